Context: an optimization exercise on an open-source flow, tuned for small area, a short achievable clock period and few clock cycles. The choices shown serve that exercise and are no tape-out recipe.
RTL that was checked went through simulation tests only; none was proved equivalent to the original.
The runs stand in the order in which they began. Some may have run side by side, so a run need not build on the results above it, and the first need not be the original design.
Not every run is shown, and edits may drop behaviour that the tests do not exercise.
Only the layout flow was run in runs 3 to 8, 16, 21 and 22; the RTL was not checked for function there.

**flow/config.mk**
```make
export PLATFORM = sky130hd
export DESIGN_NAME = geofence
export DESIGN_NICKNAME = geofence
export VERILOG_FILES = /design/flow/design.v
export SDC_FILE = /design/flow/constraint.sdc
export NUM_CORES = 4
export LEC_CHECK = 0
export CAP_MARGIN = 20
export CORE_MARGIN = 2
export CORE_UTILIZATION = 35
export GPL_ROUTABILITY_DRIVEN = 1
export PLACE_DENSITY = 0.5
export SLEW_MARGIN = 20
```
**flow/constraint.sdc**
```tcl
create_clock -name core_clock -period 24.0 [get_ports {clk}]
set_input_delay 4.8000 -clock core_clock [delete_from_list [all_inputs] [get_ports {clk}]]
set_output_delay 4.8000 -clock core_clock [all_outputs]
set_load 0.01 [all_outputs]
```
**flow/design.v**
```verilog
module geofence ( clk,reset,X,Y,R,valid,is_inside);
    input clk;
    input reset;
    input [9:0] X;
    input [9:0] Y;
    input [10:0] R;
    output valid;
    output is_inside;
    parameter S_GET = 0;
    parameter S_SORT = 1;
    parameter S_SORT2 = 10;
    parameter S_AREA = 2;
    parameter S_AREA2 = 11;
    parameter S_AREA3 = 12;
    parameter S_PREP = 3;
    parameter S_PREP2 = 4;
    parameter S_PREP3 = 5;
    parameter S_SQRT = 6;
    parameter S_SQRT2 = 7;
    parameter S_SQRT3 = 8;
    parameter S_OUT = 9;
    reg [3:0] state_r, state_w;
    reg [2:0] count_r, count_w;
    reg [9:0] X_data_r[0:5], X_data_w[0:5];
    reg [9:0] Y_data_r[0:5], Y_data_w[0:5];
    reg [10:0] R_data_r[0:5], R_data_w[0:5];
    reg [23:0] area_r, area_w;
    reg [10:0] sqrt0_r, sqrt0_w;
    reg [10:0] sqrt1_r, sqrt1_w;
    wire count_or_not;
    wire current_S_get;
    wire current_S_sort;
    wire current_S_sort2;
    wire current_S_area;
    wire current_S_area2;
    wire current_S_area3;
    wire current_S_prep;
    wire current_S_prep2;
    wire current_S_prep3;
    wire current_S_sqrt;
    wire current_S_sqrt2;
    wire current_S_sqrt3;
    wire current_S_out;
    reg exchange;
    reg [9:0] X0,X1,X2,Y0,Y1,Y2;
    reg [10:0] R1,R2;
    reg [11:0] inst_A_addsub_0, inst_B_addsub_0;
    reg [11:0] inst_A_addsub_1, inst_B_addsub_1;
    reg [11:0] inst_A_addsub_2, inst_B_addsub_2;
    reg [11:0] inst_A_addsub_3, inst_B_addsub_3;
    reg [23:0] inst_A_addsub_4, inst_B_addsub_4;
    wire [11:0] SUM_inst_addsub_0;
    wire [11:0] SUM_inst_addsub_1;
    wire [11:0] SUM_inst_addsub_2;
    wire [11:0] SUM_inst_addsub_3;
    wire [23:0] SUM_inst_addsub_4;
    reg [11:0] inst_A_mult_0, inst_B_mult_0;
    reg [11:0] inst_A_mult_1, inst_B_mult_1;
    wire [23:0] PRODUCT_inst_mult_0, PRODUCT_inst_mult_1;
    reg [19:0] radicand_0, radicand_1;
    wire [9:0] square_root_0, square_root_1;
    assign valid = current_S_out;
    assign is_inside = !area_r[23];
    assign current_S_get = state_r==S_GET;
    assign current_S_sort = state_r==S_SORT;
    assign current_S_sort2 = state_r==S_SORT2;
    assign current_S_area = state_r==S_AREA;
    assign current_S_area2 = state_r==S_AREA2;
    assign current_S_area3 = state_r==S_AREA3;
    assign current_S_prep = state_r==S_PREP;
    assign current_S_prep2 = state_r==S_PREP2;
    assign current_S_prep3 = state_r==S_PREP3;
    assign current_S_sqrt = state_r==S_SQRT;
    assign current_S_sqrt2 = state_r==S_SQRT2;
    assign current_S_sqrt3 = state_r==S_SQRT3;
    assign current_S_out = state_r==S_OUT;
    assign count_or_not = current_S_get || current_S_sort2 || current_S_area3 || current_S_sqrt3;
    wire [2:0] count_temp, count_temp2;
    assign count_temp = count_r + 3'd1;
    assign count_temp2 = count_r + 3'd2;
    reg  [23:0] SUM_inst4_pipeline_r;
    wire [23:0] SUM_inst4_pipeline_w;
    assign SUM_inst4_pipeline_w = SUM_inst_addsub_4;
    reg  [23:0] PRODUCT_mult_pipeline0_r;
    wire [23:0] PRODUCT_mult_pipeline0_w;
    assign PRODUCT_mult_pipeline0_w = PRODUCT_inst_mult_0;
    reg  [23:0] PRODUCT_mult_pipeline1_r;
    wire [23:0] PRODUCT_mult_pipeline1_w;
    assign PRODUCT_mult_pipeline1_w = PRODUCT_inst_mult_1;
    reg inst_ADD_SUB_0, inst_ADD_SUB_1, inst_ADD_SUB_2, inst_ADD_SUB_3, inst_ADD_SUB_4;
    wire CO_inst_0;
    wire inst_CI_1;
    assign inst_CI_1 = (current_S_area3) ? CO_inst_0 : 0;
    always@ (*) begin
        if((count_r==3'd4 && current_S_sort2 && (!exchange)) || (exchange && current_S_sort2)) begin
            count_w = 0;
        end
        else if ((current_S_area3 || current_S_sqrt3) && count_r==3'd5)begin
            count_w = 0;
        end
        else if(count_or_not) begin
            count_w = count_r + 1;
        end
        else begin
            count_w = count_r;
        end
    end
    always@ (*) begin
        case(state_r) 
            S_GET:  state_w = (count_r==3'd5) ? S_SORT : S_GET;
            S_SORT: state_w = S_SORT2;
            S_SORT2: state_w = (count_r==3'd4 && (!exchange)) ? S_AREA : S_SORT;
            S_AREA: state_w = S_AREA2;
            S_AREA2: state_w = S_AREA3;
            S_AREA3: state_w = (count_r==3'd5) ? S_PREP : S_AREA;
            S_PREP: state_w = S_PREP2;
            S_PREP2: state_w = S_PREP3;
            S_PREP3: state_w = S_SQRT;
            S_SQRT: state_w = S_SQRT2;
            S_SQRT2: state_w = S_SQRT3;
            S_SQRT3: state_w = (count_r==3'd5) ? S_OUT : S_PREP;
            S_OUT: state_w = S_GET;
            default: state_w = state_r;
        endcase
    end
    always@ (*) begin
        X0 = (count_r==3'd4) ? X_data_r[1] : X_data_r[0];
        Y0 = (count_r==3'd4) ? Y_data_r[1] : Y_data_r[0];
        X1 = (current_S_sort || current_S_sort2) ? X_data_r[count_temp] : X_data_r[count_r];
        Y1 = (current_S_sort || current_S_sort2) ? Y_data_r[count_temp] : Y_data_r[count_r];
        R1 =  R_data_r[count_r]; 
        X2 = ((current_S_sort || current_S_sort2)&&(count_r!=3'd4)) ? X_data_r[count_temp2] : (((current_S_sort || current_S_sort2)&&count_r==3'd4) || (count_r==3'd5)) ? X_data_r[0] : X_data_r[count_temp];
        Y2 = ((current_S_sort || current_S_sort2)&&(count_r!=3'd4)) ? Y_data_r[count_temp2] : (((current_S_sort || current_S_sort2)&&count_r==3'd4) || (count_r==3'd5)) ? Y_data_r[0] : Y_data_r[count_temp];
        R2 = (((current_S_sort || current_S_sort2)&&count_r==3'd4) || (count_r==3'd5)) ? R_data_r[0] : R_data_r[count_temp];
    end
    always@ (*) begin
        case(state_r)
            S_SORT: begin   
                inst_A_addsub_0 = {2'd0, X1};
                inst_B_addsub_0 = {2'd0, X0};
                inst_A_addsub_1 = {2'd0, Y1};
                inst_B_addsub_1 = {2'd0, Y0};
                inst_A_addsub_2 = {2'd0, X2};
                inst_B_addsub_2 = {2'd0, X0};
                inst_A_addsub_3 = {2'd0, Y2};
                inst_B_addsub_3 = {2'd0, Y0};
                inst_ADD_SUB_0 = 1;
                inst_ADD_SUB_1 = 1;
                inst_ADD_SUB_2 = 1;
                inst_ADD_SUB_3 = 1;
            end
            S_AREA3: begin   
                inst_A_addsub_0 = SUM_inst4_pipeline_r[0 +: 12];
                inst_B_addsub_0 = area_r[0 +: 12];
                inst_A_addsub_1 = SUM_inst4_pipeline_r[12 +: 12];
                inst_B_addsub_1 = area_r[12 +: 12];
                inst_A_addsub_2 = 0;
                inst_B_addsub_2 = 0;
                inst_A_addsub_3 = 0;
                inst_B_addsub_3 = 0;
                inst_ADD_SUB_0 = 0;
                inst_ADD_SUB_1 = 0;
                inst_ADD_SUB_2 = 0;
                inst_ADD_SUB_3 = 0;
            end
            S_PREP: begin
                inst_A_addsub_0 = {2'd0, X2};
                inst_B_addsub_0 = {2'd0, X1};
                inst_A_addsub_1 = {2'd0, Y2};
                inst_B_addsub_1 = {2'd0, Y1};
                inst_A_addsub_2 = 0;
                inst_B_addsub_2 = 0;
                inst_A_addsub_3 = 0;
                inst_B_addsub_3 = 0;
                inst_ADD_SUB_0 = 1;
                inst_ADD_SUB_1 = 1;
                inst_ADD_SUB_2 = 0;
                inst_ADD_SUB_3 = 0;
            end
            S_PREP3: begin
                inst_A_addsub_0 = 0;
                inst_B_addsub_0 = 0;
                inst_A_addsub_1 = 0;
                inst_B_addsub_1 = 0;
                inst_A_addsub_2 = {1'd0, sqrt1_r};
                inst_B_addsub_2 = {1'd0, R1};
                inst_A_addsub_3 = SUM_inst_addsub_2;
                inst_B_addsub_3 = {2'd0, R2};
                inst_ADD_SUB_0 = 1;
                inst_ADD_SUB_1 = 1;
                inst_ADD_SUB_2 = 0;
                inst_ADD_SUB_3 = 0;
            end
            S_SQRT: begin
                inst_A_addsub_0 = {1'd0, sqrt0_r};
                inst_B_addsub_0 = {1'd0, sqrt1_r};
                inst_A_addsub_1 = {1'd0, sqrt0_r};
                inst_B_addsub_1 = {1'd0, R1};
                inst_A_addsub_2 = {1'd0, sqrt0_r};
                inst_B_addsub_2 = {1'd0, R2};
                inst_A_addsub_3 = 0;
                inst_B_addsub_3 = 0;
                inst_ADD_SUB_0 = 1;
                inst_ADD_SUB_1 = 1;
                inst_ADD_SUB_2 = 1;
                inst_ADD_SUB_3 = 0;
            end
            default: begin
                inst_A_addsub_0 = 0;
                inst_B_addsub_0 = 0;
                inst_A_addsub_1 = 0;
                inst_B_addsub_1 = 0;
                inst_A_addsub_2 = 0;
                inst_B_addsub_2 = 0;
                inst_A_addsub_3 = 0;
                inst_B_addsub_3 = 0;
                inst_ADD_SUB_0 =  0;
                inst_ADD_SUB_1 =  0;
                inst_ADD_SUB_2 =  0;
                inst_ADD_SUB_3 =  0;
            end
        endcase
    end
    always@ (*) begin
        case(state_r)
            S_SORT: begin
                inst_A_mult_0 = SUM_inst_addsub_0;
                inst_B_mult_0 = SUM_inst_addsub_3;
                inst_A_mult_1 = SUM_inst_addsub_1;
                inst_B_mult_1 = SUM_inst_addsub_2;
            end
            S_AREA: begin
                inst_A_mult_0 = {2'd0, X1};
                inst_B_mult_0 = {2'd0, Y2};
                inst_A_mult_1 = {2'd0, X2};
                inst_B_mult_1 = {2'd0, Y1};
            end
            S_PREP: begin
                inst_A_mult_0 = SUM_inst_addsub_0;
                inst_B_mult_0 = SUM_inst_addsub_0;
                inst_A_mult_1 = SUM_inst_addsub_1;
                inst_B_mult_1 = SUM_inst_addsub_1;
            end
            S_SQRT: begin
                inst_A_mult_0 = {2'd0, sqrt0_r};
                inst_B_mult_0 = (SUM_inst_addsub_0[11]) ? (~SUM_inst_addsub_0+1) : SUM_inst_addsub_0;
                inst_A_mult_1 = (SUM_inst_addsub_1[11]) ? (~SUM_inst_addsub_1+1) : SUM_inst_addsub_1;
                inst_B_mult_1 = (SUM_inst_addsub_2[11]) ? (~SUM_inst_addsub_2+1) : SUM_inst_addsub_2;
            end
            S_SQRT3: begin
                inst_A_mult_0 = {1'd0, sqrt0_r};
                inst_B_mult_0 = {1'd0, sqrt1_r};
                inst_A_mult_1 = 0;
                inst_B_mult_1 = 0;
            end 
            default: begin
                inst_A_mult_0 = 0;
                inst_B_mult_0 = 0;
                inst_A_mult_1 = 0;
                inst_B_mult_1 = 0;
            end
        endcase
    end
    assign PRODUCT_inst_mult_0 = $signed(inst_A_mult_0) * $signed(inst_B_mult_0);
    assign PRODUCT_inst_mult_1 = $signed(inst_A_mult_1) * $signed(inst_B_mult_1);
    DW01_addsub_inst #(.width(12)) addsub0 (.inst_A(inst_A_addsub_0), .inst_B(inst_B_addsub_0), .inst_CI(1'd0), .inst_ADD_SUB(inst_ADD_SUB_0), .SUM_inst(SUM_inst_addsub_0), .CO_inst(CO_inst_0));
    DW01_addsub_inst #(.width(12)) addsub1 (.inst_A(inst_A_addsub_1), .inst_B(inst_B_addsub_1), .inst_CI(inst_CI_1), .inst_ADD_SUB(inst_ADD_SUB_1), .SUM_inst(SUM_inst_addsub_1), .CO_inst());
    DW01_addsub_inst #(.width(12)) addsub2 (.inst_A(inst_A_addsub_2), .inst_B(inst_B_addsub_2), .inst_CI(1'd0), .inst_ADD_SUB(inst_ADD_SUB_2), .SUM_inst(SUM_inst_addsub_2), .CO_inst());
    DW01_addsub_inst #(.width(12)) addsub3 (.inst_A(inst_A_addsub_3), .inst_B(inst_B_addsub_3), .inst_CI(1'd0), .inst_ADD_SUB(inst_ADD_SUB_3), .SUM_inst(SUM_inst_addsub_3), .CO_inst());
    DW01_addsub_inst #(.width(24)) addsub4 (.inst_A(inst_A_addsub_4), .inst_B(inst_B_addsub_4), .inst_CI(1'd0), .inst_ADD_SUB(inst_ADD_SUB_4), .SUM_inst(SUM_inst_addsub_4), .CO_inst());
    DW_sqrt_inst #(.radicand_width(20), .tc_mode(0)) sqrt0 (.radicand(radicand_0), .square_root(square_root_0));
    DW_sqrt_inst #(.radicand_width(20), .tc_mode(0)) sqrt1 (.radicand(radicand_1), .square_root(square_root_1));
    always@ (*) begin
        case(state_r)
            S_SORT2: begin
                inst_A_addsub_4 = PRODUCT_mult_pipeline0_r;
                inst_B_addsub_4 = PRODUCT_mult_pipeline1_r;
                inst_ADD_SUB_4 = 1;
            end
            S_AREA2: begin
                inst_A_addsub_4 = PRODUCT_mult_pipeline0_r;
                inst_B_addsub_4 = PRODUCT_mult_pipeline1_r;
                inst_ADD_SUB_4 = 1;
            end
            S_PREP: begin
                inst_A_addsub_4 = PRODUCT_inst_mult_0;
                inst_B_addsub_4 = PRODUCT_inst_mult_1;
                inst_ADD_SUB_4 = 0;
            end
            S_SQRT3: begin
                inst_A_addsub_4 = area_r;
                inst_B_addsub_4 = PRODUCT_inst_mult_0;
                inst_ADD_SUB_4 = 1;
            end
            default: begin
                inst_A_addsub_4 = 0;
                inst_B_addsub_4 = 0;
                inst_ADD_SUB_4 = 0;
            end 
        endcase
    end
    always@ (*) begin
        case(state_r) 
            S_PREP2: begin
                radicand_0 = SUM_inst4_pipeline_r[0 +: 20];
                radicand_1 = 0;
            end
            S_SQRT2: begin
                radicand_0 = PRODUCT_mult_pipeline0_r[0 +: 20];
                radicand_1 = PRODUCT_mult_pipeline1_r[0 +: 20];
            end
            default: begin
                radicand_0 = 0;
                radicand_1 = 0;
            end
        endcase
    end
    always@ (*) begin
        if(current_S_prep2) begin
            sqrt0_w = 0;
            sqrt1_w = {1'd0, square_root_0};
        end
        else if(current_S_prep3) begin
            sqrt0_w = SUM_inst_addsub_3[1 +: 11];
            sqrt1_w = sqrt1_r;
        end
        else if(current_S_sqrt2) begin
            sqrt0_w = {1'd0, square_root_0};
            sqrt1_w = {1'd0, square_root_1};
        end
        else begin
            sqrt0_w = sqrt0_r;
            sqrt1_w = sqrt1_r;
        end
    end
    always@ (*) begin
        if(current_S_get) begin
            area_w = 0;
        end
        else if(current_S_area3 && count_r!=3'd5) begin
            area_w = {SUM_inst_addsub_1, SUM_inst_addsub_0};
        end
        else if(current_S_area3 && count_r==3'd5) begin
            area_w = {SUM_inst_addsub_1, SUM_inst_addsub_0} >> 1;
        end
        else if(current_S_sqrt3) begin
            area_w = SUM_inst_addsub_4;
        end
        else begin
            area_w = area_r;
        end
    end
    always@ (*) begin
        exchange = SUM_inst_addsub_4[23] && current_S_sort2;
    end
    integer j;
    always@ (*) begin
        for(j=0; j<=5; j=j+1) begin
            X_data_w[j] = X_data_r[j];
            Y_data_w[j] = Y_data_r[j];
            R_data_w[j] = R_data_r[j];
        end
        if(current_S_get) begin
            X_data_w[0] = X_data_r[1];
            Y_data_w[0] = Y_data_r[1];
            R_data_w[0] = R_data_r[1];
            X_data_w[1] = X_data_r[2];
            Y_data_w[1] = Y_data_r[2];
            R_data_w[1] = R_data_r[2];
            X_data_w[2] = X_data_r[3];
            Y_data_w[2] = Y_data_r[3];
            R_data_w[2] = R_data_r[3];
            X_data_w[3] = X_data_r[4];
            Y_data_w[3] = Y_data_r[4];
            R_data_w[3] = R_data_r[4];
            X_data_w[4] = X_data_r[5];
            Y_data_w[4] = Y_data_r[5];
            R_data_w[4] = R_data_r[5];
            X_data_w[5] = X;
            Y_data_w[5] = Y;
            R_data_w[5] = R;
        end
        else if(exchange) begin
            if(count_r==3'd4) begin
                X_data_w[0] = X_data_r[5];
                X_data_w[5] = X_data_r[0];
                Y_data_w[0] = Y_data_r[5];
                Y_data_w[5] = Y_data_r[0];
                R_data_w[0] = R_data_r[5];
                R_data_w[5] = R_data_r[0];
            end
            else begin
                X_data_w[count_temp] = X2;
                X_data_w[count_temp2] = X1;
                Y_data_w[count_temp] = Y2;
                Y_data_w[count_temp2] = Y1;
                R_data_w[count_temp] = R_data_r[count_temp2];
                R_data_w[count_temp2] = R_data_r[count_temp];
            end
        end
    end
    integer i;
    always@ (posedge clk or posedge reset) begin
        if(reset) begin
            state_r <= 0;
            count_r <= 0;
            area_r <= 0;
            sqrt0_r <= 0;
            sqrt1_r <= 0;
            SUM_inst4_pipeline_r <= 0;
            PRODUCT_mult_pipeline0_r <= 0;
            PRODUCT_mult_pipeline1_r <= 0;
            for(i=0; i<=5; i=i+1) begin
                X_data_r[i] <= 0;
                Y_data_r[i] <= 0;
                R_data_r[i] <= 0;
            end
        end
        else begin
            state_r <= state_w;
            count_r <= count_w;
            area_r <= area_w;
            sqrt0_r <= sqrt0_w;
            sqrt1_r <= sqrt1_w;
            SUM_inst4_pipeline_r <= SUM_inst4_pipeline_w;
            PRODUCT_mult_pipeline0_r <= PRODUCT_mult_pipeline0_w;
            PRODUCT_mult_pipeline1_r <= PRODUCT_mult_pipeline1_w;
            for(i=0; i<=5; i=i+1) begin
                X_data_r[i] <= X_data_w[i];
                Y_data_r[i] <= Y_data_w[i];
                R_data_r[i] <= R_data_w[i];
            end
        end
    end
endmodule
module DW01_addsub_inst( inst_A, inst_B, inst_CI, inst_ADD_SUB, SUM_inst, CO_inst );
    parameter width = 8;
    input [width-1 : 0] inst_A;
    input [width-1 : 0] inst_B;
    input inst_CI;
    input inst_ADD_SUB;
    output [width-1 : 0] SUM_inst;
    output CO_inst;
    wire [width:0] add_r = {1'b0, inst_A} + {1'b0, inst_B} + {{width{1'b0}}, inst_CI};
    wire [width:0] sub_r = {1'b0, inst_A} - {1'b0, inst_B} - {{width{1'b0}}, inst_CI};
    assign {CO_inst, SUM_inst} = inst_ADD_SUB ? sub_r : add_r;
endmodule
module DW_sqrt_inst (radicand, square_root);
    parameter radicand_width = 8;
    parameter tc_mode = 0;
    input [radicand_width-1 : 0] radicand;
    output [(radicand_width+1)/2-1 : 0] square_root;
    localparam RW = (radicand_width+1)/2;
    localparam PW = 2*RW;
    wire [PW-1:0] rad_p = {{(PW-radicand_width){1'b0}}, radicand};
    reg [RW+1:0] rem;
    reg [RW+1:0] trial;
    reg [RW-1:0] root;
    integer k;
    always @(*) begin
        rem = 0;
        root = 0;
        for (k = RW-1; k >= 0; k = k - 1) begin
            rem = {rem[RW-1:0], rad_p[2*k+1], rad_p[2*k]};
            trial = {root, 2'b01};
            if (rem >= trial) begin
                rem = rem - trial;
                root = {root[RW-2:0], 1'b1};
            end
            else begin
                root = {root[RW-2:0], 1'b0};
            end
        end
    end
    assign square_root = root;
endmodule
```
**flow/run.sh**
```bash
#!/bin/bash
# synth_recipe.tcl (not shown) runs the flow's synth.tcl, then flattens the netlist and writes it again
# the make line also repeats each setting of config.mk as NAME=value (left out here)
make -C /OpenROAD-flow-scripts/flow DESIGN_CONFIG=/design/flow/config.mk WORK_HOME=/design/flow/orfs CLKGATE_MAP_FILE= SYNTH_SCRIPT=/design/flow/synth_recipe.tcl finish
```
==> notes.md, run 1 <==
* Per-cell via count in the routed design at 6.13
* Area taken by multi-input logic gates at 0.0349 mm²
* Post-synthesis to final-layout area growth at 8.75%
* Worst min-delay path startpoint: area_r[1]
* Top area cells in the synthesized netlist: dfrtp_1 17%, fa_1 13%, ha_1 8.8%
* Gr usage total at around 28%
* Via count of the routed design at 45838
* Worst hold-check path type: register to register
* Post-synth top flop: dfrtp_1
* Most used cell along the critical path: ha_1
* Top fanout value on the critical path at 25
* Final ANT Viol Nets at 0
* WL/cell at 26.0 µm
* Nature of the critical path startpoint: register
* Register area at 0.00776 mm²
* Proportion of register bits with asynchronous set or reset after synthesis at 100%
* Vert. Die Dim at 366 µm
* Detailed-route wire length at 194000 µm
* Setup slack of the worst register-to-register path at ~2.2 ns
* Number of filler cells placed in the layout at ~14000
* Maximum clock frequency at roughly 0.046 GHz
* Instance count of the mapped netlist at 5817
* Worst reg2reg startpoint: state_r[3]
* Sequential-to-total area share from yosys stat at 16.9%
* Minimum clock period at between 20 and 25 ns
* End of the worst register-to-register path: sqrt1_r[0]
* Sort of element at the end of the critical path: register
* Syn. warnings at 8
* Fraction of layout cells with a size suffix above 1 at 9.70%
* Clock tree from TritonCTS: yes
* Final GP Congestion at roughly 1
* Max-Slew Margin vs Limit at 11.1%
* Number of clock buffers inserted by TritonCTS at 42
* Buffer count from post-CTS setup fixing at 0
* First drt pass iteration count at 9
* Antenna violations before repair at 12
* CTS root buffer: clkbuf_16
* Data required time of the worst path at roughly 24 ns
* Hold Crit Depth at 2
* Aggregate global routing overflow at 0
* First-iteration detailed-routing DRC count at 5763
* Total Negative Setup Slacks at 0 ns
* Initial core utilization at between 30% and 40%
* Fraction of post-synthesis cell area in the top cell type by area at 16.9%
* Wire length of the first global-routing pass at 292000 µm
* I/O pin count at 35
* RSZ-0062 raised after global routing: no
* Layout Nets at approximately 6300
* Netlist area before placement at roughly 0.046 mm²
* Final cell count without fillers at 7479
* Clock buffer depth at 3
* Die extent in x at 366 µm
* Number of flip-flops and latches in the synthesized netlist at 310
* Period Utilization, post-route at 90.9%
* Number of levels in the clock H-tree at 2
* Final routed DRC violation total at 0
* Post-synth EDFFs at 0
* Die area at 0.134 mm²
* Count of cells along the worst register-to-register path at 89
* Clock-pin slew of the registers on the worst-case setup and hold paths at 0.06 ns
* Data arrival time of the critical path at 22.26 ns
* Final worst hold slack at slightly above 0.5 ns
* Cts-stage hold buffer count at 0
* Max cap viols at 0
* Pin count of the biggest net entering global routing at 175
* Terminating pin of the worst hold path: area_r[1]
* Fin Clk Skew at 0.0309 ns
* Vias in the first global route at 44093
* Final hold viol count at 0
* Commonest cells in the netlist: 737 x nand2_1, 509 x inv_1, 463 x nor2_1, 415 x o21ai_0, 365 x a21oi_1
* Mean instance size in the synthesized netlist at 7.87 µm²
* Worst-margin pin slew at 1.32 ns
* Insertion delay to the later sink of the worst-skew pair at 0.62 ns
* Area inside the core boundary at 0.130 mm²
* Post-Synthesis Net Count at ~6500
* Slowest stage delay, CP at 0.86 ns
* Max-slew violation count at 0
* Post-cts repair resize count at 0
* Port bufs at 34
* Area leader, netlist: dfrtp_1
* Final count of negative-setup-slack endpoints at 0
* Number of library cell types mapped by synthesis at between 100 and 150
* Run status: no timing/DRC/antenna violations
* FP Rows at 132
* Sinks on Clock Net at 310
* Most frequent cell after synthesis: nand2_1
* Placed Cells at between 7000 and 8000
* Hpwl dp at 142000 µm
* Cell type of the slowest stage on the worst timing path: dfrtp_1
* Type of the worst setup path: register to register
==> metal layers <==
metal,routed length (µm),GRT usage (%)
met5,49,0
met3,18600,4.77
met2,83100,42.5
met1,85000,40.6
met4,7620,9.87
==> cells by family after synthesis <==
group | after synthesis | share of synthesized area [%]
adder cells (fa/ha/maj) | 609 | 21.3
AND/OR/NAND/NOR | 1743 | 17.1
XOR/XNOR | 257 | 4.93
AO/OA/AOI/OAI | 1769 | 26.2
flip-flops | 310 | 16.9
buffers and inverters | 878 | 7.41
multiplexers | 251 | 6.01
==> layout by cell type (no fill, tap or decap), types with 66 or more instances in the layout <==
cell / netlist / final
ha_1: 323 / 318
xnor2_1: 176 / 176
mux2_2: 162 / 162
mux2i_1: 72 / 72
a21o_1: 80 / 80
nand2_1: 737 / 732
nand2b_1: 66 / 66
o211ai_1: 100 / 100
nand3_1: 138 / 137
a222oi_1: 81 / 81
a22oi_1: 100 / 100
o21ai_0: 415 / 412
nor3_1: 78 / 74
fa_1: 286 / 286
xor2_1: 80 / 80
a21oi_1: 365 / 364
o22ai_1: 78 / 75
nor2_1: 463 / 458
inv_1: 509 / 508
dfrtp_1: 310 / 308
buf_4: 7 / 168
==> sequential cells by signal, summed over array words and instances, names as in the netlist <==
name and cells:
SUM_inst4_pipeline_r 24, R_data_r 66, area_r 24, PRODUCT_mult_pipeline0_r 24, PRODUCT_mult_pipeline1_r 24, count_r 3
Y_data_r 60, state_r 4, X_data_r 60, sqrt1_r 10, sqrt0_r 11
==> critical path, delay by kind of cell, from the launching register on <==
family                   cells  cell delay, ns
flip-flops                   1            0.86
adder cells (fa/ha/maj)      9            2.91
AO/OA/AOI/OAI               39            8.22
multiplexers                 7            2.27
buffers and inverters        7            1.57
AND/OR/NAND/NOR             27            5.82
==> per-stage QoR <==
step           setup WS (ns)  area (µm²)  util, %
3_3_place_gp            2.88       48400     37.3
6_report                2.18       49800     38.4
2_1_floorplan           5.12       45800        -
5_1_grt                0.273       49800     38.4
4_1_cts                 2.33       49800     38.4
3_5_place_dp            2.38       48400     37.3
==> layout make-up <==
cell class,instances,area share [%]
Antenna cell,4,0.0201
Clock buffer,56,2.44
Tap cell,1742,4.38
Multi-Input combinational cell,4629,70.0
Inverter,518,3.92
Sequential cell,310,15.6
Timing Repair Buffer,204,3.27
Clock inverter,16,0.394
==> worst max-delay path by stage <==
stage | start | endpoint | slack [ns] | cells past startpoint
after floorplan | state_r[0] | sqrt1_r[0] | 5.12 | 93
after global placement | state_r[3] | sqrt1_r[0] | 2.88 | 88
after detailed placement | state_r[3] | sqrt1_r[0] | 2.38 | 88
after CTS | state_r[3] | sqrt1_r[0] | 2.33 | 88
after global routing | state_r[3] | sqrt1_r[0] | 0.27 | 89
final | state_r[3] | sqrt1_r[0] | 2.18 | 89
Testbench counts, summed over its fixed seeds: cycles 157,200.
Power of run 1 is left out: the tool's default activity adds up to more than one toggle a clock period on the data nets, which glitch-free logic cannot reach.
==> run 2, diff against run 1 <==
==> flow/design.v (replaced) <==
module geofence (clk, reset, X, Y, R, valid, is_inside);
    input clk;
    input reset;
    input [9:0] X;
    input [9:0] Y;
    input [10:0] R;
    output valid;
    output is_inside;
    localparam SORT = 5'd24;
    reg [4:0] cyc;
    reg valid_r;
    reg fb;                  
    reg nonconv;
    reg [1:0] sj;            
    reg [2:0] si;            
    reg sph;                 
    assign valid = valid_r;
    wire sort_done = (cyc == SORT) && sph && (sj == 2'd3) && (si == 3'd4);
    always @(posedge clk or posedge reset) begin
        if (reset) begin
            cyc <= 5'd0;
            valid_r <= 1'b0;
            fb <= 1'b0;
            sj <= 2'd0;
            si <= 3'd0;
            sph <= 1'b0;
        end else begin
            valid_r <= (cyc == 5'd22) && (fb || !nonconv);
            if (cyc == 5'd22)
                cyc <= (fb || !nonconv) ? 5'd23 : SORT;
            else if (cyc == 5'd23)
                cyc <= 5'd0;
            else if (cyc == SORT)
                cyc <= sort_done ? 5'd7 : SORT;
            else
                cyc <= cyc + 5'd1;
            if (cyc == 5'd22 && !fb && nonconv)
                fb <= 1'b1;
            else if (cyc == 5'd23)
                fb <= 1'b0;
            if (cyc == SORT) begin
                sph <= ~sph;
                if (sph) begin
                    sj <= sj + 2'd1;
                    if (sj == 2'd3) si <= si + 3'd1;
                end
            end else begin
                sph <= 1'b0; sj <= 2'd0; si <= 3'd0;
            end
        end
    end
    wire load = (cyc <= 5'd5);
    reg [9:0]  rx [0:5];
    reg [9:0]  ry [0:5];
    reg [10:0] rr [0:5];
    reg [2:0]  rk [0:5];
    wire [19:0] pkey = {X, Y};
    reg  [5:0] vld, lt, gt;
    reg  [2:0] newrank;
    integer k;
    always @(*) begin
        newrank = 3'd0;
        for (k = 0; k < 6; k = k + 1) begin
            vld[k] = (k >= 6 - cyc);
            lt[k] = vld[k] && ({rx[k], ry[k]} < pkey);
            gt[k] = vld[k] && ({rx[k], ry[k]} > pkey);
            newrank = newrank + {2'b0, lt[k]};
        end
    end
    always @(posedge clk) begin
        for (k = 0; k < 5; k = k + 1) begin
            rx[k] <= rx[k+1];
            ry[k] <= ry[k+1];
            rr[k] <= rr[k+1];
            rk[k] <= load ? rk[k+1] + {2'b0, gt[k+1]} : rk[k+1];
        end
        if (load) begin
            rx[5] <= X; ry[5] <= Y; rr[5] <= R; rk[5] <= newrank;
        end else begin
            rx[5] <= rx[0]; ry[5] <= ry[0]; rr[5] <= rr[0]; rk[5] <= rk[0];
        end
    end
    function [19:0] rdxy;
        input [2:0] want;
        input [59:0] xs, ys;
        input [17:0] ks;
        integer i;
        begin
            rdxy = 20'd0;
            for (i = 0; i < 6; i = i + 1)
                if (ks[3*i +: 3] == want) rdxy = rdxy | {xs[10*i +: 10], ys[10*i +: 10]};
        end
    endfunction
    function [10:0] rdr;
        input [2:0] want;
        input [65:0] rs;
        input [17:0] ks;
        integer i;
        begin
            rdr = 11'd0;
            for (i = 0; i < 6; i = i + 1)
                if (ks[3*i +: 3] == want) rdr = rdr | rs[11*i +: 11];
        end
    endfunction
    wire [59:0] xs = {rx[5], rx[4], rx[3], rx[2], rx[1], rx[0]};
    wire [59:0] ys = {ry[5], ry[4], ry[3], ry[2], ry[1], ry[0]};
    wire [65:0] rs = {rr[5], rr[4], rr[3], rr[2], rr[1], rr[0]};
    wire [17:0] ks = {rk[5], rk[4], rk[3], rk[2], rk[1], rk[0]};
    reg f1, f2, f3, f4;           
    reg [2:0] lastU, lastL;       
    reg [2:0] p2, p3, p4;         
    reg [2:0] p0rank;             
    reg [2:0] perm1, perm2, perm3, perm4, perm5;    
    wire [2:0] n1 = (f2 == f1) ? 3'd2 : (f3 == f1) ? 3'd3 : (f4 == f1) ? 3'd4 : 3'd5;
    wire [2:0] n2 = (f3 == f2) ? 3'd3 : (f4 == f2) ? 3'd4 : 3'd5;
    wire [2:0] n3 = (f4 == f3) ? 3'd4 : 3'd5;
    reg [2:0] sa_rank, sb_rank;   
    always @(*) begin
        case (sj)
            2'd0: begin sa_rank = perm1; sb_rank = perm2; end
            2'd1: begin sa_rank = perm2; sb_rank = perm3; end
            2'd2: begin sa_rank = perm3; sb_rank = perm4; end
            default: begin sa_rank = perm4; sb_rank = perm5; end
        endcase
    end
    reg [2:0] co, ca, cb;
    reg cx_ld;
    always @(*) begin
        cx_ld = 1'b1;
        co = 3'd0; ca = 3'd5; cb = cyc[2:0] - 3'd5;      
        if (cyc == SORT) begin
            co = p0rank; ca = sa_rank; cb = sb_rank; cx_ld = ~sph;
        end else if (cyc == 5'd11) begin
            co = 3'd0; ca = 3'd1; cb = n1;
        end else if (cyc == 5'd18) begin
            co = p2; ca = 3'd2; cb = n2;
        end else if (cyc == 5'd19) begin
            co = p3; ca = 3'd3; cb = n3;
        end else if (cyc == 5'd20) begin
            co = p4; ca = 3'd4; cb = 3'd5;
        end else if (!(cyc >= 5'd6 && cyc <= 5'd9)) begin
            cx_ld = 1'b0;
        end
    end
    wire [19:0] po = rdxy(co, xs, ys, ks);
    wire [19:0] pA = rdxy(ca, xs, ys, ks);
    wire [19:0] pB = rdxy(cb, xs, ys, ks);
    wire [10:0] ax = {1'b0, pA[19:10]} - {1'b0, po[19:10]};
    wire [10:0] ay = {1'b0, pA[9:0]}   - {1'b0, po[9:0]};
    wire [10:0] bx = {1'b0, pB[19:10]} - {1'b0, po[19:10]};
    wire [10:0] by = {1'b0, pB[9:0]}   - {1'b0, po[9:0]};
    wire [9:0] aax = ax[10] ? (10'd0 - ax[9:0]) : ax[9:0];
    wire [9:0] aay = ay[10] ? (10'd0 - ay[9:0]) : ay[9:0];
    wire [9:0] abx = bx[10] ? (10'd0 - bx[9:0]) : bx[9:0];
    wire [9:0] aby = by[10] ? (10'd0 - by[9:0]) : by[9:0];
    reg [2:0] wa, wb;
    reg wdir;                     
    reg [2:0] fo0, fo1;
    always @(*) begin
        case (cyc)
            5'd7:  begin fo0 = p0rank; fo1 = perm1; end
            5'd8:  begin fo0 = perm1;  fo1 = perm2; end
            5'd9:  begin fo0 = perm2;  fo1 = perm3; end
            5'd10: begin fo0 = perm3;  fo1 = perm4; end
            5'd11: begin fo0 = perm4;  fo1 = perm5; end
            default: begin fo0 = perm5; fo1 = p0rank; end
        endcase
        wdir = (fo0 < fo1);
        if (fb) begin
            wa = wdir ? fo0 : fo1;
            wb = wdir ? fo1 : fo0;
        end else begin
            case (cyc)
                5'd7:  begin wa = 3'd0; wb = 3'd1; end
                5'd8:  begin wa = 3'd4; wb = 3'd5; end
                5'd9:  begin wa = f2 ? lastU : lastL; wb = 3'd2; end
                5'd10: begin wa = f3 ? lastU : lastL; wb = 3'd3; end
                5'd11: begin wa = f4 ? lastU : lastL; wb = 3'd4; end
                default: begin wa = f4 ? lastL : lastU; wb = 3'd5; end
            endcase
        end
    end
    always @(posedge clk) begin
        if (cyc == 5'd8) begin
            lastU <= f1 ? 3'd1 : 3'd0;
            lastL <= f1 ? 3'd0 : 3'd1;
        end else if (cyc == 5'd9) begin
            if (f2) lastU <= 3'd2; else lastL <= 3'd2;
        end else if (cyc == 5'd10) begin
            if (f3) lastU <= 3'd3; else lastL <= 3'd3;
        end else if (cyc == 5'd11) begin
            if (f4) lastU <= 3'd4; else lastL <= 3'd4;
        end
        if (!fb) begin
            if (cyc == 5'd9)  p2 <= wa;
            if (cyc == 5'd10) p3 <= wa;
            if (cyc == 5'd11) p4 <= wa;
        end
    end
    wire [19:0] pa = rdxy(wa, xs, ys, ks);
    wire [19:0] pb = rdxy(wb, xs, ys, ks);
    wire [9:0]  s0_dx = pb[19:10] - pa[19:10];
    wire [10:0] s0_dys = {1'b0, pb[9:0]} - {1'b0, pa[9:0]};
    wire [9:0]  s0_dy = s0_dys[10] ? (10'd0 - s0_dys[9:0]) : s0_dys[9:0];
    wire [10:0] s0_h  = {1'b0, pa[9:0]} + {1'b0, pb[9:0]};
    reg [9:0] s1_dx, s1_dy; reg [10:0] s1_h; reg [2:0] s1_ra, s1_rb; reg s1_dir;
    always @(posedge clk) begin
        s1_dx <= s0_dx; s1_dy <= s0_dy; s1_h <= s0_h; s1_ra <= wa; s1_rb <= wb; s1_dir <= wdir;
    end
    reg [20:0] s1_d2;
    integer i, j;
    always @(*) begin
        s1_d2 = 21'd0;
        for (i = 0; i < 10; i = i + 1) begin
            s1_d2 = s1_d2 + ({20'd0, s1_dx[i]} << (2*i)) + ({20'd0, s1_dy[i]} << (2*i));
            for (j = i + 1; j < 10; j = j + 1)
                s1_d2 = s1_d2 + ({20'd0, s1_dx[i] & s1_dx[j]} << (i+j+1))
                              + ({20'd0, s1_dy[i] & s1_dy[j]} << (i+j+1));
        end
    end
    reg [19:0] s2_d2; reg [9:0] s2_dx; reg [10:0] s2_h; reg [2:0] s2_ra, s2_rb; reg s2_dir;
    always @(posedge clk) begin
        s2_d2 <= s1_d2[19:0]; s2_dx <= s1_dx; s2_h <= s1_h; s2_ra <= s1_ra; s2_rb <= s1_rb; s2_dir <= s1_dir;
    end
    wire [12:0] c2_r; wire [9:0] c2_q;
    nrsqrt #(0, 4) sqc0 (.r_in(13'd0), .q_in(10'd0), .rad(s2_d2), .r_out(c2_r), .q_out(c2_q));
    reg [12:0] s3_r; reg [9:0] s3_q; reg [19:0] s3_rad; reg [9:0] s3_dx; reg [10:0] s3_h; reg [2:0] s3_ra, s3_rb; reg s3_dir;
    always @(posedge clk) begin
        s3_r <= c2_r; s3_q <= c2_q; s3_rad <= s2_d2; s3_dx <= s2_dx; s3_h <= s2_h; s3_ra <= s2_ra; s3_rb <= s2_rb; s3_dir <= s2_dir;
    end
    wire [12:0] c3_r; wire [9:0] c3_q;
    nrsqrt #(4, 7) sqc1 (.r_in(s3_r), .q_in(s3_q), .rad(s3_rad), .r_out(c3_r), .q_out(c3_q));
    reg [12:0] s4_r; reg [9:0] s4_q; reg [19:0] s4_rad; reg [2:0] s4_ra, s4_rb;
    always @(posedge clk) begin
        s4_r <= c3_r; s4_q <= c3_q; s4_rad <= s3_rad; s4_ra <= s3_ra; s4_rb <= s3_rb;
    end
    wire [12:0] c4_r; wire [9:0] c4_q;
    nrsqrt #(7, 10) sqc2 (.r_in(s4_r), .q_in(s4_q), .rad(s4_rad), .r_out(c4_r), .q_out(c4_q));
    reg [9:0] s5_c; reg [2:0] s5_ra, s5_rb;
    always @(posedge clk) begin
        s5_c <= c4_q; s5_ra <= s4_ra; s5_rb <= s4_rb;
    end
    wire [10:0] ra5 = rdr(s5_ra, rs, ks);
    wire [10:0] rb5 = rdr(s5_rb, rs, ks);
    wire [11:0] e5 = {1'b0, ra5} + {1'b0, rb5};
    wire [11:0] d5 = {1'b0, ra5} - {1'b0, rb5};
    wire [12:0] sum5 = {1'b0, e5} + {3'b0, s5_c};
    wire [12:0] smc  = {1'b0, e5} - {3'b0, s5_c};
    wire [12:0] sma  = {3'b0, s5_c} - {d5[11], d5};
    wire [12:0] smb  = {3'b0, s5_c} + {d5[11], d5};
    wire [11:0] hsmc = smc[12:1];
    wire [11:0] hsma = sma[12:1];
    wire [11:0] hsmb = smb[12:1];
    wire [10:0] s5_s = sum5[11:1];
    wire [10:0] s5_p = hsmc[11] ? (11'd0 - hsmc[10:0]) : hsmc[10:0];
    wire [10:0] s5_q = hsma[11] ? (11'd0 - hsma[10:0]) : hsma[10:0];
    wire [10:0] s5_rr = hsmb[11] ? (11'd0 - hsmb[10:0]) : hsmb[10:0];
    reg [10:0] m_a0, m_b0, m_a1, m_b1;
    reg neg1, neg2;
    always @(posedge clk) begin
        if (cx_ld) begin
            m_a0 <= {1'b0, aax}; m_b0 <= {1'b0, aby};
            m_a1 <= {1'b0, aay}; m_b1 <= {1'b0, abx};
            neg1 <= ax[10] ^ by[10]; neg2 <= ay[10] ^ bx[10];
        end else begin
            m_a0 <= s5_s; m_b0 <= s5_p;
            m_a1 <= s5_q; m_b1 <= s5_rr;
        end
    end
    wire [19:0] u6 = m_a0 * m_b0;
    wire [19:0] v6 = m_a1 * m_b1;
    wire gt6 = (u6 > v6);
    wire eq6 = (u6 == v6);
    wire cz = eq6 && ((neg1 == neg2) || (u6 == 20'd0));
    wire cpos = (neg1 == neg2) ? (neg1 ^ gt6) : ~neg1;     
    always @(posedge clk) begin
        if (cyc == 5'd7)  f1 <= cpos;
        if (cyc == 5'd8)  f2 <= cpos;
        if (cyc == 5'd9)  f3 <= cpos;
        if (cyc == 5'd10) f4 <= cpos;
    end
    always @(posedge clk) begin
        if (cyc == 5'd6)
            nonconv <= 1'b0;
        else if (cyc >= 5'd7 && cyc <= 5'd10)
            nonconv <= nonconv | cz;
        else if (cyc == 5'd12)
            nonconv <= nonconv | cz | (cpos == f1);
        else if (cyc == 5'd19)
            nonconv <= nonconv | cz | (cpos == f2);
        else if (cyc == 5'd20)
            nonconv <= nonconv | cz | (cpos == f3);
        else if (cyc == 5'd21)
            nonconv <= nonconv | cz | (cpos == f4);
    end
    always @(posedge clk) begin
        if (cyc == 5'd6) begin
            p0rank <= rk[0];
            perm1 <= rk[1]; perm2 <= rk[2]; perm3 <= rk[3]; perm4 <= rk[4]; perm5 <= rk[5];
        end else if (cyc == SORT && sph && !cpos && !cz) begin
            case (sj)
                2'd0: begin perm1 <= perm2; perm2 <= perm1; end
                2'd1: begin perm2 <= perm3; perm3 <= perm2; end
                2'd2: begin perm3 <= perm4; perm4 <= perm3; end
                default: begin perm4 <= perm5; perm5 <= perm4; end
            endcase
        end
    end
    reg [19:0] s7_u, s7_v;
    always @(posedge clk) begin
        s7_u <= u6; s7_v <= v6;
    end
    wire [12:0] u7_r, v7_r; wire [9:0] u7_q, v7_q;
    nrsqrt #(0, 4) squ0 (.r_in(13'd0), .q_in(10'd0), .rad(s7_u), .r_out(u7_r), .q_out(u7_q));
    nrsqrt #(0, 4) sqv0 (.r_in(13'd0), .q_in(10'd0), .rad(s7_v), .r_out(v7_r), .q_out(v7_q));
    reg [12:0] s8_ur, s8_vr; reg [9:0] s8_uq, s8_vq; reg [19:0] s8_u, s8_v;
    always @(posedge clk) begin
        s8_ur <= u7_r; s8_vr <= v7_r; s8_uq <= u7_q; s8_vq <= v7_q; s8_u <= s7_u; s8_v <= s7_v;
    end
    wire [12:0] u8_r, v8_r; wire [9:0] u8_q, v8_q;
    nrsqrt #(4, 7) squ1 (.r_in(s8_ur), .q_in(s8_uq), .rad(s8_u), .r_out(u8_r), .q_out(u8_q));
    nrsqrt #(4, 7) sqv1 (.r_in(s8_vr), .q_in(s8_vq), .rad(s8_v), .r_out(v8_r), .q_out(v8_q));
    reg [12:0] s9_ur, s9_vr; reg [9:0] s9_uq, s9_vq; reg [19:0] s9_u, s9_v;
    always @(posedge clk) begin
        s9_ur <= u8_r; s9_vr <= v8_r; s9_uq <= u8_q; s9_vq <= v8_q; s9_u <= s8_u; s9_v <= s8_v;
    end
    wire [12:0] u9_r, v9_r; wire [9:0] u9_q, v9_q;
    nrsqrt #(7, 10) squ2 (.r_in(s9_ur), .q_in(s9_uq), .rad(s9_u), .r_out(u9_r), .q_out(u9_q));
    nrsqrt #(7, 10) sqv2 (.r_in(s9_vr), .q_in(s9_vq), .rad(s9_v), .r_out(v9_r), .q_out(v9_q));
    reg plusP;
    always @(*) begin
        if (fb)
            plusP = s3_dir;
        else case (cyc)
            5'd10: plusP = ~f1;
            5'd11: plusP = ~f4;
            5'd12: plusP = ~f2;
            5'd13: plusP = ~f3;
            5'd14: plusP = ~f4;
            default: plusP = f4;
        endcase
    end
    reg [9:0] ma_r;
    reg [11:0] mb_r;
    always @(posedge clk) begin
        if (cyc >= 5'd10 && cyc <= 5'd15) begin
            ma_r <= s3_dx;
            mb_r <= plusP ? {1'b0, s3_h} : (12'd0 - {1'b0, s3_h});
        end else begin
            ma_r <= u9_q;
            mb_r <= {1'b0, v9_q, 1'b0};
        end
    end
    wire signed [22:0] mprod = $signed({1'b0, ma_r}) * $signed(mb_r);
    reg signed [25:0] acc;
    always @(posedge clk) begin
        if (cyc >= 5'd11 && cyc <= 5'd22)
            acc <= ((cyc == 5'd11) ? -26'sd1 : acc) + mprod;
    end
    assign is_inside = acc[25];
endmodule
module nrsqrt #(parameter J0 = 0, parameter J1 = 10) (r_in, q_in, rad, r_out, q_out);
    input  [12:0] r_in;
    input  [9:0]  q_in;
    input  [19:0] rad;
    output [12:0] r_out;
    output [9:0]  q_out;
    wire [12:0] rw [J0:J1];
    wire [9:0]  qw [J0:J1];
    assign rw[J0] = r_in;
    assign qw[J0] = q_in;
    genvar j;
    generate
        for (j = J0; j < J1; j = j + 1) begin : row
            localparam W = j + 3;
            wire [W-1:0] base = {rw[j][W-3:0], rad[2*(9-j)+1], rad[2*(9-j)]};
            wire [W-1:0] t;
            wire neg = (j == 0) ? 1'b0 : rw[j][W-2];
            if (j == 0) begin : t0
                assign t = {{(W-2){1'b0}}, 2'b01};
            end else begin : tj
                assign t = {{(W-2-j){1'b0}}, qw[j][j-1:0], neg, 1'b1};
            end
            wire [W-1:0] res = neg ? base + t : base - t;
            assign rw[j+1] = {{(13-W){res[W-1]}}, res};
            assign qw[j+1] = {qw[j][8:0], ~res[W-1]};
        end
    endgenerate
    assign r_out = rw[J1];
    assign q_out = qw[J1];
endmodule
==> notes.md, run 2 <==
* Sort of element at the end of the critical path: register
* Sinks on Clock Net at 656
* Insertion delay to the later sink of the worst-skew pair at a little under 0.7 ns
* Pre-CTS setup slack at 14.25 ns
* Slowest stage delay, CP at 0.50 ns
* Hpwl dp at roughly 130000 µm
* RSZ-0062 raised after global routing: no
* Most frequent cell after synthesis: inv_1
* Area leader, netlist: dfxtp_1
* Layout Nets at 7132
* Instance count of the mapped netlist at ~6100
* Data required time of the worst path at ~25 ns
* Detailed-route wire length at 165000 µm
* Total Negative Setup Slacks at 0 ns
* Post-cts repair resize count at 0
* Maximum clock frequency at approximately 0.11 GHz
* Worst-margin pin slew at 1.08 ns
* Biggest regs: rr x66, rx x60, ry x60
* Critical Path, Cell by Cell: clkdlybuf4s50_1, inv_1, ha_1, a21o_1, a21o_1, a21o_1, a21o_1, a21oi_1, o21ai_0, a221oi_1, o21ai_0, a31oi_1, fa_1, fa_1, ha_1, fa_1, mux2_2
* Most common cell after layout, fill and taps aside: inv_1
* Final worst hold slack at 0.319 ns
* Post-synth top flop: dfxtp_1
* Nature of the critical path startpoint: primary input
* Count of cells along the worst register-to-register path at 29
* Number of levels in the clock H-tree at 3
* Biggest register: rr
* Number of flip-flops and latches in the synthesized netlist at around 660
* Commonest cells in the netlist: 712 x inv_1, 655 x ha_1, 578 x dfxtp_1, 447 x nand2_1, 396 x fa_1
* Number of library cell types mapped by synthesis at 112
* Initial core utilization at 35.2%
* Top area cells in the synthesized netlist: dfxtp_1 21%, ha_1 15%, fa_1 14%
* Via count of the routed design at 43430
* Final critical-path setup slack at 14.94 ns
* Cts-stage hold buffer count at 0
* Max cap viols at 0
* I/O pin count at 35
* Vert. Die Dim at 405 µm
* Flip-flop count of the largest register, all copies and words added at 66
* Fraction of post-synthesis cell area in the top cell type by area at between 20% and 30%
* Proportion of register bits with asynchronous set or reset after synthesis at roughly 2%
* WL/cell at between 15 and 20 µm
* FP Rows at 147
* Post-Synthesis Net Count at 7197
* Worst hold-check path type: register to register
* Post-synthesis to final-layout area growth at 9.69%
* Period Utilization, post-route at 37.7%
* Syn. warnings at 8
* Final hold viol count at 0
* Pin count of the biggest net entering global routing at 50
* Buffer count from post-CTS setup fixing at 0
* Max-Slew Margin vs Limit at 26.3%
* Hold Crit Depth at 0
* Final GP Congestion at 0.901
* Number of clock buffers inserted by TritonCTS at 79
* Clock buffer depth at 3
* Wire length of the first global-routing pass at 260000 µm
* Cell type of the slowest stage on the worst timing path: fa_1
* Mean instance size in the synthesized netlist at ~9 µm²
* Max-slew violation count at 0
* Clock-pin slew of the registers on the worst-case setup and hold paths at about 0.060 ns
* Type of the worst setup path: primary input to register
* Final routed DRC violation total at 0
* Die extent in x at 405 µm
* Port bufs at 34
* Commonest cells after routing, fill and taps aside: 712 x inv_1, 655 x ha_1, 578 x dfxtp_1
* Antenna violations before repair at 8
* Area inside the core boundary at 0.160 mm²
* Die area at 0.164 mm²
* Fin Clk Skew at 0.0360 ns
* Minimum clock period at 9.06 ns
* Vias in the first global route at approximately 44000
* Netlist area before placement at about 0.056 mm²
* First-iteration detailed-routing DRC count at 3441
* CTS root buffer: clkbuf_16
* Fraction of layout cells with a size suffix above 1 at 5.96%
* Sequential-to-total area share from yosys stat at 24.6%
* Final count of negative-setup-slack endpoints at 0
* Final ANT Viol Nets at 0
* Top fanout value on the critical path at 6
* Aggregate global routing overflow at 0
* Per-cell via count in the routed design at 5.25
* Gr usage total at 20.2%
* Run status: no timing/DRC/antenna violations
* Post-synth EDFFs at 65
* First drt pass iteration count at 7
* Number of filler cells placed in the layout at 16084
* Data arrival time of the critical path at 9.64 ns
* Clock tree from TritonCTS: yes
* Most used cell along the critical path: a21o_1
run 2: changes by cell type in the layout (fill, tap and decap cells not counted), moves of 181 or more:
cell,delta
nor2_1,-231
ha_1,+337
and2_1,+188
a22oi_1,+181
inv_1,+204
dfxtp_1,+578
o21ai_0,-222
nand2_1,-285
dfrtp_1,-295
xnor2_1,+214
run 2: final timing paths:
path | from | end | slack [ns]
setup / recovery | Y[1] | rk[5][1] | 14.94
hold / removal | s2_dir | s3_dir | 0.32
setup reg to reg | cyc[0] | s1_dy[7] | 15.12
hold reg to reg | s2_dir | s3_dir | 0.32
max in group asynchronous | reset | si[2] | 19.11
min in group asynchronous | reset | cyc[4] | 4.47
run 2: through the flow:
step                      instance area [µm²]  std cells  util [%]
after floorplan                         56400       6113         -
after global placement                  59100       8127      36.9
after detailed placement                59100       8127      36.9
after CTS                               61800       8270      38.6
after global routing                    61800       8271      38.6
final                                   61800       8273      38.6
run 2: critical path: cells and delay by family:
| kind | cells | cell delay, ns |
|---|---|---|
| multiplexers | 1 | 0.26 |
| buffers and inverters | 2 | 0.60 |
| adder cells (fa/ha/maj) | 5 | 1.95 |
| AO/OA/AOI/OAI | 9 | 1.99 |
run 2: layout make-up:
type                       instances  area (µm²)  area share, %
clock buffer                     102        2240           3.62
tap                             2160        2700           4.37
clock inverter                    41         518          0.838
sequential                       656       13800           22.4
timing repair buffer             100         836           1.35
inverter                         720        2710           4.37
multi-input combinational       4491       39000           63.0
antenna                            3        7.51         0.0121
run 2: kinds of logic (layout without fill, tap and decap cells):
group | Yosys count | in the layout | share of synthesized area (%)
other cells | 0 | 3 | 0
flops | 656 | 656 | 24.6
mux | 101 | 101 | 1.94
simple gates | 1520 | 1520 | 13.8
buf+inv | 966 | 963 | 6.58
compound gates | 1211 | 1211 | 14.9
fa+ha+maj | 1051 | 1051 | 28.6
xor+xnor | 608 | 608 | 9.60
run 2: metal layers:
| layer | vias to the layer above | global-route usage [%] | part of all wire, % |
|---|---|---|---|
| met4 | 2 | 6.54 | 3.0 |
| met5 | - | 0 | 0.012 |
| li1 | 20707 | - | - |
| met2 | 1315 | 32.6 | 45 |
| met3 | 271 | 2.52 | 5.7 |
| met1 | 21135 | 28.1 | 46 |
Testbench counts for the RTL of run 2, summed over its fixed seeds: cycles 39,072.
Power of run 2 is left out for the same reason.
==> run 3, diff against run 2 <==
--- a/flow/design.v
+++ b/flow/design.v
@@ -14,7 +14,8 @@
     reg [1:0] sj;            
     reg [2:0] si;            
-    reg sph;                 
+    reg [1:0] sph;           
     assign valid = valid_r;
-    wire sort_done = (cyc == SORT) && sph && (sj == 2'd3) && (si == 3'd4);
+    wire sort_done = (cyc == SORT) && (sph == 2'd2) && (sj == 2'd3) && (si == 3'd4);
+    wire bad;                
     always @(posedge clk or posedge reset) begin
         if (reset) begin
@@ -24,9 +25,9 @@
             sj <= 2'd0;
             si <= 3'd0;
-            sph <= 1'b0;
+            sph <= 2'd0;
         end else begin
-            valid_r <= (cyc == 5'd22) && (fb || !nonconv);
+            valid_r <= (cyc == 5'd22) && (fb || !bad);
             if (cyc == 5'd22)
-                cyc <= (fb || !nonconv) ? 5'd23 : SORT;
+                cyc <= (fb || !bad) ? 5'd23 : SORT;
             else if (cyc == 5'd23)
                 cyc <= 5'd0;
@@ -35,16 +36,16 @@
             else
                 cyc <= cyc + 5'd1;
-            if (cyc == 5'd22 && !fb && nonconv)
+            if (cyc == 5'd22 && !fb && bad)
                 fb <= 1'b1;
             else if (cyc == 5'd23)
                 fb <= 1'b0;
             if (cyc == SORT) begin
-                sph <= ~sph;
-                if (sph) begin
+                sph <= (sph == 2'd2) ? 2'd0 : sph + 2'd1;
+                if (sph == 2'd2) begin
                     sj <= sj + 2'd1;
                     if (sj == 2'd3) si <= si + 3'd1;
                 end
             end else begin
-                sph <= 1'b0; sj <= 2'd0; si <= 3'd0;
+                sph <= 2'd0; sj <= 2'd0; si <= 3'd0;
             end
         end
@@ -55,17 +56,27 @@
     reg [10:0] rr [0:5];
     reg [2:0]  rk [0:5];
+    reg [5:0]  gtr;               
+    reg [5:0]  ltr;               
+    reg [2:0]  ek [0:5];          
     wire [19:0] pkey = {X, Y};
     reg  [5:0] vld, lt, gt;
-    reg  [2:0] newrank;
     integer k;
     always @(*) begin
-        newrank = 3'd0;
         for (k = 0; k < 6; k = k + 1) begin
             vld[k] = (k >= 6 - cyc);
             lt[k] = vld[k] && ({rx[k], ry[k]} < pkey);
             gt[k] = vld[k] && ({rx[k], ry[k]} > pkey);
-            newrank = newrank + {2'b0, lt[k]};
         end
     end
+    wire newf = (cyc >= 5'd1) && (cyc <= 5'd6);
+    reg [2:0] ltcnt;
+    always @(*) begin
+        ltcnt = 3'd0;
+        for (k = 0; k < 6; k = k + 1)
+            ltcnt = ltcnt + {2'b0, ltr[k]};
+        for (k = 0; k < 5; k = k + 1)
+            ek[k] = rk[k] + {2'b0, gtr[k]};
+        ek[5] = newf ? ltcnt : rk[5];
+    end
     always @(posedge clk) begin
         for (k = 0; k < 5; k = k + 1) begin
@@ -73,10 +84,14 @@
             ry[k] <= ry[k+1];
             rr[k] <= rr[k+1];
-            rk[k] <= load ? rk[k+1] + {2'b0, gt[k+1]} : rk[k+1];
+            rk[k] <= ek[k+1];
         end
         if (load) begin
-            rx[5] <= X; ry[5] <= Y; rr[5] <= R; rk[5] <= newrank;
+            rx[5] <= X; ry[5] <= Y; rr[5] <= R;
+            gtr <= {1'b0, gt[5:1]};
+            ltr <= lt;
         end else begin
-            rx[5] <= rx[0]; ry[5] <= ry[0]; rr[5] <= rr[0]; rk[5] <= rk[0];
+            rx[5] <= rx[0]; ry[5] <= ry[0]; rr[5] <= rr[0]; rk[5] <= ek[0];
+            gtr <= 6'd0;
+            ltr <= 6'd0;
         end
     end
@@ -107,4 +122,5 @@
     wire [65:0] rs = {rr[5], rr[4], rr[3], rr[2], rr[1], rr[0]};
     wire [17:0] ks = {rk[5], rk[4], rk[3], rk[2], rk[1], rk[0]};
+    wire [17:0] eks = {ek[5], ek[4], ek[3], ek[2], ek[1], ek[0]};
     reg f1, f2, f3, f4;           
     reg [2:0] lastU, lastL;       
@@ -130,5 +146,5 @@
         co = 3'd0; ca = 3'd5; cb = cyc[2:0] - 3'd5;      
         if (cyc == SORT) begin
-            co = p0rank; ca = sa_rank; cb = sb_rank; cx_ld = ~sph;
+            co = p0rank; ca = sa_rank; cb = sb_rank; cx_ld = (sph == 2'd0);
         end else if (cyc == 5'd11) begin
             co = 3'd0; ca = 3'd1; cb = n1;
@@ -143,7 +159,7 @@
         end
     end
-    wire [19:0] po = rdxy(co, xs, ys, ks);
-    wire [19:0] pA = rdxy(ca, xs, ys, ks);
-    wire [19:0] pB = rdxy(cb, xs, ys, ks);
+    wire [19:0] po = rdxy(co, xs, ys, eks);
+    wire [19:0] pA = rdxy(ca, xs, ys, eks);
+    wire [19:0] pB = rdxy(cb, xs, ys, eks);
     wire [10:0] ax = {1'b0, pA[19:10]} - {1'b0, po[19:10]};
     wire [10:0] ay = {1'b0, pA[9:0]}   - {1'b0, po[9:0]};
@@ -224,5 +240,5 @@
     end
     wire [12:0] c2_r; wire [9:0] c2_q;
-    nrsqrt #(0, 4) sqc0 (.r_in(13'd0), .q_in(10'd0), .rad(s2_d2), .r_out(c2_r), .q_out(c2_q));
+    nrsqrt #(0, 5) sqc0 (.r_in(13'd0), .q_in(10'd0), .rad(s2_d2), .r_out(c2_r), .q_out(c2_q));
     reg [12:0] s3_r; reg [9:0] s3_q; reg [19:0] s3_rad; reg [9:0] s3_dx; reg [10:0] s3_h; reg [2:0] s3_ra, s3_rb; reg s3_dir;
     always @(posedge clk) begin
@@ -230,5 +246,5 @@
     end
     wire [12:0] c3_r; wire [9:0] c3_q;
-    nrsqrt #(4, 7) sqc1 (.r_in(s3_r), .q_in(s3_q), .rad(s3_rad), .r_out(c3_r), .q_out(c3_q));
+    nrsqrt #(5, 8) sqc1 (.r_in(s3_r), .q_in(s3_q), .rad(s3_rad), .r_out(c3_r), .q_out(c3_q));
     reg [12:0] s4_r; reg [9:0] s4_q; reg [19:0] s4_rad; reg [2:0] s4_ra, s4_rb;
     always @(posedge clk) begin
@@ -236,13 +252,13 @@
     end
     wire [12:0] c4_r; wire [9:0] c4_q;
-    nrsqrt #(7, 10) sqc2 (.r_in(s4_r), .q_in(s4_q), .rad(s4_rad), .r_out(c4_r), .q_out(c4_q));
-    reg [9:0] s5_c; reg [2:0] s5_ra, s5_rb;
-    always @(posedge clk) begin
-        s5_c <= c4_q; s5_ra <= s4_ra; s5_rb <= s4_rb;
+    nrsqrt #(8, 10) sqc2 (.r_in(s4_r), .q_in(s4_q), .rad(s4_rad), .r_out(c4_r), .q_out(c4_q));
+    wire [10:0] ra4 = rdr(s4_ra, rs, ks);
+    wire [10:0] rb4 = rdr(s4_rb, rs, ks);
+    reg [9:0] s5_c; reg [11:0] e5, d5;
+    always @(posedge clk) begin
+        s5_c <= c4_q;
+        e5 <= {1'b0, ra4} + {1'b0, rb4};
+        d5 <= {1'b0, ra4} - {1'b0, rb4};
     end
-    wire [10:0] ra5 = rdr(s5_ra, rs, ks);
-    wire [10:0] rb5 = rdr(s5_rb, rs, ks);
-    wire [11:0] e5 = {1'b0, ra5} + {1'b0, rb5};
-    wire [11:0] d5 = {1'b0, ra5} - {1'b0, rb5};
     wire [12:0] sum5 = {1'b0, e5} + {3'b0, s5_c};
     wire [12:0] smc  = {1'b0, e5} - {3'b0, s5_c};
@@ -271,6 +287,8 @@
     wire [19:0] v6 = m_a1 * m_b1;
     wire gt6 = (u6 > v6);
-    wire eq6 = (u6 == v6);
-    wire cz = eq6 && ((neg1 == neg2) || (u6 == 20'd0));
+    reg [19:0] s7_u, s7_v;
+    always @(posedge clk) begin
+        s7_u <= u6; s7_v <= v6;
+    end
     wire cpos = (neg1 == neg2) ? (neg1 ^ gt6) : ~neg1;     
     always @(posedge clk) begin
@@ -280,23 +298,30 @@
         if (cyc == 5'd10) f4 <= cpos;
     end
+    reg neg1_d, neg2_d;
+    always @(posedge clk) begin
+        neg1_d <= neg1; neg2_d <= neg2;
+    end
+    wire gt7 = (s7_u > s7_v);
+    wire eq7 = (s7_u == s7_v);
+    wire cz_r = eq7 && ((neg1_d == neg2_d) || (s7_u == 20'd0));
+    wire cpos_r = (neg1_d == neg2_d) ? (neg1_d ^ gt7) : ~neg1_d;
     always @(posedge clk) begin
         if (cyc == 5'd6)
             nonconv <= 1'b0;
-        else if (cyc >= 5'd7 && cyc <= 5'd10)
-            nonconv <= nonconv | cz;
-        else if (cyc == 5'd12)
-            nonconv <= nonconv | cz | (cpos == f1);
-        else if (cyc == 5'd19)
-            nonconv <= nonconv | cz | (cpos == f2);
+        else if (cyc >= 5'd8 && cyc <= 5'd11)
+            nonconv <= nonconv | cz_r;
+        else if (cyc == 5'd13)
+            nonconv <= nonconv | cz_r | (cpos_r == f1);
         else if (cyc == 5'd20)
-            nonconv <= nonconv | cz | (cpos == f3);
+            nonconv <= nonconv | cz_r | (cpos_r == f2);
         else if (cyc == 5'd21)
-            nonconv <= nonconv | cz | (cpos == f4);
+            nonconv <= nonconv | cz_r | (cpos_r == f3);
     end
+    assign bad = nonconv | cz_r | (cpos_r == f4);
     always @(posedge clk) begin
         if (cyc == 5'd6) begin
-            p0rank <= rk[0];
-            perm1 <= rk[1]; perm2 <= rk[2]; perm3 <= rk[3]; perm4 <= rk[4]; perm5 <= rk[5];
-        end else if (cyc == SORT && sph && !cpos && !cz) begin
+            p0rank <= ek[0];
+            perm1 <= ek[1]; perm2 <= ek[2]; perm3 <= ek[3]; perm4 <= ek[4]; perm5 <= ek[5];
+        end else if (cyc == SORT && sph == 2'd2 && !cpos_r && !cz_r) begin
             case (sj)
                 2'd0: begin perm1 <= perm2; perm2 <= perm1; end
@@ -307,11 +332,7 @@
         end
     end
-    reg [19:0] s7_u, s7_v;
-    always @(posedge clk) begin
-        s7_u <= u6; s7_v <= v6;
-    end
     wire [12:0] u7_r, v7_r; wire [9:0] u7_q, v7_q;
-    nrsqrt #(0, 4) squ0 (.r_in(13'd0), .q_in(10'd0), .rad(s7_u), .r_out(u7_r), .q_out(u7_q));
-    nrsqrt #(0, 4) sqv0 (.r_in(13'd0), .q_in(10'd0), .rad(s7_v), .r_out(v7_r), .q_out(v7_q));
+    nrsqrt #(0, 5) squ0 (.r_in(13'd0), .q_in(10'd0), .rad(s7_u), .r_out(u7_r), .q_out(u7_q));
+    nrsqrt #(0, 5) sqv0 (.r_in(13'd0), .q_in(10'd0), .rad(s7_v), .r_out(v7_r), .q_out(v7_q));
     reg [12:0] s8_ur, s8_vr; reg [9:0] s8_uq, s8_vq; reg [19:0] s8_u, s8_v;
     always @(posedge clk) begin
@@ -319,6 +340,6 @@
     end
     wire [12:0] u8_r, v8_r; wire [9:0] u8_q, v8_q;
-    nrsqrt #(4, 7) squ1 (.r_in(s8_ur), .q_in(s8_uq), .rad(s8_u), .r_out(u8_r), .q_out(u8_q));
-    nrsqrt #(4, 7) sqv1 (.r_in(s8_vr), .q_in(s8_vq), .rad(s8_v), .r_out(v8_r), .q_out(v8_q));
+    nrsqrt #(5, 8) squ1 (.r_in(s8_ur), .q_in(s8_uq), .rad(s8_u), .r_out(u8_r), .q_out(u8_q));
+    nrsqrt #(5, 8) sqv1 (.r_in(s8_vr), .q_in(s8_vq), .rad(s8_v), .r_out(v8_r), .q_out(v8_q));
     reg [12:0] s9_ur, s9_vr; reg [9:0] s9_uq, s9_vq; reg [19:0] s9_u, s9_v;
     always @(posedge clk) begin
@@ -326,6 +347,6 @@
     end
     wire [12:0] u9_r, v9_r; wire [9:0] u9_q, v9_q;
-    nrsqrt #(7, 10) squ2 (.r_in(s9_ur), .q_in(s9_uq), .rad(s9_u), .r_out(u9_r), .q_out(u9_q));
-    nrsqrt #(7, 10) sqv2 (.r_in(s9_vr), .q_in(s9_vq), .rad(s9_v), .r_out(v9_r), .q_out(v9_q));
+    nrsqrt #(8, 10) squ2 (.r_in(s9_ur), .q_in(s9_uq), .rad(s9_u), .r_out(u9_r), .q_out(u9_q));
+    nrsqrt #(8, 10) sqv2 (.r_in(s9_vr), .q_in(s9_vq), .rad(s9_v), .r_out(v9_r), .q_out(v9_q));
     reg plusP;
     always @(*) begin
--- a/flow/config.mk
+++ b/flow/config.mk
@@ -8,6 +8,7 @@
 export CAP_MARGIN = 20
 export CORE_MARGIN = 2
-export CORE_UTILIZATION = 35
+export CORE_UTILIZATION = 60
 export GPL_ROUTABILITY_DRIVEN = 1
-export PLACE_DENSITY = 0.5
+export GPL_TIMING_DRIVEN = 1
+export PLACE_DENSITY = 0.75
 export SLEW_MARGIN = 20
==> notes.md, run 3 <==
* Slowest stage delay, CP at 0.65 ns
* Max-slew violation count at 0
* Biggest register: rr
* Vias in the first global route at 44226
* Fraction of post-synthesis cell area in the top cell type by area at 21.4%
* Post-synth top flop: dfxtp_1
* Die extent in x at 311 µm
* Commonest cells after routing, fill and taps aside: 730 x inv_1, 677 x ha_1, 605 x dfxtp_1
* Maximum clock frequency at 0.114 GHz
* Sinks on Clock Net at 687
* Post-synthesis to final-layout area growth at 7.64%
* WL/cell at between 20 and 25 µm
* Pin count of the biggest net entering global routing at 69
* Sequential-to-total area share from yosys stat at 25.6%
* Worst min-delay path startpoint: s8_u[3]
* Post-place instance area at 0.0582 mm²
* RSZ-0062 raised after global routing: no
* Instance count of the mapped netlist at 6093
* Final hold viol count at 0
* Fin Clk Skew at ~0.022 ns
* Antenna violations before repair at 6
* Final GP Congestion at 0.973
* Hold Crit Depth at 0
* Port bufs at 34
* Buffer count from post-CTS setup fixing at 0
* Insertion delay to the later sink of the worst-skew pair at between 0.6 and 0.7 ns
* Max cap viols at 0
* Final count of negative-setup-slack endpoints at 0
* Proportion of register bits with asynchronous set or reset after synthesis at under 10%
* Die area at between 0.09 and 0.1 mm²
* Pre-CTS setup slack at 15.39 ns
* Nature of the critical path startpoint: register
* Gr usage total at 31.4%
* Via count of the routed design at roughly 44000
* Count of cells along the worst register-to-register path at 32
* Cell type of the slowest stage on the worst timing path: and4bb_1
* Post-Synthesis Net Count at 7199
* Most frequent cell after synthesis: inv_1
* Post-cts repair resize count at 0
* Sort of element at the end of the critical path: register
* Run status: no timing/DRC/antenna violations
* Worst hold-check path type: register to register
* Cts-stage hold buffer count at 0
* FP Rows at approximately 110
* Initial core utilization at 60.6%
* Final routed DRC violation total at 0
* CTS root buffer: clkbuf_16
* Mean instance size in the synthesized netlist at 9.29 µm²
* Detailed-route wire length at 153000 µm
* Number of clock buffers inserted by TritonCTS at 77
* Number of flip-flops and latches in the synthesized netlist at 687
* Fraction of layout cells with a size suffix above 1 at 5.28%
* Area leader, netlist: dfxtp_1
* Most common cell after layout, fill and taps aside: inv_1
* Placed Cells at 7209
* Syn. warnings at 9
* Final design instance area without fill at 0.0609 mm²
* Number of levels in the clock H-tree at 3
* Minimum clock period at 8.81 ns
* Final cell count without fillers at 7353
* First-iteration detailed-routing DRC count at around 4100
* Final critical-path setup slack at between 15 and 20 ns
* Clock-pin slew of the registers on the worst-case setup and hold paths at 0.06 ns
* Final ANT Viol Nets at 0
* Data arrival time of the critical path at 9.34 ns
* Netlist area before placement at between 0.05 and 0.06 mm²
* Clock buffer depth at 3
* Clock tree from TritonCTS: yes
* Setup slack of the worst register-to-register path at 15.19 ns
* Post-synth EDFFs at approximately 70
* Worst-margin pin slew at 1.19 ns
* Top fanout value on the critical path at 21
* Vert. Die Dim at just over 300 µm
* Type of the worst setup path: register to register
* Wire length of the first global-routing pass at 243000 µm
* Per-cell via count in the routed design at 5.98
* Flip-flop count of the largest register, all copies and words added at 66
* Terminating pin of the worst hold path: s9_u[3]
* Worst reg2reg startpoint: cyc[0]
* End of the worst register-to-register path: s1_dy[4]
* I/O pin count at 35
* Area inside the core boundary at roughly 0.093 mm²
* Commonest cells in the netlist: 730 x inv_1, 677 x ha_1, 605 x dfxtp_1, 452 x nand2_1, 411 x xnor2_1
* Number of library cell types mapped by synthesis at slightly below 100
* Total Negative Setup Slacks at 0 ns
* Biggest regs: rr x66, rx x60, ry x60
* First drt pass iteration count at 12
* Aggregate global routing overflow at 0
* Hpwl dp at 117000 µm
* Layout Nets at 7140
* Data required time of the worst path at between 20 and 25 ns
* Period Utilization, post-route at 36.7%
* Max-Slew Margin vs Limit at between 20% and 30%
* Number of filler cells placed in the layout at 7582
* Top area cells in the synthesized netlist: dfxtp_1 21%, ha_1 15%, fa_1 14%
==> run 3: cell families after synthesis <==
kind of cell | after synthesis | synth area share, %
compound gates | 1218 | 14.8
xor+xnor | 635 | 9.87
fa+ha+maj | 1073 | 29.0
buf+inv | 967 | 6.59
flops | 687 | 25.6
mux | 86 | 1.65
simple gates | 1427 | 12.5
==> run 3: through the flow <==
stage          utilization [%]  hold slack [ns]
3_3_place_gp              62.3            0.310
2_1_floorplan                -            0.310
6_report                  65.3            0.306
3_5_place_dp              62.3            0.312
4_1_cts                   65.2            0.299
5_1_grt                   65.2            0.305
==> run 3: per-layer routing <==
| layer | GRT usage (%) | vias to the layer above | wire, µm |
|---|---|---|---|
| met4 | 16.0 | 0 | 8240 |
| met5 | 0 | - | 0 |
| li1 | - | 20530 | - |
| met3 | 5.31 | 498 | 12300 |
| met2 | 50.8 | 1950 | 69700 |
| met1 | 40.7 | 21026 | 62400 |
==> run 3: final cells by class <==
type	instances	area [µm²]	share of cell area [%]
Antenna cell	2	5.00	0.00822
Clock inverter	40	583	0.957
Inverter	734	2760	4.53
Sequential cell	687	14500	23.8
Multi-Input combinational cell	4439	38500	63.3
Timing Repair Buffer	95	798	1.31
Tap cell	1254	1570	2.58
Clock buffer	102	2150	3.53
==> run 3: worst max path at each step <==
stage | start | end | slack [ns] | depth (start not counted)
floorplan | cyc[0] | s1_dy[4] | 17.00 | 32
global placement | cyc[0] | s1_dy[4] | 15.63 | 32
detailed placement | cyc[0] | s1_dy[4] | 15.39 | 32
CTS | cyc[0] | s1_dy[4] | 15.35 | 32
global route | cyc[0] | s1_dy[4] | 14.43 | 32
finish | cyc[0] | s1_dy[4] | 15.19 | 32
==> run 3: critical path: cells and delay by family, from the launching register on <==
kind | cells | cell delay [ns]
AOI/OAI and AO/OA | 16 | 4.40
xor gates and xnor gates | 2 | 0.42
DFF | 1 | 0.48
and+or+nand+nor | 7 | 1.52
muxes | 1 | 0.35
buffers and inverters | 3 | 0.55
adders and majority gates | 3 | 0.97
Power of run 3 is left out for the same reason.
==> run 4, diff against run 3 <==
--- a/flow/config.mk
+++ b/flow/config.mk
@@ -8,7 +8,6 @@
 export CAP_MARGIN = 20
 export CORE_MARGIN = 2
-export CORE_UTILIZATION = 60
+export CORE_UTILIZATION = 35
 export GPL_ROUTABILITY_DRIVEN = 1
-export GPL_TIMING_DRIVEN = 1
-export PLACE_DENSITY = 0.75
+export PLACE_DENSITY = 0.5
 export SLEW_MARGIN = 20
==> notes.md, run 4 <==
* Critical path startpoint: cyc[0]
* Final count of negative-setup-slack endpoints at 0
* Die extent in x at 406 µm
* Post-synthesis to final-layout area growth at 9.83%
* End of the worst register-to-register path: s1_dy[4]
* Buf+Inv Stages, Crit Path at 3
* Port bufs at 34
* Biggest regs: rr x66, rx x60, ry x60
* Fraction of layout cells with a size suffix above 1 at 5.45%
* Post-synthesis compound-gate area fraction at 14.8%
* Number of library cell types mapped by synthesis at 98
* Cts-stage hold buffer count at 0
* Sequential-to-total area share from yosys stat at 25.6%
* Count of cells along the worst register-to-register path at 32
* Commonest cells in the netlist: 730 x inv_1, 677 x ha_1, 605 x dfxtp_1, 452 x nand2_1, 411 x xnor2_1
* Wire length of the first global-routing pass at 260000 µm
* Largest family of logic cells by synthesized area: adder cells
* Type of the worst setup path: register to register
* Fin Clk Skew at 0.0523 ns
* Antenna violations before repair at 4
* Max-slew violation count at 0
* Final core utilization at 38.7%
* Maximum clock frequency at 0.115 GHz
* Die area at 0.165 mm²
* Post-synthesis mux area share at under 10%
* Final GP Congestion at around 0.90
* Final critical-path setup slack at roughly 15 ns
* Gr usage total at 20.4%
* WL/cell at 20.3 µm
* Clock-pin slew of the registers on the worst-case setup and hold paths at around 0.060 ns
* Number of clock buffers inserted by TritonCTS at 84
* Detailed-route wire length at 168000 µm
* Xor/xnor share of the synthesized area at 9.87%
* Number of levels in the clock H-tree at 3
* Worst reg2reg startpoint: cyc[0]
* Clock buffer depth at 3
* Top Layer Used: met5
* Worst-margin pin slew at 1.14 ns
* Post-Synthesis Net Count at 7199
* Cell type of the slowest stage on the worst timing path: and4bb_1
* Layout Nets at 7142
* Per-cell via count in the routed design at 5.19
* First-iteration detailed-routing DRC count at 3487
* Most common cell after layout, fill and taps aside: inv_1
* Pre-CTS setup slack at 15.40 ns
* Initial core utilization at 35.2%
* Area leader, netlist: dfxtp_1
* CTS root buffer: clkbuf_16
* Post-synth top flop: dfxtp_1
* Synthesized-area fraction occupied by and/or/nand/nor cells at 12.5%
* Setup slack of the worst register-to-register path at 15.31 ns
* Data required time of the worst path at 24.59 ns
* Buffer count from post-CTS setup fixing at 0
* Slowest stage delay, CP at 0.68 ns
* Via count of the routed design at 42878
* Clock tree from TritonCTS: yes
* Top fanout value on the critical path at 21
* Top area cells in the synthesized netlist: dfxtp_1 21%, ha_1 15%, fa_1 14%
* Aggregate global routing overflow at 0
* Worst hold-check path type: register to register
* Family of cells with the greatest summed delay on the critical path: compound AO/OA/AOI/OAI gates
* RSZ-0062 raised after global routing: no
* Sinks on Clock Net at between 600 and 700
* Mean instance size in the synthesized netlist at 9.29 µm²
* Final routed DRC violation total at 0
* Nature of the critical path startpoint: register
* Worst setup endpoint: s1_dy[4]
* Vias in the first global route at ~43000
* Most frequent cell after synthesis: inv_1
* Number of logic stages on the critical path including buffering at 32
* Total Negative Setup Slacks at 0 ns
* Post-synth EDFFs at between 60 and 70
* Vert. Die Dim at 406 µm
* Met2 wire length at 75000 µm
* Period Utilization, post-route at 36.2%
* Number of flip-flops and latches in the synthesized netlist at ~690
* Sort of element at the end of the critical path: register
* FP Rows at 147
* Run status: no timing/DRC/antenna violations
* Arithmetic-cell share of the synthesized area counting full adders, half adders and majority gates at 29.0%
* Max cap viols at 0
* Met3 layer wire length in the routed design at approximately 9400 µm
* Fraction of post-synthesis cell area in the top cell type by area at 21.4%
* Final ANT Viol Nets at 0
* Hpwl dp at 129000 µm
* Commonest cells after routing, fill and taps aside: 730 x inv_1, 677 x ha_1, 605 x dfxtp_1
* I/O pin count at 35
* Proportion of register bits with asynchronous set or reset after synthesis at 2.04%
* Final worst hold slack at 0.321 ns
* Data arrival time of the critical path at 9.28 ns
* Instance count of the mapped netlist at ~6100
* Max-Slew Margin vs Limit at approximately a quarter
* Insertion delay to the later sink of the worst-skew pair at between 0.7 and 0.8 ns
* Pin count of the biggest net entering global routing at 69
* Flip-flop count of the largest register, all copies and words added at 66
* Area inside the core boundary at 0.161 mm²
* First drt pass iteration count at 7
* Post-cts repair resize count at 0
* Syn. warnings at 9
* Final hold viol count at 0
* Minimum clock period at 8.69 ns
* Number of filler cells placed in the layout at 16144
* Wire length on met1 at 77200 µm
* Netlist area before placement at 0.0566 mm²
* Biggest register: rr
==> run 4: cell count changes in the layout (fill, tap and decap cells not counted), sizes merged, moves of 4 or more <==
cell / before / now
clkbuf: 102 / 109
clkinv: 14 / 28
inv: 745 / 741
buf: 61 / 56
bufinv: 10 / 6
==> run 4: area by class of cell <==
class | instances | area (µm²) | share of cell area [%]
sequential | 687 | 14500 | 23.3
antenna | 1 | 2.50 | 0.00403
inverter | 734 | 2760 | 4.44
clock buffer | 109 | 2360 | 3.80
timing repair buffer | 90 | 761 | 1.22
clock inverter | 47 | 528 | 0.850
tap | 2160 | 2700 | 4.35
multi-input combinational | 4439 | 38500 | 62.0
==> run 4: per-stage QoR <==
stage / std cells / cell area (µm²)
after detailed placement: 8110 / 59300
final: 8267 / 62100
after global routing: 8266 / 62100
after global placement: 8110 / 59300
after CTS: 8266 / 62100
after floorplan: 6093 / 56600
==> run 4: per-layer routing <==
layer  up-vias  GRT usage (%)
met2      1198           32.5
met1     20858           28.0
met4         2           7.03
met5         -              0
met3       306           3.16
li1      20514              -
==> run 4: how the worst min path moves through the flow <==
stage	startpoint	to	slack [ns]	cells past startpoint
floorplan	s1_dir	s2_dir	0.31	0
global placement	s8_u[1]	s9_u[1]	0.31	0
detailed placement	s1_h[1]	s2_h[1]	0.31	0
CTS	s2_h[5]	s3_h[5]	0.33	0
global route	s2_h[2]	s3_h[2]	0.33	0
finish	s2_h[10]	s3_h[10]	0.32	0
==> run 4: cells by family after synthesis <==
family                   after synthesis
AND/OR/NAND/NOR                     1427
AO/OA/AOI/OAI                       1218
adder cells (fa/ha/maj)             1073
buffers and inverters                967
flip-flops                           687
XOR/XNOR                             635
multiplexers                          86
==> run 4: worst reg2reg max path: cells and delay by family, from the launching register on <==
family	cells	cell delay [ns]
AO/OA/AOI/OAI	16	4.28
flip-flops	1	0.47
adder cells (fa/ha/maj)	3	0.96
buffers and inverters	3	0.58
multiplexers	1	0.35
AND/OR/NAND/NOR	7	1.54
XOR/XNOR	2	0.37
Power of run 4 is left out for the same reason.
==> run 5, diff against run 4 <==
--- a/flow/config.mk
+++ b/flow/config.mk
@@ -6,8 +6,8 @@
 export NUM_CORES = 4
 export LEC_CHECK = 0
-export CAP_MARGIN = 20
+export CAP_MARGIN = 50
 export CORE_MARGIN = 2
 export CORE_UTILIZATION = 35
 export GPL_ROUTABILITY_DRIVEN = 1
 export PLACE_DENSITY = 0.5
-export SLEW_MARGIN = 20
+export SLEW_MARGIN = 75
==> notes.md, run 5 <==
* Per-cell via count in the routed design at between 5 and 6
* Vias in the first global route at about 44000
* Commonest cells in the netlist: 730 x inv_1, 677 x ha_1, 605 x dfxtp_1, 452 x nand2_1, 411 x xnor2_1
* Period Utilization, post-route at 33.7%
* Aggregate global routing overflow at 0
* Flip-flop count of the largest register, all copies and words added at 66
* Cts-stage hold buffer count at 0
* Via count of the routed design at 43292
* Pre-CTS setup slack at between 15 and 20 ns
* Max cap viols at 0
* Run status: no timing/DRC/antenna violations
* Commonest cells after routing, fill and taps aside: 728 x inv_1, 670 x ha_1, 449 x nand2_1
* Number of logic stages on the critical path including buffering at 34
* Ant diodes at 0
* Initial core utilization at roughly a third
* Final count of negative-setup-slack endpoints at 0
* Fraction of post-synthesis cell area in the top cell type by area at 21.4%
* Post-synth EDFFs at 68
* Post-synth top flop: dfxtp_1
* Final hold viol count at 0
* RSZ-0062 raised after global routing: no
* Cell type of the slowest stage on the worst timing path: clkdlybuf4s50_1
* Number of flip-flops and latches in the synthesized netlist at around 700
* First drt pass iteration count at 9
* Instance count of the mapped netlist at ~6100
* Fraction of layout cells with a size suffix above 1 at 12.6%
* Minimum clock period at 8.10 ns
* Top area cells in the synthesized netlist: dfxtp_1 21%, ha_1 15%, fa_1 14%
* Number of clock buffers inserted by TritonCTS at 87
* Total Negative Setup Slacks at 0 ns
* Insertion delay to the later sink of the worst-skew pair at 0.73 ns
* Biggest register: rr
* Buffer count from post-CTS setup fixing at 0
* Gr usage total at 20.7%
* Maximum clock frequency at 0.123 GHz
* Wire length of the first global-routing pass at about 260000 µm
* Number of levels in the clock H-tree at 3
* Mean instance size in the synthesized netlist at 9.29 µm²
* Post-cts repair resize count at 0
* Post-synthesis to final-layout area growth at 14.9%
* Final critical-path setup slack at 15.90 ns
* Buf+Inv Stages, Crit Path at 4
* Clock tree from TritonCTS: yes
* Final GP Congestion at 0.895
* Final routed DRC violation total at 0
* Netlist area before placement at approximately 0.057 mm²
* Port bufs at 34
* Hpwl dp at between 100000 and 150000 µm
* Worst-margin pin slew at 0.400 ns
* Sort of element at the end of the critical path: register
* Antenna violations before repair at 5
* Detailed-route wire length at 170000 µm
* Pin count of the biggest net entering global routing at 35
* Nature of the critical path startpoint: register
* Slowest stage delay, CP at 0.49 ns
* Family of cells with the greatest summed delay on the critical path: compound AO/OA/AOI/OAI gates
* Worst hold-check path type: register to register
* I/O pin count at 35
* Register area at 0.0147 mm²
* Biggest regs: rr x66, rx x60, ry x60
* Area inside the core boundary at 0.161 mm²
* Max-Slew Margin vs Limit at 73.3%
* Final worst hold slack at about 0.31 ns
* Proportion of register bits with asynchronous set or reset after synthesis at 2.04%
* Hold Crit Depth at 0
* Syn. warnings at 9
* Data arrival time of the critical path at between 8 and 9 ns
* Clock-pin slew of the registers on the worst-case setup and hold paths at 0.06 ns
* Fin Clk Skew at 0.0517 ns
* CTS root buffer: clkbuf_16
* Vert. Die Dim at 406 µm
* First-iteration detailed-routing DRC count at between 3000 and 4000
* Area taken by multi-input logic gates at 0.0401 mm²
* Max-slew violation count at 0
* Type of the worst setup path: register to register
* Sinks on Clock Net at between 600 and 700
* Number of library cell types mapped by synthesis at between 90 and 100
* Die extent in x at 406 µm
* Die area at between 0.15 and 0.2 mm²
* Top fanout value on the critical path at 20
* Most common cell after layout, fill and taps aside: inv_1
* Count of cells along the worst register-to-register path at 34
* Most frequent cell after synthesis: inv_1
* Layout Nets at 7224
* Area leader, netlist: dfxtp_1
* Post-Synthesis Net Count at 7199
* FP Rows at 147
* Sequential-to-total area share from yosys stat at 25.6%
* WL/cell at 20.3 µm
* Data required time of the worst path at about 25 ns
* Number of filler cells placed in the layout at 15765
* Clock buffer depth at 3
* Final ANT Viol Nets at 0
[run 5: cells by family (layout without fill, tap and decap cells)]
family,count (synthesis),after routing,share of synthesized area (%)
AO/OA/AOI/OAI,1218,1218,14.8
multiplexers,86,86,1.65
flip-flops,687,687,25.6
XOR/XNOR,635,635,9.87
AND/OR/NAND/NOR,1427,1427,12.5
buffers and inverters,967,1066,6.59
adder cells (fa/ha/maj),1073,1073,29.0
[run 5: worst paths after layout]
path / start / endpoint / slack (ns)
max: cyc[0] / s1_dy[4] / 15.90
min: s8_u[1] / s9_u[1] / 0.31
max reg2reg: cyc[0] / s1_dy[4] / 15.90
min reg2reg: s8_u[1] / s9_u[1] / 0.31
max in group asynchronous: reset / cyc[4] / 19.44
min in group asynchronous: reset / si[2] / 4.31
[run 5: stage by stage]
stage                     utilization [%]  area, µm²  instances
after floorplan                         -      56600       6093
after global placement               36.9      59300       8110
after detailed placement             38.2      61300       8179
after CTS                            40.2      64500       8342
after global routing                 40.5      65000       8352
final                                40.5      65000       8352
[run 5: cell type report]
class,instances,share of cell area (%)
inverter,734,4.25
tap,2160,4.16
clock buffer,118,3.92
timing repair buffer,169,2.20
clock inverter,45,1.03
multi-input combinational,4439,61.8
sequential,687,22.7
[run 5: metal layers]
metal	vias to the layer above	share of wire (%)	global-route usage, %
li1	20700	-	-
met1	21077	46	28.4
met2	1207	45	33.4
met3	304	5.5	3.16
met4	4	3.2	6.37
met5	-	0.015	0
Power of run 5 is left out for the same reason.
==> run 6, diff against run 5 <==
--- a/flow/design.v
+++ b/flow/design.v
@@ -11,11 +11,31 @@
     reg valid_r;
     reg fb;                  
-    reg nonconv;
     reg [1:0] sj;            
     reg [2:0] si;            
     reg [1:0] sph;           
     assign valid = valid_r;
-    wire sort_done = (cyc == SORT) && (sph == 2'd2) && (sj == 2'd3) && (si == 3'd4);
     wire bad;                
+    wire sort_done = (cyc == SORT) && (sph == 2'd2) && (sj == 2'd3) && (si == 3'd4);
+    reg [4:0] cn;
+    reg fbn;
+    reg [1:0] sjn, sphn;
+    reg [2:0] sin;
+    always @(*) begin
+        if (cyc == 5'd22)
+            cn = (fb || !bad) ? 5'd23 : SORT;
+        else if (cyc == 5'd23)
+            cn = 5'd0;
+        else if (cyc == SORT)
+            cn = sort_done ? 5'd7 : SORT;
+        else
+            cn = cyc + 5'd1;
+        fbn = (cyc == 5'd22 && !fb && bad) ? 1'b1 : (cyc == 5'd23) ? 1'b0 : fb;
+        sphn = 2'd0; sjn = 2'd0; sin = 3'd0;
+        if (cyc == SORT) begin
+            sphn = (sph == 2'd2) ? 2'd0 : sph + 2'd1;
+            sjn = (sph == 2'd2) ? sj + 2'd1 : sj;
+            sin = (sph == 2'd2 && sj == 2'd3) ? si + 3'd1 : si;
+        end
+    end
     always @(posedge clk or posedge reset) begin
         if (reset) begin
@@ -28,28 +48,47 @@
         end else begin
             valid_r <= (cyc == 5'd22) && (fb || !bad);
-            if (cyc == 5'd22)
-                cyc <= (fb || !bad) ? 5'd23 : SORT;
-            else if (cyc == 5'd23)
-                cyc <= 5'd0;
-            else if (cyc == SORT)
-                cyc <= sort_done ? 5'd7 : SORT;
-            else
-                cyc <= cyc + 5'd1;
-            if (cyc == 5'd22 && !fb && bad)
-                fb <= 1'b1;
-            else if (cyc == 5'd23)
-                fb <= 1'b0;
-            if (cyc == SORT) begin
-                sph <= (sph == 2'd2) ? 2'd0 : sph + 2'd1;
-                if (sph == 2'd2) begin
-                    sj <= sj + 2'd1;
-                    if (sj == 2'd3) si <= si + 3'd1;
-                end
-            end else begin
-                sph <= 2'd0; sj <= 2'd0; si <= 3'd0;
-            end
+            cyc <= cn;
+            fb <= fbn;
+            sj <= sjn;
+            si <= sin;
+            sph <= sphn;
+        end
+    end
+    reg d_load, d_newf, d_cxld, d_area, d_accen, d_accfirst;
+    reg [5:0] d_vld;
+    reg [2:0] d_psel;
+    reg [3:0] d_fw;          
+    reg d_flw;               
+    reg [3:0] d_last;        
+    integer k;
+    always @(posedge clk or posedge reset) begin
+        if (reset) begin
+        d_load <= 1'b1;
+        d_newf <= 1'b0;
+        d_vld <= 6'd0;
+        d_cxld <= 1'b0;
+        d_area <= 1'b0;
+        d_psel <= 3'd0;
+        d_accen <= 1'b0;
+        d_accfirst <= 1'b0;
+        d_fw <= 4'd0;
+        d_flw <= 1'b0;
+        d_last <= 4'd0;
+        end else begin
+        d_load <= (cn <= 5'd5);
+        d_newf <= (cn >= 5'd1) && (cn <= 5'd6);
+        for (k = 0; k < 6; k = k + 1)
+            d_vld[k] <= (cn <= 5'd5) && (k >= 6 - cn);
+        d_cxld <= (cn >= 5'd6 && cn <= 5'd9) || (cn == 5'd11) || (cn >= 5'd18 && cn <= 5'd20)
+                  || (cn == SORT && sphn == 2'd0);
+        d_area <= (cn >= 5'd10) && (cn <= 5'd15);
+        d_psel <= cn[2:0] - 3'd2;                        
+        d_accen <= (cn >= 5'd11) && (cn <= 5'd22);
+        d_accfirst <= (cn == 5'd11);
+        d_fw <= {cn == 5'd10, cn == 5'd9, cn == 5'd8, cn == 5'd7};
+        d_flw <= (cn >= 5'd8) && (cn <= 5'd10);
+        d_last <= {cn == 5'd11, cn == 5'd10, cn == 5'd9, cn == 5'd8};
         end
     end
-    wire load = (cyc <= 5'd5);
     reg [9:0]  rx [0:5];
     reg [9:0]  ry [0:5];
@@ -60,14 +99,11 @@
     reg [2:0]  ek [0:5];          
     wire [19:0] pkey = {X, Y};
-    reg  [5:0] vld, lt, gt;
-    integer k;
+    reg  [5:0] lt, gt;
     always @(*) begin
         for (k = 0; k < 6; k = k + 1) begin
-            vld[k] = (k >= 6 - cyc);
-            lt[k] = vld[k] && ({rx[k], ry[k]} < pkey);
-            gt[k] = vld[k] && ({rx[k], ry[k]} > pkey);
+            lt[k] = d_vld[k] && ({rx[k], ry[k]} < pkey);
+            gt[k] = d_vld[k] && ({rx[k], ry[k]} > pkey);
         end
     end
-    wire newf = (cyc >= 5'd1) && (cyc <= 5'd6);
     reg [2:0] ltcnt;
     always @(*) begin
@@ -77,5 +113,5 @@
         for (k = 0; k < 5; k = k + 1)
             ek[k] = rk[k] + {2'b0, gtr[k]};
-        ek[5] = newf ? ltcnt : rk[5];
+        ek[5] = d_newf ? ltcnt : rk[5];
     end
     always @(posedge clk) begin
@@ -86,5 +122,5 @@
             rk[k] <= ek[k+1];
         end
-        if (load) begin
+        if (d_load) begin
             rx[5] <= X; ry[5] <= Y; rr[5] <= R;
             gtr <= {1'b0, gt[5:1]};
@@ -124,41 +160,50 @@
     wire [17:0] eks = {ek[5], ek[4], ek[3], ek[2], ek[1], ek[0]};
     reg f1, f2, f3, f4;           
+    reg flast;                    
     reg [2:0] lastU, lastL;       
     reg [2:0] p2, p3, p4;         
     reg [2:0] p0rank;             
     reg [2:0] perm1, perm2, perm3, perm4, perm5;    
-    wire [2:0] n1 = (f2 == f1) ? 3'd2 : (f3 == f1) ? 3'd3 : (f4 == f1) ? 3'd4 : 3'd5;
     wire [2:0] n2 = (f3 == f2) ? 3'd3 : (f4 == f2) ? 3'd4 : 3'd5;
     wire [2:0] n3 = (f4 == f3) ? 3'd4 : 3'd5;
-    reg [2:0] sa_rank, sb_rank;   
+    reg [2:0] co_r, ca_r, cb_r;
+    reg cb_late;                  
+    wire swap;                    
+    reg [2:0] q1n, q2n, q3n, q4n, q5n;    
     always @(*) begin
-        case (sj)
-            2'd0: begin sa_rank = perm1; sb_rank = perm2; end
-            2'd1: begin sa_rank = perm2; sb_rank = perm3; end
-            2'd2: begin sa_rank = perm3; sb_rank = perm4; end
-            default: begin sa_rank = perm4; sb_rank = perm5; end
+        q1n = perm1; q2n = perm2; q3n = perm3; q4n = perm4; q5n = perm5;
+        if (swap) case (sj)
+            2'd0: begin q1n = perm2; q2n = perm1; end
+            2'd1: begin q2n = perm3; q3n = perm2; end
+            2'd2: begin q3n = perm4; q4n = perm3; end
+            default: begin q4n = perm5; q5n = perm4; end
         endcase
     end
-    reg [2:0] co, ca, cb;
-    reg cx_ld;
-    always @(*) begin
-        cx_ld = 1'b1;
-        co = 3'd0; ca = 3'd5; cb = cyc[2:0] - 3'd5;      
-        if (cyc == SORT) begin
-            co = p0rank; ca = sa_rank; cb = sb_rank; cx_ld = (sph == 2'd0);
-        end else if (cyc == 5'd11) begin
-            co = 3'd0; ca = 3'd1; cb = n1;
-        end else if (cyc == 5'd18) begin
-            co = p2; ca = 3'd2; cb = n2;
-        end else if (cyc == 5'd19) begin
-            co = p3; ca = 3'd3; cb = n3;
-        end else if (cyc == 5'd20) begin
-            co = p4; ca = 3'd4; cb = 3'd5;
-        end else if (!(cyc >= 5'd6 && cyc <= 5'd9)) begin
-            cx_ld = 1'b0;
+    always @(posedge clk) begin
+        cb_late <= 1'b0;
+        co_r <= 3'd0; ca_r <= 3'd5; cb_r <= cn[2:0] - 3'd5;      
+        if (cn == SORT) begin
+            co_r <= p0rank;
+            case (sjn)
+                2'd0: begin ca_r <= q1n; cb_r <= q2n; end
+                2'd1: begin ca_r <= q2n; cb_r <= q3n; end
+                2'd2: begin ca_r <= q3n; cb_r <= q4n; end
+                default: begin ca_r <= q4n; cb_r <= q5n; end
+            endcase
+        end else if (cn == 5'd11) begin
+            co_r <= 3'd0; ca_r <= 3'd1;
+            cb_r <= (f2 == f1) ? 3'd2 : (f3 == f1) ? 3'd3 : 3'd4;
+            cb_late <= (f2 != f1) && (f3 != f1);
+        end else if (cn == 5'd18) begin
+            co_r <= p2; ca_r <= 3'd2; cb_r <= n2;
+        end else if (cn == 5'd19) begin
+            co_r <= p3; ca_r <= 3'd3; cb_r <= n3;
+        end else if (cn == 5'd20) begin
+            co_r <= p4; ca_r <= 3'd4; cb_r <= 3'd5;
         end
     end
-    wire [19:0] po = rdxy(co, xs, ys, eks);
-    wire [19:0] pA = rdxy(ca, xs, ys, eks);
+    wire [2:0] cb = cb_late ? ((f4 == f1) ? 3'd4 : 3'd5) : cb_r;
+    wire [19:0] po = rdxy(co_r, xs, ys, eks);
+    wire [19:0] pA = rdxy(ca_r, xs, ys, eks);
     wire [19:0] pB = rdxy(cb, xs, ys, eks);
     wire [10:0] ax = {1'b0, pA[19:10]} - {1'b0, po[19:10]};
@@ -170,9 +215,9 @@
     wire [9:0] abx = bx[10] ? (10'd0 - bx[9:0]) : bx[9:0];
     wire [9:0] aby = by[10] ? (10'd0 - by[9:0]) : by[9:0];
-    reg [2:0] wa, wb;
-    reg wdir;                     
+    reg [2:0] wa_pre, wb_pre;
+    reg wlate, winv, wdir_pre;
     reg [2:0] fo0, fo1;
     always @(*) begin
-        case (cyc)
+        case (cn)
             5'd7:  begin fo0 = p0rank; fo1 = perm1; end
             5'd8:  begin fo0 = perm1;  fo1 = perm2; end
@@ -182,34 +227,41 @@
             default: begin fo0 = perm5; fo1 = p0rank; end
         endcase
-        wdir = (fo0 < fo1);
-        if (fb) begin
-            wa = wdir ? fo0 : fo1;
-            wb = wdir ? fo1 : fo0;
+    end
+    always @(posedge clk) begin
+        wdir_pre <= (fo0 < fo1);
+        wlate <= 1'b0;
+        winv <= 1'b0;
+        if (fbn) begin
+            wa_pre <= (fo0 < fo1) ? fo0 : fo1;
+            wb_pre <= (fo0 < fo1) ? fo1 : fo0;
         end else begin
-            case (cyc)
-                5'd7:  begin wa = 3'd0; wb = 3'd1; end
-                5'd8:  begin wa = 3'd4; wb = 3'd5; end
-                5'd9:  begin wa = f2 ? lastU : lastL; wb = 3'd2; end
-                5'd10: begin wa = f3 ? lastU : lastL; wb = 3'd3; end
-                5'd11: begin wa = f4 ? lastU : lastL; wb = 3'd4; end
-                default: begin wa = f4 ? lastL : lastU; wb = 3'd5; end
+            case (cn)
+                5'd7:  begin wa_pre <= 3'd0; wb_pre <= 3'd1; end
+                5'd8:  begin wa_pre <= 3'd4; wb_pre <= 3'd5; end
+                5'd9:  begin wa_pre <= 3'd0; wb_pre <= 3'd2; wlate <= 1'b1; end
+                5'd10: begin wa_pre <= 3'd0; wb_pre <= 3'd3; wlate <= 1'b1; end
+                5'd11: begin wa_pre <= 3'd0; wb_pre <= 3'd4; wlate <= 1'b1; end
+                default: begin wa_pre <= 3'd0; wb_pre <= 3'd5; wlate <= 1'b1; winv <= 1'b1; end
             endcase
         end
     end
+    wire [2:0] wa = wlate ? ((flast ^ winv) ? lastU : lastL) : wa_pre;
+    wire [2:0] wb = wb_pre;
+    wire wdir = wdir_pre;
     always @(posedge clk) begin
-        if (cyc == 5'd8) begin
+        if (d_last[0]) begin
             lastU <= f1 ? 3'd1 : 3'd0;
             lastL <= f1 ? 3'd0 : 3'd1;
-        end else if (cyc == 5'd9) begin
-            if (f2) lastU <= 3'd2; else lastL <= 3'd2;
-        end else if (cyc == 5'd10) begin
-            if (f3) lastU <= 3'd3; else lastL <= 3'd3;
-        end else if (cyc == 5'd11) begin
-            if (f4) lastU <= 3'd4; else lastL <= 3'd4;
+        end else if (d_last[1]) begin
+            if (flast) lastU <= 3'd2; else lastL <= 3'd2;
+        end else if (d_last[2]) begin
+            if (flast) lastU <= 3'd3; else lastL <= 3'd3;
+        end else if (d_last[3]) begin
+            if (flast) lastU <= 3'd4; else lastL <= 3'd4;
         end
         if (!fb) begin
-            if (cyc == 5'd9)  p2 <= wa;
-            if (cyc == 5'd10) p3 <= wa;
-            if (cyc == 5'd11) p4 <= wa;
+            if (d_last[1]) p2 <= wa;
+            if (d_last[2]) p3 <= wa;
+            if (d_last[3]) p4 <= wa;
         end
     end
@@ -275,5 +327,5 @@
     reg neg1, neg2;
     always @(posedge clk) begin
-        if (cx_ld) begin
+        if (d_cxld) begin
             m_a0 <= {1'b0, aax}; m_b0 <= {1'b0, aby};
             m_a1 <= {1'b0, aay}; m_b1 <= {1'b0, abx};
@@ -287,14 +339,15 @@
     wire [19:0] v6 = m_a1 * m_b1;
     wire gt6 = (u6 > v6);
+    wire cpos = (neg1 == neg2) ? (neg1 ^ gt6) : ~neg1;     
     reg [19:0] s7_u, s7_v;
     always @(posedge clk) begin
         s7_u <= u6; s7_v <= v6;
     end
-    wire cpos = (neg1 == neg2) ? (neg1 ^ gt6) : ~neg1;     
     always @(posedge clk) begin
-        if (cyc == 5'd7)  f1 <= cpos;
-        if (cyc == 5'd8)  f2 <= cpos;
-        if (cyc == 5'd9)  f3 <= cpos;
-        if (cyc == 5'd10) f4 <= cpos;
+        if (d_fw[0]) f1 <= cpos;
+        if (d_fw[1]) f2 <= cpos;
+        if (d_fw[2]) f3 <= cpos;
+        if (d_fw[3]) f4 <= cpos;
+        if (d_flw) flast <= cpos;
     end
     reg neg1_d, neg2_d;
@@ -306,4 +359,5 @@
     wire cz_r = eq7 && ((neg1_d == neg2_d) || (s7_u == 20'd0));
     wire cpos_r = (neg1_d == neg2_d) ? (neg1_d ^ gt7) : ~neg1_d;
+    reg nonconv;
     always @(posedge clk) begin
         if (cyc == 5'd6)
@@ -319,15 +373,11 @@
     end
     assign bad = nonconv | cz_r | (cpos_r == f4);
+    assign swap = (cyc == SORT) && (sph == 2'd2) && !cpos_r && !cz_r;
     always @(posedge clk) begin
         if (cyc == 5'd6) begin
             p0rank <= ek[0];
             perm1 <= ek[1]; perm2 <= ek[2]; perm3 <= ek[3]; perm4 <= ek[4]; perm5 <= ek[5];
-        end else if (cyc == SORT && sph == 2'd2 && !cpos_r && !cz_r) begin
-            case (sj)
-                2'd0: begin perm1 <= perm2; perm2 <= perm1; end
-                2'd1: begin perm2 <= perm3; perm3 <= perm2; end
-                2'd2: begin perm3 <= perm4; perm4 <= perm3; end
-                default: begin perm4 <= perm5; perm5 <= perm4; end
-            endcase
+        end else begin
+            perm1 <= q1n; perm2 <= q2n; perm3 <= q3n; perm4 <= q4n; perm5 <= q5n;
         end
     end
@@ -353,10 +403,10 @@
         if (fb)
             plusP = s3_dir;
-        else case (cyc)
-            5'd10: plusP = ~f1;
-            5'd11: plusP = ~f4;
-            5'd12: plusP = ~f2;
-            5'd13: plusP = ~f3;
-            5'd14: plusP = ~f4;
+        else case (d_psel)
+            3'd0: plusP = ~f1;
+            3'd1: plusP = ~f4;
+            3'd2: plusP = ~f2;
+            3'd3: plusP = ~f3;
+            3'd4: plusP = ~f4;
             default: plusP = f4;
         endcase
@@ -365,5 +415,5 @@
     reg [11:0] mb_r;
     always @(posedge clk) begin
-        if (cyc >= 5'd10 && cyc <= 5'd15) begin
+        if (d_area) begin
             ma_r <= s3_dx;
             mb_r <= plusP ? {1'b0, s3_h} : (12'd0 - {1'b0, s3_h});
@@ -376,6 +426,6 @@
     reg signed [25:0] acc;
     always @(posedge clk) begin
-        if (cyc >= 5'd11 && cyc <= 5'd22)
-            acc <= ((cyc == 5'd11) ? -26'sd1 : acc) + mprod;
+        if (d_accen)
+            acc <= (d_accfirst ? -26'sd1 : acc) + mprod;
     end
     assign is_inside = acc[25];
--- a/flow/config.mk
+++ b/flow/config.mk
@@ -6,8 +6,8 @@
 export NUM_CORES = 4
 export LEC_CHECK = 0
-export CAP_MARGIN = 50
+export CAP_MARGIN = 20
 export CORE_MARGIN = 2
 export CORE_UTILIZATION = 35
 export GPL_ROUTABILITY_DRIVEN = 1
 export PLACE_DENSITY = 0.5
-export SLEW_MARGIN = 75
+export SLEW_MARGIN = 20
==> notes.md, run 6 <==
* Fraction of layout cells with a size suffix above 1 at 5.72%
* Maximum clock frequency at 0.132 GHz
* Clock-pin slew of the registers on the worst-case setup and hold paths at 0.06 ns
* First drt pass iteration count at 9
* Sort of element at the end of the critical path: register
* Number of library cell types mapped by synthesis at ~110
* Final routed DRC violation total at 0
* Final critical-path setup slack at 16.41 ns
* Period Utilization, post-route at 31.6%
* Vert. Die Dim at 412 µm
* Wire length of the first global-routing pass at 266000 µm
* Max-slew violation count at 0
* Aggregate global routing overflow at 0
* RSZ-0062 raised after global routing: no
* Pre-CTS setup slack at 16.31 ns
* Final GP Congestion at 0.942
* Post-synth EDFFs at 54
* Area leader, netlist: dfxtp_1
* Clock tree from TritonCTS: yes
* Die extent in x at 412 µm
* Minimum clock period at 7.59 ns
* Number of flip-flops and latches in the synthesized netlist at 726
* Per-cell via count in the routed design at 5.19
* Die area at 0.169 mm²
* Fraction of post-synthesis cell area in the top cell type by area at 22.0%
* Area inside the core boundary at roughly 0.16 mm²
* Sinks on Clock Net at 726
* Syn. warnings at 9
* Final ANT Viol Nets at 0
* Cell type of the slowest stage on the worst timing path: a221oi_1
* I/O pin count at 35
* Data arrival time of the critical path at 8.16 ns
* Gr usage total at 20.2%
* Fin Clk Skew at ~0.075 ns
* Commonest cells after routing, fill and taps aside: 799 x inv_1, 687 x ha_1, 639 x dfxtp_1
* Antenna violations before repair at 5
* CTS root buffer: clkbuf_16
* Nature of the critical path startpoint: register
* Buf+Inv Stages, Crit Path at 4
* Netlist area before placement at 0.0582 mm²
* First-iteration detailed-routing DRC count at 3449
* Type of the worst setup path: register to register
* Top area cells in the synthesized netlist: dfxtp_1 22%, ha_1 15%, fa_1 14%
* Vias in the first global route at between 40000 and 50000
* Max-Slew Margin vs Limit at 24.8%
* Post-cts repair resize count at 0
* Family of cells with the greatest summed delay on the critical path: adder cells
* Most frequent cell after synthesis: inv_1
* Number of logic stages on the critical path including buffering at 26
* Total Negative Setup Slacks at 0 ns
* Number of levels in the clock H-tree at 3
* Worst hold-check path type: register to register
* Most used cell along the critical path: fa_1
* Run status: no timing/DRC/antenna violations
* Detailed-route wire length at ~170000 µm
* Post-synth top flop: dfxtp_1
* Commonest cells in the netlist: 799 x inv_1, 687 x ha_1, 639 x dfxtp_1, 409 x xnor2_1, 396 x fa_1
* Worst-margin pin slew at 1.12 ns
* Post-synthesis to final-layout area growth at 10.2%
* Layout Nets at approximately 7300
* Cts-stage hold buffer count at 0
* Most common cell after layout, fill and taps aside: inv_1
* FP Rows at 149
* Hpwl dp at 133000 µm
* Final count of negative-setup-slack endpoints at 0
* Final hold viol count at 0
* Proportion of register bits with asynchronous set or reset after synthesis at 4.55%
* Max cap viols at 0
* Data required time of the worst path at 24.58 ns
* Via count of the routed design at 43948
* Number of clock buffers inserted by TritonCTS at 88
* Post-Synthesis Net Count at 7356
* Biggest register: rr
* Insertion delay to the later sink of the worst-skew pair at between 0.7 and 0.8 ns
* Top fanout value on the critical path at 11
* Biggest regs: rr x66, rx x60, ry x60
* Instance count of the mapped netlist at 6240
* Pin count of the biggest net entering global routing at 51
* Buffer count from post-CTS setup fixing at 0
* Port bufs at 34
* Initial core utilization at 35.3%
* Flip-flop count of the largest register, all copies and words added at between 60 and 70
* Hold Crit Depth at 0
* Count of cells along the worst register-to-register path at 26
* Clock buffer depth at 3
* Mean instance size in the synthesized netlist at 9.32 µm²
* WL/cell at 20.3 µm
* Sequential-to-total area share from yosys stat at 26.2%
* Slowest stage delay, CP at 0.69 ns
run 6: cell type report:
cell class | count | area, µm²
fill | 16532 | 101000
multi-input combinational | 4486 | 39300
sequential | 726 | 15200
inverter | 805 | 3020
tap | 2189 | 2740
clock buffer | 109 | 2390
timing repair buffer | 89 | 761
clock inverter | 56 | 667
antenna | 2 | 5.00
run 6: per-stage QoR:
step	utilization, %	hold WS, ns	area (µm²)	instances
after floorplan	-	0.310	58200	6240
after global placement	37.0	0.310	61000	8294
after detailed placement	37.0	0.312	61000	8295
after CTS	38.9	0.310	64100	8460
after global routing	38.9	0.313	64100	8460
final	38.9	0.313	64100	8462
run 6: cell families (layout without fill, tap and decap cells):
| logic type | Yosys count | after routing | synth area share [%] |
|---|---|---|---|
| compound gates | 1193 | 1193 | 14.6 |
| fa+ha+maj | 1083 | 1083 | 28.4 |
| other cells | 0 | 2 | 0 |
| flops | 726 | 726 | 26.2 |
| simple gates | 1495 | 1495 | 12.9 |
| mux | 92 | 92 | 1.71 |
| buf+inv | 1028 | 1059 | 6.69 |
| xor+xnor | 623 | 623 | 9.47 |
run 6: worst register-to-register path: cells and delay by family (launching register included):
family,cells,cell delay (ns)
and+or+nand+nor,4,0.45
AOI/OAI and AO/OA,10,2.57
DFF,1,0.57
adders and majority gates,7,3.31
xor gates and xnor gates,1,0.24
buffers and inverters,4,0.34
run 6: worst paths after layout:
check / start / endpoint / slack, ns
min: s2_ra[1] / s3_ra[1] / 0.31
max in group asynchronous: reset / d_load / 19.17
max: m_b0[4] / flast / 16.41
min reg2reg: s2_ra[1] / s3_ra[1] / 0.31
min in group asynchronous: reset / si[1] / 4.47
max reg2reg: m_b0[4] / flast / 16.41
run 6: per-layer routing:
metal	up-vias	track usage, %	routed length [µm]
li1	21083	-	-
met1	21237	27.7	79200
met2	1309	31.1	74500
met3	315	3.57	10200
met4	4	8.75	7520
met5	-	0	22
Power of run 6 is left out for the same reason.
==> run 7, diff against run 6 <==
--- a/flow/config.mk
+++ b/flow/config.mk
@@ -6,8 +6,8 @@
 export NUM_CORES = 4
 export LEC_CHECK = 0
-export CAP_MARGIN = 20
+export CAP_MARGIN = 80
 export CORE_MARGIN = 2
 export CORE_UTILIZATION = 35
 export GPL_ROUTABILITY_DRIVEN = 1
 export PLACE_DENSITY = 0.5
-export SLEW_MARGIN = 20
+export SLEW_MARGIN = 90
==> notes.md, run 7 <==
* Mean instance size in the synthesized netlist at 9.32 µm²
* Post-place instance area at 0.0961 mm²
* Sequential-to-total area share from yosys stat at a little over a quarter
* Proportion of register bits with asynchronous set or reset after synthesis at 4.55%
* Pre-CTS setup slack at 2.75 ns
* Number of flip-flops and latches in the synthesized netlist at 726
* Final GP Congestion at between 0.9 and 1
* Initial core utilization at 35.3%
* Number of clock buffers inserted by TritonCTS at 88
* Port bufs at 34
* Top area cells in the synthesized netlist: dfxtp_1 22%, ha_1 15%, fa_1 14%
* Post-synth top flop: dfxtp_1
* Most frequent cell after synthesis: inv_1
* Gr usage total at 67.4%
* Cts-stage hold buffer count at 0
* CTS root buffer: clkbuf_16
* Stop Error: [ERROR GRT-0232] Routing congestion too high. Check the congestion heatmap in the GUI.
* Run status: did not finish
* Instance count of the mapped netlist at 6240
* Netlist area before placement at 0.0582 mm²
* Area leader, netlist: dfxtp_1
* Syn. warnings at 9
* Aggregate global routing overflow at 1141
* Number of levels in the clock H-tree at 3
* Post-Synthesis Net Count at 7356
* Die extent in x at around 410 µm
* Commonest cells in the netlist: 799 x inv_1, 687 x ha_1, 639 x dfxtp_1, 409 x xnor2_1, 396 x fa_1
* Post-cts repair resize count at 0
* Number of library cell types mapped by synthesis at 105
* Vert. Die Dim at 412 µm
* Sinks on Clock Net at 726
* I/O pin count at 35
* Clock buffer depth at 3
* FP Rows at 149
* Fraction of post-synthesis cell area in the top cell type by area at a little over a fifth
* Halt Stage: 5_1_grt
* Post-synth EDFFs at 54
* Hpwl dp at about 190000 µm
* Pin count of the biggest net entering global routing at 15
* Buffer count from post-CTS setup fixing at 0
run 7: cell counts after synthesis:
No cell type changed its count.
run 7: logic make-up after synthesis:
kind of cell / Yosys count / share of synthesized area [%]
muxes: 92 / 1.71
and+or+nand+nor: 1495 / 12.9
DFF: 726 / 26.2
xor gates and xnor gates: 623 / 9.47
buffers and inverters: 1028 / 6.69
adders and majority gates: 1083 / 28.4
AOI/OAI and AO/OA: 1193 / 14.6
run 7: worst min-delay path by stage:
stage / from / to / slack (ns) / cells past startpoint
floorplan: wdir_pre / s1_dir / 0.31 / 0
global placement: s3_rb[0] / s4_rb[0] / 0.31 / 0
detailed placement: s2_h[5] / s3_h[5] / 0.31 / 0
CTS: s3_ra[0] / s4_ra[0] / 0.31 / 0
run 7: routing by layer:
metal / track usage [%] / overflow
met4: 58.7 / 313
met2: 78.8 / 577
met3: 61.6 / 121
met5: 48.7 / 5
met1: 66.5 / 125
run 7: stage by stage:
stage | std cells | util (%)
3_5_place_dp | 10717 | 58.3
3_3_place_gp | 8294 | 37.0
4_1_cts | 10880 | 60.1
2_1_floorplan | 6240 | -
==> run 8, diff against run 7 <==
--- a/flow/config.mk
+++ b/flow/config.mk
@@ -6,8 +6,8 @@
 export NUM_CORES = 4
 export LEC_CHECK = 0
-export CAP_MARGIN = 80
+export CAP_MARGIN = 50
 export CORE_MARGIN = 2
 export CORE_UTILIZATION = 35
 export GPL_ROUTABILITY_DRIVEN = 1
 export PLACE_DENSITY = 0.5
-export SLEW_MARGIN = 90
+export SLEW_MARGIN = 75
==> notes.md, run 8 <==
* Final routed DRC violation total at 0
* Most used routing layer: met2
* Type of the worst setup path: register to register
* Aggregate global routing overflow at 0
* Minimum clock period at just over 7 ns
* Vias in the first global route at 44759
* Top fanout value on the critical path at 11
* Die area at 0.169 mm²
* Cts-stage hold buffer count at 0
* RSZ-0062 raised after global routing: no
* Post-synth EDFFs at 54
* Top area cells in the synthesized netlist: dfxtp_1 22%, ha_1 15%, fa_1 14%
* Max cap viols at 0
* Buffer count from post-CTS setup fixing at 0
* Post-Synthesis Net Count at 7356
* Clock-pin slew of the registers on the worst-case setup and hold paths at approximately 0.06 ns
* Most frequent cell after synthesis: inv_1
* Wire length of the first global-routing pass at 267000 µm
* CTS root buffer: clkbuf_16
* Sort of element at the end of the critical path: register
* GR met2 Demand/Resource at between 30% and 40%
* GRT met1 Usage at between 20% and 30%
* Maximum clock frequency at 0.139 GHz
* Detailed-route wire length at 173000 µm
* Instance count of the mapped netlist at 6240
* Cell type of the slowest stage on the worst timing path: fa_1
* First-iteration detailed-routing DRC count at 3574
* I/O pin count at 35
* Insertion delay to the later sink of the worst-skew pair at 0.74 ns
* Syn. warnings at 9
* Number of flip-flops and latches in the synthesized netlist at 726
* Netlist area before placement at 0.0582 mm²
* Area taken by multi-input logic gates at 0.0410 mm²
* Gr usage total at 20.3%
* Slowest stage delay, CP at roughly 0.55 ns
* Number of library cell types mapped by synthesis at 105
* Total Negative Setup Slacks at 0 ns
* Per-cell via count in the routed design at 5.20
* Post-synthesis to final-layout area growth at 14.3%
* Clock buffer depth at 3
* Period Utilization, post-route at 29.9%
* Number of filler cells placed in the layout at 16323
* Max-Slew Margin vs Limit at between 70% and 80%
* Hpwl dp at 135000 µm
* Post-cts repair resize count at 0
* Post-synth top flop: dfxtp_1
* Port bufs at 34
* Area inside the core boundary at 0.165 mm²
* Final worst hold slack at roughly 0.32 ns
* Final count of negative-setup-slack endpoints at 0
* Proportion of register bits with asynchronous set or reset after synthesis at around 4.5%
* Final core utilization at between 40% and 50%
* Biggest register: rr
* Critical path startpoint: m_a0[7]
* Number of levels in the clock H-tree at 3
* Fraction of layout cells with a size suffix above 1 at between 10% and 20%
* Nature of the critical path startpoint: register
* FP Rows at 149
* Commonest cells after routing, fill and taps aside: 799 x inv_1, 681 x ha_1, 522 x dfxtp_1
* Clock tree from TritonCTS: yes
* Pin count of the biggest net entering global routing at 51
* Fin Clk Skew at 0.0643 ns
* Number of clock buffers inserted by TritonCTS at 86
* Antenna violations before repair at 3
* Mean instance size in the synthesized netlist at 9.32 µm²
* Worst reg2reg startpoint: m_a0[7]
* Worst min-delay path startpoint: s2_rb[2]
* Max-slew violation count at 0
* Commonest cells in the netlist: 799 x inv_1, 687 x ha_1, 639 x dfxtp_1, 409 x xnor2_1, 396 x fa_1
* Data arrival time of the critical path at 7.74 ns
* Final ANT Viol Nets at 0
* Die extent in x at 412 µm
* Run status: no timing/DRC/antenna violations
* Initial core utilization at roughly a third
* Most common cell after layout, fill and taps aside: inv_1
* Layout Nets at roughly 7400
* Worst hold-check path type: register to register
* Sinks on Clock Net at 726
* Flip-flop count of the largest register, all copies and words added at 66
* Final hold viol count at 0
* Data required time of the worst path at roughly 25 ns
* Biggest regs: rr x66, rx x60, ry x60
* Most used cell along the critical path: fa_1
* Fraction of post-synthesis cell area in the top cell type by area at 22.0%
* First drt pass iteration count at 10
* WL/cell at roughly 20 µm
* Worst-margin pin slew at 0.444 ns
* Sequential-to-total area share from yosys stat at 26.2%
* Vert. Die Dim at 412 µm
* Via count of the routed design at between 40000 and 50000
* Final GP Congestion at 0.942
* Area leader, netlist: dfxtp_1
* Global routing met3 resource utilization at 3.22%
* Register area at 0.0154 mm²
[run 8: cell counts after synthesis]
Identical to the previous run, type by type.
[run 8: final timing paths]
path                                 end  slack, ns  cells after the start
worst max register to register        f4      16.82                     27
min in group asynchronous       d_vld[3]       4.44                      3
worst min register to register  s3_rb[2]       0.32                      0
max in group asynchronous         d_cxld      19.26                      3
worst min-delay path            s3_rb[2]       0.32                      0
worst max-delay path                  f4      16.82                     27
[run 8: metrics by stage]
step | instances | instance area [µm²] | setup WS [ns]
finish | 8530 | 66500 | 16.82
global route | 8527 | 66500 | 16.38
CTS | 8521 | 66000 | 16.69
detailed placement | 8363 | 63000 | 16.21
global placement | 8294 | 61000 | 16.42
floorplan | 6240 | 58200 | 17.39
[run 8: cell type report]
class	instances	area share (%)
sequential	726	23.2
clock buffer	111	3.66
multi-input combinational	4486	61.6
timing repair buffer	163	2.09
clock inverter	47	0.824
tap	2189	4.12
antenna	3	0.0113
inverter	805	4.55
[run 8: logic make-up after synthesis]
kind of cell    after synthesis  synth area share, %
flops                       726                 26.2
buf+inv                    1028                 6.69
fa+ha+maj                  1083                 28.4
mux                          92                 1.71
xor+xnor                    623                 9.47
compound gates             1193                 14.6
simple gates               1495                 12.9
[run 8: layer usage]
metal	share of wire [%]	wire, µm
met1	46	79400
met3	5.8	10000
met2	44	76200
met5	0.082	141
met4	4.1	7040
[run 8: worst max-delay path: cells and delay by family (launching register included)]
kind	cells	cell delay [ns]
XOR/XNOR	1	0.18
AND/OR/NAND/NOR	4	0.47
adder cells (fa/ha/maj)	7	3.30
buffers and inverters	5	0.69
AO/OA/AOI/OAI	10	1.91
flip-flops	1	0.46
Power of run 8 is left out for the same reason.
==> run 9, diff against run 8 <==
--- a/flow/design.v
+++ b/flow/design.v
@@ -17,5 +17,6 @@
     wire bad;                
     wire sort_done = (cyc == SORT) && (sph == 2'd2) && (sj == 2'd3) && (si == 3'd4);
-    reg [4:0] cn;
+    reg [4:0] cn;            
+    reg [4:0] cw;            
     reg fbn;
     reg [1:0] sjn, sphn;
@@ -30,6 +31,12 @@
         else
             cn = cyc + 5'd1;
+        if (cyc == 5'd23)
+            cw = 5'd0;
+        else if (cyc == SORT)
+            cw = sort_done ? 5'd7 : SORT;
+        else
+            cw = cyc + 5'd1;
         fbn = (cyc == 5'd22 && !fb && bad) ? 1'b1 : (cyc == 5'd23) ? 1'b0 : fb;
-        sphn = 2'd0; sjn = 2'd0; sin = 3'd0;
+        sphn = 2'd3; sjn = 2'd0; sin = 3'd0;
         if (cyc == SORT) begin
             sphn = (sph == 2'd2) ? 2'd0 : sph + 2'd1;
@@ -55,4 +62,5 @@
         end
     end
+    reg d_c6;
     reg d_load, d_newf, d_cxld, d_area, d_accen, d_accfirst;
     reg [5:0] d_vld;
@@ -75,18 +83,20 @@
         d_flw <= 1'b0;
         d_last <= 4'd0;
+        d_c6 <= 1'b0;
         end else begin
-        d_load <= (cn <= 5'd5);
-        d_newf <= (cn >= 5'd1) && (cn <= 5'd6);
+        d_load <= (cw <= 5'd5);
+        d_newf <= (cw >= 5'd1) && (cw <= 5'd6);
         for (k = 0; k < 6; k = k + 1)
-            d_vld[k] <= (cn <= 5'd5) && (k >= 6 - cn);
-        d_cxld <= (cn >= 5'd6 && cn <= 5'd9) || (cn == 5'd11) || (cn >= 5'd18 && cn <= 5'd20)
-                  || (cn == SORT && sphn == 2'd0);
-        d_area <= (cn >= 5'd10) && (cn <= 5'd15);
-        d_psel <= cn[2:0] - 3'd2;                        
-        d_accen <= (cn >= 5'd11) && (cn <= 5'd22);
-        d_accfirst <= (cn == 5'd11);
-        d_fw <= {cn == 5'd10, cn == 5'd9, cn == 5'd8, cn == 5'd7};
-        d_flw <= (cn >= 5'd8) && (cn <= 5'd10);
-        d_last <= {cn == 5'd11, cn == 5'd10, cn == 5'd9, cn == 5'd8};
+            d_vld[k] <= (cw <= 5'd5) && (k >= 6 - cw);
+        d_cxld <= (cw >= 5'd6 && cw <= 5'd9) || (cw == 5'd11) || (cw >= 5'd18 && cw <= 5'd20)
+                  || (cyc == SORT && (sph == 2'd3 || sph == 2'd2));
+        d_area <= (cw >= 5'd10) && (cw <= 5'd15);
+        d_psel <= cw[2:0] - 3'd2;                        
+        d_accen <= (cw >= 5'd11) && (cw <= 5'd22);
+        d_accfirst <= (cw == 5'd11);
+        d_fw <= {cw == 5'd10, cw == 5'd9, cw == 5'd8, cw == 5'd7};
+        d_flw <= (cw >= 5'd8) && (cw <= 5'd10);
+        d_last <= {cw == 5'd11, cw == 5'd10, cw == 5'd9, cw == 5'd8};
+        d_c6 <= (cw == 5'd6);
         end
     end
@@ -103,5 +113,5 @@
         for (k = 0; k < 6; k = k + 1) begin
             lt[k] = d_vld[k] && ({rx[k], ry[k]} < pkey);
-            gt[k] = d_vld[k] && ({rx[k], ry[k]} > pkey);
+            gt[k] = d_vld[k] && !({rx[k], ry[k]} < pkey);
         end
     end
@@ -182,29 +192,57 @@
     always @(posedge clk) begin
         cb_late <= 1'b0;
-        co_r <= 3'd0; ca_r <= 3'd5; cb_r <= cn[2:0] - 3'd5;      
-        if (cn == SORT) begin
+        co_r <= 3'd0; ca_r <= 3'd5; cb_r <= cw[2:0] - 3'd5;      
+        if (cyc == SORT) begin
             co_r <= p0rank;
-            case (sjn)
-                2'd0: begin ca_r <= q1n; cb_r <= q2n; end
-                2'd1: begin ca_r <= q2n; cb_r <= q3n; end
-                2'd2: begin ca_r <= q3n; cb_r <= q4n; end
-                default: begin ca_r <= q4n; cb_r <= q5n; end
+            if (sph == 2'd3 || sj == 2'd3) begin
+                ca_r <= perm1; cb_r <= perm2;
+            end else case (sj)
+                2'd0: begin ca_r <= swap ? perm1 : perm2; cb_r <= perm3; end
+                2'd1: begin ca_r <= swap ? perm2 : perm3; cb_r <= perm4; end
+                default: begin ca_r <= swap ? perm3 : perm4; cb_r <= perm5; end
             endcase
-        end else if (cn == 5'd11) begin
+        end else if (cw == 5'd11) begin
             co_r <= 3'd0; ca_r <= 3'd1;
             cb_r <= (f2 == f1) ? 3'd2 : (f3 == f1) ? 3'd3 : 3'd4;
             cb_late <= (f2 != f1) && (f3 != f1);
-        end else if (cn == 5'd18) begin
+        end else if (cw == 5'd18) begin
             co_r <= p2; ca_r <= 3'd2; cb_r <= n2;
-        end else if (cn == 5'd19) begin
+        end else if (cw == 5'd19) begin
             co_r <= p3; ca_r <= 3'd3; cb_r <= n3;
-        end else if (cn == 5'd20) begin
+        end else if (cw == 5'd20) begin
             co_r <= p4; ca_r <= 3'd4; cb_r <= 3'd5;
         end
     end
     wire [2:0] cb = cb_late ? ((f4 == f1) ? 3'd4 : 3'd5) : cb_r;
-    wire [19:0] po = rdxy(co_r, xs, ys, eks);
-    wire [19:0] pA = rdxy(ca_r, xs, ys, eks);
-    wire [19:0] pB = rdxy(cb, xs, ys, eks);
+    wire l_none = (ltr[5:1] == 5'd0);
+    wire l_all  = (ltr[5:1] == 5'b11111);
+    wire l_one  = (ltr[5:1] == 5'b00001) || (ltr[5:1] == 5'b00010) || (ltr[5:1] == 5'b00100)
+               || (ltr[5:1] == 5'b01000) || (ltr[5:1] == 5'b10000);
+    function [5:0] esel;
+        input [2:0] want;
+        input [17:0] ks;
+        input [5:0] g;
+        input c6;
+        input n5;
+        integer i;
+        begin
+            for (i = 0; i < 5; i = i + 1)
+                esel[i] = g[i] ? (ks[3*i +: 3] == want - 3'd1) : (ks[3*i +: 3] == want);
+            esel[5] = c6 ? n5 : (ks[15 +: 3] == want);
+        end
+    endfunction
+    function [19:0] rdsel;
+        input [5:0] sel;
+        input [59:0] xs, ys;
+        integer i;
+        begin
+            rdsel = 20'd0;
+            for (i = 0; i < 6; i = i + 1)
+                if (sel[i]) rdsel = rdsel | {xs[10*i +: 10], ys[10*i +: 10]};
+        end
+    endfunction
+    wire [19:0] po = rdsel(esel(co_r, ks, gtr, d_c6, l_none), xs, ys);
+    wire [19:0] pA = rdsel(esel(ca_r, ks, gtr, d_c6, l_all), xs, ys);
+    wire [19:0] pB = rdsel(esel(cb, ks, gtr, d_c6, l_one), xs, ys);
     wire [10:0] ax = {1'b0, pA[19:10]} - {1'b0, po[19:10]};
     wire [10:0] ay = {1'b0, pA[9:0]}   - {1'b0, po[9:0]};
@@ -219,5 +257,5 @@
     reg [2:0] fo0, fo1;
     always @(*) begin
-        case (cn)
+        case (cw)
             5'd7:  begin fo0 = p0rank; fo1 = perm1; end
             5'd8:  begin fo0 = perm1;  fo1 = perm2; end
@@ -232,9 +270,9 @@
         wlate <= 1'b0;
         winv <= 1'b0;
-        if (fbn) begin
+        if (fb) begin
             wa_pre <= (fo0 < fo1) ? fo0 : fo1;
             wb_pre <= (fo0 < fo1) ? fo1 : fo0;
         end else begin
-            case (cn)
+            case (cw)
                 5'd7:  begin wa_pre <= 3'd0; wb_pre <= 3'd1; end
                 5'd8:  begin wa_pre <= 3'd4; wb_pre <= 3'd5; end
--- a/flow/config.mk
+++ b/flow/config.mk
@@ -6,8 +6,8 @@
 export NUM_CORES = 4
 export LEC_CHECK = 0
-export CAP_MARGIN = 50
+export CAP_MARGIN = 20
 export CORE_MARGIN = 2
 export CORE_UTILIZATION = 35
 export GPL_ROUTABILITY_DRIVEN = 1
 export PLACE_DENSITY = 0.5
-export SLEW_MARGIN = 75
+export SLEW_MARGIN = 20
==> notes.md, run 9 <==
* Die extent in x at slightly above 400 µm
* Number of flip-flops and latches in the synthesized netlist at 728
* Port bufs at 34
* Max cap viols at 0
* Top area cells in the synthesized netlist: dfxtp_1 21%, ha_1 15%, fa_1 14%
* Flip-flop count of the largest register, all copies and words added at 66
* First drt pass iteration count at 6
* Die area at 0.171 mm²
* Pin count of the biggest net entering global routing at a little under 80
* Vias in the first global route at 44985
* Netlist area before placement at 0.0587 mm²
* Post-synth top flop: dfxtp_1
* Final hold viol count at 0
* Sinks on Clock Net at 728
* Fraction of post-synthesis cell area in the top cell type by area at between 20% and 30%
* Clock buffer depth at 3
* Post-cts repair resize count at 0
* Fin Clk Skew at 0.0463 ns
* Final count of negative-setup-slack endpoints at 0
* I/O pin count at 35
* Data required time of the worst path at about 25 ns
* Most frequent cell after synthesis: inv_1
* RSZ-0062 raised after global routing: no
* Clock tree from TritonCTS: yes
* Sequential-to-total area share from yosys stat at 26.3%
* Final worst hold slack at 0.317 ns
* Type of the worst setup path: primary input to register
* Insertion delay to the later sink of the worst-skew pair at about 0.7 ns
* Fraction of layout cells with a size suffix above 1 at under 10%
* Vert. Die Dim at about 410 µm
* Initial core utilization at 35.2%
* Max-Slew Margin vs Limit at around 24%
* Final routed DRC violation total at 0
* Number of clock buffers inserted by TritonCTS at 87
* Layout Nets at approximately 7400
* Total Negative Setup Slacks at 0 ns
* Area leader, netlist: dfxtp_1
* Number of library cell types mapped by synthesis at 88
* Commonest cells after routing, fill and taps aside: 739 x inv_1, 683 x ha_1, 624 x dfxtp_1
* Data arrival time of the critical path at 7.86 ns
* Aggregate global routing overflow at 0
* Area inside the core boundary at 0.167 mm²
* CTS root buffer: clkbuf_16
* Nature of the critical path startpoint: primary input
* Top fanout value on the critical path at 6
* Minimum clock period at 7.25 ns
* Number of levels in the clock H-tree at 3
* Period Utilization, post-route at between 30% and 40%
* Post-synth EDFFs at slightly below 70
* Buffer count from post-CTS setup fixing at 0
* Antenna violations before repair at 5
* Final core utilization at 38.6%
* Final ANT Viol Nets at 0
* Worst hold-check path type: register to register
* Sort of element at the end of the critical path: register
* FP Rows at 150
* Post-synthesis to final-layout area growth at 9.78%
* Hpwl dp at 130000 µm
* Syn. warnings at 9
* Most common cell after layout, fill and taps aside: inv_1
* Instance count of the mapped netlist at 6375
* Max-slew violation count at 0
* Gr usage total at approximately a fifth
* Commonest cells in the netlist: 740 x inv_1, 683 x ha_1, 624 x dfxtp_1, 483 x nand2_1, 396 x fa_1
* Biggest register: rr
* Biggest regs: rr x66, rx x60, ry x60
* Cts-stage hold buffer count at 0
* Proportion of register bits with asynchronous set or reset after synthesis at 4.81%
* Maximum clock frequency at 0.138 GHz
* Mean instance size in the synthesized netlist at 9.20 µm²
* Detailed-route wire length at 169000 µm
* First-iteration detailed-routing DRC count at 3035
* Worst-margin pin slew at ~1.1 ns
* Via count of the routed design at 44252
* Wire length of the first global-routing pass at approximately 260000 µm
* Per-cell via count in the routed design at 5.16
* Post-Synthesis Net Count at 7487
* Final GP Congestion at 0.873
* WL/cell at roughly 20 µm
* Clock-pin slew of the registers on the worst-case setup and hold paths at 0.07 ns
* Run status: no timing/DRC/antenna violations
==> run 9: path summary, 6_finish.rpt <==
kind / startpoint / cells past startpoint / endpoint / slack, ns
worst max-delay path: Y[1] / 12 / gtr[2] / 16.75
worst min-delay path: s2_h[0] / 0 / s3_h[0] / 0.32
worst max register to register: m_a1[8] / 26 / f4 / 16.81
worst min register to register: s2_h[0] / 0 / s3_h[0] / 0.32
max in group asynchronous: reset / 3 / d_cxld / 19.13
min in group asynchronous: reset / 3 / cyc[4] / 4.50
==> run 9: cell type report <==
type / count / area [µm²]
sequential: 728 / 15400
fill: 16686 / 102000
clock inverter: 51 / 613
tap: 2204 / 2760
inverter: 744 / 2790
antenna: 1 / 2.50
timing repair buffer: 90 / 764
clock buffer: 110 / 2450
multi-input combinational: 4651 / 39600
==> run 9: through the flow <==
| step | cells | setup WS [ns] | instance area, µm² |
|---|---|---|---|
| after global placement | 8415 | 16.17 | 61300 |
| after global routing | 8578 | 16.39 | 64400 |
| after floorplan | 6375 | 17.12 | 58700 |
| final | 8579 | 16.75 | 64400 |
| after detailed placement | 8416 | 16.06 | 61300 |
| after CTS | 8577 | 16.78 | 64400 |
==> run 9: per-layer routing <==
layer	part of all wire, %	track usage, %	routed length (µm)	up-vias
met3	4.7	2.57	7910	287
met4	3.0	6.09	5060	0
met1	47	27.1	78500	21471
li1	-	-	-	21387
met2	46	32.3	77300	1107
met5	0	0	0	-
==> run 9: logic make-up after synthesis <==
family,Yosys count,synth area share (%)
compound gates,1253,14.4
simple gates,1567,13.2
xor+xnor,664,9.97
buf+inv,996,6.39
fa+ha+maj,1079,28.1
flops,728,26.3
mux,88,1.64
==> run 9: critical path: stages <==
cell and delay, ns:
clkdlybuf4s50_1 0.48, inv_1 0.12, ha_1 0.33, a21o_1 0.16, a21o_1 0.17, a21o_1 0.17
a21o_1 0.20, a21o_1 0.20, a2111oi_0 0.55, o21ai_0 0.26, a21o_1 0.24, and3b_1 0.16
Testbench counts for the RTL of run 9, summed over its fixed seeds: cycles 39,324.
Power of run 9 is left out for the same reason.
==> run 10, diff against run 9 <==
--- a/flow/config.mk
+++ b/flow/config.mk
@@ -6,8 +6,8 @@
 export NUM_CORES = 4
 export LEC_CHECK = 0
-export CAP_MARGIN = 20
+export CAP_MARGIN = 50
 export CORE_MARGIN = 2
 export CORE_UTILIZATION = 35
 export GPL_ROUTABILITY_DRIVEN = 1
 export PLACE_DENSITY = 0.5
-export SLEW_MARGIN = 20
+export SLEW_MARGIN = 75
==> notes.md, run 10 <==
* Most frequent cell after synthesis: inv_1
* Initial core utilization at 35.2%
* Syn. warnings at 9
* Final ANT Viol Nets at 0
* Final GP Congestion at 0.873
* Netlist area before placement at between 0.05 and 0.06 mm²
* Most common cell after layout, fill and taps aside: inv_1
* Area leader, netlist: dfxtp_1
* Data required time of the worst path at 24.45 ns
* Antenna violations before repair at 5
* Port bufs at 34
* Type of the worst setup path: register to register
* Synthesized-area fraction occupied by and/or/nand/nor cells at 13.2%
* Vert. Die Dim at 413 µm
* Biggest regs: rr x66, rx x60, ry x60
* Maximum clock frequency at between 0.1 and 0.15 GHz
* Max cap viols at 0
* Post-cts repair resize count at 0
* Via count of the routed design at 44732
* Detailed-route wire length at 170000 µm
* CTS root buffer: clkbuf_16
* Post-place instance area at 0.0635 mm²
* Fraction of post-synthesis cell area in the top cell type by area at 21.3%
* Clock-pin slew of the registers on the worst-case setup and hold paths at 0.06 ns
* Wire length of the first global-routing pass at 267000 µm
* Sequential-to-total area share from yosys stat at 26.3%
* Area taken by multi-input logic gates at between 0.04 and 0.05 mm²
* Fraction of layout cells with a size suffix above 1 at 12.5%
* Clock buffer depth at 3
* Xor/xnor share of the synthesized area at 9.97%
* Ant diodes at 0
* Arithmetic-cell share of the synthesized area counting full adders, half adders and majority gates at between 20 and 30%
* Number of clock buffers inserted by TritonCTS at 85
* Worst-margin pin slew at 0.409 ns
* Max-Slew Margin vs Limit at 72.7%
* I/O pin count at 35
* WL/cell at 19.7 µm
* Data arrival time of the critical path at roughly 7.8 ns
* Commonest cells in the netlist: 740 x inv_1, 683 x ha_1, 624 x dfxtp_1, 483 x nand2_1, 396 x fa_1
* Post-synthesis to final-layout area growth at 14.4%
* Pin count of the biggest net entering global routing at 41
* Die area at around 0.17 mm²
* RSZ-0062 raised after global routing: no
* Final routed DRC violation total at 0
* Total Negative Setup Slacks at 0 ns
* Final hold viol count at 0
* Cts-stage hold buffer count at 0
* Mean instance size in the synthesized netlist at 9.20 µm²
* Period Utilization, post-route at 30.6%
* Area inside the core boundary at 0.167 mm²
* FP Rows at 150
* Final count of negative-setup-slack endpoints at 0
* Cell type of the slowest stage on the worst timing path: fa_1
* First drt pass iteration count at 7
* Post-synth top flop: dfxtp_1
* Number of flip-flops and latches in the synthesized netlist at 728
* Sort of element at the end of the critical path: register
* Minimum clock period at 7.35 ns
* Slowest stage delay, CP at 0.57 ns
* Instance count of the mapped netlist at 6375
* Top fanout value on the critical path at 11
* Layout Nets at roughly 7500
* Vias in the first global route at around 46000
* Flip-flop count of the largest register, all copies and words added at between 60 and 70
* Post-Synthesis Net Count at 7487
* Post-synthesis mux area share at 1.64%
* Largest family of logic cells by synthesized area: adder cells
* Die extent in x at 413 µm
* Commonest cells after routing, fill and taps aside: 738 x inv_1, 675 x ha_1, 480 x nand2_1
* First-iteration detailed-routing DRC count at 2931
* Number of filler cells placed in the layout at 16385
* Post-synth EDFFs at 69
* Number of library cell types mapped by synthesis at 88
* Sinks on Clock Net at 728
* Top area cells in the synthesized netlist: dfxtp_1 21%, ha_1 15%, fa_1 14%
* Post-synthesis compound-gate area fraction at 14.4%
* Fin Clk Skew at 0.0435 ns
* Number of levels in the clock H-tree at 3
* Aggregate global routing overflow at 0
* Run status: no timing/DRC/antenna violations
* Nature of the critical path startpoint: register
* Register area at 0.0157 mm²
* Per-cell via count in the routed design at 5.16
* Biggest register: rr
* Final design instance area without fill at 0.0671 mm²
* Insertion delay to the later sink of the worst-skew pair at ~0.7 ns
* Buffer count from post-CTS setup fixing at 0
* Clock tree from TritonCTS: yes
* Worst hold-check path type: register to register
* Most used cell along the critical path: fa_1
* Max-slew violation count at 0
* Proportion of register bits with asynchronous set or reset after synthesis at under 10%
* Gr usage total at between 10% and 20%
* Hpwl dp at 131000 µm
## run 10: cell counts after synthesis
No cell type changed its count.
## run 10: final timing paths
path                       cells after the start  slack (ns)  endpoint  startpoint
max in group asynchronous                      3       19.27    d_load       reset
min in group asynchronous                      3        4.44    cyc[4]       reset
max                                           28       16.65        f4     m_a1[5]
min reg2reg                                    0        0.32  s4_ra[0]    s3_ra[0]
min                                            0        0.32  s4_ra[0]    s3_ra[0]
max reg2reg                                   28       16.65        f4     m_a1[5]
## run 10: layer usage
metal / track usage (%) / vias to the layer above / routed length (µm)
met1: 27.3 / 21789 / 78800
met4: 5.76 / 0 / 4640
met3: 2.59 / 266 / 7870
met5: 0 / - / 0
met2: 32.8 / 1153 / 79000
li1: - / 21524 / -
## run 10: critical path: cells and delay by family, from the launching register on
family | cells | cell delay (ns)
adders and majority gates | 7 | 3.25
AOI/OAI and AO/OA | 9 | 1.99
and+or+nand+nor | 6 | 0.78
buffers and inverters | 5 | 0.48
DFF | 1 | 0.47
xor gates and xnor gates | 1 | 0.13
## run 10: layout make-up
cell class | count | area share, %
multi-input cells | 4651 | 61.6
clock buffers | 114 | 3.68
clock inverters | 44 | 0.852
inverters | 744 | 4.17
well taps | 2204 | 4.11
repair buffers | 176 | 2.15
flip-flops and latches | 728 | 23.4
## run 10: logic make-up (layout without fill, tap and decap cells)
group | Yosys count | count (layout)
simple gates | 1567 | 1567
buf+inv | 996 | 1078
flops | 728 | 728
mux | 88 | 88
fa+ha+maj | 1079 | 1079
xor+xnor | 664 | 664
compound gates | 1253 | 1253
## run 10: stage by stage
step	worst slack [ns]	util (%)	hold WS [ns]	cells
5_1_grt	16.19	40.2	0.328	8661
6_report	16.65	40.2	0.325	8661
2_1_floorplan	17.12	-	0.310	6375
3_5_place_dp	16.17	38.0	0.312	8497
4_1_cts	16.64	39.9	0.324	8655
3_3_place_gp	16.17	36.7	0.311	8415
Power of run 10 is left out for the same reason.
==> run 11, diff against run 10 <==
--- a/flow/design.v
+++ b/flow/design.v
@@ -105,13 +105,15 @@
     reg [10:0] rr [0:5];
     reg [2:0]  rk [0:5];
-    reg [5:0]  gtr;               
-    reg [5:0]  ltr;               
+    reg [5:0]  xltr, xeqr, yltr;
+    wire [5:0] ltr = xltr | (xeqr & yltr);      
+    wire [5:0] gtr = {1'b0, ~ltr[4:0] & vldr[4:0]};    
     reg [2:0]  ek [0:5];          
-    wire [19:0] pkey = {X, Y};
-    reg  [5:0] lt, gt;
+    reg  [5:0] xlt, xeq, ylt;
+    reg  [5:0] vldr;
     always @(*) begin
         for (k = 0; k < 6; k = k + 1) begin
-            lt[k] = d_vld[k] && ({rx[k], ry[k]} < pkey);
-            gt[k] = d_vld[k] && !({rx[k], ry[k]} < pkey);
+            xlt[k] = d_vld[k] && (rx[k] < X);
+            xeq[k] = d_vld[k] && (rx[k] == X);
+            ylt[k] = (ry[k] < Y);
         end
     end
@@ -134,10 +136,10 @@
         if (d_load) begin
             rx[5] <= X; ry[5] <= Y; rr[5] <= R;
-            gtr <= {1'b0, gt[5:1]};
-            ltr <= lt;
+            xltr <= {1'b0, xlt[5:1]}; xeqr <= {1'b0, xeq[5:1]}; yltr <= {1'b0, ylt[5:1]};
+            vldr <= {1'b0, d_vld[5:1]};
         end else begin
             rx[5] <= rx[0]; ry[5] <= ry[0]; rr[5] <= rr[0]; rk[5] <= ek[0];
-            gtr <= 6'd0;
-            ltr <= 6'd0;
+            xltr <= 6'd0; xeqr <= 6'd0; yltr <= 6'd0;
+            vldr <= 6'd0;
         end
     end
@@ -215,8 +217,8 @@
     end
     wire [2:0] cb = cb_late ? ((f4 == f1) ? 3'd4 : 3'd5) : cb_r;
-    wire l_none = (ltr[5:1] == 5'd0);
-    wire l_all  = (ltr[5:1] == 5'b11111);
-    wire l_one  = (ltr[5:1] == 5'b00001) || (ltr[5:1] == 5'b00010) || (ltr[5:1] == 5'b00100)
-               || (ltr[5:1] == 5'b01000) || (ltr[5:1] == 5'b10000);
+    wire l_none = (ltr[4:0] == 5'd0);
+    wire l_all  = (ltr[4:0] == 5'b11111);
+    wire l_one  = (ltr[4:0] == 5'b00001) || (ltr[4:0] == 5'b00010) || (ltr[4:0] == 5'b00100)
+               || (ltr[4:0] == 5'b01000) || (ltr[4:0] == 5'b10000);
     function [5:0] esel;
         input [2:0] want;
@@ -257,11 +259,11 @@
     reg [2:0] fo0, fo1;
     always @(*) begin
-        case (cw)
-            5'd7:  begin fo0 = p0rank; fo1 = perm1; end
-            5'd8:  begin fo0 = perm1;  fo1 = perm2; end
-            5'd9:  begin fo0 = perm2;  fo1 = perm3; end
-            5'd10: begin fo0 = perm3;  fo1 = perm4; end
-            5'd11: begin fo0 = perm4;  fo1 = perm5; end
-            default: begin fo0 = perm5; fo1 = p0rank; end
+        case (cyc)
+            5'd7:  begin fo0 = perm1;  fo1 = perm2; end
+            5'd8:  begin fo0 = perm2;  fo1 = perm3; end
+            5'd9:  begin fo0 = perm3;  fo1 = perm4; end
+            5'd10: begin fo0 = perm4;  fo1 = perm5; end
+            5'd11: begin fo0 = perm5;  fo1 = p0rank; end
+            default: begin fo0 = p0rank; fo1 = perm1; end
         endcase
     end
@@ -274,10 +276,10 @@
             wb_pre <= (fo0 < fo1) ? fo1 : fo0;
         end else begin
-            case (cw)
-                5'd7:  begin wa_pre <= 3'd0; wb_pre <= 3'd1; end
-                5'd8:  begin wa_pre <= 3'd4; wb_pre <= 3'd5; end
-                5'd9:  begin wa_pre <= 3'd0; wb_pre <= 3'd2; wlate <= 1'b1; end
-                5'd10: begin wa_pre <= 3'd0; wb_pre <= 3'd3; wlate <= 1'b1; end
-                5'd11: begin wa_pre <= 3'd0; wb_pre <= 3'd4; wlate <= 1'b1; end
+            case (cyc)
+                5'd6:  begin wa_pre <= 3'd0; wb_pre <= 3'd1; end
+                5'd7:  begin wa_pre <= 3'd4; wb_pre <= 3'd5; end
+                5'd8:  begin wa_pre <= 3'd0; wb_pre <= 3'd2; wlate <= 1'b1; end
+                5'd9:  begin wa_pre <= 3'd0; wb_pre <= 3'd3; wlate <= 1'b1; end
+                5'd10: begin wa_pre <= 3'd0; wb_pre <= 3'd4; wlate <= 1'b1; end
                 default: begin wa_pre <= 3'd0; wb_pre <= 3'd5; wlate <= 1'b1; winv <= 1'b1; end
             endcase
--- a/flow/config.mk
+++ b/flow/config.mk
@@ -6,8 +6,8 @@
 export NUM_CORES = 4
 export LEC_CHECK = 0
-export CAP_MARGIN = 50
+export CAP_MARGIN = 20
 export CORE_MARGIN = 2
 export CORE_UTILIZATION = 35
 export GPL_ROUTABILITY_DRIVEN = 1
 export PLACE_DENSITY = 0.5
-export SLEW_MARGIN = 75
+export SLEW_MARGIN = 20
==> notes.md, run 11 <==
* Run status: no timing/DRC/antenna violations
* Area leader, netlist: dfxtp_1
* Mean instance size in the synthesized netlist at 9.22 µm²
* Critical path startpoint: m_b1[4]
* Final GP Congestion at between 0.8 and 0.9
* Biggest register: rr
* Cts-stage hold buffer count at 0
* I/O pin count at 35
* Worst hold-check path type: register to register
* Per-cell via count in the routed design at 5.20
* Pin count of the biggest net entering global routing at 66
* Initial core utilization at 35.2%
* Type of the worst setup path: register to register
* Worst reg2reg startpoint: m_b1[4]
* Most common cell after layout, fill and taps aside: inv_1
* Minimum clock period at 7.11 ns
* Proportion of register bits with asynchronous set or reset after synthesis at under 10%
* FP Rows at 151
* Worst-margin pin slew at 1.12 ns
* Detailed-route wire length at 171000 µm
* Number of clock buffers inserted by TritonCTS at 84
* Hpwl dp at 133000 µm
* Layout Nets at 7475
* Final ANT Viol Nets at 0
* WL/cell at 19.7 µm
* Total Negative Setup Slacks at 0 ns
* Fraction of post-synthesis cell area in the top cell type by area at 21.3%
* Data arrival time of the critical path at 7.66 ns
* Vias in the first global route at 45711
* Final routed DRC violation total at 0
* Number of flip-flops and latches in the synthesized netlist at 736
* Instance count of the mapped netlist at 6463
* First drt pass iteration count at 9
* Final count of negative-setup-slack endpoints at 0
* Data required time of the worst path at between 20 and 25 ns
* Syn. warnings at 9
* Period Utilization, post-route at slightly below 30%
* Post-synth EDFFs at 69
* Biggest regs: rr x66, rx x60, ry x60
* Aggregate global routing overflow at 0
* Wire length of the first global-routing pass at 268000 µm
* Post-cts repair resize count at 0
* Max-slew violation count at 0
* Most frequent cell after synthesis: inv_1
* Fin Clk Skew at 0.0436 ns
* Top area cells in the synthesized netlist: dfxtp_1 21%, ha_1 14%, fa_1 13%
* Netlist area before placement at 0.0596 mm²
* Setup slack of the worst register-to-register path at around 17 ns
* Sequential-to-total area share from yosys stat at 26.2%
* Nature of the critical path startpoint: register
* Port bufs at 34
* First-iteration detailed-routing DRC count at 3875
* Max cap viols at 0
* Clock-pin slew of the registers on the worst-case setup and hold paths at 0.06 ns
* Die area at 0.174 mm²
* Sort of element at the end of the critical path: register
* Number of levels in the clock H-tree at 3
* CTS root buffer: clkbuf_16
* Final hold viol count at 0
* Buffer count from post-CTS setup fixing at 0
* Flip-flop count of the largest register, all copies and words added at between 60 and 70
* Top fanout value on the critical path at 11
* Fraction of layout cells with a size suffix above 1 at 5.81%
* Commonest cells in the netlist: 781 x inv_1, 666 x ha_1, 633 x dfxtp_1, 467 x nand2_1, 395 x fa_1
* Number of filler cells placed in the layout at 16992
* Vert. Die Dim at 417 µm
* RSZ-0062 raised after global routing: no
* Area inside the core boundary at about 0.17 mm²
* Post-Synthesis Net Count at between 7000 and 8000
* Gr usage total at 19.6%
* Post-synth top flop: dfxtp_1
* Post-synthesis to final-layout area growth at 9.70%
* Insertion delay to the later sink of the worst-skew pair at 0.72 ns
* Die extent in x at about 420 µm
* Clock buffer depth at 3
* Via count of the routed design at around 45000
* Number of library cell types mapped by synthesis at around 100
* Max-Slew Margin vs Limit at 25.0%
* Maximum clock frequency at 0.141 GHz
* Commonest cells after routing, fill and taps aside: 781 x inv_1, 666 x ha_1, 633 x dfxtp_1
* Clock tree from TritonCTS: yes
* Sinks on Clock Net at 736
* Antenna violations before repair at 3
* Worst min-delay path startpoint: s8_v[3]
[run 11: cell types whose count changed after synthesis, sizes merged, moves of 22 or more]
cell    previous run  this run
a222oi             4        47
xnor2            391       366
nor2b             81        58
o21ai            207       181
nand2b            74        41
o221ai             1        23
o21a              28        51
nor2             272       317
inv              741       790
and3              15        52
a22oi            268       157
a21o             114        90
[run 11: final timing paths]
| kind | to | depth (start not counted) |
|---|---|---|
| setup / recovery | flast | 25 |
| hold reg to reg | s9_v[3] | 0 |
| min in group asynchronous | valid_r | 3 |
| hold / removal | s9_v[3] | 0 |
| setup reg to reg | flast | 25 |
| max in group asynchronous | d_load | 3 |
[run 11: layer usage]
metal  track usage (%)  routed length (µm)  share of wire (%)
met4              7.07                5880                3.4
met1              26.4               77300                 45
met3              2.71                9060                5.3
met5                 0                   0                  0
met2              32.0               78700                 46
[run 11: logic make-up (layout without fill, tap and decap cells)]
kind of cell	count (synthesis)	after routing	synth area share (%)
other cells	0	2	0
compound gates	1262	1262	15.0
simple gates	1607	1607	13.3
buf+inv	1053	1043	6.73
xor+xnor	637	637	9.53
fa+ha+maj	1061	1061	27.3
flops	736	736	26.2
mux	107	107	1.96
[run 11: area by class of cell]
type                       instances  area, µm²  share of cell area, %
multi-input combinational       4674      40100                   61.4
sequential                       736      15600                   23.9
inverter                         793       2980                   4.55
tap                             2218       2780                   4.25
clock buffer                      96       2250                   3.44
clock inverter                    62        852                   1.30
timing repair buffer              92        776                   1.19
antenna                            2       5.00                0.00766
[run 11: per-stage QoR]
stage / worst slack [ns] / utilization (%) / cells / hold WS [ns] / instance area [µm²]
2_1_floorplan: 17.59 / - / 6463 / 0.310 / 59600
3_3_place_gp: 16.91 / 36.8 / 8513 / 0.311 / 62300
3_5_place_dp: 16.85 / 36.8 / 8513 / 0.312 / 62300
4_1_cts: 16.85 / 38.6 / 8671 / 0.310 / 65400
5_1_grt: 16.47 / 38.6 / 8671 / 0.311 / 65400
6_report: 16.89 / 38.6 / 8673 / 0.322 / 65400
[run 11: critical path, cell delays in order, from the launching register on]
cell and delay (ns):
dfxtp_1 0.57, nand2_1 0.14, fa_1 0.55, inv_1 0.05, fa_1 0.56, fa_1 0.46, fa_1 0.54, inv_1 0.05
fa_1 0.53, inv_1 0.04, ha_1 0.34, and2_1 0.18, o21a_1 0.18, a311o_1 0.36, a21o_1 0.19, a21oi_1 0.29
o2111ai_1 0.17, a21o_1 0.23, xor2_1 0.15, ha_1 0.32, nand4_1 0.13, nor2_1 0.06, a221oi_1 0.39, o21ai_0 0.16
o31ai_2 0.08, buf_4 0.24
Testbench counts for the RTL of run 11, summed over its fixed seeds: cycles 39,324.
Power of run 11 is left out for the same reason.
==> run 12, diff against run 11 <==
==> flow/flow/run.sh (new file) <==
#!/bin/bash
set -euo pipefail
export SETUP_SLACK_MARGIN=17
bash standard.sh > standard_flow.log 2>&1
==> flow/standard.sh (new file) <==
#!/bin/bash
# synth_recipe.tcl (not shown) runs the flow's synth.tcl, then flattens the netlist and writes it again
# the make line also repeats each setting of config.mk as NAME=value (left out here)
make -C /OpenROAD-flow-scripts/flow DESIGN_CONFIG=/design/flow/config.mk WORK_HOME=/design/flow/orfs CLKGATE_MAP_FILE= SYNTH_SCRIPT=/design/flow/synth_recipe.tcl "${@:-finish}"
removed: flow/run.sh
==> notes.md, run 12 <==
* Sequential-to-total area share from yosys stat at 26.2%
* Most frequent cell after synthesis: inv_1
* Top area cells in the synthesized netlist: dfxtp_1 21%, ha_1 14%, fa_1 13%
* Max-Slew Margin vs Limit at 20.4%
* Most common cell after layout, fill and taps aside: inv_1
* Proportion of register bits with asynchronous set or reset after synthesis at 4.62%
* Worst hold-check path type: register to register
* First drt pass iteration count at 10
* Post-synth top flop: dfxtp_1
* Type of the worst setup path: register to register
* Setup slack of the worst register-to-register path at between 15 and 20 ns
* Sort of element at the end of the critical path: register
* Vert. Die Dim at 417 µm
* Post-synthesis to final-layout area growth at 9.86%
* Final count of negative-setup-slack endpoints at 0
* Wire length of the first global-routing pass at 268000 µm
* Cts-stage hold buffer count at 0
* Port bufs at 34
* Number of library cell types mapped by synthesis at 102
* Commonest cells in the netlist: 781 x inv_1, 666 x ha_1, 633 x dfxtp_1, 467 x nand2_1, 395 x fa_1
* Nature of the critical path startpoint: register
* Netlist area before placement at 0.0596 mm²
* RSZ-0062 raised after global routing: no
* Period Utilization, post-route at between 20% and 30%
* Flip-flop count of the largest register, all copies and words added at 66
* Number of flip-flops and latches in the synthesized netlist at 736
* Layout Nets at 7477
* Max cap viols at 0
* Final design instance area without fill at 0.0655 mm²
* First-iteration detailed-routing DRC count at 3767
* Hpwl dp at 133000 µm
* Number of levels in the clock H-tree at 3
* Worst-margin pin slew at between 1 and 1.5 ns
* Per-cell via count in the routed design at 5.21
* Clock-pin slew of the registers on the worst-case setup and hold paths at 0.06 ns
* Worst reg2reg startpoint: m_b0[6]
* Data arrival time of the critical path at 7.19 ns
* Detailed-route wire length at 171000 µm
* End of the worst register-to-register path: flast
* Clock buffer depth at 3
* Fraction of post-synthesis cell area in the top cell type by area at 21.3%
* Post-Synthesis Net Count at between 7000 and 8000
* Total Negative Setup Slacks at 0 ns
* Instance count of the mapped netlist at 6463
* Initial core utilization at 35.2%
* Final routed DRC violation total at 0
* Via count of the routed design at 45184
* Final core utilization at 38.7%
* Post-synth EDFFs at 69
* Count of cells along the worst register-to-register path at 25
* Fin Clk Skew at approximately 0.047 ns
* Fraction of layout cells with a size suffix above 1 at 6.35%
* Area leader, netlist: dfxtp_1
* Maximum clock frequency at 0.151 GHz
* Minimum clock period at 6.64 ns
* Antenna violations before repair at 3
* Critical path startpoint: m_b0[6]
* Worst setup endpoint: flast
* Data required time of the worst path at ~25 ns
* Final GP Congestion at 0.885
* I/O pin count at 35
* Top fanout value on the critical path at 11
* Area inside the core boundary at roughly 0.17 mm²
* Clock tree from TritonCTS: yes
* Aggregate global routing overflow at 0
* Biggest register: rr
* Gr usage total at 19.6%
* Max-slew violation count at 0
* CTS root buffer: clkbuf_16
* FP Rows at ~150
* Final ANT Viol Nets at 0
* Vias in the first global route at around 46000
* Mean instance size in the synthesized netlist at 9.22 µm²
* Post-place instance area at 0.0623 mm²
* Commonest cells after routing, fill and taps aside: 781 x inv_1, 665 x ha_1, 606 x dfxtp_1
* Biggest regs: rr x66, rx x60, ry x60
* Pin count of the biggest net entering global routing at 66
* Insertion delay to the later sink of the worst-skew pair at 0.72 ns
* WL/cell at 19.7 µm
* Die area at 0.174 mm²
* Final hold viol count at 0
* Run status: no timing/DRC/antenna violations
* Sinks on Clock Net at 736
* Die extent in x at 417 µm
* Syn. warnings at 9
* Number of clock buffers inserted by TritonCTS at 84
[run 12: cell count changes in the layout (fill, tap and decap cells not counted), sizes merged]
| cell | before | now |
|---|---|---|
| diode | 2 | 3 |
| buf | 58 | 60 |
[run 12: cell families after synthesis]
| family | share of synthesized area, % |
|---|---|
| xor+xnor | 9.53 |
| mux | 1.96 |
| flops | 26.2 |
| fa+ha+maj | 27.3 |
| buf+inv | 6.73 |
| simple gates | 13.3 |
| compound gates | 15.0 |
[run 12: what timing repair did]
| item | CTS | global route |
|---|---|---|
| endpoints found under the hold margin | 0 | 0 |
| buffers inserted | 0 | 2 |
| endpoints found under the setup margin | 5 | 6 |
| resized for setup | 19 | 19 |
| pin swaps | 0 | 6 |
[run 12: layout make-up]
type / instances / area [µm²]
clock inverter: 62 / 852
clock buffer: 96 / 2250
antenna: 3 / 7.51
timing repair buffer: 94 / 795
fill: 16984 / 104000
tap: 2218 / 2780
sequential: 736 / 15600
inverter: 793 / 2980
multi-input combinational: 4674 / 40200
[run 12: worst min path at each step]
stage / start / to / slack [ns] / cells past startpoint
after floorplan: wdir_pre / s1_dir / 0.31 / 0
after global placement: s2_h[10] / s3_h[10] / 0.31 / 0
after detailed placement: s2_dx[6] / s3_dx[6] / 0.31 / 0
after CTS: s2_d2[7] / s3_rad[7] / 0.31 / 0
after global routing: s2_d2[7] / s3_rad[7] / 0.31 / 0
final: s8_v[3] / s9_v[3] / 0.32 / 0
[run 12: critical path: stages, from the launching register on]
cell and delay (ns):
dfxtp_1 0.60, nand2_1 0.14, fa_1 0.44, fa_1 0.54
fa_1 0.50, inv_1 0.05, fa_1 0.52, inv_1 0.06
fa_1 0.52, inv_1 0.04, ha_1 0.23, or3_1 0.37
o21ai_0 0.12, a211o_1 0.17, nand3b_1 0.09, xor2_1 0.30
ha_1 0.32, a21o_1 0.16, a21o_1 0.16, a21o_1 0.16
a21oi_1 0.13, o21ai_0 0.12, a221oi_2 0.35, o21ai_1 0.11
o31ai_2 0.09, buf_6 0.19
[run 12: per-stage QoR]
stage	cells	hold slack, ns	setup WS (ns)
6_report	8676	0.323	17.36
5_1_grt	8673	0.311	17.00
4_1_cts	8671	0.310	17.05
3_5_place_dp	8513	0.312	16.85
3_3_place_gp	8513	0.311	16.91
2_1_floorplan	6463	0.310	17.59
[run 12: per-layer routing]
layer  global-route usage (%)  part of all wire [%]  routed length, µm  vias to the layer above
li1                         -                     -                  -                    21832
met1                     26.4                    46              77800                    21846
met2                     32.0                    46              78700                     1182
met3                     2.71                   4.9               8440                      324
met4                     7.10                   3.5               5950                        0
met5                        0                     0                  0                        -
Power of run 12 is left out for the same reason.
==> run 13, diff against run 12 <==
==> flow/flow/run.sh (replaced) <==
#!/bin/bash
set -euo pipefail
export SETUP_SLACK_MARGIN=19
bash standard.sh > standard_flow.log 2>&1
==> notes.md, run 13 <==
* Run status: no timing/DRC/antenna violations
* Biggest regs: rr x66, rx x60, ry x60
* Final hold viol count at 0
* Max cap viols at 0
* Area leader, netlist: dfxtp_1
* Type of the worst setup path: register to register
* Worst hold-check path type: register to register
* Area inside the core boundary at 0.169 mm²
* Die extent in x at 417 µm
* Max-slew violation count at 0
* Post-Synthesis Net Count at 7557
* Top fanout value on the critical path at 5
* Register area at 0.0159 mm²
* Cts-stage hold buffer count at 0
* Final count of negative-setup-slack endpoints at 0
* Pin count of the biggest net entering global routing at 66
* Initial core utilization at 35.2%
* Post-synth EDFFs at 69
* Fraction of layout cells with a size suffix above 1 at 16.1%
* Placed Cells at roughly 8500
* Port bufs at 34
* Max-Slew Margin vs Limit at 30.2%
* Antenna violations before repair at 3
* Family of cells with the greatest summed delay on the critical path: adder cells
* Instance count of the mapped netlist at between 6000 and 7000
* Sort of element at the end of the critical path: register
* Arithmetic-cell share of the synthesized area counting full adders, half adders and majority gates at 27.3%
* Vias in the first global route at ~47000
* Aggregate global routing overflow at 0
* Flip-flop count of the largest register, all copies and words added at 66
* Minimum clock period at around 6.3 ns
* Most frequent cell after synthesis: inv_1
* Fraction of post-synthesis cell area in the top cell type by area at 21.3%
* Number of clock buffers inserted by TritonCTS at 84
* First-iteration detailed-routing DRC count at 3479
* Proportion of register bits with asynchronous set or reset after synthesis at 4.62%
* Number of levels in the clock H-tree at 3
* Detailed-route wire length at 179000 µm
* Clock-pin slew of the registers on the worst-case setup and hold paths at 0.06 ns
* Syn. warnings at 9
* Per-cell via count in the routed design at 5.22
* Post-synthesis to final-layout area growth at 18.0%
* Slowest stage delay, CP at 0.56 ns
* Layout Nets at 7737
* Number of library cell types mapped by synthesis at roughly 100
* Vert. Die Dim at 417 µm
* Period Utilization, post-route at 26.2%
* Total Negative Setup Slacks at 0 ns
* Ant diodes at 0
* Sinks on Clock Net at 736
* Data required time of the worst path at 24.55 ns
* Final ANT Viol Nets at 0
* Netlist area before placement at 0.0596 mm²
* Xor/xnor share of the synthesized area at 9.53%
* Final routed DRC violation total at 0
* Final GP Congestion at 0.869
* RSZ-0062 raised after global routing: yes
* FP Rows at 151
* Commonest cells after routing, fill and taps aside: 752 x inv_1, 616 x ha_1, 536 x dfxtp_1
* Post-synthesis compound-gate area fraction at between 15 and 20%
* Clock tree from TritonCTS: yes
* Area taken by multi-input logic gates at 0.0427 mm²
* Biggest register: rr
* Post-synth top flop: dfxtp_1
* Die area at 0.174 mm²
* Nature of the critical path startpoint: register
* Maximum clock frequency at 0.159 GHz
* Worst-margin pin slew at 1.05 ns
* Final cell count without fillers at just under 9000
* Number of filler cells placed in the layout at between 15000 and 20000
* Via count of the routed design at 46613
* Post-synthesis mux area share at under 10%
* First drt pass iteration count at 13
* WL/cell at 20.0 µm
* Mean instance size in the synthesized netlist at 9.22 µm²
* Hpwl dp at 133000 µm
* Final core utilization at around two fifths
* Commonest cells in the netlist: 781 x inv_1, 666 x ha_1, 633 x dfxtp_1, 467 x nand2_1, 395 x fa_1
* CTS root buffer: clkbuf_16
* Most common cell after layout, fill and taps aside: inv_1
* Clock buffer depth at 3
* Buf+Inv Stages, Crit Path at 5
* Top area cells in the synthesized netlist: dfxtp_1 21%, ha_1 14%, fa_1 13%
* Cell type of the slowest stage on the worst timing path: fa_1
* Synthesized-area fraction occupied by and/or/nand/nor cells at 13.3%
* Largest family of logic cells by synthesized area: adder cells
* Data arrival time of the critical path at between 6 and 7 ns
* I/O pin count at 35
* Most used cell along the critical path: fa_1
* Gr usage total at 20.3%
* Number of flip-flops and latches in the synthesized netlist at 736
* Fin Clk Skew at approximately 0.082 ns
* Wire length of the first global-routing pass at between 200000 and 300000 µm
* Insertion delay to the later sink of the worst-skew pair at 0.75 ns
* Sequential-to-total area share from yosys stat at 26.2%
[run 13: worst paths after layout]
| kind | depth (start not counted) | start | slack [ns] | end |
|---|---|---|---|---|
| worst min register to register | 0 | s2_dx[2] | 0.31 | s3_dx[2] |
| max in group asynchronous | 2 | reset | 19.13 | d_accfirst |
| min in group asynchronous | 2 | reset | 4.55 | d_psel[0] |
| worst max register to register | 25 | m_a1[4] | 17.72 | f2 |
| worst min-delay path | 0 | s2_dx[2] | 0.31 | s3_dx[2] |
| worst max-delay path | 25 | m_a1[4] | 17.72 | f2 |
[run 13: area by class of cell]
class / count / share of cell area, %
Inverter: 793 / 4.32
Timing Repair Buffer: 349 / 4.25
Clock inverter: 51 / 0.854
Clock buffer: 106 / 3.28
Timing Repair inverter: 1 / 0.0107
Sequential cell: 736 / 22.6
Multi-Input combinational cell: 4678 / 60.7
Tap cell: 2218 / 3.95
[run 13: stage by stage]
step           setup WS, ns  area (µm²)  hold WS, ns
2_1_floorplan         18.03       60600        0.310
3_3_place_gp          17.04       62900        0.310
3_5_place_dp          17.03       62900        0.312
4_1_cts               17.72       68600        0.306
5_1_grt               17.45       70300        0.309
6_report              17.72       70300        0.305
[run 13: routing by layer]
metal / vias up / part of all wire, % / GRT usage, %
met5: - / 0.035 / 0.250
met4: 2 / 3.5 / 7.12
met3: 327 / 4.8 / 2.84
met2: 1201 / 47 / 33.8
met1: 22712 / 45 / 26.7
li1: 22371 / - / -
[run 13: what timing repair did]
item / in CTS / in global routing
pin swaps: 151 / 168
buffers inserted: 153 / 99
gates resized for setup: 488 / 202
endpoints found under the setup margin: 164 / 103
gates cloned: 7 / 5
[run 13: kinds of logic (layout without fill, tap and decap cells)]
family                     Yosys count  in the layout
and+or+nand+nor                   1607           1607
AOI/OAI and AO/OA                 1262           1266
adders and majority gates         1061           1061
buffers and inverters             1053           1300
DFF                                736            736
xor gates and xnor gates           637            637
muxes                              107            107
Power of run 13 is left out for the same reason.
==> run 14, diff against run 13 <==
==> flow/flow/run.sh (replaced) <==
#!/bin/bash
set -euo pipefail
export SETUP_SLACK_MARGIN=18
bash standard.sh > standard_flow.log 2>&1
==> notes.md, run 14 <==
* Run status: no timing/DRC/antenna violations
* Die area at 0.174 mm²
* Worst reg2reg startpoint: m_a1[7]
* Largest family of logic cells by synthesized area: adder cells
* Hpwl dp at 134000 µm
* Number of flip-flops and latches in the synthesized netlist at 736
* Fraction of post-synthesis cell area in the top cell type by area at 21.3%
* Maximum clock frequency at 0.159 GHz
* Max-slew violation count at 0
* Max cap viols at 0
* Insertion delay to the later sink of the worst-skew pair at 0.74 ns
* Fraction of layout cells with a size suffix above 1 at 9.76%
* Wire length on met1 at between 70000 and 80000 µm
* Data arrival time of the critical path at between 6 and 7 ns
* Mean instance size in the synthesized netlist at approximately 9.2 µm²
* Final count of negative-setup-slack endpoints at 0
* Setup slack of the worst register-to-register path at about 18 ns
* Detailed-route wire length at 174000 µm
* Total Negative Setup Slacks at 0 ns
* Via count of the routed design at 45724
* Antenna violations before repair at 3
* Post-synthesis mux area share at 1.96%
* Minimum clock period at 6.28 ns
* Initial core utilization at 35.2%
* Sinks on Clock Net at approximately 740
* Gr usage total at 19.8%
* Instance count of the mapped netlist at between 6000 and 7000
* Number of filler cells placed in the layout at 16945
* Worst min-delay path startpoint: s2_dx[8]
* Wire length of the first global-routing pass at 271000 µm
* FP Rows at around 150
* Top area cells in the synthesized netlist: dfxtp_1 21%, ha_1 14%, fa_1 13%
* Area inside the core boundary at ~0.17 mm²
* Max-Slew Margin vs Limit at between 30% and 40%
* Number of levels in the clock H-tree at 3
* Arithmetic-cell share of the synthesized area counting full adders, half adders and majority gates at 27.3%
* Biggest regs: rr x66, rx x60, ry x60
* First drt pass iteration count at 8
* Top fanout value on the critical path at 7
* Pin count of the biggest net entering global routing at 66
* Clock-pin slew of the registers on the worst-case setup and hold paths at 0.06 ns
* Biggest register: rr
* Number of library cell types mapped by synthesis at 102
* Clock tree from TritonCTS: yes
* Post-synthesis to final-layout area growth at 12.4%
* Post-synth top flop: dfxtp_1
* Worst-margin pin slew at 0.996 ns
* Most frequent cell after synthesis: inv_1
* End of the worst register-to-register path: f2
* Most common cell after layout, fill and taps aside: inv_1
* Sort of element at the end of the critical path: register
* Die extent in x at 417 µm
* Post-Synthesis Net Count at between 7000 and 8000
* Layout Nets at 7577
* Proportion of register bits with asynchronous set or reset after synthesis at roughly 4.6%
* Synthesized-area fraction occupied by and/or/nand/nor cells at a little over an eighth
* Syn. warnings at 9
* Final routed DRC violation total at 0
* Count of cells along the worst register-to-register path at 26
* Sequential-to-total area share from yosys stat at 26.2%
* Flip-flop count of the largest register, all copies and words added at 66
* Fin Clk Skew at 0.0589 ns
* Type of the worst setup path: register to register
* Period Utilization, post-route at a little over a quarter
* Clock buffer depth at 3
* Per-cell via count in the routed design at 5.21
* Met3 layer wire length in the routed design at 7640 µm
* Number of clock buffers inserted by TritonCTS at 84
* Top Layer Used: met4
* Commonest cells after routing, fill and taps aside: 770 x inv_1, 645 x ha_1, 577 x dfxtp_1
* Netlist area before placement at between 0.05 and 0.06 mm²
* Nature of the critical path startpoint: register
* Xor/xnor share of the synthesized area at 9.53%
* Worst hold-check path type: register to register
* Final hold viol count at 0
* Commonest cells in the netlist: 781 x inv_1, 666 x ha_1, 633 x dfxtp_1, 467 x nand2_1, 395 x fa_1
* Area leader, netlist: dfxtp_1
* Final GP Congestion at 0.878
* Terminating pin of the worst hold path: s3_dx[8]
* RSZ-0062 raised after global routing: yes
* Post-synth EDFFs at slightly below 70
* Hold Crit Depth at 0
* Met2 wire length at 81000 µm
* Vias in the first global route at 46304
* CTS root buffer: clkbuf_16
* Vert. Die Dim at 417 µm
* Data required time of the worst path at 24.55 ns
* WL/cell at 19.8 µm
* I/O pin count at 35
* Final ANT Viol Nets at 0
* First-iteration detailed-routing DRC count at 3382
* Aggregate global routing overflow at 0
* Port bufs at 34
* Post-synthesis compound-gate area fraction at 15.0%
[run 14: logic make-up (layout without fill, tap and decap cells)]
group,Yosys count,in the layout
simple gates,1607,1607
mux,107,107
buf+inv,1053,1145
other cells,0,1
compound gates,1262,1262
xor+xnor,637,637
flops,736,736
fa+ha+maj,1061,1061
[run 14: critical path: stages (launching register included)]
cell and delay (ns):
dfxtp_4 0.41, buf_6 0.13, nand2_4 0.05, fa_2 0.57
fa_1 0.44, fa_1 0.54, inv_2 0.04, fa_1 0.46
inv_1 0.05, fa_1 0.48, inv_2 0.05, ha_4 0.16
nor3_2 0.16, o211ai_1 0.14, a311o_1 0.32, a21o_1 0.22
a21oi_4 0.17, o2111ai_2 0.15, a21o_1 0.21, xor2_1 0.15
ha_1 0.34, nand4_1 0.13, nor2_1 0.07, a221oi_2 0.29
o21ai_1 0.13, o31ai_2 0.08, buf_6 0.20
[run 14: final cells by class]
class                      instances  area, µm²  area share (%)
clock buffer                     101       2240            3.34
timing repair buffer             194       1610            2.40
multi-input combinational       4674      40800            60.9
clock inverter                    57        772            1.15
sequential                       736      15800            23.5
tap                             2218       2780            4.14
antenna                            1       2.50         0.00374
inverter                         793       3000            4.48
[run 14: how the worst max path moves through the flow]
| stage | start | endpoint | cells past startpoint |
|---|---|---|---|
| 2_1_floorplan | Y[1] | yltr[4] | 9 |
| 3_3_place_gp | Y[1] | yltr[0] | 10 |
| 3_5_place_dp | Y[1] | yltr[3] | 10 |
| 4_1_cts | m_a0[9] | f2 | 24 |
| 5_1_grt | m_a1[7] | f2 | 26 |
| 6_report | m_a1[7] | f2 | 26 |
[run 14: metrics by stage]
step / setup slack [ns] / area, µm² / cells / util [%] / hold WS [ns]
finish: 17.72 / 67000 / 8774 / 39.6 / 0.313
global route: 17.44 / 67000 / 8773 / 39.6 / 0.320
CTS: 17.71 / 66200 / 8723 / 39.1 / 0.309
detailed placement: 17.02 / 62400 / 8511 / 36.9 / 0.312
global placement: 17.02 / 62400 / 8511 / 36.9 / 0.311
floorplan: 17.98 / 59800 / 6463 / - / 0.310
[run 14: layer usage]
metal	track usage, %	vias to the layer above
met2	33.0	1131
li1	-	22037
met4	7.30	0
met1	26.4	22240
met3	2.33	316
met5	0	-
[run 14: repair_timing]
action / CTS / global route
hold buffers: 0 / 0
pin swaps: 38 / 80
endpoints found under the hold margin: 0 / 0
buffers inserted: 54 / 50
gates resized for setup: 149 / 99
setup endpoints to repair: 36 / 57
Power of run 14 is left out for the same reason.
==> run 15, diff against run 14 <==
--- a/flow/config.mk
+++ b/flow/config.mk
@@ -8,6 +8,7 @@
 export CAP_MARGIN = 20
 export CORE_MARGIN = 2
-export CORE_UTILIZATION = 35
+export CORE_UTILIZATION = 45
 export GPL_ROUTABILITY_DRIVEN = 1
-export PLACE_DENSITY = 0.5
+export GPL_TIMING_DRIVEN = 1
+export PLACE_DENSITY = 0.6
 export SLEW_MARGIN = 20
==> notes.md, run 15 <==
* Post-synth top flop: dfxtp_1
* Clock buffer depth at 3
* Fin Clk Skew at 0.0653 ns
* FP Rows at 133
* Number of library cell types mapped by synthesis at 102
* Maximum clock frequency at approximately 0.16 GHz
* Worst-margin pin slew at 1.12 ns
* Post-synth EDFFs at 69
* Final design instance area without fill at 0.0665 mm²
* Total Negative Setup Slacks at 0 ns
* Nature of the critical path startpoint: register
* WL/cell at 19.9 µm
* Final count of negative-setup-slack endpoints at 0
* First drt pass iteration count at 13
* Max-Slew Margin vs Limit at 25.3%
* First-iteration detailed-routing DRC count at 4072
* RSZ-0062 raised after global routing: yes
* Number of flip-flops and latches in the synthesized netlist at about 740
* Die extent in x at approximately 370 µm
* Type of the worst setup path: register to register
* Initial core utilization at 45.3%
* Commonest cells after routing, fill and taps aside: 766 x inv_1, 643 x ha_1, 576 x dfxtp_1
* Pin count of the biggest net entering global routing at 66
* Antenna violations before repair at 9
* Final cell count without fillers at 8300
* Worst hold-check path type: register to register
* I/O pin count at 35
* Number of filler cells placed in the layout at 12232
* Max cap viols at 0
* Biggest register: rr
* Post-place instance area at 0.0619 mm²
* Biggest regs: rr x66, rx x60, ry x60
* Flip-flop count of the largest register, all copies and words added at 66
* Fraction of post-synthesis cell area in the top cell type by area at a little over a fifth
* Max-slew violation count at 0
* Aggregate global routing overflow at 0
* Post-Synthesis Net Count at 7557
* Data required time of the worst path at 24.49 ns
* Netlist area before placement at slightly below 0.06 mm²
* Number of clock buffers inserted by TritonCTS at 82
* Commonest cells in the netlist: 781 x inv_1, 666 x ha_1, 633 x dfxtp_1, 467 x nand2_1, 395 x fa_1
* Per-cell via count in the routed design at 5.55
* Clock-pin slew of the registers on the worst-case setup and hold paths at 0.06 ns
* Data arrival time of the critical path at roughly 6.8 ns
* Die area at between 0.1 and 0.15 mm²
* Wire length of the first global-routing pass at 260000 µm
* Placed Cells at around 8100
* Sort of element at the end of the critical path: register
* Port bufs at 34
* Insertion delay to the later sink of the worst-skew pair at between 0.7 and 0.8 ns
* Top fanout value on the critical path at 6
* Final ANT Viol Nets at 0
* Instance count of the mapped netlist at 6463
* Gr usage total at 24.2%
* Fraction of layout cells with a size suffix above 1 at under 10%
* Area leader, netlist: dfxtp_1
* Period Utilization, post-route at 26.4%
* Most frequent cell after synthesis: inv_1
* CTS root buffer: clkbuf_16
* Minimum clock period at 6.34 ns
* Hpwl dp at 126000 µm
* Sequential-to-total area share from yosys stat at between 20% and 30%
* Final routed DRC violation total at 0
* Area inside the core boundary at 0.131 mm²
* Number of levels in the clock H-tree at 3
* Post-synthesis to final-layout area growth at 11.6%
* Most common cell after layout, fill and taps aside: inv_1
* Vert. Die Dim at 368 µm
* Top area cells in the synthesized netlist: dfxtp_1 21%, ha_1 14%, fa_1 13%
* Clock tree from TritonCTS: yes
* Vias in the first global route at 45934
* Layout Nets at 7567
* Proportion of register bits with asynchronous set or reset after synthesis at under 10%
* Detailed-route wire length at 165000 µm
* Run status: no timing/DRC/antenna violations
* Final worst hold slack at 0.289 ns
* Via count of the routed design at 46095
* Syn. warnings at 9
* Sinks on Clock Net at 736
* Final hold viol count at 0
* Final GP Congestion at 0.967
* Mean instance size in the synthesized netlist at 9.22 µm²
run 15: per-stage QoR:
step                util [%]  worst slack, ns
CTS                     50.0            17.73
finish                  50.6            17.66
detailed placement      47.1            17.13
global route            50.6            17.48
floorplan                  -            17.98
global placement        47.1            17.11
run 15: final cells by class:
type	count	area, µm²	area share [%]
sequential	736	15800	23.7
multi-input combinational	4674	40800	61.4
inverter	793	3000	4.51
clock buffer	96	2230	3.35
antenna	3	7.51	0.0113
clock inverter	57	931	1.40
timing repair buffer	186	1520	2.29
tap	1755	2200	3.30
run 15: final timing paths:
| check | from | to | slack [ns] | cells after the start |
|---|---|---|---|---|
| worst max-delay path | m_a0[7] | f1 | 17.66 | 24 |
| worst min-delay path | s2_dx[6] | s3_dx[6] | 0.29 | 0 |
| worst max register to register | m_a0[7] | f1 | 17.66 | 24 |
| worst min register to register | s2_dx[6] | s3_dx[6] | 0.29 | 0 |
| max in group asynchronous | reset | d_cxld | 19.13 | 3 |
| min in group asynchronous | reset | si[1] | 4.49 | 3 |
run 15: critical path, stage by stage, from the launching register on:
cell and delay [ns]:
dfxtp_4 0.36, buf_4 0.16, and2_1 0.16, fa_1 0.50, fa_1 0.45, fa_1 0.54, fa_1 0.55, inv_1 0.05
fa_1 0.53, inv_1 0.06, ha_4 0.29, nand3_1 0.08, a211o_1 0.28, nand3b_1 0.14, xor2_2 0.27, ha_4 0.25
a21o_1 0.16, a21o_1 0.18, a21o_1 0.19, a21oi_2 0.13, o21ai_1 0.08, a221oi_2 0.34, buf_4 0.18, o31ai_4 0.07
buf_12 0.15
run 15: kinds of logic (layout without fill, tap and decap cells):
kind of cell	Yosys count	count (layout)	synth area share [%]
and+or+nand+nor	1607	1607	13.3
xor gates and xnor gates	637	637	9.53
DFF	736	736	26.2
AOI/OAI and AO/OA	1262	1262	15.0
muxes	107	107	1.96
buffers and inverters	1053	1132	6.73
adders and majority gates	1061	1061	27.3
other	0	3	0
run 15: timing repair:
action	CTS	global route
setup endpoints to repair	33	36
setup buffers	39	53
hold buffers	0	0
gates resized for setup	139	97
pin swaps	51	69
run 15: routing by layer:
layer / routed length (µm) / track usage (%) / up-vias
met5: 31 / 0 / -
met4: 6180 / 9.19 / 4
met3: 10200 / 3.68 / 364
met2: 74400 / 38.8 / 1482
met1: 74500 / 32.8 / 22251
li1: - / - / 21994
Power of run 15 is left out for the same reason.
==> run 16, diff against run 15 <==
--- a/flow/design.v
+++ b/flow/design.v
@@ -181,4 +181,27 @@
     reg [2:0] co_r, ca_r, cb_r;
     reg cb_late;                  
+    reg spar;                     
+    reg [2:0] nxa, nxb;
+    always @(*) begin
+        if (sph == 2'd3 || sj == 2'd3) begin
+            nxa = perm1; nxb = perm2;
+        end else case (sj)
+            2'd0: begin nxa = swap ? perm1 : perm2; nxb = perm3; end
+            2'd1: begin nxa = swap ? perm2 : perm3; nxb = perm4; end
+            default: begin nxa = swap ? perm3 : perm4; nxb = perm5; end
+        endcase
+    end
+    function [9:0] sort3;
+        input [2:0] p, a, b;
+        reg [2:0] lo, mid, hi;
+        reg par;
+        begin
+            par = (p > a) ^ (p > b) ^ (a > b);
+            if (p < a && p < b) begin lo = p; mid = (a < b) ? a : b; hi = (a < b) ? b : a; end
+            else if (a < b) begin lo = a; mid = (p < b) ? p : b; hi = (p < b) ? b : p; end
+            else begin lo = b; mid = (p < a) ? p : a; hi = (p < a) ? a : p; end
+            sort3 = {lo, mid, hi, par};
+        end
+    endfunction
     wire swap;                    
     reg [2:0] q1n, q2n, q3n, q4n, q5n;    
@@ -195,13 +218,6 @@
         cb_late <= 1'b0;
         co_r <= 3'd0; ca_r <= 3'd5; cb_r <= cw[2:0] - 3'd5;      
-        if (cyc == SORT) begin
-            co_r <= p0rank;
-            if (sph == 2'd3 || sj == 2'd3) begin
-                ca_r <= perm1; cb_r <= perm2;
-            end else case (sj)
-                2'd0: begin ca_r <= swap ? perm1 : perm2; cb_r <= perm3; end
-                2'd1: begin ca_r <= swap ? perm2 : perm3; cb_r <= perm4; end
-                default: begin ca_r <= swap ? perm3 : perm4; cb_r <= perm5; end
-            endcase
+        if (cyc == SORT && sph[1]) begin
+            {co_r, ca_r, cb_r, spar} <= sort3(p0rank, nxa, nxb);
         end else if (cw == 5'd11) begin
             co_r <= 3'd0; ca_r <= 3'd1;
@@ -251,7 +267,7 @@
     wire [10:0] bx = {1'b0, pB[19:10]} - {1'b0, po[19:10]};
     wire [10:0] by = {1'b0, pB[9:0]}   - {1'b0, po[9:0]};
-    wire [9:0] aax = ax[10] ? (10'd0 - ax[9:0]) : ax[9:0];
+    wire [9:0] aax = ax[9:0];            
     wire [9:0] aay = ay[10] ? (10'd0 - ay[9:0]) : ay[9:0];
-    wire [9:0] abx = bx[10] ? (10'd0 - bx[9:0]) : bx[9:0];
+    wire [9:0] abx = bx[9:0];
     wire [9:0] aby = by[10] ? (10'd0 - by[9:0]) : by[9:0];
     reg [2:0] wa_pre, wb_pre;
@@ -332,5 +348,5 @@
     end
     wire [12:0] c2_r; wire [9:0] c2_q;
-    nrsqrt #(0, 5) sqc0 (.r_in(13'd0), .q_in(10'd0), .rad(s2_d2), .r_out(c2_r), .q_out(c2_q));
+    nrsqrt #(0, 6) sqc0 (.r_in(13'd0), .q_in(10'd0), .rad(s2_d2), .r_out(c2_r), .q_out(c2_q));
     reg [12:0] s3_r; reg [9:0] s3_q; reg [19:0] s3_rad; reg [9:0] s3_dx; reg [10:0] s3_h; reg [2:0] s3_ra, s3_rb; reg s3_dir;
     always @(posedge clk) begin
@@ -338,5 +354,5 @@
     end
     wire [12:0] c3_r; wire [9:0] c3_q;
-    nrsqrt #(5, 8) sqc1 (.r_in(s3_r), .q_in(s3_q), .rad(s3_rad), .r_out(c3_r), .q_out(c3_q));
+    nrsqrt #(6, 8) sqc1 (.r_in(s3_r), .q_in(s3_q), .rad(s3_rad), .r_out(c3_r), .q_out(c3_q));
     reg [12:0] s4_r; reg [9:0] s4_q; reg [19:0] s4_rad; reg [2:0] s4_ra, s4_rb;
     always @(posedge clk) begin
@@ -370,5 +386,5 @@
             m_a0 <= {1'b0, aax}; m_b0 <= {1'b0, aby};
             m_a1 <= {1'b0, aay}; m_b1 <= {1'b0, abx};
-            neg1 <= ax[10] ^ by[10]; neg2 <= ay[10] ^ bx[10];
+            neg1 <= by[10]; neg2 <= ay[10];
         end else begin
             m_a0 <= s5_s; m_b0 <= s5_p;
@@ -413,5 +429,5 @@
     end
     assign bad = nonconv | cz_r | (cpos_r == f4);
-    assign swap = (cyc == SORT) && (sph == 2'd2) && !cpos_r && !cz_r;
+    assign swap = (cyc == SORT) && (sph == 2'd2) && !cz_r && (spar ? cpos_r : !cpos_r);
     always @(posedge clk) begin
         if (cyc == 5'd6) begin
@@ -423,6 +439,6 @@
     end
     wire [12:0] u7_r, v7_r; wire [9:0] u7_q, v7_q;
-    nrsqrt #(0, 5) squ0 (.r_in(13'd0), .q_in(10'd0), .rad(s7_u), .r_out(u7_r), .q_out(u7_q));
-    nrsqrt #(0, 5) sqv0 (.r_in(13'd0), .q_in(10'd0), .rad(s7_v), .r_out(v7_r), .q_out(v7_q));
+    nrsqrt #(0, 6) squ0 (.r_in(13'd0), .q_in(10'd0), .rad(s7_u), .r_out(u7_r), .q_out(u7_q));
+    nrsqrt #(0, 6) sqv0 (.r_in(13'd0), .q_in(10'd0), .rad(s7_v), .r_out(v7_r), .q_out(v7_q));
     reg [12:0] s8_ur, s8_vr; reg [9:0] s8_uq, s8_vq; reg [19:0] s8_u, s8_v;
     always @(posedge clk) begin
@@ -430,6 +446,6 @@
     end
     wire [12:0] u8_r, v8_r; wire [9:0] u8_q, v8_q;
-    nrsqrt #(5, 8) squ1 (.r_in(s8_ur), .q_in(s8_uq), .rad(s8_u), .r_out(u8_r), .q_out(u8_q));
-    nrsqrt #(5, 8) sqv1 (.r_in(s8_vr), .q_in(s8_vq), .rad(s8_v), .r_out(v8_r), .q_out(v8_q));
+    nrsqrt #(6, 8) squ1 (.r_in(s8_ur), .q_in(s8_uq), .rad(s8_u), .r_out(u8_r), .q_out(u8_q));
+    nrsqrt #(6, 8) sqv1 (.r_in(s8_vr), .q_in(s8_vq), .rad(s8_v), .r_out(v8_r), .q_out(v8_q));
     reg [12:0] s9_ur, s9_vr; reg [9:0] s9_uq, s9_vq; reg [19:0] s9_u, s9_v;
     always @(posedge clk) begin
@@ -463,9 +479,15 @@
         end
     end
-    wire signed [22:0] mprod = $signed({1'b0, ma_r}) * $signed(mb_r);
-    reg signed [25:0] acc;
+    reg [25:0] acc, accn;
+    integer m;
+    always @(*) begin
+        accn = d_accfirst ? 26'h3FFFFFF : acc;
+        for (m = 0; m < 11; m = m + 1)
+            accn = accn + ({16'd0, ma_r & {10{mb_r[m]}}} << m);
+        accn = accn - ({16'd0, ma_r & {10{mb_r[11]}}} << 11);
+    end
     always @(posedge clk) begin
         if (d_accen)
-            acc <= (d_accfirst ? -26'sd1 : acc) + mprod;
+            acc <= accn;
     end
     assign is_inside = acc[25];
--- a/flow/config.mk
+++ b/flow/config.mk
@@ -8,7 +8,6 @@
 export CAP_MARGIN = 20
 export CORE_MARGIN = 2
-export CORE_UTILIZATION = 45
+export CORE_UTILIZATION = 35
 export GPL_ROUTABILITY_DRIVEN = 1
-export GPL_TIMING_DRIVEN = 1
-export PLACE_DENSITY = 0.6
+export PLACE_DENSITY = 0.5
 export SLEW_MARGIN = 20
==> notes.md, run 16 <==
* Proportion of register bits with asynchronous set or reset after synthesis at 4.61%
* Max-slew violation count at 0
* Mean instance size in the synthesized netlist at roughly 9.3 µm²
* Number of flip-flops and latches in the synthesized netlist at approximately 740
* Layout Nets at 7257
* Slowest stage delay, CP at between 0.5 and 0.6 ns
* Insertion delay to the later sink of the worst-skew pair at 0.72 ns
* Period Utilization, post-route at 28.6%
* CTS root buffer: clkbuf_16
* Nature of the critical path startpoint: register
* Syn. warnings at 9
* Gr usage total at 20.0%
* Fin Clk Skew at ~0.058 ns
* Fraction of post-synthesis cell area in the top cell type by area at 22.1%
* Biggest register: rr
* Port bufs at 34
* Aggregate global routing overflow at 0
* Hold Crit Depth at 0
* Pre-CTS setup slack at between 15 and 20 ns
* Wire length of the first global-routing pass at ~260000 µm
* Fraction of layout cells with a size suffix above 1 at 11.0%
* RSZ-0062 raised after global routing: yes
* Xor/xnor share of the synthesized area at a little under a tenth
* FP Rows at 148
* Final ANT Viol Nets at 0
* Number of levels in the clock H-tree at 3
* Most used cell along the critical path: fa_1
* Clock-pin slew of the registers on the worst-case setup and hold paths at around 0.06 ns
* Initial core utilization at 35.3%
* Post-synthesis compound-gate area fraction at 14.9%
* Per-cell via count in the routed design at 5.21
* Arithmetic-cell share of the synthesized area counting full adders, half adders and majority gates at 27.4%
* Maximum clock frequency at 0.146 GHz
* Area leader, netlist: dfxtp_1
* Area taken by multi-input logic gates at 0.0395 mm²
* Largest family of logic cells by synthesized area: adder cells
* Flip-flop count of the largest register, all copies and words added at 66
* Final critical-path setup slack at 17.14 ns
* Number of filler cells placed in the layout at between 15000 and 20000
* Max-Slew Margin vs Limit at 31.0%
* Post-synth EDFFs at 70
* Worst reg2reg startpoint: m_b0[4]
* Post-synth top flop: dfxtp_1
* Synthesized-area fraction occupied by and/or/nand/nor cells at 13.0%
* Hpwl dp at about 130000 µm
* Vert. Die Dim at 409 µm
* Detailed-route wire length at 170000 µm
* Sequential-to-total area share from yosys stat at 27.2%
* Max cap viols at 0
* Final routed DRC violation total at 0
* Vias in the first global route at 44347
* Run status: no timing/DRC/antenna violations
* Commonest cells after routing, fill and taps aside: 669 x ha_1, 643 x inv_1, 563 x dfxtp_1
* Cts-stage hold buffer count at 0
* I/O pin count at 35
* Worst-margin pin slew at 1.03 ns
* Clock tree from TritonCTS: yes
* Clock buffer depth at 3
* Top area cells in the synthesized netlist: dfxtp_1 22%, ha_1 15%, fa_1 12%
* Data required time of the worst path at 24.46 ns
* Data arrival time of the critical path at 7.32 ns
* Worst min-delay path startpoint: s3_ra[2]
* Post-Synthesis Net Count at 7235
* First-iteration detailed-routing DRC count at 3178
* Sinks on Clock Net at 737
* Antenna violations before repair at 6
* Register area at 0.0158 mm²
* Count of cells along the worst register-to-register path at 28
* Die area at around 0.17 mm²
* Instance count of the mapped netlist at 6152
* Critical path startpoint: m_b0[4]
* Netlist area before placement at 0.0574 mm²
* Number of clock buffers inserted by TritonCTS at 89
* Most common cell after layout, fill and taps aside: ha_1
* Setup slack of the worst register-to-register path at 17.14 ns
* Final GP Congestion at 0.882
* Worst hold-check path type: register to register
* Die extent in x at 409 µm
* Via count of the routed design at 43864
* Biggest regs: rr x66, rx x60, ry x60
* Total Negative Setup Slacks at 0 ns
* First drt pass iteration count at 13
* Sort of element at the end of the critical path: register
* Final hold viol count at 0
* Minimum clock period at 6.86 ns
* Type of the worst setup path: register to register
* WL/cell at 20.2 µm
* Number of library cell types mapped by synthesis at 90
* Pin count of the biggest net entering global routing at 38
* Area inside the core boundary at 0.163 mm²
* Final count of negative-setup-slack endpoints at 0
* Post-synthesis to final-layout area growth at 13.8%
* Cell type of the slowest stage on the worst timing path: fa_1
* Top fanout value on the critical path at 6
* Most frequent cell after synthesis: ha_1
* Final core utilization at 40.1%
* Commonest cells in the netlist: 704 x ha_1, 666 x inv_1, 633 x dfxtp_1, 445 x nand2_1, 408 x xnor2_1
* Post-synthesis mux area share at 1.85%
[run 16: cell count changes after synthesis, sizes merged, moves of 25 or more]
| cell | before | now |
|---|---|---|
| xor2 | 269 | 213 |
| a222oi | 47 | 72 |
| xnor2 | 366 | 408 |
| ha | 666 | 704 |
| nor2 | 317 | 251 |
| and3 | 52 | 19 |
| a31oi | 48 | 22 |
| fa | 395 | 346 |
| inv | 790 | 666 |
[run 16: layout make-up]
class	count	share of cell area [%]
diodes	2	0.00766
clock buffers	113	3.84
flip-flops and latches	737	24.2
inverters	669	3.90
clock inverters	48	1.06
multi-input cells	4497	60.5
repair buffers	180	2.32
well taps	2175	4.17
[run 16: final timing paths]
kind	to
worst max-delay path	f2
worst min-delay path	s4_ra[2]
worst max register to register	f2
worst min register to register	s4_ra[2]
max in group asynchronous	d_load
min in group asynchronous	sj[1]
[run 16: cell families (layout without fill, tap and decap cells)]
group | after synthesis | count (layout)
fa+ha+maj | 1050 | 1050
simple gates | 1494 | 1494
xor+xnor | 623 | 623
other cells | 0 | 2
flops | 737 | 737
mux | 95 | 95
compound gates | 1235 | 1235
buf+inv | 918 | 1010
[run 16: what timing repair did]
action                                  4_1_cts  5_1_grt
cloned                                        0        1
pin swaps                                    20       76
gates resized for setup                     194      172
buffers inserted                             26       58
endpoints found under the setup margin       50       54
[run 16: through the flow]
step / hold slack (ns) / instances / instance area, µm²
floorplan: 0.310 / 6152 / 58000
global placement: 0.310 / 8173 / 60400
detailed placement: 0.312 / 8173 / 60400
CTS: 0.326 / 8360 / 64200
global route: 0.330 / 8419 / 65300
finish: 0.324 / 8421 / 65300
[run 16: worst max-delay path: cells and delay by family (launching register included)]
| family | cells | cell delay (ns) |
|---|---|---|
| adders and majority gates | 7 | 3.01 |
| xor gates and xnor gates | 1 | 0.10 |
| AOI/OAI and AO/OA | 8 | 1.08 |
| buffers and inverters | 5 | 0.42 |
| and+or+nand+nor | 6 | 1.44 |
| DFF | 1 | 0.36 |
| muxes | 1 | 0.21 |
[run 16: routing by layer]
| metal | vias to the layer above | wire length, µm | track usage (%) |
|---|---|---|---|
| met5 | - | 13 | 0 |
| met4 | 2 | 5370 | 6.30 |
| met3 | 308 | 9990 | 3.46 |
| met2 | 1218 | 77400 | 32.1 |
| met1 | 21287 | 77200 | 27.1 |
| li1 | 21049 | - | - |
Power of run 16 is left out for the same reason.
==> run 17, diff against run 16 <==
--- a/flow/design.v
+++ b/flow/design.v
@@ -348,5 +348,5 @@
     end
     wire [12:0] c2_r; wire [9:0] c2_q;
-    nrsqrt #(0, 6) sqc0 (.r_in(13'd0), .q_in(10'd0), .rad(s2_d2), .r_out(c2_r), .q_out(c2_q));
+    nrsqrt #(0, 5) sqc0 (.r_in(13'd0), .q_in(10'd0), .rad(s2_d2), .r_out(c2_r), .q_out(c2_q));
     reg [12:0] s3_r; reg [9:0] s3_q; reg [19:0] s3_rad; reg [9:0] s3_dx; reg [10:0] s3_h; reg [2:0] s3_ra, s3_rb; reg s3_dir;
     always @(posedge clk) begin
@@ -354,5 +354,5 @@
     end
     wire [12:0] c3_r; wire [9:0] c3_q;
-    nrsqrt #(6, 8) sqc1 (.r_in(s3_r), .q_in(s3_q), .rad(s3_rad), .r_out(c3_r), .q_out(c3_q));
+    nrsqrt #(5, 8) sqc1 (.r_in(s3_r), .q_in(s3_q), .rad(s3_rad), .r_out(c3_r), .q_out(c3_q));
     reg [12:0] s4_r; reg [9:0] s4_q; reg [19:0] s4_rad; reg [2:0] s4_ra, s4_rb;
     always @(posedge clk) begin
@@ -439,6 +439,6 @@
     end
     wire [12:0] u7_r, v7_r; wire [9:0] u7_q, v7_q;
-    nrsqrt #(0, 6) squ0 (.r_in(13'd0), .q_in(10'd0), .rad(s7_u), .r_out(u7_r), .q_out(u7_q));
-    nrsqrt #(0, 6) sqv0 (.r_in(13'd0), .q_in(10'd0), .rad(s7_v), .r_out(v7_r), .q_out(v7_q));
+    nrsqrt #(0, 5) squ0 (.r_in(13'd0), .q_in(10'd0), .rad(s7_u), .r_out(u7_r), .q_out(u7_q));
+    nrsqrt #(0, 5) sqv0 (.r_in(13'd0), .q_in(10'd0), .rad(s7_v), .r_out(v7_r), .q_out(v7_q));
     reg [12:0] s8_ur, s8_vr; reg [9:0] s8_uq, s8_vq; reg [19:0] s8_u, s8_v;
     always @(posedge clk) begin
@@ -446,6 +446,6 @@
     end
     wire [12:0] u8_r, v8_r; wire [9:0] u8_q, v8_q;
-    nrsqrt #(6, 8) squ1 (.r_in(s8_ur), .q_in(s8_uq), .rad(s8_u), .r_out(u8_r), .q_out(u8_q));
-    nrsqrt #(6, 8) sqv1 (.r_in(s8_vr), .q_in(s8_vq), .rad(s8_v), .r_out(v8_r), .q_out(v8_q));
+    nrsqrt #(5, 8) squ1 (.r_in(s8_ur), .q_in(s8_uq), .rad(s8_u), .r_out(u8_r), .q_out(u8_q));
+    nrsqrt #(5, 8) sqv1 (.r_in(s8_vr), .q_in(s8_vq), .rad(s8_v), .r_out(v8_r), .q_out(v8_q));
     reg [12:0] s9_ur, s9_vr; reg [9:0] s9_uq, s9_vq; reg [19:0] s9_u, s9_v;
     always @(posedge clk) begin
==> notes.md, run 17 <==
* First drt pass iteration count at 12
* Antenna violations before repair at 5
* Fraction of post-synthesis cell area in the top cell type by area at 22.1%
* Flip-flop count of the largest register, all copies and words added at 66
* Nature of the critical path startpoint: register
* Die area at 0.167 mm²
* Gr usage total at about a fifth
* Period Utilization, post-route at about a quarter
* Fraction of layout cells with a size suffix above 1 at 11.0%
* WL/cell at 19.7 µm
* Vias in the first global route at 43938
* Worst-margin pin slew at 0.884 ns
* Data required time of the worst path at 24.57 ns
* Post-synthesis to final-layout area growth at 14.3%
* Final count of negative-setup-slack endpoints at 0
* Area inside the core boundary at about 0.16 mm²
* Most frequent cell after synthesis: ha_1
* Insertion delay to the later sink of the worst-skew pair at 0.71 ns
* Netlist area before placement at 0.0573 mm²
* Vert. Die Dim at 409 µm
* Hpwl dp at 126000 µm
* Type of the worst setup path: register to register
* Data arrival time of the critical path at ~7.0 ns
* Top area cells in the synthesized netlist: dfxtp_1 22%, ha_1 15%, fa_1 12%
* Post-synth top flop: dfxtp_1
* Max-slew violation count at 0
* Max cap viols at 0
* Proportion of register bits with asynchronous set or reset after synthesis at 4.61%
* Initial core utilization at between 30% and 40%
* Port bufs at 34
* Total Negative Setup Slacks at 0 ns
* Top fanout value on the critical path at 7
* Sequential-to-total area share from yosys stat at between 20% and 30%
* First-iteration detailed-routing DRC count at 3690
* Clock-pin slew of the registers on the worst-case setup and hold paths at roughly 0.06 ns
* Placed Cells at 8197
* Buf+Inv Stages, Crit Path at 6
* Number of flip-flops and latches in the synthesized netlist at 737
* Mean instance size in the synthesized netlist at about 9.3 µm²
* Biggest regs: rr x66, rx x60, ry x60
* Commonest cells after routing, fill and taps aside: 668 x ha_1, 647 x inv_1, 566 x dfxtp_1
* Most common cell after layout, fill and taps aside: ha_1
* Slowest stage delay, CP at 0.53 ns
* Via count of the routed design at 43798
* Layout Nets at 7303
* Final hold viol count at 0
* Maximum clock frequency at roughly 0.16 GHz
* Cell type of the slowest stage on the worst timing path: fa_2
* Aggregate global routing overflow at 0
* Minimum clock period at 6.41 ns
* RSZ-0062 raised after global routing: yes
* Number of logic stages on the critical path including buffering at 25
* Syn. warnings at 9
* Number of clock buffers inserted by TritonCTS at 88
* Wire length of the first global-routing pass at 259000 µm
* CTS root buffer: clkbuf_16
* Family of cells with the greatest summed delay on the critical path: adder cells
* Post-synth EDFFs at 70
* I/O pin count at 35
* Number of levels in the clock H-tree at 3
* Most used cell along the critical path: fa_1
* Detailed-route wire length at 167000 µm
* Post-Synthesis Net Count at 7253
* Number of library cell types mapped by synthesis at 85
* Final GP Congestion at 0.872
* Pin count of the biggest net entering global routing at 76
* Instance count of the mapped netlist at 6169
* Final ANT Viol Nets at 0
* Die extent in x at around 410 µm
* Commonest cells in the netlist: 705 x ha_1, 673 x inv_1, 633 x dfxtp_1, 505 x nand2_1, 415 x xnor2_1
* Fin Clk Skew at 0.0661 ns
* Final routed DRC violation total at 0
* Count of cells along the worst register-to-register path at 25
* Clock tree from TritonCTS: yes
* Sinks on Clock Net at 737
* Per-cell via count in the routed design at roughly 5.2
* Run status: no timing/DRC/antenna violations
* Max-Slew Margin vs Limit at 39.6%
* Worst hold-check path type: register to register
* Area leader, netlist: dfxtp_1
* Biggest register: rr
* Sort of element at the end of the critical path: register
* Final cell count without fillers at 8466
* Hold Crit Depth at 0
* Clock buffer depth at 3
* FP Rows at ~150
run 17: cell types whose count changed after synthesis, moves of 9 or more:
cell,delta
o21ai_0,-12
and2_1,-25
a21o_1,-10
a222oi_1,+27
a22oi_1,-57
xor2_1,+10
nand3_1,-23
nor2_1,+19
nand2_1,+60
a221o_1,-9
a211oi_1,-9
nor2b_1,+10
run 17: per-layer routing:
layer  global-route usage, %  wire length (µm)  up-vias
li1                        -                 -    21093
met1                    27.4             77700    21140
met2                    31.5             74900     1247
met3                    2.34              8900      318
met4                    6.43              5320        0
met5                       0                 0        -
run 17: worst paths after layout:
path / from / slack, ns / endpoint
max reg2reg: m_a1[6] / 17.59 / flast
min: s2_d2[6] / 0.30 / s3_rad[6]
min reg2reg: s2_d2[6] / 0.30 / s3_rad[6]
max: m_a1[6] / 17.59 / flast
max in group asynchronous: reset / 19.17 / d_load
min in group asynchronous: reset / 4.49 / d_accfirst
run 17: repair_timing:
| item | CTS | global route |
|---|---|---|
| hold buffers | 0 | 0 |
| buffers inserted | 67 | 40 |
| gates resized for setup | 254 | 113 |
| pin swaps | 96 | 75 |
| endpoints found under the hold margin | 0 | 0 |
| endpoints found under the setup margin | 37 | 60 |
run 17: final cells by class:
class | instances | area, µm²
Antenna cell | 3 | 7.51
Clock buffer | 105 | 2370
Clock inverter | 54 | 762
Fill cell | 16275 | 97200
Inverter | 676 | 2580
Multi-Input combinational cell | 4507 | 39400
Sequential cell | 737 | 15800
Tap cell | 2175 | 2720
Timing Repair Buffer | 209 | 1810
run 17: kinds of logic (layout without fill, tap and decap cells):
group                      count (synthesis)  count (layout)  synth area share [%]
buffers and inverters                    925            1044                  6.07
other                                      0               3                     0
and+or+nand+nor                         1537            1537                  13.2
xor gates and xnor gates                 638             638                  9.76
adders and majority gates               1051            1051                  27.5
DFF                                      737             737                  27.3
muxes                                     94              94                  1.78
AOI/OAI and AO/OA                       1187            1187                  14.5
run 17: through the flow:
stage / area (µm²) / worst slack (ns) / hold slack, ns / util [%]
final: 65400 / 17.59 / 0.295 / 40.2
after global routing: 65400 / 17.36 / 0.299 / 40.2
after CTS: 64700 / 17.65 / 0.292 / 39.8
after detailed placement: 60300 / 16.62 / 0.312 / 37.1
after global placement: 60300 / 16.63 / 0.311 / 37.1
after floorplan: 57700 / 17.51 / 0.310 / -
Testbench counts for the RTL of run 17, summed over its fixed seeds: cycles 39,324.
Power of run 17 is left out for the same reason.
==> run 18, diff against run 17 <==
--- a/flow/design.v
+++ b/flow/design.v
@@ -7,5 +7,5 @@
     output valid;
     output is_inside;
-    localparam SORT = 5'd24;
+    localparam SORT = 5'd25;
     reg [4:0] cyc;
     reg valid_r;
@@ -23,7 +23,7 @@
     reg [2:0] sin;
     always @(*) begin
-        if (cyc == 5'd22)
-            cn = (fb || !bad) ? 5'd23 : SORT;
-        else if (cyc == 5'd23)
+        if (cyc == 5'd23)
+            cn = (fb || !bad) ? 5'd24 : SORT;
+        else if (cyc == 5'd24)
             cn = 5'd0;
         else if (cyc == SORT)
@@ -31,5 +31,5 @@
         else
             cn = cyc + 5'd1;
-        if (cyc == 5'd23)
+        if (cyc == 5'd24)
             cw = 5'd0;
         else if (cyc == SORT)
@@ -37,5 +37,5 @@
         else
             cw = cyc + 5'd1;
-        fbn = (cyc == 5'd22 && !fb && bad) ? 1'b1 : (cyc == 5'd23) ? 1'b0 : fb;
+        fbn = (cyc == 5'd23 && !fb && bad) ? 1'b1 : (cyc == 5'd24) ? 1'b0 : fb;
         sphn = 2'd3; sjn = 2'd0; sin = 3'd0;
         if (cyc == SORT) begin
@@ -54,5 +54,5 @@
             sph <= 2'd0;
         end else begin
-            valid_r <= (cyc == 5'd22) && (fb || !bad);
+            valid_r <= (cyc == 5'd23) && (fb || !bad);
             cyc <= cn;
             fb <= fbn;
@@ -89,13 +89,13 @@
         for (k = 0; k < 6; k = k + 1)
             d_vld[k] <= (cw <= 5'd5) && (k >= 6 - cw);
-        d_cxld <= (cw >= 5'd6 && cw <= 5'd9) || (cw == 5'd11) || (cw >= 5'd18 && cw <= 5'd20)
+        d_cxld <= (cw >= 5'd6 && cw <= 5'd9) || (cw == 5'd12) || (cw >= 5'd19 && cw <= 5'd21)
                   || (cyc == SORT && (sph == 2'd3 || sph == 2'd2));
-        d_area <= (cw >= 5'd10) && (cw <= 5'd15);
-        d_psel <= cw[2:0] - 3'd2;                        
-        d_accen <= (cw >= 5'd11) && (cw <= 5'd22);
-        d_accfirst <= (cw == 5'd11);
-        d_fw <= {cw == 5'd10, cw == 5'd9, cw == 5'd8, cw == 5'd7};
-        d_flw <= (cw >= 5'd8) && (cw <= 5'd10);
-        d_last <= {cw == 5'd11, cw == 5'd10, cw == 5'd9, cw == 5'd8};
+        d_area <= (cw >= 5'd11) && (cw <= 5'd16);
+        d_psel <= cw[2:0] - 3'd3;                        
+        d_accen <= (cw >= 5'd12) && (cw <= 5'd23);
+        d_accfirst <= (cw == 5'd12);
+        d_fw <= {cw == 5'd11, cw == 5'd10, cw == 5'd9, cw == 5'd8};
+        d_flw <= (cw >= 5'd9) && (cw <= 5'd11);
+        d_last <= {cw == 5'd12, cw == 5'd11, cw == 5'd10, cw == 5'd9};
         d_c6 <= (cw == 5'd6);
         end
@@ -220,13 +220,13 @@
         if (cyc == SORT && sph[1]) begin
             {co_r, ca_r, cb_r, spar} <= sort3(p0rank, nxa, nxb);
-        end else if (cw == 5'd11) begin
+        end else if (cw == 5'd12) begin
             co_r <= 3'd0; ca_r <= 3'd1;
             cb_r <= (f2 == f1) ? 3'd2 : (f3 == f1) ? 3'd3 : 3'd4;
             cb_late <= (f2 != f1) && (f3 != f1);
-        end else if (cw == 5'd18) begin
-            co_r <= p2; ca_r <= 3'd2; cb_r <= n2;
         end else if (cw == 5'd19) begin
-            co_r <= p3; ca_r <= 3'd3; cb_r <= n3;
+            co_r <= p2; ca_r <= 3'd2; cb_r <= n2;
         end else if (cw == 5'd20) begin
+            co_r <= p3; ca_r <= 3'd3; cb_r <= n3;
+        end else if (cw == 5'd21) begin
             co_r <= p4; ca_r <= 3'd4; cb_r <= 3'd5;
         end
@@ -276,10 +276,10 @@
     always @(*) begin
         case (cyc)
-            5'd7:  begin fo0 = perm1;  fo1 = perm2; end
-            5'd8:  begin fo0 = perm2;  fo1 = perm3; end
-            5'd9:  begin fo0 = perm3;  fo1 = perm4; end
-            5'd10: begin fo0 = perm4;  fo1 = perm5; end
-            5'd11: begin fo0 = perm5;  fo1 = p0rank; end
-            default: begin fo0 = p0rank; fo1 = perm1; end
+            5'd7:  begin fo0 = p0rank; fo1 = perm1; end
+            5'd8:  begin fo0 = perm1;  fo1 = perm2; end
+            5'd9:  begin fo0 = perm2;  fo1 = perm3; end
+            5'd10: begin fo0 = perm3;  fo1 = perm4; end
+            5'd11: begin fo0 = perm4;  fo1 = perm5; end
+            default: begin fo0 = perm5; fo1 = p0rank; end
         endcase
     end
@@ -293,9 +293,9 @@
         end else begin
             case (cyc)
-                5'd6:  begin wa_pre <= 3'd0; wb_pre <= 3'd1; end
-                5'd7:  begin wa_pre <= 3'd4; wb_pre <= 3'd5; end
-                5'd8:  begin wa_pre <= 3'd0; wb_pre <= 3'd2; wlate <= 1'b1; end
-                5'd9:  begin wa_pre <= 3'd0; wb_pre <= 3'd3; wlate <= 1'b1; end
-                5'd10: begin wa_pre <= 3'd0; wb_pre <= 3'd4; wlate <= 1'b1; end
+                5'd7:  begin wa_pre <= 3'd0; wb_pre <= 3'd1; end
+                5'd8:  begin wa_pre <= 3'd4; wb_pre <= 3'd5; end
+                5'd9:  begin wa_pre <= 3'd0; wb_pre <= 3'd2; wlate <= 1'b1; end
+                5'd10: begin wa_pre <= 3'd0; wb_pre <= 3'd3; wlate <= 1'b1; end
+                5'd11: begin wa_pre <= 3'd0; wb_pre <= 3'd4; wlate <= 1'b1; end
                 default: begin wa_pre <= 3'd0; wb_pre <= 3'd5; wlate <= 1'b1; winv <= 1'b1; end
             endcase
@@ -394,17 +394,8 @@
     wire [19:0] u6 = m_a0 * m_b0;
     wire [19:0] v6 = m_a1 * m_b1;
-    wire gt6 = (u6 > v6);
-    wire cpos = (neg1 == neg2) ? (neg1 ^ gt6) : ~neg1;     
     reg [19:0] s7_u, s7_v;
     always @(posedge clk) begin
         s7_u <= u6; s7_v <= v6;
     end
-    always @(posedge clk) begin
-        if (d_fw[0]) f1 <= cpos;
-        if (d_fw[1]) f2 <= cpos;
-        if (d_fw[2]) f3 <= cpos;
-        if (d_fw[3]) f4 <= cpos;
-        if (d_flw) flast <= cpos;
-    end
     reg neg1_d, neg2_d;
     always @(posedge clk) begin
@@ -421,11 +412,18 @@
         else if (cyc >= 5'd8 && cyc <= 5'd11)
             nonconv <= nonconv | cz_r;
-        else if (cyc == 5'd13)
+        else if (cyc == 5'd14)
             nonconv <= nonconv | cz_r | (cpos_r == f1);
-        else if (cyc == 5'd20)
-            nonconv <= nonconv | cz_r | (cpos_r == f2);
         else if (cyc == 5'd21)
+            nonconv <= nonconv | cz_r | (cpos_r == f2);
+        else if (cyc == 5'd22)
             nonconv <= nonconv | cz_r | (cpos_r == f3);
     end
+    always @(posedge clk) begin
+        if (d_fw[0]) f1 <= cpos_r;
+        if (d_fw[1]) f2 <= cpos_r;
+        if (d_fw[2]) f3 <= cpos_r;
+        if (d_fw[3]) f4 <= cpos_r;
+        if (d_flw) flast <= cpos_r;
+    end
     assign bad = nonconv | cz_r | (cpos_r == f4);
     assign swap = (cyc == SORT) && (sph == 2'd2) && !cz_r && (spar ? cpos_r : !cpos_r);
==> notes.md, run 18 <==
* Run status: no timing/DRC/antenna violations
* First drt pass iteration count at 7
* Fin Clk Skew at 0.0495 ns
* Sequential-to-total area share from yosys stat at ~28%
* Vert. Die Dim at 406 µm
* Pin count of the biggest net entering global routing at 80
* Vias in the first global route at approximately 43000
* Die area at roughly 0.17 mm²
* Syn. warnings at 9
* CTS root buffer: clkbuf_16
* Final GP Congestion at 0.864
* Final count of negative-setup-slack endpoints at 0
* Proportion of register bits with asynchronous set or reset after synthesis at 4.61%
* Gr usage total at 19.6%
* Post-synthesis to final-layout area growth at 11.3%
* WL/cell at 19.5 µm
* Cell type of the slowest stage on the worst timing path: edfxtp_1
* Number of flip-flops and latches in the synthesized netlist at between 700 and 800
* Post-synth EDFFs at 70
* Period Utilization, post-route at 25.2%
* Insertion delay to the later sink of the worst-skew pair at between 0.7 and 0.8 ns
* Port bufs at 34
* Area inside the core boundary at 0.161 mm²
* Top area cells in the synthesized netlist: dfxtp_1 22%, ha_1 15%, fa_1 12%
* Max-slew violation count at 0
* Mean instance size in the synthesized netlist at approximately 9.3 µm²
* Via count of the routed design at around 43000
* Post-synth top flop: dfxtp_1
* Instance count of the mapped netlist at 6091
* Slowest stage delay, CP at about 0.40 ns
* Antenna violations before repair at 6
* Hpwl dp at 124000 µm
* Sinks on Clock Net at approximately 740
* Die extent in x at a little over 400 µm
* Most frequent cell after synthesis: ha_1
* Clock buffer depth at 3
* Fraction of post-synthesis cell area in the top cell type by area at 22.4%
* Number of clock buffers inserted by TritonCTS at 89
* Layout Nets at 7101
* Maximum clock frequency at 0.165 GHz
* Nature of the critical path startpoint: register
* Max cap viols at 0
* Top fanout value on the critical path at 2
* Data required time of the worst path at 19.20 ns
* Biggest register: rr
* RSZ-0062 raised after global routing: yes
* Number of levels in the clock H-tree at 3
* Max-Slew Margin vs Limit at 36.0%
* Area leader, netlist: dfxtp_1
* Commonest cells after routing, fill and taps aside: 666 x ha_1, 632 x inv_1, 601 x dfxtp_1
* Worst hold-check path type: register to register
* Wire length of the first global-routing pass at approximately 250000 µm
* Final ANT Viol Nets at 0
* Most common cell after layout, fill and taps aside: ha_1
* Final hold viol count at 0
* Buf+Inv Stages, Crit Path at 1
* Clock tree from TritonCTS: yes
* FP Rows at 147
* Flip-flop count of the largest register, all copies and words added at between 60 and 70
* Minimum clock period at 6.05 ns
* Post-Synthesis Net Count at 7148
* First-iteration detailed-routing DRC count at 3490
* Critical Path, Cell by Cell: buf_6
* Biggest regs: rr x66, rx x60, ry x60
* Aggregate global routing overflow at 0
* Clock-pin slew of the registers on the worst-case setup and hold paths at around 0.060 ns
* Type of the worst setup path: register to primary output
* Initial core utilization at 35.3%
* Per-cell via count in the routed design at 5.17
* Cts-stage hold buffer count at 0
* Final routed DRC violation total at 0
* Data arrival time of the critical path at about 1.3 ns
* Number of library cell types mapped by synthesis at 90
* Worst-margin pin slew at 0.953 ns
* Commonest cells in the netlist: 678 x ha_1, 640 x inv_1, 633 x dfxtp_1, 474 x nand2_1, 412 x xnor2_1
* Detailed-route wire length at 161000 µm
* Netlist area before placement at 0.0566 mm²
* Total Negative Setup Slacks at 0 ns
* I/O pin count at 35
* Family of cells with the greatest summed delay on the critical path: flip-flops
* Number of filler cells placed in the layout at 15936
* Fraction of layout cells with a size suffix above 1 at 7.42%
* Sort of element at the end of the critical path: primary output
## run 18: cell count changes after synthesis, moves of 27 or more
cell      change
ha_1         -27
a222oi_1     -73
a22oi_1     +133
inv_1        -33
nand2_1      -31
nand3_1      +29
## run 18: kinds of logic after synthesis
group | after synthesis | share of synthesized area, %
muxes | 90 | 1.79
buffers and inverters | 890 | 5.97
DFF | 737 | 27.6
xor gates and xnor gates | 636 | 9.87
AOI/OAI and AO/OA | 1218 | 14.7
adders and majority gates | 1024 | 27.2
and+or+nand+nor | 1496 | 12.9
## run 18: worst paths after layout
check | start | to | slack (ns) | depth (start not counted)
hold / removal | s3_ra[2] | s4_ra[2] | 0.32 | 0
setup reg to reg | d_accfirst | acc[25] | 18.22 | 18
setup / recovery | acc[25] | is_inside | 17.95 | 1
hold reg to reg | s3_ra[2] | s4_ra[2] | 0.32 | 0
max in group asynchronous | reset | d_load | 19.17 | 3
min in group asynchronous | reset | cyc[2] | 4.48 | 3
## run 18: per-stage QoR
step	cell area, µm²	std cells	utilization (%)	setup slack, ns	hold slack [ns]
4_1_cts	62700	8269	39.1	17.89	0.324
3_3_place_gp	59400	8096	37.0	16.46	0.310
6_report	63100	8281	39.3	17.95	0.322
5_1_grt	63100	8280	39.3	17.86	0.322
2_1_floorplan	56800	6091	-	17.51	0.310
3_5_place_dp	59400	8096	37.0	16.48	0.312
## run 18: final cells by class
class	instances	area (µm²)	share of cell area [%]
Sequential cell	737	15700	24.9
Clock buffer	126	2580	4.09
Tap cell	2160	2700	4.29
Inverter	640	2440	3.87
Clock inverter	41	634	1.01
Multi-Input combinational cell	4464	38100	60.4
Timing Repair Buffer	112	927	1.47
Antenna cell	1	2.50	0.00397
## run 18: what timing repair did
action                     in CTS  in global routing
setup endpoints to repair      30                 48
resized for setup              86                 70
pin swaps                      18                 20
setup buffers                   6                 11
## run 18: metal layers
layer	GRT usage (%)	routed length (µm)	share of wire [%]	up-vias
li1	-	-	-	20576
met1	26.9	74900	47	20814
met2	31.5	72500	45	1136
met3	3.43	9080	5.6	277
met4	5.54	4450	2.8	6
met5	0	44	0.027	-
Testbench counts for the RTL of run 18, summed over its fixed seeds: cycles 40,936.
Power of run 18 is left out for the same reason.
==> run 19, diff against run 18 <==
--- a/flow/design.v
+++ b/flow/design.v
@@ -105,15 +105,22 @@
     reg [10:0] rr [0:5];
     reg [2:0]  rk [0:5];
-    reg [5:0]  xltr, xeqr, yltr;
-    wire [5:0] ltr = xltr | (xeqr & yltr);      
+    reg [5:0]  xhl, xhe, xll, xle, yhl, yhe, yll;
+    wire [5:0] xltr = xhl | (xhe & xll);
+    wire [5:0] xeqr = xhe & xle;
+    wire [5:0] yltr = yhl | (yhe & yll);
+    wire [5:0] ltr = (xltr | (xeqr & yltr)) & vldr;   
     wire [5:0] gtr = {1'b0, ~ltr[4:0] & vldr[4:0]};    
     reg [2:0]  ek [0:5];          
-    reg  [5:0] xlt, xeq, ylt;
+    reg  [5:0] cxhl, cxhe, cxll, cxle, cyhl, cyhe, cyll;
     reg  [5:0] vldr;
     always @(*) begin
         for (k = 0; k < 6; k = k + 1) begin
-            xlt[k] = d_vld[k] && (rx[k] < X);
-            xeq[k] = d_vld[k] && (rx[k] == X);
-            ylt[k] = (ry[k] < Y);
+            cxhl[k] = (rx[k][9:5] < X[9:5]);
+            cxhe[k] = (rx[k][9:5] == X[9:5]);
+            cxll[k] = (rx[k][4:0] < X[4:0]);
+            cxle[k] = (rx[k][4:0] == X[4:0]);
+            cyhl[k] = (ry[k][9:5] < Y[9:5]);
+            cyhe[k] = (ry[k][9:5] == Y[9:5]);
+            cyll[k] = (ry[k][4:0] < Y[4:0]);
         end
     end
@@ -136,9 +143,12 @@
         if (d_load) begin
             rx[5] <= X; ry[5] <= Y; rr[5] <= R;
-            xltr <= {1'b0, xlt[5:1]}; xeqr <= {1'b0, xeq[5:1]}; yltr <= {1'b0, ylt[5:1]};
+            xhl <= {1'b0, cxhl[5:1]}; xhe <= {1'b0, cxhe[5:1]};
+            xll <= {1'b0, cxll[5:1]}; xle <= {1'b0, cxle[5:1]};
+            yhl <= {1'b0, cyhl[5:1]}; yhe <= {1'b0, cyhe[5:1]}; yll <= {1'b0, cyll[5:1]};
             vldr <= {1'b0, d_vld[5:1]};
         end else begin
             rx[5] <= rx[0]; ry[5] <= ry[0]; rr[5] <= rr[0]; rk[5] <= ek[0];
-            xltr <= 6'd0; xeqr <= 6'd0; yltr <= 6'd0;
+            xhl <= 6'd0; xhe <= 6'd0; xll <= 6'd0; xle <= 6'd0;
+            yhl <= 6'd0; yhe <= 6'd0; yll <= 6'd0;
             vldr <= 6'd0;
         end
==> notes.md, run 19 <==
* Die area at 0.166 mm²
* RSZ-0062 raised after global routing: yes
* Max-slew violation count at 0
* Maximum clock frequency at 0.165 GHz
* Clock tree from TritonCTS: yes
* Family of cells with the greatest summed delay on the critical path: flip-flops
* Worst-margin pin slew at 1.11 ns
* Type of the worst setup path: register to primary output
* Biggest register: rr
* Run status: no timing/DRC/antenna violations
* Netlist area before placement at 0.0571 mm²
* Data required time of the worst path at 19.20 ns
* Critical Path, Cell by Cell: buf_6
* Max-Slew Margin vs Limit at 26.3%
* Final hold viol count at 0
* Post-synth top flop: dfxtp_1
* Die extent in x at 408 µm
* Buf+Inv Stages, Crit Path at 1
* Final routed DRC violation total at 0
* CTS root buffer: clkbuf_16
* Commonest cells after routing, fill and taps aside: 677 x ha_1, 631 x inv_1, 618 x dfxtp_1
* Most common cell after layout, fill and taps aside: ha_1
* Syn. warnings at 9
* Vias in the first global route at roughly 44000
* First-iteration detailed-routing DRC count at 3746
* Clock-pin slew of the registers on the worst-case setup and hold paths at 0.06 ns
* Number of flip-flops and latches in the synthesized netlist at 757
* Top fanout value on the critical path at 2
* Wire length of the first global-routing pass at 258000 µm
* Data arrival time of the critical path at 1.25 ns
* Commonest cells in the netlist: 680 x ha_1, 653 x dfxtp_1, 633 x inv_1, 456 x nand2_1, 425 x xnor2_1
* WL/cell at 20.1 µm
* Area inside the core boundary at ~0.16 mm²
* Fraction of layout cells with a size suffix above 1 at 7.36%
* Final design instance area without fill at 0.0636 mm²
* Mean instance size in the synthesized netlist at 9.37 µm²
* Proportion of register bits with asynchronous set or reset after synthesis at 4.49%
* Biggest regs: rr x66, rx x60, ry x60
* Number of clock buffers inserted by TritonCTS at 89
* Number of library cell types mapped by synthesis at 93
* Detailed-route wire length at 166000 µm
* Worst hold-check path type: register to register
* Cts-stage hold buffer count at 0
* Layout Nets at 7114
* Cell type of the slowest stage on the worst timing path: edfxtp_1
* Total Negative Setup Slacks at 0 ns
* Final GP Congestion at around 0.87
* Post-place instance area at 0.0599 mm²
* Sinks on Clock Net at 757
* Aggregate global routing overflow at 0
* Fin Clk Skew at approximately 0.033 ns
* Gr usage total at between 10% and 20%
* Fraction of post-synthesis cell area in the top cell type by area at 22.9%
* Final ANT Viol Nets at 0
* I/O pin count at 35
* Post-synth EDFFs at 70
* Minimum clock period at 6.05 ns
* Port bufs at 34
* Sequential-to-total area share from yosys stat at 28.1%
* Number of filler cells placed in the layout at 16208
* Number of logic stages on the critical path including buffering at 1
* Nature of the critical path startpoint: register
* Number of levels in the clock H-tree at 3
* Clock buffer depth at 3
* Slowest stage delay, CP at ~0.4 ns
* Vert. Die Dim at 408 µm
* Final count of negative-setup-slack endpoints at 0
* Period Utilization, post-route at around 25%
* Sort of element at the end of the critical path: primary output
* Via count of the routed design at 43103
* Area leader, netlist: dfxtp_1
* Hpwl dp at 127000 µm
* Pin count of the biggest net entering global routing at 79
* Most frequent cell after synthesis: ha_1
* Count of cells along the worst register-to-register path at 18
* Antenna violations before repair at 10
* Flip-flop count of the largest register, all copies and words added at 66
* Instance count of the mapped netlist at approximately 6100
* Insertion delay to the later sink of the worst-skew pair at 0.71 ns
* First drt pass iteration count at 11
* Per-cell via count in the routed design at 5.19
* Post-synthesis to final-layout area growth at 11.3%
* Initial core utilization at 35.2%
* Post-Synthesis Net Count at 7155
* FP Rows at 148
* Hold Crit Depth at 0
* Max cap viols at 0
* Top area cells in the synthesized netlist: dfxtp_1 23%, ha_1 15%, fa_1 12%
==> run 19: cell count changes in the layout (fill, tap and decap cells not counted), sizes merged, moves of 16 or more <==
cell    previous run  this run
a21o             109        81
a222oi            26        77
a22oi            252       176
and2             240       275
dfxtp            633       653
nand2            474       456
nand3            120       101
o211ai            15        31
==> run 19: path summary, 6_finish.rpt <==
| kind | startpoint | endpoint | slack [ns] |
|---|---|---|---|
| setup / recovery | acc[25] | is_inside | 17.95 |
| hold / removal | s1_rb[0] | s2_rb[0] | 0.32 |
| setup reg to reg | d_accfirst | acc[25] | 18.18 |
| hold reg to reg | s1_rb[0] | s2_rb[0] | 0.32 |
| max in group asynchronous | reset | d_accfirst | 19.06 |
| min in group asynchronous | reset | d_vld[1] | 4.53 |
==> run 19: logic make-up after synthesis <==
| logic type | count (synthesis) | synth area share (%) |
|---|---|---|
| and+or+nand+nor | 1508 | 13.0 |
| buffers and inverters | 886 | 5.87 |
| adders and majority gates | 1026 | 27.0 |
| xor gates and xnor gates | 641 | 9.87 |
| DFF | 757 | 28.1 |
| muxes | 93 | 1.79 |
| AOI/OAI and AO/OA | 1185 | 14.4 |
==> run 19: layout make-up <==
class / count / area, µm² / share of cell area, %
timing repair buffer: 118 / 995 / 1.56
clock buffer: 114 / 2470 / 3.89
clock inverter: 48 / 647 / 1.02
antenna: 3 / 7.51 / 0.0118
multi-input combinational: 4453 / 38300 / 60.2
sequential: 757 / 16100 / 25.3
inverter: 636 / 2390 / 3.76
tap: 2175 / 2720 / 4.28
==> run 19: repair_timing <==
action	4_1_cts	5_1_grt
pin swaps	1	16
endpoints found under the hold margin	0	0
buffers inserted	4	25
gates cloned	0	0
resized for setup	26	82
endpoints found under the setup margin	18	57
==> run 19: layer usage <==
metal	routed length, µm	global-route usage [%]
met5	18	0
met4	6610	7.77
met3	9430	2.74
met2	73400	31.1
met1	77000	27.2
==> run 19: through the flow <==
step / cells / hold slack, ns / util, % / worst slack [ns]
floorplan: 6096 / 0.310 / - / 18.00
global placement: 8110 / 0.310 / 36.9 / 17.34
detailed placement: 8110 / 0.312 / 36.9 / 17.21
CTS: 8276 / 0.320 / 38.8 / 17.88
global route: 8301 / 0.321 / 39.1 / 17.89
finish: 8304 / 0.319 / 39.1 / 17.95
Testbench counts for the RTL of run 19, summed over its fixed seeds: cycles 40,936.
Power of run 19 is left out for the same reason.
==> run 20, diff against run 19 <==
==> flow/flow/run.sh (replaced) <==
#!/bin/bash
set -euo pipefail
export SETUP_SLACK_MARGIN=19
bash standard.sh > standard_flow.log 2>&1
==> notes.md, run 20 <==
* Nature of the critical path startpoint: register
* Final GP Congestion at 0.899
* Syn. warnings at 9
* Initial core utilization at a little over a third
* Final critical-path setup slack at 17.96 ns
* Via count of the routed design at 45011
* Biggest register: rr
* Pre-CTS setup slack at 17.35 ns
* Die extent in x at 408 µm
* Cell type of the slowest stage on the worst timing path: edfxtp_1
* Flip-flop count of the largest register, all copies and words added at between 60 and 70
* Number of filler cells placed in the layout at between 15000 and 20000
* Maximum clock frequency at ~0.17 GHz
* Period Utilization, post-route at about a quarter
* Gr usage total at 20.5%
* Critical Path, Cell by Cell: buf_2
* Minimum clock period at 6.04 ns
* Area taken by multi-input logic gates at ~0.042 mm²
* Proportion of register bits with asynchronous set or reset after synthesis at 4.49%
* CTS root buffer: clkbuf_16
* Buf+Inv Stages, Crit Path at 1
* Area inside the core boundary at 0.162 mm²
* Netlist area before placement at 0.0571 mm²
* First drt pass iteration count at 12
* Most common cell after layout, fill and taps aside: inv_1
* Post-synthesis to final-layout area growth at 23.8%
* Aggregate global routing overflow at 0
* Mean instance size in the synthesized netlist at 9.37 µm²
* Type of the worst setup path: register to primary output
* Max-slew violation count at 0
* Max cap viols at 0
* Instance count of the mapped netlist at 6096
* I/O pin count at 35
* Sequential-to-total area share from yosys stat at between 20 and 30%
* Sort of element at the end of the critical path: primary output
* Register area at 0.0163 mm²
* Per-cell via count in the routed design at between 5 and 6
* Clock tree from TritonCTS: yes
* Fin Clk Skew at 0.0683 ns
* Fraction of post-synthesis cell area in the top cell type by area at 22.9%
* Commonest cells after routing, fill and taps aside: 588 x inv_1, 559 x dfxtp_1, 547 x ha_1
* Worst-margin pin slew at approximately 0.95 ns
* FP Rows at 148
* Slowest stage delay, CP at 0.38 ns
* Post-synth top flop: dfxtp_1
* Insertion delay to the later sink of the worst-skew pair at 0.71 ns
* Vert. Die Dim at around 410 µm
* Wire length of the first global-routing pass at roughly 270000 µm
* First-iteration detailed-routing DRC count at 4088
* Antenna violations before repair at 7
* Final routed DRC violation total at 0
* Commonest cells in the netlist: 680 x ha_1, 653 x dfxtp_1, 633 x inv_1, 456 x nand2_1, 425 x xnor2_1
* Vias in the first global route at 44581
* Clock buffer depth at 3
* Post-synth EDFFs at 70
* Max-Slew Margin vs Limit at 36.4%
* Data required time of the worst path at 19.20 ns
* Data arrival time of the critical path at around 1.2 ns
* Fraction of layout cells with a size suffix above 1 at 20.9%
* Pin count of the biggest net entering global routing at a little under 80
* Family of cells with the greatest summed delay on the critical path: flip-flops
* Number of levels in the clock H-tree at 3
* RSZ-0062 raised after global routing: yes
* Hpwl dp at roughly 130000 µm
* Post-Synthesis Net Count at 7155
* Total Negative Setup Slacks at 0 ns
* WL/cell at 20.4 µm
* Biggest regs: rr x66, rx x60, ry x60
* Detailed-route wire length at between 150000 and 200000 µm
* Final hold viol count at 0
* Worst hold-check path type: register to register
* Number of library cell types mapped by synthesis at between 90 and 100
* Layout Nets at 7467
* Top area cells in the synthesized netlist: dfxtp_1 23%, ha_1 15%, fa_1 12%
* Area leader, netlist: dfxtp_1
* Port bufs at 34
* Run status: no timing/DRC/antenna violations
* Final ANT Viol Nets at 0
* Die area at between 0.15 and 0.2 mm²
* Final count of negative-setup-slack endpoints at 0
* Number of flip-flops and latches in the synthesized netlist at 757
* Most frequent cell after synthesis: ha_1
* Top fanout value on the critical path at 2
* Sinks on Clock Net at between 700 and 800
* Clock-pin slew of the registers on the worst-case setup and hold paths at 0.06 ns
* Number of clock buffers inserted by TritonCTS at 89
* Final core utilization at 43.5%
## run 20: routing by layer
layer  GRT usage, %  share of wire, %
met1           27.7                45
met2           33.2                46
met3           3.00               5.5
met4           6.96               4.0
met5              0            0.0073
## run 20: area by class of cell
type                       instances  share of cell area [%]
clock inverter                    45                   0.846
timing repair inverter             1                  0.0106
timing repair buffer             469                    5.85
clock buffer                     119                    3.57
sequential                       757                    23.1
multi-input combinational       4454                    59.1
inverter                         636                    3.67
tap                             2175                    3.85
antenna                            2                 0.00708
## run 20: worst paths after layout
kind | to | slack (ns) | startpoint | depth (start not counted)
min in group asynchronous | sph[1] | 4.65 | reset | 2
max | is_inside | 17.96 | acc[25] | 1
min reg2reg | s3_h[10] | 0.32 | s2_h[10] | 0
min | s3_h[10] | 0.32 | s2_h[10] | 0
max reg2reg | acc[23] | 18.30 | d_accfirst | 19
max in group asynchronous | d_load | 19.02 | reset | 2
## run 20: stage by stage
stage	instances	hold WS, ns	instance area (µm²)
6_report	8658	0.324	70700
5_1_grt	8656	0.327	70700
4_1_cts	8513	0.325	68100
3_5_place_dp	8118	0.312	61400
3_3_place_gp	8118	0.311	61400
2_1_floorplan	6096	0.310	58800
## run 20: cell families (layout without fill, tap and decap cells)
kind of cell | count (synthesis) | count (layout) | synth area share, %
adders and majority gates | 1026 | 1026 | 27.0
DFF | 757 | 757 | 28.1
other | 0 | 2 | 0
AOI/OAI and AO/OA | 1185 | 1186 | 14.4
and+or+nand+nor | 1508 | 1508 | 13.0
buffers and inverters | 886 | 1270 | 5.87
muxes | 93 | 93 | 1.79
xor gates and xnor gates | 641 | 641 | 9.87
## run 20: worst reg2reg max path, stage by stage, from the launching register on
cell and delay (ns):
dfrtp_2 0.42, buf_12 0.14, or2_4 0.23, fa_1 0.52
fa_1 0.44, fa_1 0.53, inv_2 0.04, fa_1 0.51
inv_2 0.04, fa_2 0.58, ha_4 0.22, o21a_1 0.19
o21a_1 0.20, o21ai_4 0.22, o31ai_4 0.10, o41a_1 0.34
and4_1 0.24, a2111oi_4 0.26, buf_4 0.18, xnor2_2 0.05
## run 20: what timing repair did
action / in CTS / in global routing
buffers inserted: 221 / 130
endpoints found under the setup margin: 186 / 108
pin swaps: 203 / 248
gates cloned: 10 / 13
gates resized for setup: 574 / 353
hold buffers: 0 / 0
Power of run 20 is left out for the same reason.
==> run 21, diff against run 20 <==
--- a/flow/design.v
+++ b/flow/design.v
@@ -105,22 +105,26 @@
     reg [10:0] rr [0:5];
     reg [2:0]  rk [0:5];
-    reg [5:0]  xhl, xhe, xll, xle, yhl, yhe, yll;
-    wire [5:0] xltr = xhl | (xhe & xll);
-    wire [5:0] xeqr = xhe & xle;
-    wire [5:0] yltr = yhl | (yhe & yll);
+    reg [5:0]  xl2, xe2, xl1, xe1, xl0, xe0, yl2, ye2, yl1, ye1, yl0;
+    wire [5:0] xltr = xl2 | (xe2 & (xl1 | (xe1 & xl0)));
+    wire [5:0] xeqr = xe2 & xe1 & xe0;
+    wire [5:0] yltr = yl2 | (ye2 & (yl1 | (ye1 & yl0)));
     wire [5:0] ltr = (xltr | (xeqr & yltr)) & vldr;   
     wire [5:0] gtr = {1'b0, ~ltr[4:0] & vldr[4:0]};    
     reg [2:0]  ek [0:5];          
-    reg  [5:0] cxhl, cxhe, cxll, cxle, cyhl, cyhe, cyll;
+    reg  [5:0] cxl2, cxe2, cxl1, cxe1, cxl0, cxe0, cyl2, cye2, cyl1, cye1, cyl0;
     reg  [5:0] vldr;
     always @(*) begin
         for (k = 0; k < 6; k = k + 1) begin
-            cxhl[k] = (rx[k][9:5] < X[9:5]);
-            cxhe[k] = (rx[k][9:5] == X[9:5]);
-            cxll[k] = (rx[k][4:0] < X[4:0]);
-            cxle[k] = (rx[k][4:0] == X[4:0]);
-            cyhl[k] = (ry[k][9:5] < Y[9:5]);
-            cyhe[k] = (ry[k][9:5] == Y[9:5]);
-            cyll[k] = (ry[k][4:0] < Y[4:0]);
+            cxl2[k] = (rx[k][9:7] < X[9:7]);
+            cxe2[k] = (rx[k][9:7] == X[9:7]);
+            cxl1[k] = (rx[k][6:4] < X[6:4]);
+            cxe1[k] = (rx[k][6:4] == X[6:4]);
+            cxl0[k] = (rx[k][3:0] < X[3:0]);
+            cxe0[k] = (rx[k][3:0] == X[3:0]);
+            cyl2[k] = (ry[k][9:7] < Y[9:7]);
+            cye2[k] = (ry[k][9:7] == Y[9:7]);
+            cyl1[k] = (ry[k][6:4] < Y[6:4]);
+            cye1[k] = (ry[k][6:4] == Y[6:4]);
+            cyl0[k] = (ry[k][3:0] < Y[3:0]);
         end
     end
@@ -143,12 +147,14 @@
         if (d_load) begin
             rx[5] <= X; ry[5] <= Y; rr[5] <= R;
-            xhl <= {1'b0, cxhl[5:1]}; xhe <= {1'b0, cxhe[5:1]};
-            xll <= {1'b0, cxll[5:1]}; xle <= {1'b0, cxle[5:1]};
-            yhl <= {1'b0, cyhl[5:1]}; yhe <= {1'b0, cyhe[5:1]}; yll <= {1'b0, cyll[5:1]};
+            xl2 <= {1'b0, cxl2[5:1]}; xe2 <= {1'b0, cxe2[5:1]};
+            xl1 <= {1'b0, cxl1[5:1]}; xe1 <= {1'b0, cxe1[5:1]};
+            xl0 <= {1'b0, cxl0[5:1]}; xe0 <= {1'b0, cxe0[5:1]};
+            yl2 <= {1'b0, cyl2[5:1]}; ye2 <= {1'b0, cye2[5:1]};
+            yl1 <= {1'b0, cyl1[5:1]}; ye1 <= {1'b0, cye1[5:1]}; yl0 <= {1'b0, cyl0[5:1]};
             vldr <= {1'b0, d_vld[5:1]};
         end else begin
             rx[5] <= rx[0]; ry[5] <= ry[0]; rr[5] <= rr[0]; rk[5] <= ek[0];
-            xhl <= 6'd0; xhe <= 6'd0; xll <= 6'd0; xle <= 6'd0;
-            yhl <= 6'd0; yhe <= 6'd0; yll <= 6'd0;
+            xl2 <= 6'd0; xe2 <= 6'd0; xl1 <= 6'd0; xe1 <= 6'd0; xl0 <= 6'd0; xe0 <= 6'd0;
+            yl2 <= 6'd0; ye2 <= 6'd0; yl1 <= 6'd0; ye1 <= 6'd0; yl0 <= 6'd0;
             vldr <= 6'd0;
         end
==> flow/flow/run.sh (replaced) <==
#!/bin/bash
set -euo pipefail
export SETUP_SLACK_MARGIN=18
bash standard.sh > standard_flow.log 2>&1
==> notes.md, run 21 <==
* Run status: no timing/DRC/antenna violations
* WL/cell at slightly below 20 µm
* Commonest cells after routing, fill and taps aside: 676 x ha_1, 636 x dfxtp_1, 633 x inv_1
* Final ANT Viol Nets at 0
* Data arrival time of the critical path at between 1 and 1.5 ns
* Final hold viol count at 0
* Mean instance size in the synthesized netlist at 9.40 µm²
* RSZ-0062 raised after global routing: yes
* Total Negative Setup Slacks at 0 ns
* Commonest cells in the netlist: 679 x ha_1, 673 x dfxtp_1, 634 x inv_1, 470 x nand2_1, 429 x xnor2_1
* Post-synth EDFFs at 70
* Final routed DRC violation total at 0
* FP Rows at approximately 150
* Top area cells in the synthesized netlist: dfxtp_1 23%, ha_1 15%, fa_1 12%
* Post-synthesis to final-layout area growth at 11.1%
* Post-synth top flop: dfxtp_1
* Cts-stage hold buffer count at 0
* Fraction of layout cells with a size suffix above 1 at 7.29%
* Worst min-delay path startpoint: s1_h[5]
* Die extent in x at 409 µm
* Pin count of the biggest net entering global routing at around 80
* Max-Slew Margin vs Limit at between 20 and 30%
* Flip-flop count of the largest register, all copies and words added at 66
* Instance count of the mapped netlist at 6101
* Maximum clock frequency at 0.166 GHz
* Minimum clock period at 6.03 ns
* Detailed-route wire length at 163000 µm
* First-iteration detailed-routing DRC count at 3519
* Antenna violations before repair at 3
* Sequential-to-total area share from yosys stat at 28.7%
* Syn. warnings at 9
* Sinks on Clock Net at 777
* Gr usage total at 19.4%
* Per-cell via count in the routed design at just over 5
* Final GP Congestion at 0.872
* Fin Clk Skew at 0.0240 ns
* Initial core utilization at 35.2%
* Hpwl dp at 125000 µm
* Critical path startpoint: acc[25]
* Slowest stage delay, CP at around 0.4 ns
* I/O pin count at 35
* Worst-margin pin slew at 1.04 ns
* Vias in the first global route at 43389
* Number of flip-flops and latches in the synthesized netlist at 777
* Number of clock buffers inserted by TritonCTS at 90
* Die area at around 0.17 mm²
* Number of library cell types mapped by synthesis at 91
* Worst hold-check path type: register to register
* Top fanout value on the critical path at 2
* Hold Crit Depth at 0
* Sort of element at the end of the critical path: primary output
* Wire length of the first global-routing pass at 255000 µm
* Type of the worst setup path: register to primary output
* Most frequent cell after synthesis: ha_1
* Port bufs at 34
* Cell type of the slowest stage on the worst timing path: edfxtp_1
* Clock buffer depth at 3
* First drt pass iteration count at 13
* Via count of the routed design at 42596
* Proportion of register bits with asynchronous set or reset after synthesis at 4.38%
* Family of cells with the greatest summed delay on the critical path: flip-flops
* Biggest register: rr
* Setup slack of the worst register-to-register path at between 15 and 20 ns
* Critical Path, Cell by Cell: buf_6
* Buf+Inv Stages, Crit Path at 1
* Insertion delay to the later sink of the worst-skew pair at around 0.71 ns
* Count of cells along the worst register-to-register path at 20
* CTS root buffer: clkbuf_16
* Number of logic stages on the critical path including buffering at 1
* Period Utilization, post-route at 25.1%
* Netlist area before placement at 0.0573 mm²
* Number of filler cells placed in the layout at 16238
* Data required time of the worst path at 19.20 ns
* Nature of the critical path startpoint: register
* Number of levels in the clock H-tree at 3
* Area leader, netlist: dfxtp_1
* Max-slew violation count at 0
* Most common cell after layout, fill and taps aside: ha_1
* Max cap viols at 0
* Area inside the core boundary at between 0.15 and 0.2 mm²
* Clock-pin slew of the registers on the worst-case setup and hold paths at 0.06 ns
* Layout Nets at 7100
* Vert. Die Dim at 409 µm
* Post-Synthesis Net Count at ~7200
* Aggregate global routing overflow at 0
* Fraction of post-synthesis cell area in the top cell type by area at 23.5%
* Clock tree from TritonCTS: yes
* Final count of negative-setup-slack endpoints at 0
* Worst reg2reg startpoint: d_accfirst
* Biggest regs: rr x66, rx x60, ry x60
==> run 21: cell count changes after synthesis, moves of 13 or more <==
cell,change
o211ai_1,-24
a211oi_1,+13
clkbuf_1,+24
nor2b_1,+20
nand2_1,+14
a222oi_1,+26
buf_2,-15
dfxtp_1,+20
nor3_1,+24
nand2b_1,+13
and4_1,+16
and3_1,-21
a22oi_1,-38
o21a_1,+13
==> run 21: timing repair <==
| action | in CTS | in global routing |
|---|---|---|
| resized for setup | 19 | 97 |
| cloned | 0 | 1 |
| pin swaps | 4 | 14 |
| buffers inserted | 7 | 8 |
| endpoints found under the setup margin | 29 | 54 |
==> run 21: worst paths after layout <==
| path | end |
|---|---|
| worst min-delay path | s2_h[5] |
| worst max-delay path | is_inside |
| worst max register to register | acc[23] |
| max in group asynchronous | d_load |
| min in group asynchronous | d_area |
| worst min register to register | s2_h[5] |
==> run 21: cell type report <==
cell class	instances	area, µm²	area share (%)
multi-input cells	4431	38000	59.6
flip-flops and latches	777	16500	25.9
well taps	2175	2720	4.27
clock buffers	112	2490	3.91
inverters	635	2380	3.74
repair buffers	107	918	1.44
clock inverters	55	723	1.14
diodes	2	5.00	0.00786
==> run 21: kinds of logic after synthesis <==
group / count (synthesis) / synth area share (%)
xor+xnor: 639 / 9.85
compound gates: 1126 / 13.6
simple gates: 1547 / 13.3
buf+inv: 893 / 5.89
mux: 94 / 1.78
flops: 777 / 28.7
fa+ha+maj: 1025 / 26.9
==> run 21: per-layer routing <==
layer  global-route usage, %  vias up  part of all wire, %
met5                       0        -                    0
met4                    6.44        0                  3.1
met3                    3.26      279                  5.3
met2                    31.7     1144                   46
met1                    25.9    20593                   46
li1                        -    20580                    -
==> run 21: stage by stage <==
stage	util (%)	instances	hold slack, ns	setup WS (ns)	instance area (µm²)
2_1_floorplan	-	6101	0.310	18.24	57300
3_3_place_gp	36.8	8109	0.310	17.34	60000
3_5_place_dp	36.8	8109	0.312	17.37	60000
4_1_cts	38.9	8283	0.311	17.89	63300
5_1_grt	39.1	8293	0.324	17.89	63700
6_report	39.1	8294	0.317	17.97	63700
Power of run 21 is left out for the same reason.
==> run 22, diff against run 21 <==
==> flow/flow/run.sh (replaced) <==
#!/bin/bash
set -euo pipefail
export SETUP_SLACK_MARGIN=18.5
bash standard.sh > standard_flow.log 2>&1
==> notes.md, run 22 <==
* Insertion delay to the later sink of the worst-skew pair at 0.73 ns
* Family of cells with the greatest summed delay on the critical path: flip-flops
* Worst reg2reg startpoint: d_accfirst
* Data arrival time of the critical path at ~1.3 ns
* First drt pass iteration count at 9
* Vert. Die Dim at about 410 µm
* Max-Slew Margin vs Limit at 34.6%
* Worst min-delay path startpoint: s1_dir
* Per-cell via count in the routed design at 5.18
* Buf+Inv Stages, Crit Path at 1
* Biggest register: rr
* Clock buffer depth at 3
* Count of cells along the worst register-to-register path at 19
* Period Utilization, post-route at 25.2%
* Number of flip-flops and latches in the synthesized netlist at 777
* Hpwl dp at 126000 µm
* Commonest cells after routing, fill and taps aside: 636 x ha_1, 623 x inv_1, 590 x dfxtp_1
* Worst-margin pin slew at about 0.98 ns
* Data required time of the worst path at ~19 ns
* Top fanout value on the critical path at 2
* Post-synthesis to final-layout area growth at 14.0%
* Aggregate global routing overflow at 0
* Nature of the critical path startpoint: register
* Number of filler cells placed in the layout at 16170
* Number of library cell types mapped by synthesis at 91
* Via count of the routed design at 43309
* GR met2 Demand/Resource at 32.7%
* Maximum clock frequency at 0.165 GHz
* Antenna violations before repair at 6
* Global routing met3 resource utilization at 3.04%
* Cts-stage hold buffer count at 0
* Max cap viols at 0
* Final critical-path setup slack at 17.95 ns
* Area inside the core boundary at ~0.16 mm²
* Post-synth top flop: dfxtp_1
* Hold Crit Depth at 0
* Pin count of the biggest net entering global routing at 81
* Commonest cells in the netlist: 679 x ha_1, 673 x dfxtp_1, 634 x inv_1, 470 x nand2_1, 429 x xnor2_1
* Placed Cells at 8106
* Netlist area before placement at 0.0573 mm²
* WL/cell at roughly 20 µm
* Area leader, netlist: dfxtp_1
* Most common cell after layout, fill and taps aside: ha_1
* RSZ-0062 raised after global routing: yes
* Terminating pin of the worst hold path: s2_dir
* Clock tree from TritonCTS: yes
* Number of levels in the clock H-tree at 3
* Final routed DRC violation total at 0
* End of the worst register-to-register path: acc[22]
* Post-Synthesis Net Count at 7159
* Final ANT Viol Nets at 0
* Instance count of the mapped netlist at 6101
* Layout Nets at 7168
* Number of logic stages on the critical path including buffering at 1
* Most frequent cell after synthesis: ha_1
* Worst hold-check path type: register to register
* Proportion of register bits with asynchronous set or reset after synthesis at 4.38%
* Initial core utilization at 35.2%
* Run status: no timing/DRC/antenna violations
* Max-slew violation count at 0
* GRT met1 Usage at 26.7%
* Final hold viol count at 0
* Die area at 0.167 mm²
* Slowest stage delay, CP at 0.40 ns
* Total Negative Setup Slacks at 0 ns
* I/O pin count at 35
* Sequential-to-total area share from yosys stat at 28.7%
* Wire length of the first global-routing pass at roughly 260000 µm
* Fraction of layout cells with a size suffix above 1 at 10.9%
* Critical Path, Cell by Cell: buf_6
* Final cell count without fillers at 8364
* Fraction of post-synthesis cell area in the top cell type by area at 23.5%
* Number of clock buffers inserted by TritonCTS at 91
* Final design instance area without fill at 0.0654 mm²
* Minimum clock period at 6.05 ns
* Register area at 0.0166 mm²
* Port bufs at 34
* Final count of negative-setup-slack endpoints at 0
* Biggest regs: rr x66, rx x60, ry x60
* Post-place instance area at roughly 0.06 mm²
* Syn. warnings at 9
* Final GP Congestion at 0.848
* Mean instance size in the synthesized netlist at 9.40 µm²
* Pre-CTS setup slack at 17.39 ns
* Gr usage total at 19.8%
* Post-synth EDFFs at 70
* Vias in the first global route at about 44000
* Setup slack of the worst register-to-register path at 18.47 ns
* Top area cells in the synthesized netlist: dfxtp_1 23%, ha_1 15%, fa_1 12%
* Fin Clk Skew at just under 0.05 ns
* CTS root buffer: clkbuf_16
* Detailed-route wire length at approximately 170000 µm
* Most used routing layer: met2
* Flip-flop count of the largest register, all copies and words added at 66
* Type of the worst setup path: register to primary output
* Area taken by multi-input logic gates at 0.0389 mm²
* Sort of element at the end of the critical path: primary output
* FP Rows at approximately 150
* Die extent in x at approximately 410 µm
* Clock-pin slew of the registers on the worst-case setup and hold paths at around 0.07 ns
* Cell type of the slowest stage on the worst timing path: edfxtp_1
* First-iteration detailed-routing DRC count at about 3500
* Sinks on Clock Net at 777
run 22: cell counts after synthesis:
Identical to the previous run, type by type.
run 22: stage by stage:
stage                     hold slack [ns]  util (%)
after global routing                0.319      40.2
after floorplan                     0.310         -
final                               0.319      40.2
after detailed placement            0.312      37.2
after global placement              0.310      37.2
after CTS                           0.314      39.6
run 22: per-layer routing:
layer | wire, µm | vias up
met1 | 75600 | 21094
met5 | 10 | -
met2 | 77100 | 1206
met4 | 4940 | 2
li1 | - | 20730
met3 | 8950 | 277
run 22: what timing repair did:
action / CTS / global route
gates cloned: 1 / 2
setup buffers: 32 / 51
pin swaps: 39 / 74
endpoints found under the setup margin: 111 / 77
gates resized for setup: 158 / 169
run 22: how the worst max path moves through the flow:
stage	from	endpoint
after CTS	acc[25]	is_inside
after global placement	X[2]	xl0[3]
after detailed placement	X[2]	xl0[3]
after floorplan	Y[1]	yl0[0]
after global routing	acc[25]	is_inside
final	acc[25]	is_inside
run 22: kinds of logic after synthesis:
| group | after synthesis | share of synthesized area, % |
|---|---|---|
| compound gates | 1126 | 13.6 |
| xor+xnor | 639 | 9.85 |
| fa+ha+maj | 1025 | 26.9 |
| buf+inv | 893 | 5.89 |
| flops | 777 | 28.7 |
| mux | 94 | 1.78 |
| simple gates | 1547 | 13.3 |
run 22: cell type report:
cell class / count / area share, %
Inverter: 635 / 3.81
Clock inverter: 52 / 1.01
Clock buffer: 119 / 3.90
Antenna cell: 1 / 0.00383
Sequential cell: 777 / 25.4
Multi-Input combinational cell: 4432 / 59.5
Timing Repair Buffer: 173 / 2.21
Tap cell: 2175 / 4.16
Power of run 22 is left out for the same reason.

port drivers added, routing unchanged:
How much do the figures lean on ideal ports? The routed layouts below were timed once more, with nothing changed but the port constraints.
Step 1 assumes that a clkbuf_16 drives the clock port and a buf_2 every other input.
Step 2 moves the port delays by t, midway between the first and last clock arrival at a register: inputs arrive t later, outputs are due t later. That takes back most of the time a late clock gives input paths.
Slacks: no drivers / after step 1 / after step 2; pairs: no drivers / after step 1.
run | t (ns) | setup WS [ns] | worst setup path at the end | worst register clock-pin slew, ns | worst slew at a driven data input, ns
run 1 | 0.671 | 2.183 / 2.183 / 2.183 | register to register | 0.07 / 0.07 | 0.08
run 2 | 0.749 | 14.941 / 14.992 / 14.243 | input to register | 0.07 / 0.07 | 0.13
run 3 | 0.707 | 15.192 / 15.192 / 15.192 | register to register | 0.07 / 0.07 | 0.07
run 4 | 0.760 | 15.310 / 15.310 / 15.310 | register to register | 0.07 / 0.07 | 0.07
run 5 | 0.790 | 15.901 / 15.901 / 15.901 | register to register | 0.06 / 0.06 | 0.06
run 6 | 0.770 | 16.414 / 16.414 / 16.359 | input to register | 0.07 / 0.07 | 0.06
run 8 | 0.779 | 16.816 / 16.816 / 16.172 | input to register | 0.07 / 0.07 | 0.06
run 9 | 0.772 | 16.750 / 16.804 / 16.032 | input to register | 0.07 / 0.07 | 0.07
run 10 | 0.761 | 16.647 / 16.647 / 16.230 | input to register | 0.07 / 0.07 | 0.07
run 11 | 0.776 | 16.886 / 16.886 / 16.886 | register to register | 0.07 / 0.07 | 0.07
run 12 | 0.776 | 17.363 / 17.363 / 16.936 | input to register | 0.07 / 0.07 | 0.08
run 13 | 0.788 | 17.716 / 17.716 / 17.716 | register to register | 0.07 / 0.07 | 0.06
run 14 | 0.789 | 17.722 / 17.722 / 17.336 | input to register | 0.07 / 0.07 | 0.08
run 15 | 0.779 | 17.660 / 17.660 / 17.367 | input to register | 0.07 / 0.07 | 0.12
run 16 | 0.766 | 17.143 / 17.143 / 17.143 | register to register | 0.07 / 0.07 | 0.19
run 17 | 0.758 | 17.591 / 17.591 / 17.211 | input to register | 0.07 / 0.07 | 0.17
run 18 | 0.778 | 17.951 / 17.866 / 17.206 | input to register | 0.07 / 0.07 | 0.12
run 19 | 0.780 | 17.950 / 17.862 / 17.319 | input to register | 0.07 / 0.07 | 0.11
run 20 | 0.765 | 17.958 / 17.873 / 18.025 | input to register | 0.07 / 0.07 | 0.12
run 21 | 0.778 | 17.965 / 17.885 / 17.306 | input to register | 0.07 / 0.07 | 0.12
run 22 | 0.786 | 17.954 / 17.872 / 17.734 | input to register | 0.07 / 0.07 | 0.12
After both steps every run listed still meets setup and hold. The setup slack of run 18, which loses most, moves by -0.085 ns with the drivers and by -0.745 ns with both steps.
